From an optimization exercise on the open Yosys and OpenROAD flow, aimed at small area; shortcuts taken in it are not production practice. The RTL was checked by simulation tests, not by an equivalence proof against the original design. The runs stand in the order in which they began. Some may have run side by side, so a run need not build on the results above it, and the first need not be the original design. Not every run is shown, and edits may drop behaviour that the tests do not exercise. No activity file was given, so power comes from the tool's default toggle rates.

`config.mk`:
```
export PLATFORM = sky130hd
export DESIGN_NAME = nvdl_term
export DESIGN_NICKNAME = nvdl_term
export VERILOG_FILES = /design/flow/design.v
export SDC_FILE = /design/flow/constraint.sdc
export NUM_CORES = 4
export LEC_CHECK = 0
export CAP_MARGIN = 30
export CORE_MARGIN = 2
export CORE_UTILIZATION = 25
export SLEW_MARGIN = 30
export SYNTH_MEMORY_MAX_BITS = 65536
```
`constraint.sdc`:
```
create_clock -name core_clock -period 12.0 [get_ports {clk}]
set_input_delay 2.4000 -clock core_clock [delete_from_list [all_inputs] [get_ports {clk}]]
set_output_delay 2.4000 -clock core_clock [all_outputs]
set_load 0.01 [all_outputs]
```
`design.v`:
```
module ps2_keyboard(
    input clk,
    input rst,
    input ps2_clk,
    input ps2_data,
    input next,
    output reg ready, overflow,
    output [7:0] data
);
reg [9:0] buffer;
reg [7:0] fifo[7:0];
reg [2:0] w_ptr, r_ptr;
reg [3:0] count;
reg [2:0] ps2_clk_sync;
always @(posedge clk) begin
    ps2_clk_sync <= {ps2_clk_sync[1:0], ps2_clk};
end
wire sampling = ps2_clk_sync[2] & ~ps2_clk_sync[1];
always @(posedge clk) begin
    if (rst) begin
        count <= 0;
        w_ptr <= 0;
        r_ptr <= 0;
        overflow <= 0;
        ready <= 0;
        fifo[0] <= 0; fifo[1] <= 0; fifo[2] <= 0; fifo[3] <= 0;
        fifo[4] <= 0; fifo[5] <= 0; fifo[6] <= 0; fifo[7] <= 0;
    end else begin
        if (ready) begin
            if (next) begin
                r_ptr <= r_ptr + 1;
                if (w_ptr == r_ptr + 3'b1)
                    ready <= 0;
            end
        end
        if (sampling) begin
            if (count == 4'd10) begin
                if ((buffer[0] == 0) && (ps2_data) && (^buffer[9:1])) begin
                    fifo[w_ptr] <= buffer[8:1];
                    w_ptr <= w_ptr + 1;
                    ready <= 1;
                    overflow <= overflow | (r_ptr == w_ptr + 3'b1);
                end
                count <= 0;
            end else begin
                buffer[count] <= ps2_data;
                count <= count + 1;
            end
        end
    end
end
assign data = fifo[r_ptr];
endmodule
module keyboard(
    input clk,
    input rst,
    input ready,
    input overflow,
    input [7:0] data,
    output reg set_rst,
    output reg set_next,
    output reg ctrl,
    output reg alt,
    output reg shift,
    output reg caps,
    output reg [7:0] key
);
parameter S0 = 0, S1 = 1;
parameter k_ctrl = 8'h14, k_alt = 8'h11, k_shift = 8'h12, k_break = 8'hF0, k_caps = 8'h58;
reg [2:0] state;
always @(posedge clk) begin
    if (rst) begin
        state <= S0;
        set_rst <= 1;
        set_next <= 0;
        ctrl <= 0;
        alt <= 0;
        shift <= 0;
        caps <= 0;
        key <= 0;
    end else if (overflow) begin
        set_rst <= 1;
    end else if (set_rst) begin
        set_rst <= 0;
    end else if (set_next) begin
        set_next <= 0;
    end else begin
        if (state == S0) begin  
            if (ready) begin
                set_next <= 1;
                if (data == k_break) begin
                    state <= S1;
                end else if (data == k_ctrl) begin
                    ctrl <= 1;
                    state <= S0;
                end else if (data == k_alt) begin
                    alt <= 1;
                    state <= S0;
                end else if (data == k_shift) begin
                    shift <= 1;
                    state <= S0;
                end else if (data == k_caps) begin
                    caps <= ~caps;
                    state <= S0;
                end else begin
                    key <= data;
                    state <= S0;
                end
             end else begin
                key <= key;
             end
        end else if (state == S1) begin
            if (ready) begin
                set_next <= 1;
                state <= S0;
                if (data == k_break) begin
                    set_rst <= 1;
                end else if (data == k_ctrl) begin
                    ctrl <= 0;
                end else if (data == k_alt) begin
                    alt <= 0;
                end else if (data == k_shift) begin
                    shift <= 0;
                end else if (data == k_caps) begin
                    caps <= caps;
                end else begin
                    key <= 0;
                end
            end else begin
                key <= key;
            end
        end else begin
            state <= S0;
            key <= 0;
        end
    end
end
endmodule
module keycode_to_ascii(
    input [7:0] keycode,
    input shift,
    output valid,
    output [7:0] ascii
);
    reg [7:0] rom [0:255];
    wire [7:0] shifted_keycode = keycode | ({7'b0, shift} << 7);
    initial begin
        $readmemh("keycode_to_ascii.mem", rom, 0, 255);
    end
    assign ascii = rom[shifted_keycode];
    assign valid = |ascii;
endmodule
module terminal(
  input clk,
  input rst,
  input in_valid,
  input [7:0] in_ascii,
  output reg we,
  output reg [4:0] wr_addr,
  output reg [6:0] wc_addr,
  output [2:0] fg_color,
  output [2:0] bg_color,
  output [7:0] w_ascii
);
parameter ascii_enter = 8'h0A;
assign fg_color = 3'd7;
assign bg_color = 3'd0;
parameter S0 = 2'b00, S1 = 2'b01, S2 = 2'b11;
reg [1:0] state;
reg [31:0] cnt;
reg [7:0] last_ascii;
always @(posedge clk) begin
  if (rst) begin
    wr_addr <= 0;
    wc_addr <= 0;
    we <= 1;
    state <= S0;
  end else if (we == 1) begin
    we <= 0;
  end else begin
    if (state == S0) begin
      if (in_valid) begin
        state <= S1;
        last_ascii <= in_ascii;
        if (in_ascii == ascii_enter) begin
          if (wr_addr == 5'd29) begin
            wr_addr <= 0;
          end else begin
            wr_addr <= wr_addr + 1;
          end
          wc_addr <= 0;
        end else begin
          we <= 1;
        end
      end
    end else if (state == S1) begin
      we <= 0;
      state <= S2;
      cnt <= 0;
      if (last_ascii != ascii_enter) begin
        if (wc_addr == 7'd69) begin
          if (wr_addr == 5'd29) begin
            wc_addr <= 0;
            wr_addr <= 0;
          end else begin
            wc_addr <= 0;
            wr_addr <= wr_addr + 1;
          end
        end else begin
          wc_addr <= wc_addr + 1;
        end
      end
    end else if (state == S2) begin
      if (!in_valid) begin
        state <= S0;
      end else if ((in_ascii != last_ascii) || cnt == 32'd49999) begin
        state <= S0;
      end else begin
        cnt <= cnt + 1;
      end
    end
  end
end
assign w_ascii = in_ascii;
endmodule
module vga_ctrl(
    input pclk,
    input reset,
    input [11:0] vga_data,
    output [9:0] h_addr,
    output [9:0] v_addr,
    output hsync,
    output vsync,
    output valid,
    output [3:0] vga_r,
    output [3:0] vga_g,
    output [3:0] vga_b
);
parameter h_frontporch = 96;
parameter h_active = 144;
parameter h_backporch = 784;
parameter h_total = 800;
parameter v_frontporch = 2;
parameter v_active = 35;
parameter v_backporch = 515;
parameter v_total = 525;
reg [9:0] x_cnt;
reg [9:0] y_cnt;
wire h_valid;
wire v_valid;
always @(posedge pclk) begin
    if (reset == 1'b1) begin
        x_cnt <= 1;
        y_cnt <= 1;
    end
    else begin
        if (x_cnt == h_total) begin
            x_cnt <= 1;
            if (y_cnt == v_total)
                y_cnt <= 1;
            else
                y_cnt <= y_cnt + 1;
        end
        else
            x_cnt <= x_cnt + 1;
    end
end
assign hsync = (x_cnt > h_frontporch);
assign vsync = (y_cnt > v_frontporch);
assign h_valid = (x_cnt > h_active) & (x_cnt <= h_backporch);
assign v_valid = (y_cnt > v_active) & (y_cnt <= v_backporch);
assign valid = h_valid & v_valid;
assign h_addr = h_valid ? (x_cnt - 10'd145) : {10{1'b0}};
assign v_addr = v_valid ? (y_cnt - 10'd36) : {10{1'b0}};
assign {vga_r, vga_g, vga_b} = (valid) ? vga_data : 12'b0;
endmodule
module vga_bitmap(
  input [7:0] ascii,
  input [3:0] ir_addr,
  input [3:0] ic_addr,
  output vga_bit
);
reg [11:0] bitmap [4095:0];
initial begin
  $readmemh("vga_font.hex", bitmap);
end
wire [11:0] pixel_row;
assign pixel_row = bitmap[{ascii, ir_addr}];
assign vga_bit = pixel_row[ic_addr];
endmodule
module vga_render(
  input [2:0] fg_color,
  input [2:0] bg_color,
  input vga_bit,
  output [11:0] vga_data
);
reg [11:0] palette [7:0];
initial begin
  $readmemh("vga_color.hex", palette);
end
assign vga_data = 
  (vga_bit) ? 
  palette[fg_color] : 
  palette[bg_color];
endmodule
module nvdl_term (
  input clk,
  input rst,
  input ps2_clk,
  input ps2_dat,
  output vram_we,
  output [11:0] vram_waddr,
  output [7:0] vram_wascii,
  output [2:0] vram_wfg,
  output [2:0] vram_wbg,
  output [11:0] vram_raddr,
  input [7:0] vram_rascii,
  input [2:0] vram_rfg,
  input [2:0] vram_rbg,
  output [3:0] vga_r,
  output [3:0] vga_g,
  output [3:0] vga_b,
  output vga_hs,
  output vga_vs,
  output vga_valid
);
wire [11:0] VGA_DATA;
wire [9:0] VGA_HADDR, VGA_VADDR;
vga_ctrl vga_ctrl(
  .pclk(clk),
  .reset(rst),
  .vga_data(VGA_DATA),
  .h_addr(VGA_HADDR),
  .v_addr(VGA_VADDR),
  .hsync(vga_hs),
  .vsync(vga_vs),
  .valid(vga_valid),
  .vga_r(vga_r),
  .vga_g(vga_g),
  .vga_b(vga_b)
);
wire [2:0] fg_color, bg_color, w_fg_color, w_bg_color;
wire [7:0] ascii, w_ascii;
wire vga_bit;
wire [4:0] r_addr, wr_addr;
wire [6:0] c_addr, wc_addr;
wire [3:0] ir_addr;
wire [3:0] ic_addr;
assign r_addr = VGA_VADDR[8:4];
assign c_addr = VGA_HADDR / 9;
assign ir_addr = VGA_VADDR[3:0];
assign ic_addr = VGA_HADDR % 9;
wire cmem_we;
vga_render vga_render(
  .fg_color(fg_color),
  .bg_color(bg_color),
  .vga_bit(vga_bit),
  .vga_data(VGA_DATA)
);
assign vram_raddr = {c_addr, r_addr};
assign ascii = vram_rascii;
assign fg_color = vram_rfg;
assign bg_color = vram_rbg;
assign vram_we = cmem_we;
assign vram_waddr = {wc_addr, wr_addr};
assign vram_wascii = w_ascii;
assign vram_wfg = w_fg_color;
assign vram_wbg = w_bg_color;
vga_bitmap vga_bitmap(
  .ascii(ascii),
  .ir_addr(ir_addr),
  .ic_addr(ic_addr),
  .vga_bit(vga_bit)
);
wire valid;
wire [7:0] in_ascii;
terminal terminal(
  .clk(clk),
  .rst(rst),
  .we(cmem_we),
  .wr_addr(wr_addr),
  .wc_addr(wc_addr),
  .fg_color(w_fg_color),
  .bg_color(w_bg_color),
  .w_ascii(w_ascii),
  .in_valid(valid),
  .in_ascii(in_ascii)
);
wire ready, next, overflow;
wire [7:0] data;
wire set_rst;
wire ctrl, alt, shift, caps;
wire [7:0] key;
ps2_keyboard ps2_keyboard(
    .clk(clk),
    .rst(set_rst),
    .ps2_clk(ps2_clk),
    .ps2_data(ps2_dat),
    .next(next),
    .ready(ready),
    .overflow(overflow),
    .data(data)
);
keyboard keyboard(
    .clk(clk),
    .rst(rst),
    .ready(ready),
    .overflow(overflow),
    .data(data),
    .set_rst(set_rst),
    .set_next(next),
    .ctrl(ctrl),
    .alt(alt),
    .shift(shift),
    .caps(caps),
    .key(key)
);
keycode_to_ascii conventer(
    .keycode(key),
    .shift(shift | caps),
    .valid(valid),
    .ascii(in_ascii)
);
endmodule
```
`keycode_to_ascii.mem`:
```
@00
00 00 00 00   00 00 00 00   00 00 00 00   00 09 60 00
@10
00 00 00 00   00 71 31 00   00 00 7A 73   61 77 32 00
@20
00 63 78 64   65 34 33 00   00 20 76 66   74 72 35 00
@30
00 6E 62 68   67 79 36 00   00 00 6D 6A   75 37 38 00
@40
00 2C 6B 69   6F 30 39 00   00 2E 2F 6C   3B 70 2D 00
@50
00 00 27 00   5B 3D 00 00   00 00 0A 5D   00 5C 00 00
@60
00 00 00 00   00 00 08 00   00 00 00 00   00 00 00 00
@70
00 00 00 00   00 00 1B 00   00 00 00 00   00 00 00 00
@80
00 00 00 00   00 00 00 00   00 00 00 00   00 09 7E 00
@90
00 00 00 00   00 51 21 00   00 00 5A 53   41 57 40 00
@A0
00 43 58 44   45 24 23 00   00 20 56 46   54 52 25 00
@B0
00 4E 42 48   47 59 5E 00   00 00 4D 4A   55 26 2A 00
@C0
00 3C 4B 49   4F 29 28 00   00 3E 3F 4C   3A 50 5F 00
@D0
00 00 22 00   7B 2B 00 00   00 00 0A 7D   00 7C 00 00
@E0
00 00 00 00   00 00 08 00   00 00 00 00   00 00 00 00
@F0
00 00 00 00   00 00 1B 00   00 00 00 00   00 00 00 00

```
`vga_color.hex`:
```
000
F00
0F0
FF0
00F
F0F
0FF
FFF
```
`vga_font.hex`:
```
000
000
000
000
000
000
000
000
000
000
000
000
000
000
000
000
000
000
0FC
102
14A
102
102
17A
132
102
102
0FC
000
000
000
000
000
000
0FC
1FE
1B6
1FE
1FE
186
1CE
1FE
1FE
0FC
000
000
000
000
000
000
000
000
06C
0FE
0FE
0FE
0FE
07C
038
010
000
000
000
000
000
000
000
000
010
038
07C
0FE
07C
038
010
000
000
000
000
000
000
000
000
030
078
078
1CE
1CE
1CE
030
030
078
000
000
000
000
000
000
000
030
078
0FC
1FE
1FE
0FC
030
030
078
000
000
000
000
000
000
000
000
000
000
030
078
078
030
000
000
000
000
000
000
1FE
1FE
1FE
1FE
1FE
1FE
1CE
186
186
1CE
1FE
1FE
1FE
1FE
1FE
1FE
000
000
000
000
000
078
0CC
084
084
0CC
078
000
000
000
000
000
1FE
1FE
1FE
1FE
1FE
186
132
17A
17A
132
186
1FE
1FE
1FE
1FE
1FE
000
000
0F0
0E0
0B0
098
03C
066
066
066
066
03C
000
000
000
000
000
000
078
0CC
0CC
0CC
0CC
078
030
0FC
030
030
000
000
000
000
000
000
1F8
198
1F8
018
018
018
018
01C
01E
00E
000
000
000
000
000
000
1FC
18C
1FC
18C
18C
18C
18C
1CC
1CE
0CE
006
000
000
000
000
000
000
030
030
1B6
078
1CE
078
1B6
030
030
000
000
000
000
000
002
006
00E
01E
03E
0FE
03E
01E
00E
006
002
000
000
000
000
000
080
0C0
0E0
0F0
0F8
0FE
0F8
0F0
0E0
0C0
080
000
000
000
000
000
000
030
078
0FC
030
030
030
0FC
078
030
000
000
000
000
000
000
000
0CC
0CC
0CC
0CC
0CC
0CC
0CC
000
0CC
0CC
000
000
000
000
000
000
1FC
1B6
1B6
1B6
1BC
1B0
1B0
1B0
1B0
1B0
000
000
000
000
000
07C
0C6
00C
038
06C
0C6
0C6
06C
038
060
0C6
07C
000
000
000
000
000
000
000
000
000
000
000
0FE
0FE
0FE
0FE
000
000
000
000
000
000
030
078
0FC
030
030
030
0FC
078
030
0FC
000
000
000
000
000
000
030
078
0FC
030
030
030
030
030
030
030
000
000
000
000
000
000
030
030
030
030
030
030
030
0FC
078
030
000
000
000
000
000
000
000
000
000
030
060
0FE
060
030
000
000
000
000
000
000
000
000
000
000
000
018
00C
0FE
00C
018
000
000
000
000
000
000
000
000
000
000
000
000
006
006
006
0FE
000
000
000
000
000
000
000
000
000
000
000
028
06C
0FE
06C
028
000
000
000
000
000
000
000
000
000
000
010
038
038
07C
07C
0FE
0FE
000
000
000
000
000
000
000
000
000
0FE
0FE
07C
07C
038
038
010
000
000
000
000
000
000
000
000
000
000
000
000
000
000
000
000
000
000
000
000
000
000
000
030
078
078
078
030
030
030
000
030
030
000
000
000
000
000
0CC
0CC
0CC
048
000
000
000
000
000
000
000
000
000
000
000
000
000
000
06C
06C
0FE
06C
06C
06C
0FE
06C
06C
000
000
000
000
030
030
07C
0C6
086
006
07C
0C0
0C0
0C2
0C6
07C
030
030
000
000
000
000
000
000
086
0C6
060
030
018
00C
0C6
0C2
000
000
000
000
000
000
038
06C
06C
038
0DC
076
066
066
066
0DC
000
000
000
000
000
018
018
018
00C
000
000
000
000
000
000
000
000
000
000
000
000
000
060
030
018
018
018
018
018
018
030
060
000
000
000
000
000
000
018
030
060
060
060
060
060
060
030
018
000
000
000
000
000
000
000
000
000
0CC
078
1FE
078
0CC
000
000
000
000
000
000
000
000
000
000
000
030
030
0FC
030
030
000
000
000
000
000
000
000
000
000
000
000
000
000
000
000
030
030
030
018
000
000
000
000
000
000
000
000
000
000
0FE
000
000
000
000
000
000
000
000
000
000
000
000
000
000
000
000
000
000
030
030
000
000
000
000
000
000
000
000
080
0C0
060
030
018
00C
006
002
000
000
000
000
000
000
038
06C
0C6
0C6
0D6
0D6
0C6
0C6
06C
038
000
000
000
000
000
000
030
038
03C
030
030
030
030
030
030
0FC
000
000
000
000
000
000
07C
0C6
0C0
060
030
018
00C
006
0C6
0FE
000
000
000
000
000
000
07C
0C6
0C0
0C0
078
0C0
0C0
0C0
0C6
07C
000
000
000
000
000
000
060
070
078
06C
066
0FE
060
060
060
0F0
000
000
000
000
000
000
0FE
006
006
006
07E
0C0
0C0
0C0
0C6
07C
000
000
000
000
000
000
038
00C
006
006
07E
0C6
0C6
0C6
0C6
07C
000
000
000
000
000
000
0FE
0C6
0C0
0C0
060
030
018
018
018
018
000
000
000
000
000
000
07C
0C6
0C6
0C6
07C
0C6
0C6
0C6
0C6
07C
000
000
000
000
000
000
07C
0C6
0C6
0C6
0FC
0C0
0C0
0C0
060
03C
000
000
000
000
000
000
000
000
030
030
000
000
000
030
030
000
000
000
000
000
000
000
000
000
030
030
000
000
000
030
030
018
000
000
000
000
000
000
000
0C0
060
030
018
00C
018
030
060
0C0
000
000
000
000
000
000
000
000
000
0FC
000
000
0FC
000
000
000
000
000
000
000
000
000
000
00C
018
030
060
0C0
060
030
018
00C
000
000
000
000
000
000
07C
0C6
0C6
060
030
030
030
000
030
030
000
000
000
000
000
000
000
07C
0C6
0C6
0F6
0F6
0F6
076
006
07C
000
000
000
000
000
000
010
038
06C
0C6
0C6
0FE
0C6
0C6
0C6
0C6
000
000
000
000
000
000
07E
0CC
0CC
0CC
07C
0CC
0CC
0CC
0CC
07E
000
000
000
000
000
000
078
0CC
086
006
006
006
006
086
0CC
078
000
000
000
000
000
000
03E
06C
0CC
0CC
0CC
0CC
0CC
0CC
06C
03E
000
000
000
000
000
000
0FE
0CC
08C
02C
03C
02C
00C
08C
0CC
0FE
000
000
000
000
000
000
0FE
0CC
08C
02C
03C
02C
00C
00C
00C
01E
000
000
000
000
000
000
078
0CC
086
006
006
0F6
0C6
0C6
0CC
0B8
000
000
000
000
000
000
0C6
0C6
0C6
0C6
0FE
0C6
0C6
0C6
0C6
0C6
000
000
000
000
000
000
078
030
030
030
030
030
030
030
030
078
000
000
000
000
000
000
0F0
060
060
060
060
060
066
066
066
03C
000
000
000
000
000
000
0CE
0CC
0CC
06C
03C
03C
06C
0CC
0CC
0CE
000
000
000
000
000
000
01E
00C
00C
00C
00C
00C
00C
08C
0CC
0FE
000
000
000
000
000
000
0C6
0EE
0FE
0FE
0D6
0C6
0C6
0C6
0C6
0C6
000
000
000
000
000
000
0C6
0CE
0DE
0FE
0F6
0E6
0C6
0C6
0C6
0C6
000
000
000
000
000
000
07C
0C6
0C6
0C6
0C6
0C6
0C6
0C6
0C6
07C
000
000
000
000
000
000
07E
0CC
0CC
0CC
07C
00C
00C
00C
00C
01E
000
000
000
000
000
000
07C
0C6
0C6
0C6
0C6
0C6
0C6
0D6
0F6
07C
060
0E0
000
000
000
000
07E
0CC
0CC
0CC
07C
06C
0CC
0CC
0CC
0CE
000
000
000
000
000
000
07C
0C6
0C6
00C
038
060
0C0
0C6
0C6
07C
000
000
000
000
000
000
0FC
0FC
0B4
030
030
030
030
030
030
078
000
000
000
000
000
000
0C6
0C6
0C6
0C6
0C6
0C6
0C6
0C6
0C6
07C
000
000
000
000
000
000
0C6
0C6
0C6
0C6
0C6
0C6
0C6
06C
038
010
000
000
000
000
000
000
0C6
0C6
0C6
0C6
0D6
0D6
0D6
0FE
0EE
06C
000
000
000
000
000
000
0C6
0C6
06C
07C
038
038
07C
06C
0C6
0C6
000
000
000
000
000
000
0CC
0CC
0CC
0CC
078
030
030
030
030
078
000
000
000
000
000
000
0FE
0C6
0C2
060
030
018
00C
086
0C6
0FE
000
000
000
000
000
000
078
018
018
018
018
018
018
018
018
078
000
000
000
000
000
000
000
002
006
00E
01C
038
070
0E0
0C0
080
000
000
000
000
000
000
078
060
060
060
060
060
060
060
060
078
000
000
000
000
010
038
06C
0C6
000
000
000
000
000
000
000
000
000
000
000
000
000
000
000
000
000
000
000
000
000
000
000
000
000
1FE
000
000
018
018
030
000
000
000
000
000
000
000
000
000
000
000
000
000
000
000
000
000
000
03C
060
07C
066
066
066
0DC
000
000
000
000
000
000
00E
00C
00C
03C
06C
0CC
0CC
0CC
0CC
07C
000
000
000
000
000
000
000
000
000
07C
0C6
006
006
006
0C6
07C
000
000
000
000
000
000
070
060
060
078
06C
066
066
066
066
0DC
000
000
000
000
000
000
000
000
000
07C
0C6
0FE
006
006
0C6
07C
000
000
000
000
000
000
038
06C
04C
00C
01E
00C
00C
00C
00C
01E
000
000
000
000
000
000
000
000
000
0DC
066
066
066
066
066
07C
060
066
03C
000
000
000
00E
00C
00C
06C
0DC
0CC
0CC
0CC
0CC
0CE
000
000
000
000
000
000
030
030
000
038
030
030
030
030
030
078
000
000
000
000
000
000
0C0
0C0
000
0E0
0C0
0C0
0C0
0C0
0C0
0C0
0CC
0CC
078
000
000
000
00E
00C
00C
0CC
06C
03C
03C
06C
0CC
0CE
000
000
000
000
000
000
038
030
030
030
030
030
030
030
030
078
000
000
000
000
000
000
000
000
000
06E
0FE
0D6
0D6
0D6
0D6
0C6
000
000
000
000
000
000
000
000
000
076
0CC
0CC
0CC
0CC
0CC
0CC
000
000
000
000
000
000
000
000
000
07C
0C6
0C6
0C6
0C6
0C6
07C
000
000
000
000
000
000
000
000
000
076
0CC
0CC
0CC
0CC
0CC
07C
00C
00C
01E
000
000
000
000
000
000
0DC
066
066
066
066
066
07C
060
060
0F0
000
000
000
000
000
000
076
0DC
0CC
00C
00C
00C
01E
000
000
000
000
000
000
000
000
000
07C
0C6
00C
038
060
0C6
07C
000
000
000
000
000
000
010
018
018
07E
018
018
018
018
0D8
070
000
000
000
000
000
000
000
000
000
066
066
066
066
066
066
0DC
000
000
000
000
000
000
000
000
000
0CC
0CC
0CC
0CC
0CC
078
030
000
000
000
000
000
000
000
000
000
0C6
0C6
0D6
0D6
0D6
0FE
06C
000
000
000
000
000
000
000
000
000
0C6
06C
038
038
038
06C
0C6
000
000
000
000
000
000
000
000
000
0C6
0C6
0C6
0C6
0C6
0C6
0FC
0C0
060
03E
000
000
000
000
000
000
0FE
066
030
018
00C
0C6
0FE
000
000
000
000
000
000
0E0
030
030
030
01C
030
030
030
030
0E0
000
000
000
000
000
000
030
030
030
030
000
030
030
030
030
030
000
000
000
000
000
000
01C
030
030
030
0E0
030
030
030
030
01C
000
000
000
000
000
000
0DC
076
000
000
000
000
000
000
000
000
000
000
000
000
000
000
000
000
010
038
06C
0C6
0C6
0C6
0FE
000
000
000
000
000
000
000
010
038
06C
0C6
0C6
0FE
0C6
0C6
0C6
0C6
000
000
000
000
000
000
07E
0CC
0CC
0CC
07C
0CC
0CC
0CC
0CC
07E
000
000
000
000
000
000
0FE
086
006
006
006
006
006
006
006
006
000
000
000
000
000
000
010
038
06C
0C6
0C6
0C6
0C6
0C6
0C6
0FE
000
000
000
000
000
000
0FE
0CC
08C
02C
03C
02C
00C
08C
0CC
0FE
000
000
000
000
000
000
0FE
0C6
0C2
060
030
018
00C
086
0C6
0FE
000
000
000
000
000
000
0C6
0C6
0C6
0C6
0FE
0C6
0C6
0C6
0C6
0C6
000
000
000
000
000
000
07C
0C6
0C6
0C6
0FE
0C6
0C6
0C6
0C6
07C
000
000
000
000
000
000
078
030
030
030
030
030
030
030
030
078
000
000
000
000
000
000
0CE
0CC
0CC
06C
03C
03C
06C
0CC
0CC
0CE
000
000
000
000
000
000
010
038
06C
0C6
0C6
0C6
0C6
0C6
0C6
0C6
000
000
000
000
000
000
0C6
0EE
0FE
0FE
0D6
0C6
0C6
0C6
0C6
0C6
000
000
000
000
000
000
0C6
0CE
0DE
0FE
0F6
0E6
0C6
0C6
0C6
0C6
000
000
000
000
000
000
0FE
082
000
000
07C
000
000
000
082
0FE
000
000
000
000
000
000
07C
0C6
0C6
0C6
0C6
0C6
0C6
0C6
0C6
07C
000
000
000
000
000
000
0FE
0C6
0C6
0C6
0C6
0C6
0C6
0C6
0C6
0C6
000
000
000
000
000
000
07E
0CC
0CC
0CC
07C
00C
00C
00C
00C
01E
000
000
000
000
000
000
0FE
0C6
08C
018
030
030
018
08C
0C6
0FE
000
000
000
000
000
000
0FC
0FC
0B4
030
030
030
030
030
030
078
000
000
000
000
000
000
0CC
0CC
0CC
0CC
078
030
030
030
030
078
000
000
000
000
000
000
07C
0D6
0D6
0D6
0D6
0D6
07C
010
010
07C
000
000
000
000
000
000
0C6
0C6
06C
07C
038
038
07C
06C
0C6
0C6
000
000
000
000
000
000
0D6
0D6
0D6
0D6
0D6
0D6
07C
010
010
07C
000
000
000
000
000
000
07C
0C6
0C6
0C6
0C6
0C6
0EE
06C
06C
0EE
000
000
000
000
000
000
000
000
000
0DC
066
066
066
066
066
0DC
000
000
000
000
000
000
03C
066
066
066
03E
066
066
066
066
03E
006
006
006
000
000
000
000
000
000
0C6
0C6
0C6
0C6
06C
038
06C
0C6
0C6
07C
000
000
000
07E
006
00C
018
030
07C
0C6
0C6
0C6
07C
000
000
000
000
000
000
000
000
000
0FC
006
006
07C
006
006
0FC
000
000
000
000
000
000
0FE
060
030
018
00C
006
006
006
006
07C
0C0
0C0
078
000
000
000
000
000
000
076
0CC
0CC
0CC
0CC
0CC
0CC
000
000
000
000
000
000
03C
066
060
060
07C
066
066
066
066
03C
000
000
000
000
000
000
000
000
000
030
030
030
030
030
030
0E0
000
000
000
000
000
000
000
000
000
0CE
06C
03C
03C
06C
0CC
0CE
000
000
000
000
000
000
07C
0C6
0C0
0C0
0F8
0CC
0C6
0C6
0C6
0C6
000
000
000
000
000
000
000
000
000
066
066
066
066
066
066
0DE
006
006
006
000
000
000
000
000
000
0CC
0CC
0CC
0CC
0CC
078
030
000
000
000
000
000
000
0FE
060
030
018
00C
00C
078
00C
006
07C
0C0
0C0
078
000
000
000
000
000
000
07C
0C6
0C6
0C6
0C6
0C6
07C
000
000
000
000
000
000
000
000
000
0FE
0C6
0C6
0C6
0C6
0C6
0C6
000
000
000
000
000
000
000
000
000
078
0CC
0CC
0CC
0CC
0CC
07C
00C
00C
00C
000
000
000
000
000
000
0FC
066
066
066
066
066
03C
000
000
000
000
000
000
000
000
000
07C
0C6
006
07C
0C0
0C6
07C
000
000
000
000
000
000
000
000
000
07E
018
018
018
018
0D8
070
000
000
000
000
000
000
000
000
000
0C6
0C6
0C6
0C6
0C6
0C6
07C
000
000
000
000
000
000
000
000
000
07C
006
076
0D6
0D6
0D6
07C
010
010
010
000
000
000
000
000
000
0C6
06C
038
038
038
06C
0C6
000
000
000
000
000
000
000
000
000
0D6
0D6
0D6
0D6
0D6
0D6
07C
010
010
010
000
044
110
044
110
044
110
044
110
044
110
044
110
044
110
044
110
154
0AB
154
0AB
154
0AB
154
0AB
154
0AB
154
0AB
154
0AB
154
0AB
177
1DC
177
1DC
177
1DC
177
1DC
177
1DC
177
1DC
177
1DC
177
1DC
031
031
031
031
031
031
031
031
031
031
031
031
031
031
031
031
030
030
030
030
030
030
030
03E
030
030
030
030
030
030
030
030
030
030
030
030
030
03E
030
03E
030
030
030
030
030
030
030
030
0D8
0D8
0D8
0D8
0D8
0D8
0D8
0DE
0D8
0D8
0D8
0D8
0D8
0D8
0D8
0D8
000
000
000
000
000
000
000
0FE
0D8
0D8
0D8
0D8
0D8
0D8
0D8
0D8
000
000
000
000
000
03E
030
03E
030
030
030
030
030
030
030
030
0D8
0D8
0D8
0D8
0D8
0DE
0C0
0DE
0D8
0D8
0D8
0D8
0D8
0D8
0D8
0D8
0D8
0D8
0D8
0D8
0D8
0D8
0D8
0D8
0D8
0D8
0D8
0D8
0D8
0D8
0D8
0D8
000
000
000
000
000
0FE
0C0
0DE
0D8
0D8
0D8
0D8
0D8
0D8
0D8
0D8
0D8
0D8
0D8
0D8
0D8
0DE
0C0
0FE
000
000
000
000
000
000
000
000
0D8
0D8
0D8
0D8
0D8
0D8
0D8
0FE
000
000
000
000
000
000
000
000
030
030
030
030
030
03E
030
03E
000
000
000
000
000
000
000
000
000
000
000
000
000
000
000
03E
030
030
030
030
030
030
030
030
030
030
030
030
030
030
030
1F0
000
000
000
000
000
000
000
000
030
030
030
030
030
030
030
1FF
000
000
000
000
000
000
000
000
000
000
000
000
000
000
000
1FF
030
030
030
030
030
030
030
030
030
030
030
030
030
030
030
1F1
030
030
030
030
030
030
030
030
000
000
000
000
000
000
000
1FF
000
000
000
000
000
000
000
000
030
030
030
030
030
030
030
1FF
030
030
030
030
030
030
030
030
030
030
030
030
030
1F0
030
1F1
030
030
030
030
030
030
030
030
0D8
0D8
0D8
0D8
0D8
0D9
0D8
1D9
0D8
0D8
0D8
0D8
0D8
0D8
0D8
0D8
0D8
0D8
0D8
0D8
0D8
1D8
018
1F9
000
000
000
000
000
000
000
000
000
000
000
000
000
1F9
018
1D9
0D8
0D8
0D8
0D8
0D8
0D8
0D8
0D8
0D8
0D8
0D8
0D8
0D8
1DF
000
1FF
000
000
000
000
000
000
000
000
000
000
000
000
000
1FF
000
1DF
0D8
0D8
0D8
0D8
0D8
0D8
0D8
0D8
0D8
0D8
0D8
0D8
0D8
1D9
018
1D9
0D8
0D8
0D8
0D8
0D8
0D8
0D8
0D8
000
000
000
000
000
1FF
000
1FF
000
000
000
000
000
000
000
000
0D8
0D8
0D8
0D8
0D8
1DF
000
1DF
0D8
0D8
0D8
0D8
0D8
0D8
0D8
0D8
030
030
030
030
030
1FF
000
1FF
000
000
000
000
000
000
000
000
0D8
0D8
0D8
0D8
0D8
0D9
0D8
1FF
000
000
000
000
000
000
000
000
000
000
000
000
000
1FE
000
1FF
030
030
030
030
030
030
030
030
000
000
000
000
000
001
000
1FF
0D8
0D8
0D8
0D8
0D8
0D8
0D8
0D8
0D8
0D8
0D8
0D8
0D8
0D8
0D8
1F9
000
000
000
000
000
000
000
000
030
030
030
030
030
1F0
030
1F1
000
000
000
000
000
000
000
000
000
000
000
000
000
1F1
030
1F1
030
030
030
030
030
030
030
030
000
000
000
000
000
001
000
1F9
0D8
0D8
0D8
0D8
0D8
0D8
0D8
0D8
0D8
0D8
0D8
0D8
0D8
0D8
0D8
1FF
0D8
0D8
0D8
0D8
0D8
0D8
0D8
0D8
030
030
030
030
030
1FE
030
1FF
030
030
030
030
030
030
030
030
030
030
030
030
030
031
030
03F
000
000
000
000
000
000
000
000
000
000
000
000
000
000
000
1F0
030
030
030
030
030
030
030
030
1FE
1FE
1FE
1FE
1FE
1FE
1FE
1FF
1FE
1FE
1FE
1FE
1FE
1FE
1FE
1FE
001
001
001
001
001
001
001
1FF
1FF
1FF
1FF
1FF
1FF
1FF
1FF
1FF
01E
01E
01E
01E
01E
01E
01E
01F
01F
01F
01F
01F
01F
01F
01F
01F
1E0
1E0
1E0
1E0
1E0
1E0
1E0
1E0
1E0
1E0
1E0
1E0
1E0
1E0
1E0
1E0
1FF
1FF
1FF
1FF
1FF
1FF
1FF
001
001
001
001
001
001
001
001
001
000
000
000
000
000
06C
0C6
0D6
0D6
0D6
0D6
06C
000
000
000
000
000
060
030
018
000
0DC
066
066
066
066
066
0DC
000
000
000
000
000
0C0
060
030
000
0FC
006
006
07C
006
006
0FC
000
000
000
000
000
0C0
060
030
000
076
0CC
0CC
0CC
0CC
0CC
0CC
000
000
000
000
000
000
0CC
0CC
000
030
030
030
030
030
030
0E0
000
000
000
000
000
0C0
060
030
000
030
030
030
030
030
030
0E0
000
000
000
000
000
0C0
060
030
000
07C
0C6
0C6
0C6
0C6
0C6
07C
000
000
000
000
000
0C0
060
030
000
0C6
0C6
0C6
0C6
0C6
0C6
07C
000
000
000
000
000
000
0C6
0C6
000
0C6
0C6
0C6
0C6
0C6
0C6
07C
000
000
000
000
000
0C0
060
030
000
06C
0C6
0D6
0D6
0D6
0D6
06C
000
000
000
000
00C
006
012
038
06C
0C6
0C6
0FE
0C6
0C6
0C6
0C6
000
000
000
000
00C
006
0FA
098
018
018
0F8
018
018
018
098
0F8
000
000
000
000
030
030
0D6
0C6
0C6
0C6
0FE
0C6
0C6
0C6
0C6
0C6
000
000
000
000
00C
006
07A
030
030
030
030
030
030
030
030
078
000
000
000
000
00C
006
07A
0CC
0CC
0CC
0CC
0CC
0CC
0CC
0CC
078
000
000
000
000
060
030
0CC
0CC
0CC
0CC
078
030
030
030
030
078
000
000
000
000
00C
006
07A
0CC
0CC
0CC
0CC
0CC
078
000
000
0FC
000
000
000
000
000
000
000
000
030
030
0FC
030
030
000
000
1FE
000
000
000
000
000
000
000
018
030
060
0C0
060
030
018
000
0FC
000
000
000
000
000
000
000
060
030
018
00C
018
030
060
000
0FC
000
000
000
000
0C6
0C6
038
030
030
030
030
030
030
030
030
078
000
000
000
000
0C6
0C6
000
0CC
0CC
0CC
078
030
030
030
030
078
000
000
000
000
000
000
000
000
030
030
000
0FC
000
030
030
000
000
000
000
000
000
000
000
000
000
0DC
076
000
0DC
076
000
000
000
000
000
000
000
038
06C
06C
038
000
000
000
000
000
000
000
000
000
000
000
000
000
000
000
000
000
000
030
030
000
000
000
000
000
000
000
000
000
000
000
000
000
000
000
030
000
000
000
000
000
000
000
000
1E0
060
060
060
060
060
06E
06C
06C
078
070
000
000
000
000
000
036
06C
06C
06C
06C
06C
000
000
000
000
000
000
000
000
000
000
01C
036
018
00C
026
03E
000
000
000
000
000
000
000
000
000
000
000
000
000
07C
07C
07C
07C
07C
07C
07C
000
000
000
000
000
000
000
000
000
000
000
000
000
000
000
000
000
000
000
000
000
```
`run.sh`:
```
#!/bin/bash
# synth_recipe.tcl (not shown) runs the flow's synth.tcl, then flattens the netlist and writes it again
# the make line also repeats each setting of config.mk as NAME=value (left out here)
make -C /OpenROAD-flow-scripts/flow DESIGN_CONFIG=/design/flow/config.mk WORK_HOME=/design/flow/orfs CLKGATE_MAP_FILE= SYNTH_SCRIPT=/design/flow/synth_recipe.tcl finish
```
==> flow_summary.json, run 1 <==
{
  "cts_root_buf": "clkbuf_16",
  "ys.flop_type": "edfxtp_1",
  "finalMaxSlewViolations": 0,
  "initial_core_util": 0.252,
  "synth_top_cell_by_area": "edfxtp_1",
  "rows": 114,
  "clockBufferDepth": 2,
  "status": "complete, no violations",
  "r2r-end": "terminal.cnt[16]",
  "path_depth": 35,
  "grt_pass1_wl_um": 279000,
  "tightest_slew_ns": 1.23,
  "routed_wirelength_um": 209000,
  "synth-edff-count": 113,
  "htree_levels": 4,
  "crit_fanout": 9,
  "skew_ns": 0.0202,
  "path_clk_slew_ns": 0.08,
  "ys_seq_elements": 179,
  "insertion_delay_ns": 0.46,
  "maxCapViolCount": 0,
  "timing.rr.start": "keyboard.key[1]",
  "synth_warnings": 7,
  "final_hold_viol_count": 0,
  "die_x_um": 316,
  "synthToLayoutAreaGrowth_pct": 18.7,
  "grt-ovfl-total": 0,
  "ios": 72,
  "grt_max_degree": 73,
  "dp_hpwl_um": 157000,
  "dieArea_um2": 99700,
  "period_share": 0.954,
  "layout_min_cycle_time_ns": 11.45,
  "nets": 3687,
  "fmaxAchievable_mhz": 87.3,
  "start_kind": "register",
  "tritoncts": "done",
  "vdd_ir_drop_max_v": 0.000105,
  "synth.area.top_cells": "edfxtp_1 14%, o21ai_0 6.7%, a21oi_1 6.7%",
  "critPathSlowestCell": "clkdlybuf4s50_1",
  "drc": 0,
  "ys_types": 100,
  "core_um2": 96600,
  "portBuffers": 64,
  "syn_avg_cell_area_um2": 6.88,
  "dr.first_iter.drc_count": 5771,
  "crit_required_ns": 9.60,
  "n_fill_cell": 10700,
  "crit_path_frequent_cell": "ha_1",
  "ys_seq_area_frac": 0.194,
  "postCtsSetupBuffers": 0,
  "power_density_nw_per_um2": 65.8,
  "num_vias": 33800,
  "avgRoutedWirePerCell_um": 42.6,
  "hold_buffers": 0,
  "utilization": 0.299,
  "r2r_cells": 16,
  "critical_path.endpoint": "vga_r[2]",
  "cts_buffers": 17,
  "place_congestion": 1.13,
  "track_usage": 0.406,
  "r2r_setup_slack_ns": 6.29,
  "antenna_found_initial": 34,
  "synth_cells": 3532,
  "syn-cell-area_um2": 24300,
  "critPathTopFamily": "compound AO/OA/AOI/OAI gates",
  "max-slew-margin-rel": 0.180,
  "drive_above_1_share": 0.143,
  "setup_viol": 0,
  "async_flop_share": 0,
  "p_leak_uw": 0.0103,
  "ant_nets": 0,
  "critPathLaunch": "vga_ctrl.x_cnt[0]",
  "synth_top_area_frac": 0.140,
  "crit_arrival_ns": 9.05,
  "critPathKind": "register to primary output",
  "worst-path-buf-inv": 3,
  "drt_first_pass_iters": 6,
  "holdCritPathClass": "register to register",
  "endpoint_kind": "primary output",
  "die_h_um": 316,
  "grt_pass1_vias": 30800,
  "clkSinkCount": 179,
  "via_per_inst": 6.89,
  "critical_path.max_stage_delay_ns": 0.58,
  "whs_ns": 0.333
}
synthesized netlist by cell type (all sizes together) (19+ instances only):
| library cell | instances |
|---|---|
| nor2 | 403 |
| clkbuf | 286 |
| nand4 | 24 |
| or3 | 33 |
| a221oi | 33 |
| o31ai | 44 |
| a2111oi | 19 |
| a31oi | 85 |
| nand3 | 129 |
| edfxtp | 113 |
| a21oi | 325 |
| a211oi | 55 |
| mux2i | 42 |
| xor2 | 44 |
| dfxtp | 66 |
| nand2 | 416 |
| buf | 63 |
| or2 | 20 |
| a311oi | 41 |
| nor4 | 27 |
| o21ai | 330 |
| o32ai | 20 |
| o221ai | 37 |
| o22ai | 37 |
| a32oi | 22 |
| xnor2 | 46 |
| ha | 62 |
| nor3 | 93 |
| mux4 | 21 |
| and3 | 24 |
| o211ai | 71 |
| inv | 60 |
| o21a | 23 |
| and2 | 80 |
| o311ai | 39 |
how the worst min path moves through the flow:
| stage | from | endpoint | slack [ns] | cells past startpoint |
|---|---|---|---|---|
| 3_5_place_dp | ps2_keyboard.ps2_clk_sync[0] | ps2_keyboard.ps2_clk_sync[1] | 0.32 | 0 |
| 3_3_place_gp | ps2_keyboard.ps2_clk_sync[0] | ps2_keyboard.ps2_clk_sync[1] | 0.31 | 0 |
| 6_report | ps2_keyboard.ps2_clk_sync[0] | ps2_keyboard.ps2_clk_sync[1] | 0.33 | 0 |
| 4_1_cts | ps2_keyboard.ps2_clk_sync[0] | ps2_keyboard.ps2_clk_sync[1] | 0.34 | 0 |
| 5_1_grt | ps2_keyboard.ps2_clk_sync[0] | ps2_keyboard.ps2_clk_sync[1] | 0.35 | 0 |
| 2_1_floorplan | ps2_keyboard.ps2_clk_sync[0] | ps2_keyboard.ps2_clk_sync[1] | 0.31 | 0 |
area by class of cell:
type,count,area (um^2),share of cell area
multi-input combinational,2943,18300,0.633
timing repair buffer,400,3350,0.116
antenna,18,45.0,0.00156
sequential,179,4720,0.163
clock inverter,15,215,0.00746
tap,1276,1600,0.0553
inverter,66,251,0.00872
clock buffer,17,425,0.0147
stage by stage:
stage,setup TNS [ns],cell area (um^2),std cells,setup slack (ns),power (uW)
after floorplan,0,24300,3537,1.37,948
after global routing,-0.00174,28800,4897,-0.00132,1920
after detailed placement,0,28000,4864,0.265,1260
final,0,28900,4914,0.550,1900
after CTS,0,28700,4896,0.0334,1860
after global placement,0,28000,4862,0.330,1270
power by group:
group          switching [uW]  internal, uW
Combinational             465           170
Clock                     308           292
Sequential               8.19           656
logic make-up after synthesis:
| logic type | share of synthesized area |
|---|---|
| adders and majority gates | 0.0327 |
| and+or+nand+nor | 0.252 |
| AOI/OAI and AO/OA | 0.379 |
| muxes | 0.0416 |
| DFF | 0.194 |
| buffers and inverters | 0.0680 |
| other | 0.000309 |
| xor gates and xnor gates | 0.0324 |
timing repair:
item | in CTS | in global routing
pin swaps | 0 | 2
hold endpoints to repair | 0 | 0
gates resized for setup | 6 | 18
setup endpoints to repair | 12 | 12
metal layers:
layer	GRT usage	wire (um)
met1	0.534	85000
met2	0.532	77800
met3	0.183	29900
met4	0.252	16200
met5	0.0114	270
sequential cells by signal, summed over array words and instances, names as in the netlist, 2 cells and up, named ones only:
register and flops:
keyboard.key 8, ps2_keyboard.buffer 10, ps2_keyboard.count 4, ps2_keyboard.fifo 64, ps2_keyboard.ps2_clk_sync 3, ps2_keyboard.r_ptr 3, ps2_keyboard.w_ptr 3, terminal.cnt 32
terminal.last_ascii 7, terminal.state 2, terminal.wc_addr 7, terminal.wr_addr 5, vga_ctrl.x_cnt 10, vga_ctrl.y_cnt 10
cell usage in the layout, fill, tap and decap left out, types with 38 or more instances in the layout:
master / count
a211oi_1: 51
a21oi_1: 323
a311oi_1: 41
a31oi_1: 85
and2_1: 78
buf_4: 322
clkdlybuf4s50_1: 58
dfxtp_1: 64
edfxtp_1: 113
ha_1: 61
inv_1: 55
mux2i_1: 38
nand2_1: 412
nand3_1: 128
nor2_1: 392
nor3_1: 89
o211ai_1: 68
o21ai_0: 321
xnor2_1: 46
xor2_1: 44
## Run 2: large edit since run 1, in outline
design.v: 424 -> 3152 lines; modules unchanged: 1
  ps2_keyboard: edited, 53 -> 39 lines
  keyboard: edited, 85 -> 48 lines
  terminal: edited, 73 -> 67 lines
  vga_ctrl: edited, 51 -> 41 lines
  vga_bitmap: edited, 14 -> 14 lines
  vga_font_logic: new, 2813 lines, shown in part
  vga_render: edited, 15 -> 14 lines
  nvdl_term: edited, 119 -> 102 lines
==> module ps2_keyboard as of run 2 <==
module ps2_keyboard(
    input clk,
    input rst,
    input ps2_clk,
    input ps2_data,
    input next,
    output reg ready,
    output overflow,
    output [7:0] data
);
reg [2:0] ps2_clk_sync;
always @(posedge clk) begin
    ps2_clk_sync <= {ps2_clk_sync[1:0], ps2_clk};
end
wire sampling = ps2_clk_sync[2] & ~ps2_clk_sync[1];
reg [10:0] sh;
reg restart;
wire frame_end = sampling & sh[0] & ~restart;
wire good = ~sh[1] & ps2_data & (^sh[10:2]);
always @(posedge clk) begin
    if (sampling & ~frame_end)
        sh <= restart ? {ps2_data, 10'b1000000000} : {ps2_data, sh[10:1]};
end
always @(posedge clk) begin
    if (rst) begin
        restart <= 1'b1;
        ready <= 1'b0;
    end else begin
        if (sampling)
            restart <= frame_end;
        if (frame_end & good)
            ready <= 1'b1;
        else if (next)
            ready <= 1'b0;
    end
end
assign overflow = 1'b0;
assign data = sh[9:2];
endmodule
==> module keyboard as of run 2 <==
module keyboard(
    input clk,
    input rst,
    input ready,
    input [7:0] data,
    output reg set_rst,
    output reg set_next,
    output reg shift,
    output reg caps,
    output reg [7:0] key
);
parameter k_ctrl = 8'h14, k_alt = 8'h11, k_shift = 8'h12, k_break = 8'hF0, k_caps = 8'h58;
reg brk;
always @(posedge clk) begin
    if (rst) begin
        brk <= 0;
        set_rst <= 1;
        set_next <= 0;
        shift <= 0;
        caps <= 0;
        key <= 0;
    end else if (set_rst) begin
        set_rst <= 0;
    end else if (set_next) begin
        set_next <= 0;
    end else if (ready) begin
        set_next <= 1;
        if (!brk) begin
            if (data == k_break)
                brk <= 1;
            else if (data == k_shift)
                shift <= 1;
            else if (data == k_caps)
                caps <= ~caps;
            else if (data != k_ctrl && data != k_alt)
                key <= data;
        end else begin
            brk <= 0;
            if (data == k_break)
                set_rst <= 1;
            else if (data == k_shift)
                shift <= 0;
            else if (data != k_ctrl && data != k_alt && data != k_caps)
                key <= 0;
        end
    end
end
endmodule
==> module terminal as of run 2 <==
module terminal(
  input clk,
  input rst,
  input in_valid,
  input [7:0] in_ascii,
  output reg we,
  output reg [4:0] wr_addr,
  output reg [6:0] wc_addr
);
parameter ascii_enter = 8'h0A;
parameter S0 = 2'b00, S1 = 2'b01, S2 = 2'b11;
reg [1:0] state;
reg [15:0] cnt;
reg [6:0] last_ascii;
wire [15:0] cnt_next = {cnt[14:0], cnt[15] ^ cnt[14] ^ cnt[12] ^ cnt[3]};
wire cnt_done = (cnt == 16'h6B78);
always @(posedge clk) begin
  if (rst) begin
    wr_addr <= 0;
    wc_addr <= 0;
    we <= 1;
    state <= S0;
  end else if (we == 1) begin
    we <= 0;
  end else begin
    if (state == S0) begin
      if (in_valid) begin
        state <= S1;
        last_ascii <= in_ascii[6:0];
        if (in_ascii == ascii_enter) begin
          if (wr_addr == 5'd29) begin
            wr_addr <= 0;
          end else begin
            wr_addr <= wr_addr + 1;
          end
          wc_addr <= 0;
        end else begin
          we <= 1;
        end
      end
    end else if (state == S1) begin
      state <= S2;
      cnt <= 16'hFFFF;
      if (last_ascii != ascii_enter[6:0]) begin
        if (wc_addr == 7'd69) begin
          wc_addr <= 0;
          if (wr_addr == 5'd29) begin
            wr_addr <= 0;
          end else begin
            wr_addr <= wr_addr + 1;
          end
        end else begin
          wc_addr <= wc_addr + 1;
        end
      end
    end else begin
      if (!in_valid) begin
        state <= S0;
      end else if ((in_ascii[6:0] != last_ascii) || cnt_done) begin
        state <= S0;
      end else begin
        cnt <= cnt_next;
      end
    end
  end
end
endmodule
==> module vga_ctrl as of run 2 <==
module vga_ctrl(
    input pclk,
    input reset,
    output [6:0] col,
    output [3:0] m,
    output [4:0] row,
    output [3:0] ir,
    output hsync,
    output vsync,
    output valid
);
reg [6:0] q;
reg [3:0] mc;
reg [9:0] vv;
wire eol = (q == 7'd72) & (mc == 4'd7);
always @(posedge pclk) begin
    if (reset) begin
        q <= 7'd112;
        mc <= 4'd0;
        vv <= 10'h3DD;
    end else if (eol) begin
        q <= 7'd112;
        mc <= 4'd0;
        vv <= (vv == 10'd489) ? 10'h3DD : vv + 10'd1;
    end else if (mc == 4'd8) begin
        mc <= 4'd0;
        q <= q + 7'd1;
    end else begin
        mc <= mc + 4'd1;
    end
end
wire h_valid = (q <= 7'd70) | ((q == 7'd71) & (mc == 4'd0));
wire v_valid = ~vv[9] & (vv[8:0] <= 9'd479);
assign hsync = ~((q >= 7'd112) & ((q <= 7'd121) | ((q == 7'd122) & (mc <= 4'd5))));
assign vsync = ~((vv == 10'h3DD) | (vv == 10'h3DE));
assign valid = h_valid & v_valid;
assign col = h_valid ? q : 7'd0;
assign row = v_valid ? vv[8:4] : 5'd0;
assign m = mc;
assign ir = vv[3:0];
endmodule
==> module vga_bitmap as of run 2 <==
module vga_bitmap(
  input [7:0] ascii,
  input [3:0] ir_addr,
  input [3:0] ic_addr,
  output vga_bit
);
vga_font_logic font(
  .r3(ir_addr[3]), .r2(ir_addr[2]), .r1(ir_addr[1]), .r0(ir_addr[0]),
  .a7(ascii[7]), .a6(ascii[6]), .a5(ascii[5]), .a4(ascii[4]),
  .a3(ascii[3]), .a2(ascii[2]), .a1(ascii[1]), .a0(ascii[0]),
  .m3(ic_addr[3]), .m2(ic_addr[2]), .m1(ic_addr[1]), .m0(ic_addr[0]),
  .p(vga_bit)
);
endmodule
==> module vga_font_logic as of run 2, first 26 of 2813 lines <==
module vga_font_logic ( 
    r3, r2, r1, r0, a7, a6, a5, a4, a3, a2, a1, a0, m3, m2, m1, m0,
    p  );
  input  r3, r2, r1, r0, a7, a6, a5, a4, a3, a2, a1, a0, m3, m2, m1, m0;
  output p;
  wire new_n18, new_n19, new_n20, new_n21, new_n22, new_n23, new_n24,
    new_n25, new_n26, new_n27, new_n28, new_n29, new_n30, new_n31, new_n32,
    new_n33, new_n34, new_n35, new_n36, new_n37, new_n38, new_n39, new_n40,
    new_n41, new_n42, new_n43, new_n44, new_n45, new_n46, new_n47, new_n48,
    new_n49, new_n50, new_n51, new_n52, new_n53, new_n54, new_n55, new_n56,
    new_n57, new_n58, new_n59, new_n60, new_n61, new_n62, new_n63, new_n64,
    new_n65, new_n66, new_n67, new_n68, new_n69, new_n70, new_n71, new_n72,
    new_n73, new_n74, new_n75, new_n76, new_n77, new_n78, new_n79, new_n80,
    new_n81, new_n82, new_n83, new_n84, new_n85, new_n86, new_n87, new_n88,
    new_n89, new_n90, new_n91, new_n92, new_n93, new_n94, new_n95, new_n96,
    new_n97, new_n98, new_n99, new_n100, new_n101, new_n102, new_n103,
    new_n104, new_n105, new_n106, new_n107, new_n108, new_n109, new_n110,
    new_n111, new_n112, new_n113, new_n114, new_n115, new_n116, new_n117,
    new_n118, new_n119, new_n120, new_n121, new_n122, new_n123, new_n124,
    new_n125, new_n126, new_n127, new_n128, new_n129, new_n130, new_n131,
    new_n132, new_n133, new_n134, new_n135, new_n136, new_n137, new_n138,
    new_n139, new_n140, new_n141, new_n142, new_n143, new_n144, new_n145,
    new_n146, new_n147, new_n148, new_n149, new_n150, new_n151, new_n152,
    new_n153, new_n154, new_n155, new_n156, new_n157, new_n158, new_n159,
    new_n160, new_n161, new_n162, new_n163, new_n164, new_n165, new_n166,
    new_n167, new_n168, new_n169, new_n170, new_n171, new_n172, new_n173,
==> module vga_render as of run 2 <==
module vga_render(
  input [2:0] fg_color,
  input [2:0] bg_color,
  input vga_bit,
  input valid,
  output [3:0] vga_r,
  output [3:0] vga_g,
  output [3:0] vga_b
);
wire [2:0] c = (vga_bit ? fg_color : bg_color) & {3{valid}};
assign vga_r = {4{c[0]}};
assign vga_g = {4{c[1]}};
assign vga_b = {4{c[2]}};
endmodule
==> module nvdl_term as of run 2 <==
module nvdl_term (
  input clk,
  input rst,
  input ps2_clk,
  input ps2_dat,
  output vram_we,
  output [11:0] vram_waddr,
  output [7:0] vram_wascii,
  output [2:0] vram_wfg,
  output [2:0] vram_wbg,
  output [11:0] vram_raddr,
  input [7:0] vram_rascii,
  input [2:0] vram_rfg,
  input [2:0] vram_rbg,
  output [3:0] vga_r,
  output [3:0] vga_g,
  output [3:0] vga_b,
  output vga_hs,
  output vga_vs,
  output vga_valid
);
wire [6:0] c_addr;
wire [4:0] r_addr;
wire [3:0] ic_addr, ir_addr;
wire vga_bit;
vga_ctrl vga_ctrl(
  .pclk(clk),
  .reset(rst),
  .col(c_addr),
  .m(ic_addr),
  .row(r_addr),
  .ir(ir_addr),
  .hsync(vga_hs),
  .vsync(vga_vs),
  .valid(vga_valid)
);
assign vram_raddr = {c_addr, r_addr};
vga_bitmap vga_bitmap(
  .ascii(vram_rascii),
  .ir_addr(ir_addr),
  .ic_addr(ic_addr),
  .vga_bit(vga_bit)
);
vga_render vga_render(
  .fg_color(vram_rfg),
  .bg_color(vram_rbg),
  .vga_bit(vga_bit),
  .valid(vga_valid),
  .vga_r(vga_r),
  .vga_g(vga_g),
  .vga_b(vga_b)
);
wire valid;
wire [7:0] in_ascii;
wire [4:0] wr_addr;
wire [6:0] wc_addr;
terminal terminal(
  .clk(clk),
  .rst(rst),
  .we(vram_we),
  .wr_addr(wr_addr),
  .wc_addr(wc_addr),
  .in_valid(valid),
  .in_ascii(in_ascii)
);
assign vram_waddr = {wc_addr, wr_addr};
assign vram_wascii = in_ascii;
assign vram_wfg = 3'd7;
assign vram_wbg = 3'd0;
wire ready, next, overflow;
wire [7:0] data;
wire set_rst;
wire shift, caps;
wire [7:0] key;
ps2_keyboard ps2_keyboard(
    .clk(clk),
    .rst(set_rst),
    .ps2_clk(ps2_clk),
    .ps2_data(ps2_dat),
    .next(next),
    .ready(ready),
    .overflow(overflow),
    .data(data)
);
keyboard keyboard(
    .clk(clk),
    .rst(rst),
    .ready(ready),
    .data(data),
    .set_rst(set_rst),
    .set_next(next),
    .shift(shift),
    .caps(caps),
    .key(key)
);
keycode_to_ascii conventer(
    .keycode(key),
    .shift(shift | caps),
    .valid(valid),
    .ascii(in_ascii)
);
endmodule
removed: vga_color.hex
removed: vga_font.hex
--- a/config.mk
+++ b/config.mk
@@ -5,6 +5,7 @@
 export SDC_FILE = /design/flow/constraint.sdc
 export NUM_CORES = 4
 export LEC_CHECK = 0
+export ABC_AREA = 1
 export CAP_MARGIN = 30
 export CORE_MARGIN = 2
 export CORE_UTILIZATION = 25
==> run 2 against run 1 <==
Still clean on timing, DRC and antenna. Die area is 38% lower. Hold slack got worse by 0.0032 ns. Largest cell class unchanged. Fmax up 21%.
==> flow_summary.json, run 2 <==
{
  "status": "complete, no violations",
  "rsz0062_at_grt": "false",
  "r2r_cells": 14,
  "ys.flop_type": "dfxtp_1",
  "cts_root_buf": "clkbuf_16",
  "portBuffers": 64,
  "grt_pass1_vias": 20500,
  "via_per_inst": 6.17,
  "core_um2": 59100,
  "ys_seq_area_frac": 0.140,
  "track_usage": 0.371,
  "synth_cells": 2845,
  "routed_wirelength_um": 120000,
  "dp_hpwl_um": 89800,
  "grt_pass1_wl_um": 164000,
  "die_h_um": 249,
  "layout_setup_ws_ns": 2.52,
  "timing.rr.start": "keyboard.key[4]",
  "syn-cell-area_um2": 15000,
  "cts_buffers": 9,
  "synth_warnings": 5,
  "hold_buffers": 0,
  "tritoncts": "done",
  "grt_max_degree": 77,
  "path_clk_slew_ns": 0.07,
  "power_density_nw_per_um2": 79.1,
  "final.setup.tns_ns": 0,
  "start_kind": "primary input",
  "dr.first_iter.drc_count": 4094,
  "synthToLayoutAreaGrowth_pct": 11.1,
  "skew_ns": 0.00760,
  "period_share": 0.790,
  "finalMaxSlewViolations": 0,
  "num_vias": 22100,
  "initial_core_util": 0.253,
  "r2r-end": "terminal.cnt[12]",
  "insertion_delay_ns": 0.36,
  "crit_arrival_ns": 7.08,
  "tightest_slew_ns": 1.08,
  "ios": 72,
  "crit_required_ns": 9.60,
  "whs_path_depth": 0,
  "r2r_setup_slack_ns": 7.94,
  "holdCritPathClass": "register to register",
  "setup_viol": 0,
  "async_flop_share": 0,
  "cts.repair.resized": 0,
  "fmaxAchievable_mhz": 105,
  "clockBufferDepth": 2,
  "crit_fanout": 76,
  "drc": 0,
  "yosysMostFrequentCell": "nand2_1",
  "layout_commonest_cell": "nand2_1",
  "grt-ovfl-total": 0,
  "max-slew-margin-rel": 0.270,
  "synth_top_area_frac": 0.248,
  "largest_register_ffs": 16,
  "ys_seq_elements": 88,
  "top_regs": "terminal.cnt (16), ps2_keyboard.sh (11), vga_ctrl.vv (10)",
  "critPathLaunch": "vram_rascii[0]",
  "layout_min_cycle_time_ns": 9.48,
  "clkSinkCount": 88,
  "die_x_um": 249,
  "drt_first_pass_iters": 8,
  "maxCapViolCount": 0,
  "ys_types": 54,
  "synth_commonest_cells": "990 x nand2_1, 418 x nand3_1, 239 x inv_1, 239 x nor2_1, 216 x a21oi_1",
  "drive_above_1_share": 0.0569,
  "place_congestion": 1.10,
  "antenna_found_initial": 9,
  "nets": 2866,
  "postCtsSetupBuffers": 0,
  "critPathSlowestCell": "clkinv_1",
  "fin_cells": 3589,
  "vdd_ir_drop_max_v": 0.0000653,
  "hold_start": "ps2_keyboard.ps2_clk_sync[0]",
  "hold_path_end": "ps2_keyboard.ps2_clk_sync[1]",
  "htree_levels": 3,
  "path_cells": "buf_4 > buf_12 > nand2_1 > clkinv_1 > nand2_1 > nor2_1 > o21ai_0 > nand2_1 > a21oi_1 > a21oi_1 > nand2_1 > nand3_1 > nand3_1 > nand3_1 > nand3_2 > nand2_2 > nand2_1 > nand2_1 > nor2_1 > clkdlybuf4s50_1",
  "final_cell_mix": "990 x nand2_1, 418 x nand3_1, 237 x inv_1, 233 x nor2_1, 216 x a21oi_1",
  "endpoint_kind": "primary output",
  "synth-edff-count": 34,
  "p_leak_uw": 0.00796,
  "rows": 89,
  "dieArea_um2": 61900,
  "critPathKind": "primary input to primary output",
  "avgRoutedWirePerCell_um": 33.3,
  "place_ws_ns": 2.84,
  "worst-path-buf-inv": 4,
  "synth.area.top_cells": "nand2_1 25%, nand3_1 14%, a21oi_1 7.2%",
  "syn_avg_cell_area_um2": 5.27,
  "critPathTopFamily": "simple AND/OR/NAND/NOR gates",
  "synth_top_cell_by_area": "nand2_1",
  "post_dp_cell_area_um2": 16300,
  "top_register": "terminal.cnt",
  "ant_nets": 0,
  "dp.cells": 3568,
  "stdcell_area_um2": 16600,
  "crit_path_frequent_cell": "nand2_1",
  "final_hold_viol_count": 0,
  "utilization": 0.281,
  "critical_path.max_stage_delay_ns": 0.71
}
[run 2: through the flow]
| stage | hold WS [ns] | power (uW) |
|---|---|---|
| 6_report | 0.330 | 1320 |
| 2_1_floorplan | 0.310 | 658 |
| 3_3_place_gp | 0.312 | 954 |
| 4_1_cts | 0.331 | 1270 |
| 5_1_grt | 0.338 | 1350 |
| 3_5_place_dp | 0.316 | 938 |
[run 2: worst max path at each step]
stage | cells past startpoint | endpoint | slack [ns]
floorplan | 18 | vga_g[1] | 4.79
global placement | 20 | vga_b[1] | 2.76
detailed placement | 22 | vga_r[2] | 2.84
CTS | 22 | vga_r[1] | 2.82
global route | 22 | vga_r[1] | 2.33
finish | 20 | vga_r[1] | 2.52
[run 2: layout make-up]
class                   instances  area, um^2
clock inverters                 7         119
inverters                     256         977
clock buffers                   9         225
multi-input cells            2332       11100
diodes                          5        12.5
well taps                     773         967
flip-flops and latches         88        2100
fillers                      6944       42500
repair buffers                119        1100
[run 2: kinds of logic after synthesis]
kind of cell / count (synthesis) / synth area share
and+or+nand+nor: 1796 / 0.518
buffers and inverters: 430 / 0.120
adders and majority gates: 42 / 0.0351
DFF: 88 / 0.140
other: 2 / 0.000501
AOI/OAI and AO/OA: 466 / 0.174
xor gates and xnor gates: 21 / 0.0123
[run 2: layer usage]
layer	vias to the layer above	share of wire	track usage
li1	9344	-	-
met1	10300	0.39	0.477
met2	1939	0.39	0.520
met3	519	0.13	0.115
met4	6	0.088	0.269
met5	-	0.00025	0
[run 2: power by group]
| part | total [uW] | switching, uW | internal (uW) | leakage [uW] |
|---|---|---|---|---|
| logic | 664 | 529 | 135 | 0.00705 |
| registers | 322 | 6.22 | 315 | 0.000752 |
| clock network | 331 | 128 | 204 | 0.000162 |
==> inputs of run 3 (changes only) <==
--- a/design.v
+++ b/design.v
@@ -91,13 +91,296 @@
     output valid,
     output [7:0] ascii
 );
-    reg [7:0] rom [0:255];
-    wire [7:0] shifted_keycode = keycode | ({7'b0, shift} << 7);
-    initial begin
-        $readmemh("keycode_to_ascii.mem", rom, 0, 255);
-    end
-    assign ascii = rom[shifted_keycode];
-    assign valid = |ascii;
+wire [6:0] o;
+keycode_rom_logic rom(
+    .i7(keycode[7] | shift), .i6(keycode[6]), .i5(keycode[5]), .i4(keycode[4]),
+    .i3(keycode[3]), .i2(keycode[2]), .i1(keycode[1]), .i0(keycode[0]),
+    .o6(o[6]), .o5(o[5]), .o4(o[4]), .o3(o[3]), .o2(o[2]), .o1(o[1]), .o0(o[0]),
+    .v(valid)
+);
+assign ascii = {1'b0, o};
+endmodule
+module keycode_rom_logic ( 
+    i0, i1, i2, i3, i4, i5, i6, i7,
+    o0, o1, o2, o3, o4, o5, o6, v  );
+  input  i0, i1, i2, i3, i4, i5, i6, i7;
+  output o0, o1, o2, o3, o4, o5, o6, v;
+  wire new_n17, new_n18, new_n19, new_n20, new_n21, new_n22, new_n23,
+    new_n24, new_n25, new_n26, new_n27, new_n28, new_n29, new_n30, new_n31,
+    new_n32, new_n33, new_n34, new_n35, new_n36, new_n37, new_n38, new_n39,
+    new_n40, new_n41, new_n42, new_n43, new_n44, new_n45, new_n46, new_n47,
+    new_n48, new_n49, new_n50, new_n51, new_n52, new_n53, new_n54, new_n55,
+    new_n56, new_n57, new_n58, new_n59, new_n60, new_n61, new_n62, new_n63,
+    new_n64, new_n65, new_n66, new_n67, new_n68, new_n69, new_n70, new_n71,
+    new_n72, new_n73, new_n74, new_n75, new_n76, new_n77, new_n78, new_n79,
+    new_n80, new_n81, new_n82, new_n83, new_n84, new_n85, new_n86, new_n87,
+    new_n88, new_n89, new_n90, new_n91, new_n92, new_n93, new_n94, new_n96,
+    new_n97, new_n98, new_n99, new_n100, new_n101, new_n102, new_n103,
+    new_n104, new_n105, new_n106, new_n107, new_n108, new_n109, new_n110,
+    new_n111, new_n112, new_n113, new_n114, new_n115, new_n116, new_n117,
+    new_n118, new_n119, new_n120, new_n121, new_n122, new_n123, new_n124,
+    new_n125, new_n126, new_n127, new_n128, new_n129, new_n130, new_n131,
+    new_n132, new_n133, new_n134, new_n136, new_n137, new_n138, new_n139,
+    new_n140, new_n141, new_n142, new_n143, new_n144, new_n145, new_n146,
+    new_n147, new_n148, new_n149, new_n150, new_n151, new_n152, new_n153,
+    new_n154, new_n155, new_n156, new_n157, new_n158, new_n159, new_n160,
+    new_n161, new_n162, new_n163, new_n164, new_n165, new_n166, new_n167,
+    new_n169, new_n170, new_n171, new_n172, new_n173, new_n174, new_n175,
+    new_n176, new_n177, new_n178, new_n179, new_n181, new_n182, new_n183,
+    new_n184, new_n185, new_n186, new_n187, new_n188, new_n189, new_n190,
+    new_n191, new_n192, new_n193, new_n194, new_n195, new_n196, new_n197,
+    new_n198, new_n199, new_n200, new_n201, new_n202, new_n203, new_n205,
+    new_n206, new_n207, new_n208, new_n209, new_n210, new_n211, new_n212,
+    new_n213, new_n214, new_n215, new_n216, new_n217, new_n218, new_n219,
+    new_n220, new_n221, new_n222, new_n223, new_n224, new_n225, new_n226,
+    new_n227, new_n228, new_n229, new_n230, new_n231, new_n233, new_n234,
+    new_n235, new_n236, new_n237, new_n238, new_n239, new_n240, new_n241,
+    new_n242, new_n243, new_n244, new_n245, new_n246, new_n247, new_n248,
+    new_n250, new_n251, new_n252, new_n253, new_n254, new_n255, new_n256,
+    new_n257, new_n258;
+  assign new_n17 = ~i3 & i5;
+  assign new_n18 = ~i6 & ~new_n17;
+  assign new_n19 = i3 & i4;
+  assign new_n20 = new_n18 & ~new_n19;
+  assign new_n21 = ~i3 & ~i5;
+  assign new_n22 = ~i4 & ~i5;
+  assign new_n23 = i6 & ~new_n22;
+  assign new_n24 = i4 & ~i5;
+  assign new_n25 = i3 & new_n24;
+  assign new_n26 = i7 & ~new_n25;
+  assign new_n27 = ~i7 & ~new_n22;
+  assign new_n28 = ~new_n26 & ~new_n27;
+  assign new_n29 = i6 & ~new_n21;
+  assign new_n30 = ~new_n28 & new_n29;
+  assign new_n31 = ~new_n23 & ~new_n30;
+  assign new_n32 = ~new_n21 & ~new_n31;
+  assign new_n33 = ~i0 & ~new_n20;
+  assign new_n34 = ~new_n32 & new_n33;
+  assign new_n35 = new_n21 & ~new_n28;
+  assign new_n36 = i6 & ~new_n35;
+  assign new_n37 = i3 & ~new_n22;
+  assign new_n38 = i4 & i5;
+  assign new_n39 = ~i3 & ~new_n38;
+  assign new_n40 = ~new_n37 & ~new_n39;
+  assign new_n41 = ~i6 & ~new_n40;
+  assign new_n42 = i3 & new_n38;
+  assign new_n43 = ~i4 & i5;
+  assign new_n44 = ~i3 & new_n43;
+  assign new_n45 = ~new_n42 & ~new_n44;
+  assign new_n46 = i7 & ~new_n45;
+  assign new_n47 = i4 & ~new_n46;
+  assign new_n48 = new_n41 & ~new_n47;
+  assign new_n49 = i0 & ~new_n36;
+  assign new_n50 = ~new_n48 & new_n49;
+  assign new_n51 = ~new_n34 & ~new_n50;
+  assign new_n52 = i2 & ~new_n51;
+  assign new_n53 = i3 & new_n22;
+  assign new_n54 = i6 & ~new_n53;
+  assign new_n55 = i0 & ~i2;
+  assign new_n56 = ~new_n18 & new_n55;
+  assign new_n57 = ~new_n54 & new_n56;
+  assign new_n58 = new_n43 & new_n57;
+  assign new_n59 = ~new_n52 & ~new_n58;
+  assign new_n60 = ~i1 & ~new_n59;
+  assign new_n61 = ~i6 & ~new_n42;
+  assign new_n62 = ~i5 & ~i7;
+  assign new_n63 = ~new_n19 & new_n62;
+  assign new_n64 = new_n23 & ~new_n63;
+  assign new_n65 = ~i0 & ~new_n64;
+  assign new_n66 = ~new_n61 & new_n65;
+  assign new_n67 = ~new_n17 & ~new_n37;
+  assign new_n68 = ~i3 & new_n22;
+  assign new_n69 = new_n67 & ~new_n68;
+  assign new_n70 = ~i6 & ~new_n19;
+  assign new_n71 = ~new_n44 & new_n70;
+  assign new_n72 = i0 & ~new_n71;
+  assign new_n73 = ~i5 & ~new_n69;
+  assign new_n74 = new_n72 & new_n73;
+  assign new_n75 = ~new_n66 & ~new_n74;
+  assign new_n76 = ~i2 & ~new_n75;
+  assign new_n77 = ~i6 & ~new_n43;
+  assign new_n78 = i4 & new_n39;
+  assign new_n79 = new_n77 & ~new_n78;
+  assign new_n80 = ~i0 & ~new_n54;
+  assign new_n81 = new_n40 & ~new_n62;
+  assign new_n82 = i6 & ~new_n81;
+  assign new_n83 = ~i0 & ~new_n82;
+  assign new_n84 = i3 & ~new_n24;
+  assign new_n85 = ~new_n17 & new_n23;
+  assign new_n86 = ~i0 & ~new_n85;
+  assign new_n87 = ~new_n84 & new_n86;
+  assign new_n88 = new_n63 & new_n87;
+  assign new_n89 = ~new_n83 & ~new_n88;
+  assign new_n90 = ~new_n80 & new_n89;
+  assign new_n91 = i2 & ~new_n79;
+  assign new_n92 = ~new_n90 & new_n91;
+  assign new_n93 = ~new_n76 & ~new_n92;
+  assign new_n94 = i1 & ~new_n93;
+  assign o0 = new_n60 | new_n94;
+  assign new_n96 = ~i6 & new_n37;
+  assign new_n97 = i0 & ~new_n96;
+  assign new_n98 = i6 & new_n67;
+  assign new_n99 = ~i0 & ~new_n98;
+  assign new_n100 = i3 & ~i5;
+  assign new_n101 = i6 & ~new_n100;
+  assign new_n102 = ~new_n22 & new_n101;
+  assign new_n103 = ~i6 & new_n67;
+  assign new_n104 = ~new_n102 & ~new_n103;
+  assign new_n105 = new_n45 & new_n104;
+  assign new_n106 = new_n99 & ~new_n105;
+  assign new_n107 = ~new_n97 & ~new_n106;
+  assign new_n108 = ~i2 & ~new_n107;
+  assign new_n109 = ~i7 & ~new_n67;
+  assign new_n110 = ~new_n84 & new_n109;
+  assign new_n111 = ~new_n38 & ~new_n53;
+  assign new_n112 = i7 & ~new_n111;
+  assign new_n113 = ~i6 & ~new_n46;
+  assign new_n114 = ~new_n112 & new_n113;
+  assign new_n115 = ~new_n110 & new_n114;
+  assign new_n116 = new_n83 & ~new_n115;
+  assign new_n117 = i2 & ~new_n116;
+  assign new_n118 = ~new_n108 & ~new_n117;
+  assign new_n119 = i1 & ~new_n118;
+  assign new_n120 = i7 & ~new_n69;
+  assign new_n121 = ~new_n27 & ~new_n120;
+  assign new_n122 = ~i0 & new_n71;
+  assign new_n123 = ~new_n102 & ~new_n122;
+  assign new_n124 = new_n121 & ~new_n123;
+  assign new_n125 = new_n97 & ~new_n124;
+  assign new_n126 = ~i6 & ~new_n38;
+  assign new_n127 = new_n18 & ~new_n43;
+  assign new_n128 = ~new_n23 & ~new_n127;
+  assign new_n129 = ~new_n126 & new_n128;
+  assign new_n130 = new_n99 & ~new_n129;
+  assign new_n131 = i2 & ~new_n130;
+  assign new_n132 = ~new_n125 & new_n131;
+  assign new_n133 = ~i1 & ~new_n57;
+  assign new_n134 = ~new_n132 & new_n133;
+  assign o1 = ~new_n119 & ~new_n134;
+  assign new_n136 = ~new_n22 & new_n45;
+  assign new_n137 = ~i6 & ~new_n136;
+  assign new_n138 = ~new_n77 & ~new_n137;
+  assign new_n139 = ~new_n81 & ~new_n138;
+  assign new_n140 = i2 & new_n80;
+  assign new_n141 = ~new_n139 & new_n140;
+  assign new_n142 = ~new_n29 & ~new_n103;
+  assign new_n143 = new_n99 & ~new_n142;
+  assign new_n144 = ~new_n87 & ~new_n143;
+  assign new_n145 = i0 & ~new_n77;
+  assign new_n146 = ~new_n101 & new_n145;
+  assign new_n147 = ~new_n65 & ~new_n146;
+  assign new_n148 = ~i2 & ~new_n147;
+  assign new_n149 = new_n144 & new_n148;
+  assign new_n150 = ~new_n141 & ~new_n149;
+  assign new_n151 = i1 & ~new_n150;
+  assign new_n152 = i0 & new_n126;
+  assign new_n153 = new_n123 & ~new_n152;
+  assign new_n154 = ~i2 & ~new_n153;
+  assign new_n155 = i0 & new_n128;
+  assign new_n156 = ~i2 & ~new_n155;
+  assign new_n157 = ~new_n154 & ~new_n156;
+  assign new_n158 = ~i0 & ~new_n100;
+  assign new_n159 = new_n104 & new_n158;
+  assign new_n160 = ~new_n62 & new_n101;
+  assign new_n161 = ~new_n24 & new_n36;
+  assign new_n162 = new_n72 & ~new_n160;
+  assign new_n163 = ~new_n161 & new_n162;
+  assign new_n164 = i2 & ~new_n159;
+  assign new_n165 = ~new_n163 & new_n164;
+  assign new_n166 = ~i1 & new_n157;
+  assign new_n167 = ~new_n165 & new_n166;
+  assign o2 = new_n151 | new_n167;
+  assign new_n169 = ~new_n41 & ~new_n161;
+  assign new_n170 = i0 & ~new_n169;
+  assign new_n171 = ~new_n99 & ~new_n170;
+  assign new_n172 = i2 & ~new_n171;
+  assign new_n173 = new_n157 & ~new_n172;
+  assign new_n174 = ~i1 & ~new_n173;
+  assign new_n175 = new_n61 & ~new_n112;
+  assign new_n176 = new_n86 & ~new_n175;
+  assign new_n177 = i2 & ~new_n176;
+  assign new_n178 = ~new_n154 & ~new_n177;
+  assign new_n179 = i1 & ~new_n178;
+  assign o3 = ~new_n174 & ~new_n179;
+  assign new_n181 = ~i0 & ~new_n77;
+  assign new_n182 = ~new_n25 & ~new_n181;
+  assign new_n183 = ~new_n54 & ~new_n82;
+  assign new_n184 = ~i0 & ~new_n183;
+  assign new_n185 = ~i2 & ~new_n182;
+  assign new_n186 = ~new_n184 & new_n185;
+  assign new_n187 = ~i6 & ~new_n27;
+  assign new_n188 = ~new_n81 & new_n187;
+  assign new_n189 = i2 & ~new_n188;
+  assign new_n190 = ~new_n89 & new_n189;
+  assign new_n191 = ~new_n186 & ~new_n190;
+  assign new_n192 = i1 & ~new_n191;
+  assign new_n193 = i0 & i6;
+  assign new_n194 = ~i2 & i7;
+  assign new_n195 = new_n22 & new_n194;
+  assign new_n196 = new_n193 & new_n195;
+  assign new_n197 = ~new_n136 & new_n187;
+  assign new_n198 = ~new_n160 & ~new_n197;
+  assign new_n199 = i0 & ~new_n198;
+  assign new_n200 = i2 & new_n144;
+  assign new_n201 = ~new_n199 & new_n200;
+  assign new_n202 = ~new_n196 & ~new_n201;
+  assign new_n203 = ~i1 & ~new_n202;
+  assign o4 = new_n192 | new_n203;
+  assign new_n205 = ~i6 & ~new_n109;
+  assign new_n206 = i6 & ~new_n121;
+  assign new_n207 = ~new_n144 & new_n206;
+  assign new_n208 = ~new_n28 & new_n193;
+  assign new_n209 = ~i2 & ~new_n205;
+  assign new_n210 = ~new_n208 & new_n209;
+  assign new_n211 = ~new_n207 & new_n210;
+  assign new_n212 = ~i6 & new_n68;
+  assign new_n213 = new_n86 & ~new_n212;
+  assign new_n214 = new_n47 & new_n120;
+  assign new_n215 = i2 & new_n213;
+  assign new_n216 = new_n31 & new_n215;
+  assign new_n217 = ~new_n214 & new_n216;
+  assign new_n218 = ~new_n211 & ~new_n217;
+  assign new_n219 = i1 & ~new_n218;
+  assign new_n220 = ~i0 & ~new_n205;
+  assign new_n221 = ~new_n206 & new_n220;
+  assign new_n222 = ~new_n46 & new_n187;
+  assign new_n223 = i0 & ~new_n30;
+  assign new_n224 = ~new_n222 & new_n223;
+  assign new_n225 = ~new_n221 & ~new_n224;
+  assign new_n226 = i2 & ~new_n225;
+  assign new_n227 = ~i2 & ~new_n46;
+  assign new_n228 = new_n155 & new_n227;
+  assign new_n229 = ~new_n214 & new_n228;
+  assign new_n230 = ~new_n226 & ~new_n229;
+  assign new_n231 = ~i1 & ~new_n230;
+  assign o5 = new_n219 | new_n231;
+  assign new_n233 = ~i0 & ~new_n142;
+  assign new_n234 = ~new_n101 & ~new_n137;
+  assign new_n235 = i0 & ~new_n234;
+  assign new_n236 = i2 & ~new_n233;
+  assign new_n237 = ~new_n235 & new_n236;
+  assign new_n238 = ~i6 & new_n56;
+  assign new_n239 = ~i1 & ~new_n238;
+  assign new_n240 = ~new_n237 & new_n239;
+  assign new_n241 = ~i2 & new_n104;
+  assign new_n242 = ~new_n233 & new_n241;
+  assign new_n243 = ~i6 & ~new_n53;
+  assign new_n244 = ~new_n214 & new_n243;
+  assign new_n245 = ~new_n89 & new_n140;
+  assign new_n246 = ~new_n244 & new_n245;
+  assign new_n247 = i1 & ~new_n242;
+  assign new_n248 = ~new_n246 & new_n247;
+  assign o6 = ~new_n240 & ~new_n248;
+  assign new_n250 = ~new_n69 & ~new_n104;
+  assign new_n251 = ~new_n143 & ~new_n250;
+  assign new_n252 = i2 & ~new_n251;
+  assign new_n253 = ~new_n156 & ~new_n252;
+  assign new_n254 = ~i1 & ~new_n253;
+  assign new_n255 = i2 & ~new_n213;
+  assign new_n256 = ~new_n104 & new_n108;
+  assign new_n257 = ~new_n255 & ~new_n256;
+  assign new_n258 = i1 & ~new_n257;
+  assign v = ~new_n254 & ~new_n258;
 endmodule
 module terminal(
   input clk,
@@ -116,6 +399,12 @@
 wire [15:0] cnt_next = {cnt[14:0], cnt[15] ^ cnt[14] ^ cnt[12] ^ cnt[3]};
 wire cnt_done = (cnt == 16'h6B78);
 always @(posedge clk) begin
+  if (state == S2)
+    cnt <= cnt_next;
+  else
+    cnt <= 16'hFFFF;
+end
+always @(posedge clk) begin
   if (rst) begin
     wr_addr <= 0;
     wc_addr <= 0;
@@ -141,7 +430,6 @@
       end
     end else if (state == S1) begin
       state <= S2;
-      cnt <= 16'hFFFF;
       if (last_ascii != ascii_enter[6:0]) begin
         if (wc_addr == 7'd69) begin
           wc_addr <= 0;
@@ -159,8 +447,6 @@
         state <= S0;
       end else if ((in_ascii[6:0] != last_ascii) || cnt_done) begin
         state <= S0;
-      end else begin
-        cnt <= cnt_next;
       end
     end
   end
--- a/config.mk
+++ b/config.mk
@@ -8,6 +8,6 @@
 export ABC_AREA = 1
 export CAP_MARGIN = 30
 export CORE_MARGIN = 2
-export CORE_UTILIZATION = 25
+export CORE_UTILIZATION = 60
 export SLEW_MARGIN = 30
 export SYNTH_MEMORY_MAX_BITS = 65536
removed: keycode_to_ascii.mem
==> run 3 against run 2 <==
The flow now stops in 5_1_grt. Area after synthesis shrank 2.7%. Synthesized cell count shrank 1.4%.
==> flow_summary.json, run 3 <==
{
  "synth_top_cell_by_area": "nand2_1",
  "syn-cell-area_um2": 14600,
  "synth_compound_area_frac": 0.166,
  "ys_seq_elements": 88,
  "post_dp_cell_area_um2": 15000,
  "ys_seq_area_frac": 0.133,
  "synth_cells": 2806,
  "failed_stage": "5_1_grt",
  "dp.cells": 3056,
  "dp_hpwl_um": 63000,
  "synth_mux_area_frac": 0,
  "place_ws_ns": 2.79,
  "synth_fa_ha_area_frac": 0.0301,
  "die_x_um": 160,
  "async_flop_share": 0,
  "htree_levels": 3,
  "cts_root_buf": "clkbuf_16",
  "synth_top_area_frac": 0.253,
  "portBuffers": 64,
  "synth_commonest_cells": "981 x nand2_1, 426 x nand3_1, 235 x inv_1, 227 x nor2_1, 209 x a21oi_1",
  "syn_avg_cell_area_um2": 5.19,
  "hold_buffers": 0,
  "postCtsSetupBuffers": 0,
  "ys.flop_type": "dfxtp_1",
  "synth_top_family_by_area": "simple AND/OR/NAND/NOR gates",
  "synth_warnings": 4,
  "yosysMostFrequentCell": "nand2_1",
  "error": "[ERROR GRT-0116] Global routing finished with congestion. Check the congestion regions in the DRC Viewer.",
  "ios": 72,
  "synth-xor-area-share": 0.0102,
  "place_congestion": 1.41,
  "die_h_um": 160,
  "cts_buffers": 9,
  "initial_core_util": 0.605,
  "cts.repair.resized": 0,
  "clockBufferDepth": 2,
  "yosys.area_share.simple": 0.534,
  "synth.area.top_cells": "nand2_1 25%, nand3_1 15%, dfxtp_1 9.6%",
  "ys_types": 56,
  "rows": 57,
  "clkSinkCount": 88,
  "grt_max_degree": 62,
  "synth-edff-count": 18,
  "status": "aborted with a tool error"
}
==> run 3: worst min path at each step <==
| stage | startpoint | to | slack, ns | cells after the start |
|---|---|---|---|---|
| floorplan | ps2_keyboard.ps2_clk_sync[0] | ps2_keyboard.ps2_clk_sync[1] | 0.31 | 0 |
| global placement | ps2_keyboard.ps2_clk_sync[0] | ps2_keyboard.ps2_clk_sync[1] | 0.32 | 0 |
| detailed placement | ps2_keyboard.ps2_clk_sync[0] | ps2_keyboard.ps2_clk_sync[1] | 0.32 | 0 |
| CTS | ps2_keyboard.ps2_clk_sync[0] | ps2_keyboard.ps2_clk_sync[1] | 0.33 | 0 |
==> run 3: cells by family after synthesis <==
| group | Yosys count |
|---|---|
| and+or+nand+nor | 1786 |
| other | 2 |
| adders and majority gates | 35 |
| xor gates and xnor gates | 17 |
| buffers and inverters | 437 |
| DFF | 88 |
| AOI/OAI and AO/OA | 441 |
==> run 3: stage by stage <==
| stage | hold slack (ns) | total power, uW | utilization |
|---|---|---|---|
| CTS | 0.331 | 1100 | 0.635 |
| detailed placement | 0.322 | 825 | 0.622 |
| global placement | 0.316 | 825 | 0.622 |
| floorplan | 0.310 | 643 | - |
==> run 3: power groups by stage <==
stage	registers, uW	logic (uW)	clock network, uW
4_1_cts	309	511	284
3_5_place_dp	316	509	0
3_3_place_gp	316	510	0
2_1_floorplan	314	329	0
==> inputs of run 4 (changes only) <==
==> flow/run.sh (new file) <==
#!/bin/bash
# Own flow: the standard synthesis, then the combinational logic between
# the (untouched) flip-flops is re-mapped by ABC for area, then the standard flow's
# standard layout from the floorplan on. Each tool's output goes to a log
# file in the work folder.
set -euo pipefail
WORK=$(pwd)
FL=$WORK/flow
R=$WORK/orfs/results/$FLOW_PLATFORM/nvdl_term/base
LIB=$FLOW_HOME/platforms/$FLOW_PLATFORM/lib/sky130_fd_sc_hd__tt_025C_1v80.lib
YOSYS=yosys
if [[ -x $FLOW_HOME/../tools/install/yosys/bin/yosys ]]; then
  YOSYS=$FLOW_HOME/../tools/install/yosys/bin/yosys
fi

bash standard.sh synth > $WORK/flow_synth.log 2>&1
cp $R/1_2_yosys.v $WORK/remap_in.v

# 2. re-map the combinational logic; sequential cells stay black boxes
SEQ=$(awk '/^ *cell *\(/{c=$0; gsub(/.*cell *\( *"?|"? *\).*/,"",c)} /^ *(ff|latch|statetable) *\(/{print c}' $LIB | sort -u)
DU=$(sed 's/^/-dont_use /' $FL/dont_use.txt | tr '\n' ' ')
{
  echo "read_liberty -ignore_miss_func $LIB"
  echo "read_verilog -defer $WORK/remap_in.v"
  echo "hierarchy -top $FLOW_TOP"
  for c in $SEQ; do
    if grep -q "$c " $WORK/remap_in.v; then echo "blackbox $c"; fi
  done
  echo "flatten"
  echo "opt_clean -purge"
  echo "tee -o $WORK/remap_stat_in.txt stat"
  echo "abc -liberty $LIB $DU -script $FL/remap.abc"
  echo "opt_clean -purge"
  echo "read_liberty -lib -overwrite -ignore_miss_func $LIB"
  echo "splitnets"
  echo "opt_clean -purge"
  echo "hilomap -singleton -hicell sky130_fd_sc_hd__conb_1 HI -locell sky130_fd_sc_hd__conb_1 LO"
  echo "insbuf -buf sky130_fd_sc_hd__buf_1 A X"
  echo "check -assert"
  echo "tee -o $WORK/remap_stat.txt stat -liberty $LIB"
  echo "write_verilog -noattr -nohex -nodec $WORK/remap_out.v"
} > $WORK/remap.ys
$YOSYS -s $WORK/remap.ys > $WORK/flow_remap.log 2>&1

# 3. standard layout on the re-mapped netlist
cp $WORK/remap_out.v $R/1_2_yosys.v
rm -f $R/1_synth.odb $R/1_synth.sdc
bash standard.sh > $WORK/flow_layout.log 2>&1
==> flow/dont_use.txt (new file) <==
sky130_fd_sc_hd__probe_p_8
sky130_fd_sc_hd__probec_p_8
sky130_fd_sc_hd__lpflow_bleeder_1
sky130_fd_sc_hd__lpflow_clkbufkapwr_1
sky130_fd_sc_hd__lpflow_clkbufkapwr_16
sky130_fd_sc_hd__lpflow_clkbufkapwr_2
sky130_fd_sc_hd__lpflow_clkbufkapwr_4
sky130_fd_sc_hd__lpflow_clkbufkapwr_8
sky130_fd_sc_hd__lpflow_clkinvkapwr_1
sky130_fd_sc_hd__lpflow_clkinvkapwr_16
sky130_fd_sc_hd__lpflow_clkinvkapwr_2
sky130_fd_sc_hd__lpflow_clkinvkapwr_4
sky130_fd_sc_hd__lpflow_clkinvkapwr_8
sky130_fd_sc_hd__lpflow_decapkapwr_12
sky130_fd_sc_hd__lpflow_decapkapwr_3
sky130_fd_sc_hd__lpflow_decapkapwr_4
sky130_fd_sc_hd__lpflow_decapkapwr_6
sky130_fd_sc_hd__lpflow_decapkapwr_8
sky130_fd_sc_hd__lpflow_inputiso0n_1
sky130_fd_sc_hd__lpflow_inputiso0p_1
sky130_fd_sc_hd__lpflow_inputiso1n_1
sky130_fd_sc_hd__lpflow_inputiso1p_1
sky130_fd_sc_hd__lpflow_inputisolatch_1
sky130_fd_sc_hd__lpflow_isobufsrc_1
sky130_fd_sc_hd__lpflow_isobufsrc_16
sky130_fd_sc_hd__lpflow_isobufsrc_2
sky130_fd_sc_hd__lpflow_isobufsrc_4
sky130_fd_sc_hd__lpflow_isobufsrc_8
sky130_fd_sc_hd__lpflow_isobufsrckapwr_16
sky130_fd_sc_hd__lpflow_lsbuf_lh_hl_isowell_tap_1
sky130_fd_sc_hd__lpflow_lsbuf_lh_hl_isowell_tap_2
sky130_fd_sc_hd__lpflow_lsbuf_lh_hl_isowell_tap_4
sky130_fd_sc_hd__lpflow_lsbuf_lh_isowell_4
sky130_fd_sc_hd__lpflow_lsbuf_lh_isowell_tap_1
sky130_fd_sc_hd__lpflow_lsbuf_lh_isowell_tap_2
sky130_fd_sc_hd__lpflow_lsbuf_lh_isowell_tap_4
sky130_fd_sc_hd__fill_1
sky130_fd_sc_hd__fill_2
sky130_fd_sc_hd__fill_4
sky130_fd_sc_hd__fill_8
==> flow/remap.abc (new file) <==
strash
dc2
balance -l; resub -K 6 -l; rewrite -l; resub -K 6 -N 2 -l; refactor -l; resub -K 8 -l; balance -l; resub -K 8 -N 2 -l; rewrite -l; resub -K 10 -l; rewrite -z -l; resub -K 10 -N 2 -l; balance -l; resub -K 12 -l; refactor -z -l; resub -K 12 -N 2 -l; rewrite -z -l; balance -l
dc2
balance -l; resub -K 6 -l; rewrite -l; resub -K 6 -N 2 -l; refactor -l; resub -K 8 -l; balance -l; resub -K 8 -N 2 -l; rewrite -l; resub -K 10 -l; rewrite -z -l; resub -K 10 -N 2 -l; balance -l; resub -K 12 -l; refactor -z -l; resub -K 12 -N 2 -l; rewrite -z -l; balance -l
dch -f
map -a
topo
==> standard.sh (new file) <==
#!/bin/bash
# synth_recipe.tcl (not shown) runs the flow's synth.tcl, then flattens the netlist and writes it again
# the make line also repeats each setting of config.mk as NAME=value (left out here)
make -C /OpenROAD-flow-scripts/flow DESIGN_CONFIG=/design/flow/config.mk WORK_HOME=/design/flow/orfs CLKGATE_MAP_FILE= SYNTH_SCRIPT=/design/flow/synth_recipe.tcl "${@:-finish}"
--- a/config.mk
+++ b/config.mk
@@ -8,6 +8,6 @@
 export ABC_AREA = 1
 export CAP_MARGIN = 30
 export CORE_MARGIN = 2
-export CORE_UTILIZATION = 60
+export CORE_UTILIZATION = 40
 export SLEW_MARGIN = 30
 export SYNTH_MEMORY_MAX_BITS = 65536
removed: run.sh
==> run 4 against run 3 <==
The run again fails in 5_1_grt. Area after synthesis down 20%. Synthesized cell count down 24%.
==> flow_summary.json, run 4 <==
{
  "grt_max_degree": 49,
  "syn-cell-area_um2": 11600,
  "place_congestion": 1.43,
  "dp.cells": 2621,
  "postCtsSetupBuffers": 0,
  "die_x_um": 175,
  "cts_root_buf": "clkbuf_16",
  "clockBufferDepth": 2,
  "ios": 72,
  "cts_buffers": 9,
  "htree_levels": 3,
  "synth_warnings": 4,
  "rows": 62,
  "portBuffers": 64,
  "die_h_um": 175,
  "cts.repair.resized": 0,
  "syn_avg_cell_area_um2": 5.47,
  "initial_core_util": 0.406,
  "status": "aborted with a tool error",
  "dp_hpwl_um": 66900,
  "error": "[ERROR GRT-0116] Global routing finished with congestion. Check the congestion regions in the DRC Viewer.",
  "synth_cells": 2129,
  "hold_buffers": 0,
  "failed_stage": "5_1_grt"
}
==> run 4: how the worst min path moves through the flow <==
stage,endpoint
2_1_floorplan,ps2_keyboard.ps2_clk_sync[1]
3_3_place_gp,ps2_keyboard.ps2_clk_sync[1]
3_5_place_dp,ps2_keyboard.ps2_clk_sync[1]
4_1_cts,ps2_keyboard.ps2_clk_sync[1]
==> run 4: through the flow <==
| stage | cell area, um^2 | setup WS [ns] |
|---|---|---|
| 4_1_cts | 13500 | 2.14 |
| 3_5_place_dp | 13200 | 2.25 |
| 3_3_place_gp | 13200 | 2.17 |
| 2_1_floorplan | 11700 | 2.53 |
==> run 4: power groups by stage <==
stage          Clock [uW]  Combinational (uW)  Sequential (uW)
4_1_cts               280                 429              309
3_5_place_dp            0                 427              315
3_3_place_gp            0                 442              315
2_1_floorplan           0                 218              314
## Run 5: large edit since run 4, in outline
design.v: 3438 -> 3058 lines; modules unchanged: 5
  ps2_keyboard: edited, 39 -> 33 lines
  keyboard: edited, 48 -> 43 lines
  keycode_rom_logic: edited, 282 -> 211 lines
  vga_font_logic: edited, 2813 -> 2518 lines, shown in part
  nvdl_term: edited, 102 -> 99 lines
==> module ps2_keyboard, changes in run 5 <==
@@ -3,9 +3,7 @@
     input rst,
     input ps2_clk,
     input ps2_data,
-    input next,
     output reg ready,
-    output overflow,
     output [7:0] data
 );
 reg [2:0] ps2_clk_sync;
@@ -28,12 +26,8 @@
     end else begin
         if (sampling)
             restart <= frame_end;
-        if (frame_end & good)
-            ready <= 1'b1;
-        else if (next)
-            ready <= 1'b0;
+        ready <= frame_end & good;
     end
 end
-assign overflow = 1'b0;
 assign data = sh[9:2];
 endmodule
==> module keyboard, changes in run 5 <==
@@ -4,7 +4,6 @@
     input ready,
     input [7:0] data,
     output reg set_rst,
-    output reg set_next,
     output reg shift,
     output reg caps,
     output reg [7:0] key
@@ -15,16 +14,12 @@
     if (rst) begin
         brk <= 0;
         set_rst <= 1;
-        set_next <= 0;
         shift <= 0;
         caps <= 0;
         key <= 0;
     end else if (set_rst) begin
         set_rst <= 0;
-    end else if (set_next) begin
-        set_next <= 0;
     end else if (ready) begin
-        set_next <= 1;
         if (!brk) begin
             if (data == k_break)
                 brk <= 1;
==> module keycode_rom_logic as of run 5 <==
module keycode_rom_logic ( 
    i7, i6, i5, i4, i3, i2, i1, i0,
    o0, o1, o2, o3, o4, o5, o6, v  );
  input  i7, i6, i5, i4, i3, i2, i1, i0;
  output o0, o1, o2, o3, o4, o5, o6, v;
  wire new_n17, new_n18, new_n19, new_n20, new_n21, new_n22, new_n23,
    new_n24, new_n25, new_n26, new_n27, new_n28, new_n29, new_n30, new_n31,
    new_n32, new_n33, new_n34, new_n35, new_n36, new_n37, new_n38, new_n39,
    new_n40, new_n41, new_n42, new_n43, new_n44, new_n45, new_n46, new_n47,
    new_n48, new_n49, new_n50, new_n51, new_n52, new_n53, new_n54, new_n55,
    new_n56, new_n57, new_n58, new_n59, new_n60, new_n61, new_n63, new_n64,
    new_n65, new_n66, new_n67, new_n68, new_n69, new_n70, new_n71, new_n72,
    new_n73, new_n74, new_n75, new_n76, new_n77, new_n78, new_n79, new_n80,
    new_n81, new_n82, new_n83, new_n84, new_n85, new_n86, new_n87, new_n88,
    new_n89, new_n90, new_n91, new_n92, new_n93, new_n94, new_n95, new_n96,
    new_n97, new_n98, new_n99, new_n100, new_n101, new_n103, new_n104,
    new_n105, new_n106, new_n107, new_n108, new_n109, new_n110, new_n111,
    new_n112, new_n113, new_n114, new_n115, new_n116, new_n117, new_n118,
    new_n119, new_n120, new_n121, new_n122, new_n123, new_n124, new_n125,
    new_n126, new_n127, new_n128, new_n129, new_n130, new_n132, new_n133,
    new_n134, new_n135, new_n136, new_n137, new_n138, new_n139, new_n140,
    new_n141, new_n142, new_n143, new_n144, new_n145, new_n146, new_n148,
    new_n149, new_n150, new_n151, new_n153, new_n154, new_n155, new_n156,
    new_n157, new_n158, new_n159, new_n160, new_n161, new_n162, new_n163,
    new_n164, new_n165, new_n166, new_n167, new_n168, new_n169, new_n170,
    new_n171, new_n172, new_n173, new_n174, new_n175, new_n176, new_n177,
    new_n179, new_n180, new_n181, new_n182, new_n183, new_n184, new_n185,
    new_n186, new_n187, new_n188, new_n189, new_n190, new_n191, new_n192,
    new_n193, new_n194, new_n195;
  assign new_n17 = i2 & i0;
  assign new_n18 = i5 & ~i3;
  assign new_n19 = ~i4 & ~new_n18;
  assign new_n20 = ~i1 & ~new_n19;
  assign new_n21 = new_n17 & ~new_n20;
  assign new_n22 = i4 & i3;
  assign new_n23 = i2 & i1;
  assign new_n24 = ~new_n22 & ~new_n23;
  assign new_n25 = ~i6 & ~i5;
  assign new_n26 = ~new_n17 & new_n25;
  assign new_n27 = new_n24 & new_n26;
  assign new_n28 = i0 & ~new_n22;
  assign new_n29 = ~i2 & ~i1;
  assign new_n30 = ~new_n28 & new_n29;
  assign new_n31 = ~i4 & ~i3;
  assign new_n32 = i1 & ~i0;
  assign new_n33 = new_n31 & new_n32;
  assign new_n34 = ~new_n30 & ~new_n33;
  assign new_n35 = ~new_n27 & new_n34;
  assign new_n36 = ~new_n21 & new_n35;
  assign new_n37 = ~new_n23 & ~new_n29;
  assign new_n38 = i4 & ~new_n37;
  assign new_n39 = ~i1 & ~i0;
  assign new_n40 = i3 & ~new_n39;
  assign new_n41 = i1 & i0;
  assign new_n42 = ~i3 & ~new_n41;
  assign new_n43 = ~new_n40 & ~new_n42;
  assign new_n44 = ~new_n38 & ~new_n43;
  assign new_n45 = i6 & ~new_n44;
  assign new_n46 = new_n36 & ~new_n45;
  assign new_n47 = ~new_n32 & ~new_n37;
  assign new_n48 = ~i5 & i4;
  assign new_n49 = ~new_n25 & ~new_n48;
  assign new_n50 = i3 & new_n17;
  assign new_n51 = ~new_n49 & ~new_n50;
  assign new_n52 = ~new_n47 & ~new_n51;
  assign new_n53 = ~new_n46 & ~new_n52;
  assign new_n54 = i6 & i5;
  assign new_n55 = ~new_n53 & ~new_n54;
  assign new_n56 = new_n18 & ~new_n37;
  assign new_n57 = i5 & i3;
  assign new_n58 = i0 & new_n57;
  assign new_n59 = new_n37 & new_n58;
  assign new_n60 = ~new_n56 & ~new_n59;
  assign new_n61 = new_n32 & ~new_n60;
  assign v = new_n55 | new_n61;
  assign new_n63 = ~i4 & i3;
  assign new_n64 = ~i1 & new_n63;
  assign new_n65 = ~new_n39 & ~new_n64;
  assign new_n66 = i2 & ~new_n65;
  assign new_n67 = i4 & ~i3;
  assign new_n68 = ~i2 & new_n65;
  assign new_n69 = ~new_n67 & ~new_n68;
  assign new_n70 = ~new_n66 & new_n69;
  assign new_n71 = i7 & new_n70;
  assign new_n72 = ~i4 & i2;
  assign new_n73 = ~i1 & ~new_n72;
  assign new_n74 = i5 & ~new_n73;
  assign new_n75 = ~i2 & new_n67;
  assign new_n76 = ~new_n63 & ~new_n75;
  assign new_n77 = ~new_n74 & new_n76;
  assign new_n78 = ~new_n71 & new_n77;
  assign new_n79 = i1 & new_n22;
  assign new_n80 = ~i2 & new_n79;
  assign new_n81 = ~new_n64 & new_n72;
  assign new_n82 = ~new_n80 & ~new_n81;
  assign new_n83 = ~i6 & ~new_n82;
  assign new_n84 = i6 & ~new_n31;
  assign new_n85 = ~new_n83 & ~new_n84;
  assign new_n86 = ~i0 & ~new_n85;
  assign new_n87 = ~i5 & i0;
  assign new_n88 = new_n85 & new_n87;
  assign new_n89 = ~new_n86 & ~new_n88;
  assign new_n90 = ~new_n78 & new_n89;
  assign new_n91 = new_n32 & ~new_n49;
  assign new_n92 = ~i7 & ~i0;
  assign new_n93 = i6 & ~i1;
  assign new_n94 = ~new_n92 & new_n93;
  assign new_n95 = ~new_n91 & ~new_n94;
  assign new_n96 = ~i7 & ~i4;
  assign new_n97 = i7 & ~i2;
  assign new_n98 = ~i3 & ~new_n97;
  assign new_n99 = ~new_n96 & new_n98;
  assign new_n100 = ~new_n95 & ~new_n99;
  assign new_n101 = ~new_n90 & ~new_n100;
  assign o0 = v & new_n101;
  assign new_n103 = new_n25 & new_n36;
  assign new_n104 = i7 & i4;
  assign new_n105 = new_n23 & new_n104;
  assign new_n106 = ~new_n96 & ~new_n105;
  assign new_n107 = ~new_n43 & new_n106;
  assign new_n108 = new_n103 & new_n107;
  assign new_n109 = i3 & new_n108;
  assign new_n110 = ~new_n31 & v;
  assign new_n111 = ~o0 & ~new_n110;
  assign new_n112 = i5 & new_n105;
  assign new_n113 = i7 & ~i3;
  assign new_n114 = i0 & ~new_n113;
  assign new_n115 = new_n72 & new_n114;
  assign new_n116 = ~i2 & ~i0;
  assign new_n117 = ~i6 & ~new_n116;
  assign new_n118 = ~new_n75 & ~new_n117;
  assign new_n119 = ~new_n57 & new_n118;
  assign new_n120 = ~new_n115 & new_n119;
  assign new_n121 = ~new_n112 & ~new_n120;
  assign new_n122 = ~new_n31 & ~new_n96;
  assign new_n123 = ~new_n114 & new_n122;
  assign new_n124 = new_n65 & ~new_n123;
  assign new_n125 = ~new_n121 & ~new_n124;
  assign new_n126 = ~i0 & ~new_n72;
  assign new_n127 = new_n24 & new_n126;
  assign new_n128 = new_n60 & ~new_n127;
  assign new_n129 = ~new_n125 & new_n128;
  assign new_n130 = ~new_n111 & ~new_n129;
  assign o1 = new_n109 | new_n130;
  assign new_n132 = i0 & new_n67;
  assign new_n133 = ~new_n79 & ~new_n132;
  assign new_n134 = ~new_n118 & ~new_n133;
  assign new_n135 = ~i5 & ~new_n108;
  assign new_n136 = ~new_n134 & ~new_n135;
  assign new_n137 = ~new_n43 & ~new_n136;
  assign new_n138 = ~i6 & ~new_n29;
  assign new_n139 = ~new_n75 & new_n138;
  assign new_n140 = ~new_n137 & ~new_n139;
  assign new_n141 = ~new_n136 & new_n139;
  assign new_n142 = ~i7 & new_n75;
  assign new_n143 = new_n48 & ~new_n114;
  assign new_n144 = ~new_n142 & new_n143;
  assign new_n145 = new_n46 & ~new_n144;
  assign new_n146 = ~new_n141 & new_n145;
  assign o2 = ~new_n140 & new_n146;
  assign new_n148 = new_n25 & ~new_n92;
  assign new_n149 = new_n133 & ~new_n148;
  assign new_n150 = ~new_n48 & ~new_n149;
  assign new_n151 = new_n121 & ~new_n150;
  assign o3 = v & ~new_n151;
  assign new_n153 = i2 & new_n40;
  assign new_n154 = ~i3 & new_n39;
  assign new_n155 = ~new_n41 & ~new_n154;
  assign new_n156 = new_n31 & new_n116;
  assign new_n157 = new_n155 & ~new_n156;
  assign new_n158 = ~new_n153 & new_n157;
  assign new_n159 = i6 & ~new_n158;
  assign new_n160 = new_n55 & ~new_n159;
  assign new_n161 = ~new_n110 & ~new_n160;
  assign new_n162 = new_n78 & ~new_n125;
  assign new_n163 = ~new_n78 & new_n125;
  assign new_n164 = i1 & ~new_n163;
  assign new_n165 = ~new_n162 & new_n164;
  assign new_n166 = ~i2 & new_n96;
  assign new_n167 = new_n17 & new_n113;
  assign new_n168 = i6 & ~new_n167;
  assign new_n169 = ~new_n166 & new_n168;
  assign new_n170 = ~new_n165 & new_n169;
  assign new_n171 = ~i4 & i1;
  assign new_n172 = ~i2 & ~new_n171;
  assign new_n173 = i5 & ~new_n172;
  assign new_n174 = new_n155 & new_n173;
  assign new_n175 = ~new_n71 & new_n174;
  assign new_n176 = ~new_n170 & ~new_n175;
  assign new_n177 = ~new_n161 & ~new_n176;
  assign o4 = new_n108 | new_n177;
  assign new_n179 = ~i7 & new_n23;
  assign new_n180 = i5 & ~new_n70;
  assign new_n181 = ~new_n159 & ~new_n180;
  assign new_n182 = ~new_n179 & ~new_n181;
  assign new_n183 = new_n55 & new_n182;
  assign new_n184 = ~i7 & ~new_n49;
  assign new_n185 = i7 & new_n49;
  assign new_n186 = ~new_n184 & ~new_n185;
  assign new_n187 = new_n183 & new_n186;
  assign new_n188 = ~new_n37 & new_n78;
  assign new_n189 = new_n103 & ~new_n188;
  assign new_n190 = new_n104 & new_n189;
  assign new_n191 = i3 & ~new_n49;
  assign new_n192 = new_n55 & ~new_n191;
  assign new_n193 = ~new_n103 & ~new_n192;
  assign new_n194 = ~new_n183 & ~new_n193;
  assign new_n195 = ~new_n190 & new_n194;
  assign o5 = new_n187 | new_n195;
  assign o6 = new_n183 | new_n189;
endmodule
==> module vga_font_logic as of run 5, first 26 of 2518 lines <==
module vga_font_logic ( 
    r3, r2, r1, r0, a7, a6, a5, a4, a3, a2, a1, a0, m3, m2, m1, m0,
    p  );
  input  r3, r2, r1, r0, a7, a6, a5, a4, a3, a2, a1, a0, m3, m2, m1, m0;
  output p;
  wire new_n18, new_n19, new_n20, new_n21, new_n22, new_n23, new_n24,
    new_n25, new_n26, new_n27, new_n28, new_n29, new_n30, new_n31, new_n32,
    new_n33, new_n34, new_n35, new_n36, new_n37, new_n38, new_n39, new_n40,
    new_n41, new_n42, new_n43, new_n44, new_n45, new_n46, new_n47, new_n48,
    new_n49, new_n50, new_n51, new_n52, new_n53, new_n54, new_n55, new_n56,
    new_n57, new_n58, new_n59, new_n60, new_n61, new_n62, new_n63, new_n64,
    new_n65, new_n66, new_n67, new_n68, new_n69, new_n70, new_n71, new_n72,
    new_n73, new_n74, new_n75, new_n76, new_n77, new_n78, new_n79, new_n80,
    new_n81, new_n82, new_n83, new_n84, new_n85, new_n86, new_n87, new_n88,
    new_n89, new_n90, new_n91, new_n92, new_n93, new_n94, new_n95, new_n96,
    new_n97, new_n98, new_n99, new_n100, new_n101, new_n102, new_n103,
    new_n104, new_n105, new_n106, new_n107, new_n108, new_n109, new_n110,
    new_n111, new_n112, new_n113, new_n114, new_n115, new_n116, new_n117,
    new_n118, new_n119, new_n120, new_n121, new_n122, new_n123, new_n124,
    new_n125, new_n126, new_n127, new_n128, new_n129, new_n130, new_n131,
    new_n132, new_n133, new_n134, new_n135, new_n136, new_n137, new_n138,
    new_n139, new_n140, new_n141, new_n142, new_n143, new_n144, new_n145,
    new_n146, new_n147, new_n148, new_n149, new_n150, new_n151, new_n152,
    new_n153, new_n154, new_n155, new_n156, new_n157, new_n158, new_n159,
    new_n160, new_n161, new_n162, new_n163, new_n164, new_n165, new_n166,
    new_n167, new_n168, new_n169, new_n170, new_n171, new_n172, new_n173,
==> module nvdl_term, changes in run 5 <==
@@ -67,7 +67,7 @@
 assign vram_wascii = in_ascii;
 assign vram_wfg = 3'd7;
 assign vram_wbg = 3'd0;
-wire ready, next, overflow;
+wire ready;
 wire [7:0] data;
 wire set_rst;
 wire shift, caps;
@@ -77,9 +77,7 @@
     .rst(set_rst),
     .ps2_clk(ps2_clk),
     .ps2_data(ps2_dat),
-    .next(next),
     .ready(ready),
-    .overflow(overflow),
     .data(data)
 );
 keyboard keyboard(
@@ -88,7 +86,6 @@
     .ready(ready),
     .data(data),
     .set_rst(set_rst),
-    .set_next(next),
     .shift(shift),
     .caps(caps),
     .key(key)
--- a/flow/run.sh
+++ b/flow/run.sh
@@ -45,4 +45,6 @@
 # 3. standard layout on the re-mapped netlist
 cp $WORK/remap_out.v $R/1_2_yosys.v
 rm -f $R/1_synth.odb $R/1_synth.sdc
+# port buffers: the smallest buffer instead of the library pick
+export BUFFER_PORTS_ARGS="-buffer_cell sky130_fd_sc_hd__buf_1"
 bash standard.sh > $WORK/flow_layout.log 2>&1
==> flow/remap.abc (replaced) <==
strash
dc2
balance -l; resub -K 6 -l; rewrite -l; resub -K 6 -N 2 -l; refactor -l; resub -K 8 -l; balance -l; resub -K 8 -N 2 -l; rewrite -l; resub -K 10 -l; rewrite -z -l; resub -K 10 -N 2 -l; balance -l; resub -K 12 -l; refactor -z -l; resub -K 12 -N 2 -l; rewrite -z -l; balance -l
dc2
balance -l; resub -K 6 -l; rewrite -l; resub -K 6 -N 2 -l; refactor -l; resub -K 8 -l; balance -l; resub -K 8 -N 2 -l; rewrite -l; resub -K 10 -l; rewrite -z -l; resub -K 10 -N 2 -l; balance -l; resub -K 12 -l; refactor -z -l; resub -K 12 -N 2 -l; rewrite -z -l; balance -l
dc2
balance -l; resub -K 6 -l; rewrite -l; resub -K 6 -N 2 -l; refactor -l; resub -K 8 -l; balance -l; resub -K 8 -N 2 -l; rewrite -l; resub -K 10 -l; rewrite -z -l; resub -K 10 -N 2 -l; balance -l; resub -K 12 -l; refactor -z -l; resub -K 12 -N 2 -l; rewrite -z -l; balance -l
&get -n
&dch -f
&nf -a -p -R 1000 -C 32 -F 8 -A 8
&put
strash
&get -n
&dch -f
&nf -a -p -R 1000 -C 32 -F 8 -A 8
&put
topo
--- a/config.mk
+++ b/config.mk
@@ -8,6 +8,7 @@
 export ABC_AREA = 1
 export CAP_MARGIN = 30
 export CORE_MARGIN = 2
-export CORE_UTILIZATION = 40
+export CORE_UTILIZATION = 25
+export PLACE_DENSITY = 0.45
 export SLEW_MARGIN = 30
 export SYNTH_MEMORY_MAX_BITS = 65536
==> run 5 against run 4 <==
The run now finishes clean. Synthesized cell count fell by 22%. Area after synthesis is 8.5% lower.
==> flow_summary.json, run 5 <==
{
  "gr-max-usage-layer": "met2",
  "nets": 1846,
  "antenna_found_initial": 12,
  "hold_buffers": 0,
  "crit_arrival_ns": 7.65,
  "maxCapViolCount": 0,
  "cts_buffers": 9,
  "hold_start": "ps2_keyboard.ps2_clk_sync[0]",
  "dp.cells": 2355,
  "initial_core_util": 0.253,
  "grt-ovfl-total": 0,
  "start_kind": "register",
  "fmaxAchievable_mhz": 99.5,
  "finalMaxSlewViolations": 0,
  "insertion_delay_ns": 0.36,
  "place_congestion": 1.17,
  "cts.repair.resized": 0,
  "via_per_inst": 7.69,
  "r2r-end": "terminal.wc_addr[6]",
  "dp_hpwl_um": 76800,
  "p_leak_uw": 0.00415,
  "layout_min_cycle_time_ns": 10.05,
  "whs_ns": 0.333,
  "num_vias": 18300,
  "r2r_setup_slack_ns": 7.29,
  "endpoint_kind": "primary output",
  "vdd_ir_drop_max_v": 0.0000614,
  "rsz0062_at_grt": "false",
  "grt_pass1_vias": 16500,
  "synthToLayoutAreaGrowth_pct": 20.7,
  "largest_register_ffs": 16,
  "path_cells": "buf_4 > nand2_1 > buf_4 > nand2_1 > nor2_2 > nor2_1 > buf_4 > o21bai_1 > o21ai_0 > nor2_1 > nor2_1 > o41ai_1 > a221o_1 > a31oi_1 > a21oi_1 > o32ai_1 > o21ai_0 > o32ai_1 > buf_4 > o221ai_1 > o31ai_1 > mux2i_1 > nor2_1 > buf_1",
  "postCtsSetupBuffers": 0,
  "cts_root_buf": "clkbuf_16",
  "core_um2": 42000,
  "crit_fanout": 34,
  "path_clk_slew_ns": 0.06,
  "n_fill_cell": 4822,
  "status": "complete, no violations",
  "critical_path.max_stage_delay_ns": 0.80,
  "timing.rr.start": "keyboard.key[2]",
  "syn_avg_cell_area_um2": 6.44,
  "critPathSlowestCell": "nor2_2",
  "rows": 75,
  "final_cell_mix": "226 x nor2_1, 212 x nand2_1, 177 x o21ai_0, 168 x a21oi_1, 119 x buf_4",
  "met1_usage": 0.560,
  "top_register": "terminal.cnt",
  "final.setup.tns_ns": 0,
  "dr.first_iter.drc_count": 3535,
  "critPathKind": "register to primary output",
  "period_share": 0.838,
  "grt_pass1_wl_um": 145000,
  "final_hold_viol_count": 0,
  "die_h_um": 210,
  "drive_above_1_share": 0.0889,
  "layout_commonest_cell": "nor2_1",
  "hold_path_end": "ps2_keyboard.ps2_clk_sync[1]",
  "fin_cells": 2384,
  "holdCritPathClass": "register to register",
  "tightest_slew_ns": 1.19,
  "grt_max_degree": 92,
  "multi_input_area_um2": 8680,
  "grtUsageMet2": 0.606,
  "ant_nets": 0,
  "seq_area_um2": 1930,
  "synth_cells": 1655,
  "dieArea_um2": 44300,
  "top_regs": "terminal.cnt (16), ps2_keyboard.sh (11), vga_ctrl.vv (10)",
  "max-slew-margin-rel": 0.201,
  "whs_path_depth": 0,
  "synth_warnings": 4,
  "critPathTopFamily": "compound AO/OA/AOI/OAI gates",
  "crit_required_ns": 9.60,
  "skew_ns": 0.00919,
  "ios": 72,
  "die_x_um": 210,
  "routed_wirelength_um": 108000,
  "syn-cell-area_um2": 10700,
  "drt_first_pass_iters": 11,
  "portBuffers": 64,
  "power_density_nw_per_um2": 87.3,
  "r2r_cells": 18,
  "track_usage": 0.476,
  "drc": 0,
  "setup_viol": 0,
  "tritoncts": "done",
  "clkSinkCount": 87,
  "use_met3": 0.306,
  "worst-path-buf-inv": 5,
  "clockBufferDepth": 2,
  "avgRoutedWirePerCell_um": 45.5,
  "htree_levels": 3
}
==> run 5: layer usage <==
metal  vias up  share of wire
met5         -         0.0039
met2      1998           0.36
met4        18           0.10
met1      8722           0.37
met3       675           0.17
li1       6909              -
==> run 5: layout make-up <==
| type | instances | area share |
|---|---|---|
| Clock inverter | 7 | 0.00798 |
| Timing Repair Buffer | 185 | 0.0907 |
| Tap cell | 539 | 0.0525 |
| Antenna cell | 12 | 0.00234 |
| Multi-Input combinational cell | 1531 | 0.675 |
| Inverter | 14 | 0.00409 |
| Clock buffer | 9 | 0.0175 |
| Sequential cell | 87 | 0.150 |
==> run 5: worst max path at each step <==
| stage | start | end | slack (ns) | cells after the start |
|---|---|---|---|---|
| 6_report | vga_ctrl.mc[1] | vga_g[2] | 1.95 | 24 |
| 5_1_grt | vram_rascii[2] | vga_g[1] | 2.04 | 17 |
| 4_1_cts | vram_rascii[2] | vga_g[2] | 2.40 | 15 |
| 3_5_place_dp | vram_rascii[2] | vga_g[2] | 2.42 | 15 |
| 3_3_place_gp | vram_rascii[2] | vga_b[0] | 2.24 | 19 |
| 2_1_floorplan | vram_rascii[0] | vga_b[1] | 3.80 | 12 |
==> run 5: report_power, final <==
group          internal [uW]  switching, uW  leakage [uW]
Sequential               302           4.50      0.000729
Combinational            108            402       0.00327
Clock                    184            122      0.000157
==> run 5: through the flow <==
step | util | instance area [um^2] | setup WS (ns) | total power (uW)
6_report | 0.306 | 12900 | 1.95 | 1120
5_1_grt | 0.305 | 12800 | 2.04 | 1130
4_1_cts | 0.304 | 12800 | 2.40 | 1070
3_5_place_dp | 0.296 | 12500 | 2.42 | 759
3_3_place_gp | 0.296 | 12400 | 2.24 | 777
2_1_floorplan | - | 10700 | 3.80 | 501
==> run 6: too many edits to list; what changed since run 5 <==
design.v: 3058 -> 3026 lines; modules unchanged: 9
  vga_font_logic: edited, 2518 -> 2486 lines, shown in part
==> module vga_font_logic, changes in run 6, first 42 of 4322 lines <==
@@ -335,2184 +335,2152 @@
     new_n2140, new_n2141, new_n2142, new_n2143, new_n2144, new_n2145,
     new_n2146, new_n2147, new_n2148, new_n2149, new_n2150, new_n2151,
     new_n2152, new_n2153, new_n2154, new_n2155, new_n2156, new_n2157,
-    new_n2158, new_n2159, new_n2160, new_n2161, new_n2162, new_n2163,
-    new_n2164, new_n2165, new_n2166, new_n2167, new_n2168, new_n2169,
-    new_n2170, new_n2171, new_n2172, new_n2173, new_n2174, new_n2175,
-    new_n2176, new_n2177, new_n2178, new_n2179, new_n2180, new_n2181,
-    new_n2182, new_n2183, new_n2184, new_n2185, new_n2186, new_n2187,
-    new_n2188, new_n2189, new_n2190;
-  assign new_n18 = r3 & ~r2;
-  assign new_n19 = ~m3 & m1;
-  assign new_n20 = m2 & new_n19;
+    new_n2158, new_n2159, new_n2160, new_n2161, new_n2162, new_n2163;
+  assign new_n18 = a1 & ~a0;
+  assign new_n19 = ~m3 & ~m2;
+  assign new_n20 = ~m1 & ~m0;
   assign new_n21 = m1 & m0;
-  assign new_n22 = ~m3 & ~m2;
-  assign new_n23 = ~m1 & ~m0;
-  assign new_n24 = new_n22 & ~new_n23;
-  assign new_n25 = ~new_n21 & new_n24;
-  assign new_n26 = ~new_n20 & ~new_n25;
+  assign new_n22 = ~new_n20 & ~new_n21;
+  assign new_n23 = new_n19 & new_n22;
+  assign new_n24 = ~m3 & m2;
+  assign new_n25 = m1 & new_n24;
+  assign new_n26 = ~new_n23 & ~new_n25;
   assign new_n27 = r1 & ~new_n26;
-  assign new_n28 = r1 & r0;
-  assign new_n29 = ~m3 & m2;
-  assign new_n30 = ~new_n19 & ~new_n29;
+  assign new_n28 = r1 & ~r0;
+  assign new_n29 = ~m3 & m1;
+  assign new_n30 = ~new_n24 & ~new_n29;
   assign new_n31 = new_n28 & ~new_n30;
   assign new_n32 = ~new_n27 & ~new_n31;
-  assign new_n33 = r0 & m0;
-  assign new_n34 = new_n27 & new_n33;
-  assign new_n35 = ~new_n32 & ~new_n34;
-  assign new_n36 = ~r1 & ~new_n26;
-  assign new_n37 = ~new_n35 & ~new_n36;
--- a/config.mk
+++ b/config.mk
@@ -6,9 +6,11 @@
 export NUM_CORES = 4
 export LEC_CHECK = 0
 export ABC_AREA = 1
-export CAP_MARGIN = 30
+export CAP_MARGIN = 10
+export CELL_PAD_IN_SITES_DETAIL_PLACEMENT = 1
+export CELL_PAD_IN_SITES_GLOBAL_PLACEMENT = 2
 export CORE_MARGIN = 2
 export CORE_UTILIZATION = 25
 export PLACE_DENSITY = 0.45
-export SLEW_MARGIN = 30
+export SLEW_MARGIN = 10
 export SYNTH_MEMORY_MAX_BITS = 65536
==> run 6 against run 5 <==
Sequential share of layout area up 0.16 points. Global-route usage is 1.3 points higher. Sequential cell count is the same. Setup slack worse by 0.27 ns. Sequential power hardly changed. Power decreased by 3.5%. Clock skew up 0.0016 ns.
==> flow_summary.json, run 6 <==
{
  "status": "complete, no violations",
  "avgRoutedWirePerCell_um": 46.1,
  "seq_area_um2": 1930,
  "drc": 0,
  "crit_arrival_ns": 7.92,
  "final_hold_viol_count": 0,
  "synth_cells": 1650,
  "setup_viol": 0,
  "maxCapViolCount": 0,
  "antenna_found_initial": 12,
  "track_usage": 0.489,
  "period_share": 0.860,
  "p_int_uw": 549,
  "clockBufferDepth": 2,
  "power_density_nw_per_um2": 85.1,
  "combPwrFrac": 0.454,
  "nets": 1840,
  "crit_required_ns": 9.60,
  "n_fill_cell": 5419,
  "routed_wirelength_um": 109000,
  "endpoint_kind": "primary output",
  "rsz0062_at_grt": "false",
  "crit_fanout": 33,
  "top_regs": "terminal.cnt (16), ps2_keyboard.sh (11), vga_ctrl.vv (10)",
  "gr-max-usage-layer": "met2",
  "synthToLayoutAreaGrowth_pct": 20.2,
  "grt-ovfl-total": 0,
  "multi_input_area_um2": 8560,
  "cts_buffers": 9,
  "grt_pass1_wl_um": 148000,
  "final.setup.tns_ns": 0,
  "die_x_um": 210,
  "dr.first_iter.drc_count": 3190,
  "core_um2": 41900,
  "layout_min_cycle_time_ns": 10.32,
  "place_congestion": 1.15,
  "grt_max_degree": 72,
  "largest_register_ffs": 16,
  "top_register": "terminal.cnt",
  "fin_cells": 2373,
  "utilization": 0.304,
  "rows": 75,
  "whs_ns": 0.338,
  "drive_above_1_share": 0.0859,
  "p_leak_uw": 0.00404,
  "num_vias": 18200,
  "ios": 72,
  "final_cell_mix": "231 x nor2_1, 208 x nand2_1, 182 x a21oi_1, 171 x o21ai_0, 117 x buf_4",
  "switching_share": 0.493,
  "via_per_inst": 7.66,
  "grt_pass1_vias": 17000,
  "vdd_ir_drop_max_v": 0.0000594,
  "skew_ns": 0.0108,
  "finalMaxSlewViolations": 0,
  "die_h_um": 210,
  "max-slew-margin-rel": 0.0614,
  "critPathKind": "register to primary output",
  "syn_avg_cell_area_um2": 6.41,
  "drt_first_pass_iters": 6,
  "fmaxAchievable_mhz": 96.9,
  "dp_hpwl_um": 76500,
  "use_met3": 0.253,
  "switchingPower_uw": 534,
  "initial_core_util": 0.253,
  "cts.repair.resized": 0,
  "start_kind": "register",
  "clkPwrFrac": 0.263,
  "hold_buffers": 0,
  "met1_usage": 0.570,
  "cts_root_buf": "clkbuf_16",
  "ant_nets": 0,
  "insertion_delay_ns": 0.38,
  "layout_commonest_cell": "nor2_1",
  "tightest_slew_ns": 1.40,
  "dp.cells": 2348,
  "postCtsSetupBuffers": 0,
  "grtUsageMet2": 0.676,
  "clkSinkCount": 87,
  "synth_warnings": 4,
  "syn-cell-area_um2": 10600,
  "dieArea_um2": 44000,
  "p_seq_frac": 0.283,
  "tritoncts": "done",
  "holdCritPathClass": "register to register",
  "portBuffers": 64,
  "path_clk_slew_ns": 0.07,
  "htree_levels": 3
}
-- run 6: metrics by stage --
stage / instance area, um^2 / setup WS (ns) / power [uW]
finish: 12700 / 1.68 / 1080
global route: 12700 / 1.68 / 1080
CTS: 12700 / 2.21 / 1030
detailed placement: 12400 / 2.23 / 747
global placement: 12400 / 2.19 / 759
floorplan: 10600 / 3.49 / 493
-- run 6: power by group through the flow --
stage,Combinational (uW),Clock [uW],Sequential [uW]
after floorplan,178,0,315
after global placement,446,0,313
after detailed placement,433,0,313
after CTS,435,293,306
after global routing,476,302,307
final,492,284,307
-- run 6: layout make-up --
cell class | instances | share of cell area
flip-flops and latches | 87 | 0.151
diodes | 7 | 0.00138
repair buffers | 184 | 0.0927
clock buffers | 9 | 0.0177
inverters | 20 | 0.00590
well taps | 539 | 0.0530
clock inverters | 7 | 0.00482
multi-input cells | 1520 | 0.673
-- run 6: path summary, 6_finish.rpt --
kind | slack, ns | cells past startpoint | from | to
max | 1.68 | 24 | vga_ctrl.mc[0] | vga_g[1]
min | 0.34 | 0 | ps2_keyboard.ps2_clk_sync[0] | ps2_keyboard.ps2_clk_sync[1]
max reg2reg | 6.67 | 20 | keyboard.key[3] | terminal.wr_addr[4]
min reg2reg | 0.34 | 0 | ps2_keyboard.ps2_clk_sync[0] | ps2_keyboard.ps2_clk_sync[1]
-- run 6: worst max-delay path, cell delays in order (launching register included) --
cell and delay [ns]:
dfxtp_1 0.31, buf_4 0.53, nor2_1 0.08, buf_4 0.22, nor2_1 0.12, buf_4 0.23
nand2_1 0.10, buf_4 0.21, nand2_1 0.57, nand2_1 0.42, o21ai_1 0.74, and2_0 0.25
buf_4 0.22, a21oi_1 0.10, nor3_1 0.50, o21ai_0 0.36, a311oi_1 0.75, nor4_1 0.17
nor2_1 0.33, a221oi_1 0.17, a21oi_1 0.18, o22a_1 0.35, o21ai_0 0.12, a21oi_1 0.25
buf_1 0.20
-- run 6: metal layers --
metal  routed length (um)  up-vias
met5                   56        -
met4                10700        8
met3                16800      673
met2                42300     1854
met1                39400     8806
li1                     -     6845
==> inputs of run 7 (changes only) <==
--- a/design.v
+++ b/design.v
@@ -310,7 +310,7 @@
   output reg [6:0] wc_addr
 );
 parameter ascii_enter = 8'h0A;
-parameter S0 = 2'b00, S1 = 2'b01, S2 = 2'b11;
+parameter S0 = 2'b00, S1C = 2'b01, S1E = 2'b10, S2 = 2'b11;
 reg [1:0] state;
 reg [15:0] cnt;
 reg [6:0] last_ascii;
@@ -333,9 +333,9 @@
   end else begin
     if (state == S0) begin
       if (in_valid) begin
-        state <= S1;
         last_ascii <= in_ascii[6:0];
         if (in_ascii == ascii_enter) begin
+          state <= S1E;
           if (wr_addr == 5'd29) begin
             wr_addr <= 0;
           end else begin
@@ -343,12 +343,15 @@
           end
           wc_addr <= 0;
         end else begin
+          state <= S1C;
           we <= 1;
         end
       end
-    end else if (state == S1) begin
+    end else if (state == S1E) begin
       state <= S2;
-      if (last_ascii != ascii_enter[6:0]) begin
+    end else if (state == S1C) begin
+      state <= S2;
+      begin
         if (wc_addr == 7'd69) begin
           wc_addr <= 0;
           if (wr_addr == 5'd29) begin
--- a/config.mk
+++ b/config.mk
@@ -6,11 +6,11 @@
 export NUM_CORES = 4
 export LEC_CHECK = 0
 export ABC_AREA = 1
-export CAP_MARGIN = 10
+export CAP_MARGIN = 20
 export CELL_PAD_IN_SITES_DETAIL_PLACEMENT = 1
 export CELL_PAD_IN_SITES_GLOBAL_PLACEMENT = 2
 export CORE_MARGIN = 2
 export CORE_UTILIZATION = 25
 export PLACE_DENSITY = 0.45
-export SLEW_MARGIN = 10
+export SLEW_MARGIN = 20
 export SYNTH_MEMORY_MAX_BITS = 65536
==> run 7 against run 6 <==
Highest routed layer unchanged. Largest cell class unchanged. Via count about the same. Hold slack got worse by 0.010 ns. Clock power increased by 7%. Setup slack got worse by 0.51 ns. Non-clock buffer count increased by 1. Fmax decreased by 4.7%.
==> flow_summary.json, run 7 <==
{
  "max-slew-margin-rel": 0.0471,
  "via_per_inst": 7.66,
  "vdd_ir_drop_max_v": 0.0000528,
  "final.setup.tns_ns": 0,
  "initial_core_util": 0.253,
  "switchingPower_uw": 535,
  "drc": 0,
  "rows": 75,
  "ant_nets": 0,
  "nets": 1840,
  "ios": 72,
  "dp_hpwl_um": 75700,
  "track_usage": 0.489,
  "crit_fanout": 26,
  "hold_buffers": 0,
  "synth_cells": 1649,
  "cts_root_buf": "clkbuf_16",
  "die_h_um": 209,
  "clkPwrFrac": 0.274,
  "crit_required_ns": 9.60,
  "endpoint_kind": "primary output",
  "final_cell_mix": "228 x nor2_1, 194 x nand2_1, 192 x a21oi_1, 178 x o21ai_0, 120 x buf_4",
  "insertion_delay_ns": 0.39,
  "top_regs": "terminal.cnt (16), ps2_keyboard.sh (11), vga_ctrl.vv (10)",
  "status": "complete, no violations",
  "routed_wirelength_um": 110000,
  "largest_register_ffs": 16,
  "drt_first_pass_iters": 6,
  "utilization": 0.304,
  "cts_buffers": 9,
  "dp.cells": 2349,
  "layout_min_cycle_time_ns": 10.83,
  "finalMaxSlewViolations": 0,
  "final_hold_viol_count": 0,
  "antenna_found_initial": 12,
  "p_leak_uw": 0.00411,
  "whs_ns": 0.328,
  "dieArea_um2": 43900,
  "syn-cell-area_um2": 10600,
  "num_vias": 18200,
  "power_density_nw_per_um2": 87.1,
  "grt_max_degree": 45,
  "holdCritPathClass": "register to register",
  "clkSinkCount": 87,
  "synthToLayoutAreaGrowth_pct": 20.2,
  "top_register": "terminal.cnt",
  "path_clk_slew_ns": 0.07,
  "rsz0062_at_grt": "false",
  "crit_arrival_ns": 8.43,
  "syn_avg_cell_area_um2": 6.40,
  "period_share": 0.903,
  "stdcell_area_um2": 12700,
  "combPwrFrac": 0.449,
  "portBuffers": 64,
  "fin_cells": 2373,
  "grt_pass1_vias": 16900,
  "die_x_um": 209,
  "core_um2": 41800,
  "synth_warnings": 4,
  "layout_commonest_cell": "nor2_1",
  "grt_pass1_wl_um": 147000,
  "tritoncts": "done",
  "skew_ns": 0.0140,
  "clockBufferDepth": 2,
  "dr.first_iter.drc_count": 3613,
  "tightest_slew_ns": 1.42,
  "r2r_setup_slack_ns": 7.35,
  "n_fill_cell": 5368,
  "post_dp_cell_area_um2": 12300,
  "start_kind": "primary input",
  "switching_share": 0.484,
  "cts.repair.resized": 0,
  "drive_above_1_share": 0.0854,
  "postCtsSetupBuffers": 0,
  "maxCapViolCount": 0,
  "fmaxAchievable_mhz": 92.3,
  "avgRoutedWirePerCell_um": 46.2,
  "p_seq_frac": 0.277,
  "grt-ovfl-total": 0,
  "setup_viol": 0,
  "place_congestion": 1.14,
  "p_int_uw": 570,
  "htree_levels": 3,
  "critPathKind": "primary input to primary output"
}
## run 7: cell types whose count changed in the layout (fill, tap and decap cells not counted), moves of 6 or more
| cell | delta |
|---|---|
| o41ai_1 | -8 |
| nand2b_1 | +7 |
| o22ai_1 | +7 |
| o221ai_1 | -9 |
| a21oi_1 | +10 |
| a311oi_1 | -8 |
| a2111oi_0 | -7 |
| nand2_1 | -14 |
| o21ai_0 | +7 |
| clkinv_1 | -6 |
| nor3_1 | +11 |
## run 7: critical path, cell delays in order
cell	delay [ns]
clkbuf_2	0.42
buf_4	0.38
nand2b_1	0.54
buf_4	0.38
nor2_1	1.00
o221ai_1	0.29
a21oi_1	0.21
a311oi_1	0.07
o31ai_1	0.11
nor3_1	0.13
a221oi_1	0.33
o21ai_0	0.16
a31oi_1	0.69
o21ai_0	0.23
a32oi_1	0.35
buf_4	0.22
mux2i_1	0.08
nor2_1	0.20
buf_1	0.18
## run 7: final timing paths
check,start,endpoint,cells after the start
worst min-delay path,ps2_keyboard.ps2_clk_sync[0],ps2_keyboard.ps2_clk_sync[1],0
worst min register to register,ps2_keyboard.ps2_clk_sync[0],ps2_keyboard.ps2_clk_sync[1],0
worst max-delay path,vram_rascii[2],vga_r[1],19
worst max register to register,keyboard.key[3],terminal.wc_addr[5],17
## run 7: cell type report
class                   instances  area (um^2)  area share
diodes                          7         17.5     0.00138
clock buffers                   9          225      0.0178
clock inverters                 7         75.1     0.00592
inverters                      14         52.6     0.00414
multi-input cells            1525         8540       0.674
flip-flops and latches         87         1930       0.152
well taps                     539          674      0.0532
repair buffers                185         1170      0.0922
## run 7: per-layer routing
| metal | up-vias | track usage | wire (um) |
|---|---|---|---|
| met2 | 1890 | 0.664 | 41300 |
| met4 | 18 | 0.362 | 10900 |
| met1 | 8797 | 0.567 | 39700 |
| met3 | 668 | 0.269 | 17300 |
| met5 | - | 0.0556 | 368 |
| li1 | 6807 | - | - |
## run 7: through the flow
step                      setup WS (ns)  total power, uW
after floorplan                    3.37              492
after global placement             1.97              757
after detailed placement           2.09              745
after CTS                          2.05             1050
after global routing               1.36             1100
final                              1.17             1100
## run 7: power groups by stage
stage | clock network [uW] | registers [uW] | logic (uW)
after floorplan | 0 | 315 | 177
after global placement | 0 | 312 | 444
after detailed placement | 0 | 313 | 432
after CTS | 313 | 306 | 434
after global routing | 320 | 307 | 475
final | 303 | 306 | 496
==> run 8: too many edits to list; what changed since run 7 <==
design.v: 3029 -> 2980 lines; modules unchanged: 9
  vga_font_logic: edited, 2486 -> 2437 lines, shown in part
==> module vga_font_logic as of run 8, first 26 of 2437 lines <==
module vga_font_logic ( 
    r3, r2, r1, r0, a7, a6, a5, a4, a3, a2, a1, a0, m3, m2, m1, m0,
    p  );
  input  r3, r2, r1, r0, a7, a6, a5, a4, a3, a2, a1, a0, m3, m2, m1, m0;
  output p;
  wire new_n18, new_n19, new_n20, new_n21, new_n22, new_n23, new_n24,
    new_n25, new_n26, new_n27, new_n28, new_n29, new_n30, new_n31, new_n32,
    new_n33, new_n34, new_n35, new_n36, new_n37, new_n38, new_n39, new_n40,
    new_n41, new_n42, new_n43, new_n44, new_n45, new_n46, new_n47, new_n48,
    new_n49, new_n50, new_n51, new_n52, new_n53, new_n54, new_n55, new_n56,
    new_n57, new_n58, new_n59, new_n60, new_n61, new_n62, new_n63, new_n64,
    new_n65, new_n66, new_n67, new_n68, new_n69, new_n70, new_n71, new_n72,
    new_n73, new_n74, new_n75, new_n76, new_n77, new_n78, new_n79, new_n80,
    new_n81, new_n82, new_n83, new_n84, new_n85, new_n86, new_n87, new_n88,
    new_n89, new_n90, new_n91, new_n92, new_n93, new_n94, new_n95, new_n96,
    new_n97, new_n98, new_n99, new_n100, new_n101, new_n102, new_n103,
    new_n104, new_n105, new_n106, new_n107, new_n108, new_n109, new_n110,
    new_n111, new_n112, new_n113, new_n114, new_n115, new_n116, new_n117,
    new_n118, new_n119, new_n120, new_n121, new_n122, new_n123, new_n124,
    new_n125, new_n126, new_n127, new_n128, new_n129, new_n130, new_n131,
    new_n132, new_n133, new_n134, new_n135, new_n136, new_n137, new_n138,
    new_n139, new_n140, new_n141, new_n142, new_n143, new_n144, new_n145,
    new_n146, new_n147, new_n148, new_n149, new_n150, new_n151, new_n152,
    new_n153, new_n154, new_n155, new_n156, new_n157, new_n158, new_n159,
    new_n160, new_n161, new_n162, new_n163, new_n164, new_n165, new_n166,
    new_n167, new_n168, new_n169, new_n170, new_n171, new_n172, new_n173,
==> run 8 against run 7 <==
Still clean. Synthesized cell count decreased by 1.2%. Clock power down 5%. Sequential power about the same. Count of clock-buffer cells in the layout unchanged. Critical endpoint is now vga_b[0].
==> flow_summary.json, run 8 <==
{
  "antenna_found_initial": 7,
  "final_hold_viol_count": 0,
  "dieArea_um2": 43800,
  "finalPower_uw": 1190,
  "r2r_setup_slack_ns": 7.12,
  "crit_arrival_ns": 8.13,
  "rsz0062_at_grt": "false",
  "crit_fanout": 37,
  "hold_buffers": 0,
  "htree_levels": 3,
  "layout_min_cycle_time_ns": 10.53,
  "maxCapViolCount": 0,
  "path_clk_slew_ns": 0.08,
  "postCtsSetupBuffers": 0,
  "setup_viol": 0,
  "grt_pass1_vias": 16800,
  "r2r_cells": 20,
  "power_density_nw_per_um2": 94.2,
  "dr.first_iter.drc_count": 3433,
  "crit_required_ns": 9.60,
  "clockBufferDepth": 2,
  "cts_root_buf": "clkbuf_16",
  "clkSinkCount": 87,
  "ios": 72,
  "syn-cell-area_um2": 10500,
  "period_share": 0.878,
  "tritoncts": "done",
  "crit_path_frequent_cell": "nand2_1",
  "final.setup.tns_ns": 0,
  "layout_commonest_cell": "nand2_1",
  "synth_cells": 1630,
  "synthToLayoutAreaGrowth_pct": 19.8,
  "cts_buffers": 9,
  "holdCritPathClass": "register to register",
  "fmaxAchievable_mhz": 94.9,
  "dp_hpwl_um": 73100,
  "insertion_delay_ns": 0.38,
  "die_x_um": 209,
  "top_register": "terminal.cnt",
  "avgRoutedWirePerCell_um": 44.6,
  "place_congestion": 1.18,
  "nets": 1819,
  "tightest_slew_ns": 1.30,
  "core_um2": 41800,
  "r2r-end": "terminal.wc_addr[6]",
  "drc": 0,
  "hold_path_end": "ps2_keyboard.ps2_clk_sync[1]",
  "max-slew-margin-rel": 0.110,
  "critPathKind": "register to primary output",
  "largest_register_ffs": 16,
  "final_cell_mix": "212 x nand2_1, 193 x nor2_1, 174 x a21oi_1, 167 x o21ai_0, 117 x buf_4",
  "routed_wirelength_um": 105000,
  "rows": 75,
  "vdd_ir_drop_max_v": 0.0000782,
  "start_kind": "register",
  "portBuffers": 64,
  "ant_nets": 0,
  "status": "complete, no violations",
  "initial_core_util": 0.252,
  "p_leak_uw": 0.00404,
  "hold_start": "ps2_keyboard.ps2_clk_sync[0]",
  "track_usage": 0.466,
  "via_per_inst": 7.60,
  "die_h_um": 209,
  "grt-ovfl-total": 0,
  "grt_max_degree": 43,
  "num_vias": 17900,
  "syn_avg_cell_area_um2": 6.47,
  "finalMaxSlewViolations": 0,
  "critPathSlowestCell": "a2111oi_0",
  "grt_pass1_wl_um": 142000,
  "path_cells": "buf_4 > nor2_1 > nor2_1 > and2_0 > a21oi_1 > o21ai_0 > and2_0 > buf_4 > nand2_1 > nand2_1 > a21oi_1 > o22ai_1 > nand2_1 > a31oi_1 > a2111oi_0 > a31oi_1 > nand2_1 > a211oi_1 > a311oi_1 > a31oi_1 > buf_4 > a21oi_1 > buf_1",
  "whs_path_depth": 0,
  "drt_first_pass_iters": 14,
  "drive_above_1_share": 0.0869,
  "skew_ns": 0.00975,
  "timing.rr.start": "keyboard.key[3]",
  "critical_path.max_stage_delay_ns": 1.13,
  "top_regs": "terminal.cnt (16), ps2_keyboard.sh (11), vga_ctrl.vv (10)",
  "cts.repair.resized": 0,
  "endpoint_kind": "primary output",
  "synth_warnings": 4
}
run 8: routing by layer:
metal  global-route usage  part of all wire  vias to the layer above  wire, um
li1                     -                 -                     6763         -
met1                0.529              0.36                     8576     37300
met2                0.647              0.38                     1828     39900
met3                0.256              0.16                      689     16800
met4                0.356              0.10                        6     10700
met5               0.0122           0.00086                        -        90
run 8: through the flow:
step	utilization	area [um^2]	setup WS, ns	hold WS (ns)	cells
2_1_floorplan	-	10600	3.55	0.310	1635
3_3_place_gp	0.294	12300	2.17	0.311	2326
3_5_place_dp	0.294	12300	2.34	0.316	2326
4_1_cts	0.302	12600	2.30	0.335	2342
5_1_grt	0.302	12600	1.60	0.336	2347
6_report	0.302	12600	1.47	0.335	2351
run 8: power breakdown:
group	switching, uW	internal, uW	total (uW)	leakage [uW]
combinational	470	123	593	0.00316
clock	141	147	288	0.000147
sequential	6.55	302	308	0.000732
run 8: area by class of cell:
class	instances	area (um^2)
Clock buffer	9	225
Fill cell	5353	29100
Antenna cell	6	15.0
Tap cell	539	674
Multi-Input combinational cell	1497	8490
Inverter	23	86.3
Clock inverter	7	73.8
Sequential cell	87	1930
Timing Repair Buffer	183	1140
run 8: critical path: cells and delay by family (launching register included):
family	cells	cell delay [ns]
flip-flops	1	0.51
AO/OA/AOI/OAI	11	3.32
AND/OR/NAND/NOR	8	2.83
buffers and inverters	4	1.07
run 8: worst max path at each step:
stage,from,end,slack [ns],cells after the start
floorplan,vram_rascii[0],vga_b[1],3.55,14
global placement,vram_rascii[0],vga_g[2],2.17,17
detailed placement,vram_rascii[0],vga_b[0],2.34,17
CTS,vga_ctrl.mc[2],vga_b[0],2.30,23
global route,vram_rascii[0],vga_r[3],1.60,20
finish,vga_ctrl.mc[2],vga_b[0],1.47,23
==> inputs of run 9 (changes only) <==
--- a/config.mk
+++ b/config.mk
@@ -11,6 +11,7 @@
 export CELL_PAD_IN_SITES_GLOBAL_PLACEMENT = 2
 export CORE_MARGIN = 2
 export CORE_UTILIZATION = 25
+export CTS_BUF_LIST = sky130_fd_sc_hd__clkbuf_8
 export PLACE_DENSITY = 0.45
 export SLEW_MARGIN = 20
 export SYNTH_MEMORY_MAX_BITS = 65536
==> run 9 against run 8 <==
Still clean. Sequential power hardly changed. Critical path depth stayed put. Clock skew is 0.0029 ns higher. Synthesized cell count stayed put. Routed wire length is 0.31% higher. Register-to-register slack worse by 0.02 ns. Final cell count is 0.13% lower. Critical path type unchanged. Largest power group unchanged.
==> flow_summary.json, run 9 <==
{
  "critical_path.max_stage_delay_ns": 1.14,
  "whs_ns": 0.340,
  "stdcell_area_um2": 12500,
  "cts.repair.resized": 0,
  "hold_buffers": 0,
  "synth_cells": 1630,
  "finalMaxSlewViolations": 0,
  "maxCapViolCount": 0,
  "dieArea_um2": 43800,
  "period_share": 0.886,
  "ios": 72,
  "finalPower_uw": 1120,
  "path_cells": "buf_4 > nor2_1 > nor2_1 > and2_0 > a21oi_1 > o21ai_0 > and2_0 > buf_4 > nand2_1 > nand2_1 > a21oi_1 > o22ai_1 > nand2_1 > a31oi_1 > a2111oi_0 > a31oi_1 > nand2_1 > a211oi_1 > a311oi_1 > a31oi_1 > buf_4 > a21oi_1 > buf_1",
  "via_per_inst": 7.68,
  "layout_min_cycle_time_ns": 10.63,
  "grt_pass1_vias": 16700,
  "tightest_slew_ns": 1.37,
  "antenna_found_initial": 7,
  "grt-ovfl-total": 0,
  "crit_path_frequent_cell": "nand2_1",
  "cts_buffers": 9,
  "syn_avg_cell_area_um2": 6.47,
  "drive_above_1_share": 0.0864,
  "crit_fanout": 37,
  "insertion_delay_ns": 0.42,
  "gr-max-usage-layer": "met2",
  "path_clk_slew_ns": 0.10,
  "rsz0062_at_grt": "false",
  "seq_area_um2": 1930,
  "cts_root_buf": "clkbuf_8",
  "critPathSlowestCell": "a2111oi_0",
  "status": "complete, no violations",
  "crit_required_ns": 9.60,
  "num_vias": 18000,
  "max-slew-margin-rel": 0.0754,
  "ant_nets": 0,
  "drc": 0,
  "clkSinkCount": 87,
  "final_hold_viol_count": 0,
  "synth_warnings": 4,
  "clockBufferDepth": 2,
  "dp.cells": 2326,
  "holdCritPathClass": "register to register",
  "portBuffers": 64,
  "power_density_nw_per_um2": 89.2,
  "die_h_um": 209,
  "htree_levels": 3,
  "use_met3": 0.261,
  "dr.first_iter.drc_count": 3599,
  "top_register": "terminal.cnt",
  "largest_register_ffs": 16,
  "fin_cells": 2348,
  "final_cell_mix": "212 x nand2_1, 193 x nor2_1, 174 x a21oi_1, 168 x o21ai_0, 116 x buf_4",
  "synthToLayoutAreaGrowth_pct": 18.7,
  "post_dp_cell_area_um2": 12300,
  "start_kind": "register",
  "skew_ns": 0.0126,
  "dp_hpwl_um": 73100,
  "crit_arrival_ns": 8.23,
  "place_congestion": 1.18,
  "avgRoutedWirePerCell_um": 44.8,
  "critPathKind": "register to primary output",
  "worst-path-buf-inv": 4,
  "vdd_ir_drop_max_v": 0.0000562,
  "final.setup.tns_ns": 0,
  "routed_wirelength_um": 105000,
  "syn-cell-area_um2": 10500,
  "setup_viol": 0,
  "rows": 75,
  "multi_input_area_um2": 8490,
  "die_x_um": 209,
  "fmaxAchievable_mhz": 94.1,
  "n_fill_cell": 5358,
  "initial_core_util": 0.252,
  "track_usage": 0.466,
  "grt_max_degree": 43,
  "core_um2": 41800,
  "postCtsSetupBuffers": 0,
  "grtUsageMet2": 0.644,
  "met1_usage": 0.528,
  "layout_commonest_cell": "nand2_1",
  "grt_pass1_wl_um": 142000,
  "r2r_setup_slack_ns": 7.10,
  "nets": 1818,
  "tritoncts": "done",
  "endpoint_kind": "primary output",
  "critPathTopFamily": "compound AO/OA/AOI/OAI gates",
  "top_regs": "terminal.cnt (16), ps2_keyboard.sh (11), vga_ctrl.vv (10)",
  "drt_first_pass_iters": 7,
  "p_leak_uw": 0.00399
}
-- run 9: area by class of cell --
class / instances / share of cell area
inverters: 23 / 0.00690
well taps: 539 / 0.0539
clock buffers: 9 / 0.00990
flip-flops and latches: 87 / 0.154
multi-input cells: 1497 / 0.678
clock inverters: 7 / 0.00590
diodes: 4 / 0.000800
repair buffers: 182 / 0.0904
-- run 9: final timing paths --
path | start | to | depth (start not counted)
setup reg to reg | keyboard.key[3] | terminal.wc_addr[6] | 20
hold reg to reg | ps2_keyboard.ps2_clk_sync[0] | ps2_keyboard.ps2_clk_sync[1] | 0
hold / removal | ps2_keyboard.ps2_clk_sync[0] | ps2_keyboard.ps2_clk_sync[1] | 0
setup / recovery | vga_ctrl.mc[2] | vga_b[0] | 23
-- run 9: worst register-to-register path, delay by kind of cell (launching register included) --
| kind | cells | cell delay, ns |
|---|---|---|
| compound gates | 7 | 1.25 |
| simple gates | 11 | 2.54 |
| flops | 1 | 0.72 |
| buf+inv | 1 | 0.12 |
| xor+xnor | 1 | 0.16 |
-- run 9: stage by stage --
stage | worst slack [ns] | utilization
final | 1.37 | 0.300
after global routing | 1.57 | 0.300
after CTS | 2.21 | 0.299
after detailed placement | 2.34 | 0.294
after global placement | 2.17 | 0.294
after floorplan | 3.55 | -
-- run 9: report_power, final --
group          internal, uW  switching, uW
clock network          81.8            133
logic                   123            470
registers               302           6.64
-- run 9: per-layer routing --
metal | vias to the layer above | wire (um)
met4 | 10 | 10400
met1 | 8751 | 37500
met3 | 665 | 16900
met2 | 1850 | 40300
li1 | 6754 | -
met5 | - | 113

afterwards: timing with drivers on the ports:
How much do the figures lean on ideal ports? The routed layouts below were timed once more, with nothing changed but the port constraints.
Step 1: set_driving_cell puts a clkbuf_16 on clk and a buf_2 on each other input, an assumption about the parent block.
Step 2 times the ports against the registers' clock, not the clock port: input delays grow and output delays shrink by t, the midpoint of the rising clock arrivals with the driver on.
Three values: ideal, step 1, step 2; two values: the first two.
run | t, ns | setup slack, ns | worst slew at a driven data input, ns
run 1 | 0.510 | 0.550 / 0.495 / 1.005 | 0.04
run 2 | 0.397 | 2.518 / 2.494 / 2.494 | 0.04
run 5 | 0.383 | 1.948 / 1.918 / 2.006 | 0.11
run 6 | 0.441 | 1.678 / 1.612 / 1.699 | 0.06
run 7 | 0.447 | 1.167 / 1.146 / 1.146 | 0.03
run 8 | 0.434 | 1.467 / 1.406 / 1.576 | 0.03
run 9 | 0.472 | 1.370 / 1.317 / 1.584 | 0.03
After both steps setup and hold are still met in every run listed. The setup slack of run 2, which loses most, moves by -0.024 ns with the drivers and by -0.024 ns with both steps.
